From an optimization exercise on the open Yosys and OpenROAD flow, aimed at small area; shortcuts taken in it are not production practice. At most, simulation tests tie the RTL to the original design; equivalence was not proved. Runs are listed by start time; runs that overlapped did not see each other's results, and the first one shown may already differ from the original design. Not every run is shown, and edits may drop behaviour that the tests do not exercise. Function not checked in runs 1 and 8 to 10: the RTL went through the layout flow alone. The flow treats the clock pin as an ideal source, which a real chip does not have. Power and IR drop assume default switching activity.

`design.v`:
```
module HastiBus(input clk, input reset,
    input [31:0] io_master_haddr,
    input  io_master_hwrite,
    input [2:0] io_master_hsize,
    input [2:0] io_master_hburst,
    input [3:0] io_master_hprot,
    input [1:0] io_master_htrans,
    input  io_master_hmastlock,
    input [31:0] io_master_hwdata,
    output[31:0] io_master_hrdata,
    output io_master_hready,
    output io_master_hresp,
    output[31:0] io_slaves_2_haddr,
    output io_slaves_2_hwrite,
    output[2:0] io_slaves_2_hsize,
    output[2:0] io_slaves_2_hburst,
    output[3:0] io_slaves_2_hprot,
    output[1:0] io_slaves_2_htrans,
    output io_slaves_2_hmastlock,
    output[31:0] io_slaves_2_hwdata,
    input [31:0] io_slaves_2_hrdata,
    output io_slaves_2_hsel,
    output io_slaves_2_hreadyin,
    input  io_slaves_2_hreadyout,
    input  io_slaves_2_hresp,
    output[31:0] io_slaves_1_haddr,
    output io_slaves_1_hwrite,
    output[2:0] io_slaves_1_hsize,
    output[2:0] io_slaves_1_hburst,
    output[3:0] io_slaves_1_hprot,
    output[1:0] io_slaves_1_htrans,
    output io_slaves_1_hmastlock,
    output[31:0] io_slaves_1_hwdata,
    input [31:0] io_slaves_1_hrdata,
    output io_slaves_1_hsel,
    output io_slaves_1_hreadyin,
    input  io_slaves_1_hreadyout,
    input  io_slaves_1_hresp,
    output[31:0] io_slaves_0_haddr,
    output io_slaves_0_hwrite,
    output[2:0] io_slaves_0_hsize,
    output[2:0] io_slaves_0_hburst,
    output[3:0] io_slaves_0_hprot,
    output[1:0] io_slaves_0_htrans,
    output io_slaves_0_hmastlock,
    output[31:0] io_slaves_0_hwdata,
    input [31:0] io_slaves_0_hrdata,
    output io_slaves_0_hsel,
    output io_slaves_0_hreadyin,
    input  io_slaves_0_hreadyout,
    input  io_slaves_0_hresp
);
  wire T0;
  reg  skb_valid;
  wire T67;
  wire T1;
  wire T2;
  wire T3;
  wire T4;
  wire T5;
  wire T6;
  wire[2:0] T7;
  wire[2:0] T8;
  wire[2:0] T9;
  wire T10;
  wire T11;
  wire[1:0] master_htrans;
  reg [1:0] skb_htrans;
  wire[1:0] T12;
  wire T13;
  wire T14;
  wire[3:0] T15;
  wire[31:0] master_haddr;
  reg [31:0] skb_haddr;
  wire[31:0] T16;
  wire T17;
  wire T18;
  wire T19;
  wire[3:0] T20;
  wire T21;
  wire T22;
  wire T23;
  wire[3:0] T24;
  wire T25;
  wire T26;
  wire T27;
  wire T28;
  wire T29;
  wire T30;
  wire T31;
  wire T32;
  reg  R33;
  wire T68;
  wire T34;
  wire T35;
  reg  R36;
  wire T69;
  wire T37;
  reg  R38;
  wire T70;
  wire T39;
  wire master_hready;
  wire T40;
  wire T41;
  wire T42;
  wire T43;
  wire T44;
  wire T45;
  wire T46;
  wire T47;
  wire[31:0] master_hwdata;
  wire master_hmastlock;
  reg  skb_hmastlock;
  wire T48;
  wire[3:0] master_hprot;
  reg [3:0] skb_hprot;
  wire[3:0] T49;
  wire[2:0] master_hburst;
  reg [2:0] skb_hburst;
  wire[2:0] T50;
  wire[2:0] master_hsize;
  reg [2:0] skb_hsize;
  wire[2:0] T51;
  wire master_hwrite;
  reg  skb_hwrite;
  wire T52;
  wire T53;
  wire T54;
  wire T55;
  wire T56;
  wire T57;
  wire T58;
  wire T59;
  wire T60;
  wire T61;
  wire[31:0] T62;
  wire[31:0] T63;
  wire[31:0] T64;
  wire[31:0] T65;
  wire[31:0] T66;
  assign io_slaves_0_hreadyin = T0;
  assign T0 = skb_valid | io_master_hready;
  assign T67 = reset ? 1'h0 : T1;
  assign T1 = master_hready ? T2 : skb_valid;
  assign T2 = T32 & T3;
  assign T3 = T25 | T4;
  assign T4 = T6 & T5;
  assign T5 = io_slaves_2_hreadyout ^ 1'h1;
  assign T6 = T7[2];
  assign T7 = T21 ? 3'h1 : T8;
  assign T8 = T17 ? 3'h2 : T9;
  assign T9 = T10 ? 3'h4 : 3'h0;
  assign T10 = T14 & T11;
  assign T11 = master_htrans != 2'h0;
  assign master_htrans = skb_valid ? skb_htrans : io_master_htrans;
  assign T12 = T13 ? io_master_htrans : skb_htrans;
  assign T13 = master_hready & T2;
  assign T14 = T15 == 4'h0;
  assign T15 = master_haddr[31:28];
  assign master_haddr = skb_valid ? skb_haddr : io_master_haddr;
  assign T16 = T13 ? io_master_haddr : skb_haddr;
  assign T17 = T19 & T18;
  assign T18 = master_htrans != 2'h0;
  assign T19 = T20 == 4'h2;
  assign T20 = master_haddr[31:28];
  assign T21 = T23 & T22;
  assign T22 = master_htrans != 2'h0;
  assign T23 = T24 == 4'h3;
  assign T24 = master_haddr[31:28];
  assign T25 = T29 | T26;
  assign T26 = T28 & T27;
  assign T27 = io_slaves_1_hreadyout ^ 1'h1;
  assign T28 = T7[1];
  assign T29 = T31 & T30;
  assign T30 = io_slaves_0_hreadyout ^ 1'h1;
  assign T31 = T7[0];
  assign T32 = T35 | R33;
  assign T68 = reset ? 1'h0 : T34;
  assign T34 = master_hready ? T6 : R33;
  assign T35 = R38 | R36;
  assign T69 = reset ? 1'h0 : T37;
  assign T37 = master_hready ? T28 : R36;
  assign T70 = reset ? 1'h0 : T39;
  assign T39 = master_hready ? T31 : R38;
  assign master_hready = T45 | T40;
  assign T40 = T42 | T41;
  assign T41 = R33 ? io_slaves_2_hreadyout : 1'h0;
  assign T42 = T44 | T43;
  assign T43 = R36 ? io_slaves_1_hreadyout : 1'h0;
  assign T44 = R38 ? io_slaves_0_hreadyout : 1'h0;
  assign T45 = T46 == 1'h0;
  assign T46 = T47 | R33;
  assign T47 = R38 | R36;
  assign io_slaves_0_hsel = T31;
  assign io_slaves_0_hwdata = master_hwdata;
  assign master_hwdata = io_master_hwdata;
  assign io_slaves_0_hmastlock = master_hmastlock;
  assign master_hmastlock = skb_valid ? skb_hmastlock : io_master_hmastlock;
  assign T48 = T13 ? io_master_hmastlock : skb_hmastlock;
  assign io_slaves_0_htrans = master_htrans;
  assign io_slaves_0_hprot = master_hprot;
  assign master_hprot = skb_valid ? skb_hprot : io_master_hprot;
  assign T49 = T13 ? io_master_hprot : skb_hprot;
  assign io_slaves_0_hburst = master_hburst;
  assign master_hburst = skb_valid ? skb_hburst : io_master_hburst;
  assign T50 = T13 ? io_master_hburst : skb_hburst;
  assign io_slaves_0_hsize = master_hsize;
  assign master_hsize = skb_valid ? skb_hsize : io_master_hsize;
  assign T51 = T13 ? io_master_hsize : skb_hsize;
  assign io_slaves_0_hwrite = master_hwrite;
  assign master_hwrite = skb_valid ? skb_hwrite : io_master_hwrite;
  assign T52 = T13 ? io_master_hwrite : skb_hwrite;
  assign io_slaves_0_haddr = master_haddr;
  assign io_slaves_1_hreadyin = T53;
  assign T53 = skb_valid | io_master_hready;
  assign io_slaves_1_hsel = T28;
  assign io_slaves_1_hwdata = master_hwdata;
  assign io_slaves_1_hmastlock = master_hmastlock;
  assign io_slaves_1_htrans = master_htrans;
  assign io_slaves_1_hprot = master_hprot;
  assign io_slaves_1_hburst = master_hburst;
  assign io_slaves_1_hsize = master_hsize;
  assign io_slaves_1_hwrite = master_hwrite;
  assign io_slaves_1_haddr = master_haddr;
  assign io_slaves_2_hreadyin = T54;
  assign T54 = skb_valid | io_master_hready;
  assign io_slaves_2_hsel = T6;
  assign io_slaves_2_hwdata = master_hwdata;
  assign io_slaves_2_hmastlock = master_hmastlock;
  assign io_slaves_2_htrans = master_htrans;
  assign io_slaves_2_hprot = master_hprot;
  assign io_slaves_2_hburst = master_hburst;
  assign io_slaves_2_hsize = master_hsize;
  assign io_slaves_2_hwrite = master_hwrite;
  assign io_slaves_2_haddr = master_haddr;
  assign io_master_hresp = T55;
  assign T55 = T57 | T56;
  assign T56 = R33 ? io_slaves_2_hresp : 1'h0;
  assign T57 = T59 | T58;
  assign T58 = R36 ? io_slaves_1_hresp : 1'h0;
  assign T59 = R38 ? io_slaves_0_hresp : 1'h0;
  assign io_master_hready = T60;
  assign T60 = T61 & master_hready;
  assign T61 = skb_valid ^ 1'h1;
  assign io_master_hrdata = T62;
  assign T62 = T64 | T63;
  assign T63 = R33 ? io_slaves_2_hrdata : 32'h0;
  assign T64 = T66 | T65;
  assign T65 = R36 ? io_slaves_1_hrdata : 32'h0;
  assign T66 = R38 ? io_slaves_0_hrdata : 32'h0;
  always @(posedge clk) begin
    if(reset) begin
      skb_valid <= 1'h0;
    end else if(master_hready) begin
      skb_valid <= T2;
    end
    if(T13) begin
      skb_htrans <= io_master_htrans;
    end
    if(T13) begin
      skb_haddr <= io_master_haddr;
    end
    if(reset) begin
      R33 <= 1'h0;
    end else if(master_hready) begin
      R33 <= T6;
    end
    if(reset) begin
      R36 <= 1'h0;
    end else if(master_hready) begin
      R36 <= T28;
    end
    if(reset) begin
      R38 <= 1'h0;
    end else if(master_hready) begin
      R38 <= T31;
    end
    if(T13) begin
      skb_hmastlock <= io_master_hmastlock;
    end
    if(T13) begin
      skb_hprot <= io_master_hprot;
    end
    if(T13) begin
      skb_hburst <= io_master_hburst;
    end
    if(T13) begin
      skb_hsize <= io_master_hsize;
    end
    if(T13) begin
      skb_hwrite <= io_master_hwrite;
    end
  end
endmodule
module HastiSlaveMux(input clk, input reset,
    input [31:0] io_ins_2_haddr,
    input  io_ins_2_hwrite,
    input [2:0] io_ins_2_hsize,
    input [2:0] io_ins_2_hburst,
    input [3:0] io_ins_2_hprot,
    input [1:0] io_ins_2_htrans,
    input  io_ins_2_hmastlock,
    input [31:0] io_ins_2_hwdata,
    output[31:0] io_ins_2_hrdata,
    input  io_ins_2_hsel,
    input  io_ins_2_hreadyin,
    output io_ins_2_hreadyout,
    output io_ins_2_hresp,
    input [31:0] io_ins_1_haddr,
    input  io_ins_1_hwrite,
    input [2:0] io_ins_1_hsize,
    input [2:0] io_ins_1_hburst,
    input [3:0] io_ins_1_hprot,
    input [1:0] io_ins_1_htrans,
    input  io_ins_1_hmastlock,
    input [31:0] io_ins_1_hwdata,
    output[31:0] io_ins_1_hrdata,
    input  io_ins_1_hsel,
    input  io_ins_1_hreadyin,
    output io_ins_1_hreadyout,
    output io_ins_1_hresp,
    input [31:0] io_ins_0_haddr,
    input  io_ins_0_hwrite,
    input [2:0] io_ins_0_hsize,
    input [2:0] io_ins_0_hburst,
    input [3:0] io_ins_0_hprot,
    input [1:0] io_ins_0_htrans,
    input  io_ins_0_hmastlock,
    input [31:0] io_ins_0_hwdata,
    output[31:0] io_ins_0_hrdata,
    input  io_ins_0_hsel,
    input  io_ins_0_hreadyin,
    output io_ins_0_hreadyout,
    output io_ins_0_hresp,
    output[31:0] io_out_haddr,
    output io_out_hwrite,
    output[2:0] io_out_hsize,
    output[2:0] io_out_hburst,
    output[3:0] io_out_hprot,
    output[1:0] io_out_htrans,
    output io_out_hmastlock,
    output[31:0] io_out_hwdata,
    input [31:0] io_out_hrdata,
    output io_out_hsel,
    output io_out_hreadyin,
    input  io_out_hreadyout,
    input  io_out_hresp
);
  wire T0;
  wire T1;
  wire[2:0] T2;
  wire[2:0] T3;
  wire[2:0] T4;
  wire requests_2;
  reg  R5;
  wire T168;
  wire T6;
  wire T7;
  wire T8;
  wire T9;
  wire T10;
  wire T11;
  wire T12;
  wire T13;
  wire T14;
  wire requests_1;
  reg  R15;
  wire T169;
  wire T16;
  wire T17;
  wire T18;
  wire T19;
  wire T20;
  wire T21;
  wire T22;
  wire T23;
  wire T24;
  wire T25;
  wire requests_0;
  reg  R26;
  wire T170;
  wire T27;
  wire T28;
  wire T29;
  wire T30;
  wire T31;
  wire T32;
  wire T33;
  wire T34;
  wire T35;
  wire T36;
  wire T37;
  wire[31:0] T38;
  wire[31:0] T39;
  reg  R40;
  wire T171;
  wire T41;
  wire[31:0] T42;
  wire[31:0] T43;
  reg  R44;
  wire T172;
  wire T45;
  wire[31:0] T46;
  reg  R47;
  wire T173;
  wire T48;
  wire T49;
  wire T50;
  wire T51;
  reg  R52;
  wire T53;
  wire T54;
  wire T55;
  wire T56;
  wire T57;
  reg  R58;
  wire T59;
  wire T60;
  wire T61;
  wire T62;
  reg  R63;
  wire T64;
  wire T65;
  wire[1:0] T66;
  wire[1:0] T67;
  wire[1:0] T68;
  reg [1:0] R69;
  wire[1:0] T70;
  wire[1:0] T71;
  wire[1:0] T72;
  wire[1:0] T73;
  reg [1:0] R74;
  wire[1:0] T75;
  wire[1:0] T76;
  wire[1:0] T77;
  reg [1:0] R78;
  wire[1:0] T79;
  wire[3:0] T80;
  wire[3:0] T81;
  wire[3:0] T82;
  reg [3:0] R83;
  wire[3:0] T84;
  wire[3:0] T85;
  wire[3:0] T86;
  wire[3:0] T87;
  reg [3:0] R88;
  wire[3:0] T89;
  wire[3:0] T90;
  wire[3:0] T91;
  reg [3:0] R92;
  wire[3:0] T93;
  wire[2:0] T94;
  wire[2:0] T95;
  wire[2:0] T96;
  reg [2:0] R97;
  wire[2:0] T98;
  wire[2:0] T99;
  wire[2:0] T100;
  wire[2:0] T101;
  reg [2:0] R102;
  wire[2:0] T103;
  wire[2:0] T104;
  wire[2:0] T105;
  reg [2:0] R106;
  wire[2:0] T107;
  wire[2:0] T108;
  wire[2:0] T109;
  wire[2:0] T110;
  reg [2:0] R111;
  wire[2:0] T112;
  wire[2:0] T113;
  wire[2:0] T114;
  wire[2:0] T115;
  reg [2:0] R116;
  wire[2:0] T117;
  wire[2:0] T118;
  wire[2:0] T119;
  reg [2:0] R120;
  wire[2:0] T121;
  wire T122;
  wire T123;
  wire T124;
  reg  R125;
  wire T126;
  wire T127;
  wire T128;
  wire T129;
  reg  R130;
  wire T131;
  wire T132;
  wire T133;
  reg  R134;
  wire T135;
  wire[31:0] T136;
  wire[31:0] T137;
  wire[31:0] T138;
  reg [31:0] R139;
  wire[31:0] T140;
  wire[31:0] T141;
  wire[31:0] T142;
  wire[31:0] T143;
  reg [31:0] R144;
  wire[31:0] T145;
  wire[31:0] T146;
  wire[31:0] T147;
  reg [31:0] R148;
  wire[31:0] T149;
  wire T150;
  wire T151;
  wire T152;
  wire T153;
  wire[31:0] T154;
  wire[31:0] T155;
  wire[31:0] T174;
  wire T156;
  wire T157;
  wire T158;
  wire T159;
  wire[31:0] T160;
  wire[31:0] T161;
  wire[31:0] T175;
  wire T162;
  wire T163;
  wire T164;
  wire T165;
  wire[31:0] T166;
  wire[31:0] T167;
  wire[31:0] T176;
  assign io_out_hreadyin = io_out_hreadyout;
  assign io_out_hsel = T0;
  assign T0 = T37 | T1;
  assign T1 = T2[2];
  assign T2 = requests_0 ? 3'h1 : T3;
  assign T3 = requests_1 ? 3'h2 : T4;
  assign T4 = requests_2 ? 3'h4 : 3'h0;
  assign requests_2 = T14 | R5;
  assign T168 = reset ? 1'h0 : T6;
  assign T6 = T10 ? T9 : T7;
  assign T7 = T8 ? 1'h0 : R5;
  assign T8 = io_out_hreadyout & T1;
  assign T9 = io_ins_2_hsel & io_ins_2_hreadyin;
  assign T10 = io_out_hreadyout & T11;
  assign T11 = T13 & T12;
  assign T12 = R5 ^ 1'h1;
  assign T13 = T1 ^ 1'h1;
  assign T14 = io_ins_2_hsel & io_ins_2_hreadyin;
  assign requests_1 = T25 | R15;
  assign T169 = reset ? 1'h0 : T16;
  assign T16 = T21 ? T20 : T17;
  assign T17 = T18 ? 1'h0 : R15;
  assign T18 = io_out_hreadyout & T19;
  assign T19 = T2[1];
  assign T20 = io_ins_1_hsel & io_ins_1_hreadyin;
  assign T21 = io_out_hreadyout & T22;
  assign T22 = T24 & T23;
  assign T23 = R15 ^ 1'h1;
  assign T24 = T19 ^ 1'h1;
  assign T25 = io_ins_1_hsel & io_ins_1_hreadyin;
  assign requests_0 = T36 | R26;
  assign T170 = reset ? 1'h0 : T27;
  assign T27 = T32 ? T31 : T28;
  assign T28 = T29 ? 1'h0 : R26;
  assign T29 = io_out_hreadyout & T30;
  assign T30 = T2[0];
  assign T31 = io_ins_0_hsel & io_ins_0_hreadyin;
  assign T32 = io_out_hreadyout & T33;
  assign T33 = T35 & T34;
  assign T34 = R26 ^ 1'h1;
  assign T35 = T30 ^ 1'h1;
  assign T36 = io_ins_0_hsel & io_ins_0_hreadyin;
  assign T37 = T30 | T19;
  assign io_out_hwdata = T38;
  assign T38 = T42 | T39;
  assign T39 = R40 ? io_ins_2_hwdata : 32'h0;
  assign T171 = reset ? 1'h1 : T41;
  assign T41 = io_out_hreadyout ? T1 : R40;
  assign T42 = T46 | T43;
  assign T43 = R44 ? io_ins_1_hwdata : 32'h0;
  assign T172 = reset ? 1'h1 : T45;
  assign T45 = io_out_hreadyout ? T19 : R44;
  assign T46 = R47 ? io_ins_0_hwdata : 32'h0;
  assign T173 = reset ? 1'h1 : T48;
  assign T48 = io_out_hreadyout ? T30 : R47;
  assign io_out_hmastlock = T49;
  assign T49 = T55 | T50;
  assign T50 = T1 ? T51 : 1'h0;
  assign T51 = R5 ? R52 : io_ins_2_hmastlock;
  assign T53 = T54 ? io_ins_2_hmastlock : R52;
  assign T54 = T10 & T9;
  assign T55 = T61 | T56;
  assign T56 = T19 ? T57 : 1'h0;
  assign T57 = R15 ? R58 : io_ins_1_hmastlock;
  assign T59 = T60 ? io_ins_1_hmastlock : R58;
  assign T60 = T21 & T20;
  assign T61 = T30 ? T62 : 1'h0;
  assign T62 = R26 ? R63 : io_ins_0_hmastlock;
  assign T64 = T65 ? io_ins_0_hmastlock : R63;
  assign T65 = T32 & T31;
  assign io_out_htrans = T66;
  assign T66 = T71 | T67;
  assign T67 = T1 ? T68 : 2'h0;
  assign T68 = R5 ? R69 : io_ins_2_htrans;
  assign T70 = T54 ? io_ins_2_htrans : R69;
  assign T71 = T76 | T72;
  assign T72 = T19 ? T73 : 2'h0;
  assign T73 = R15 ? R74 : io_ins_1_htrans;
  assign T75 = T60 ? io_ins_1_htrans : R74;
  assign T76 = T30 ? T77 : 2'h0;
  assign T77 = R26 ? R78 : io_ins_0_htrans;
  assign T79 = T65 ? io_ins_0_htrans : R78;
  assign io_out_hprot = T80;
  assign T80 = T85 | T81;
  assign T81 = T1 ? T82 : 4'h0;
  assign T82 = R5 ? R83 : io_ins_2_hprot;
  assign T84 = T54 ? io_ins_2_hprot : R83;
  assign T85 = T90 | T86;
  assign T86 = T19 ? T87 : 4'h0;
  assign T87 = R15 ? R88 : io_ins_1_hprot;
  assign T89 = T60 ? io_ins_1_hprot : R88;
  assign T90 = T30 ? T91 : 4'h0;
  assign T91 = R26 ? R92 : io_ins_0_hprot;
  assign T93 = T65 ? io_ins_0_hprot : R92;
  assign io_out_hburst = T94;
  assign T94 = T99 | T95;
  assign T95 = T1 ? T96 : 3'h0;
  assign T96 = R5 ? R97 : io_ins_2_hburst;
  assign T98 = T54 ? io_ins_2_hburst : R97;
  assign T99 = T104 | T100;
  assign T100 = T19 ? T101 : 3'h0;
  assign T101 = R15 ? R102 : io_ins_1_hburst;
  assign T103 = T60 ? io_ins_1_hburst : R102;
  assign T104 = T30 ? T105 : 3'h0;
  assign T105 = R26 ? R106 : io_ins_0_hburst;
  assign T107 = T65 ? io_ins_0_hburst : R106;
  assign io_out_hsize = T108;
  assign T108 = T113 | T109;
  assign T109 = T1 ? T110 : 3'h0;
  assign T110 = R5 ? R111 : io_ins_2_hsize;
  assign T112 = T54 ? io_ins_2_hsize : R111;
  assign T113 = T118 | T114;
  assign T114 = T19 ? T115 : 3'h0;
  assign T115 = R15 ? R116 : io_ins_1_hsize;
  assign T117 = T60 ? io_ins_1_hsize : R116;
  assign T118 = T30 ? T119 : 3'h0;
  assign T119 = R26 ? R120 : io_ins_0_hsize;
  assign T121 = T65 ? io_ins_0_hsize : R120;
  assign io_out_hwrite = T122;
  assign T122 = T127 | T123;
  assign T123 = T1 ? T124 : 1'h0;
  assign T124 = R5 ? R125 : io_ins_2_hwrite;
  assign T126 = T54 ? io_ins_2_hwrite : R125;
  assign T127 = T132 | T128;
  assign T128 = T19 ? T129 : 1'h0;
  assign T129 = R15 ? R130 : io_ins_1_hwrite;
  assign T131 = T60 ? io_ins_1_hwrite : R130;
  assign T132 = T30 ? T133 : 1'h0;
  assign T133 = R26 ? R134 : io_ins_0_hwrite;
  assign T135 = T65 ? io_ins_0_hwrite : R134;
  assign io_out_haddr = T136;
  assign T136 = T141 | T137;
  assign T137 = T1 ? T138 : 32'h0;
  assign T138 = R5 ? R139 : io_ins_2_haddr;
  assign T140 = T54 ? io_ins_2_haddr : R139;
  assign T141 = T146 | T142;
  assign T142 = T19 ? T143 : 32'h0;
  assign T143 = R15 ? R144 : io_ins_1_haddr;
  assign T145 = T60 ? io_ins_1_haddr : R144;
  assign T146 = T30 ? T147 : 32'h0;
  assign T147 = R26 ? R148 : io_ins_0_haddr;
  assign T149 = T65 ? io_ins_0_haddr : R148;
  assign io_ins_0_hresp = T150;
  assign T150 = R47 & io_out_hresp;
  assign io_ins_0_hreadyout = T151;
  assign T151 = io_out_hreadyout & T152;
  assign T152 = T153 | R47;
  assign T153 = R26 ^ 1'h1;
  assign io_ins_0_hrdata = T154;
  assign T154 = T155 & io_out_hrdata;
  assign T155 = 32'h0 - T174;
  assign T174 = {31'h0, R47};
  assign io_ins_1_hresp = T156;
  assign T156 = R44 & io_out_hresp;
  assign io_ins_1_hreadyout = T157;
  assign T157 = io_out_hreadyout & T158;
  assign T158 = T159 | R44;
  assign T159 = R15 ^ 1'h1;
  assign io_ins_1_hrdata = T160;
  assign T160 = T161 & io_out_hrdata;
  assign T161 = 32'h0 - T175;
  assign T175 = {31'h0, R44};
  assign io_ins_2_hresp = T162;
  assign T162 = R40 & io_out_hresp;
  assign io_ins_2_hreadyout = T163;
  assign T163 = io_out_hreadyout & T164;
  assign T164 = T165 | R40;
  assign T165 = R5 ^ 1'h1;
  assign io_ins_2_hrdata = T166;
  assign T166 = T167 & io_out_hrdata;
  assign T167 = 32'h0 - T176;
  assign T176 = {31'h0, R40};
  always @(posedge clk) begin
    if(reset) begin
      R5 <= 1'h0;
    end else if(T10) begin
      R5 <= T9;
    end else if(T8) begin
      R5 <= 1'h0;
    end
    if(reset) begin
      R15 <= 1'h0;
    end else if(T21) begin
      R15 <= T20;
    end else if(T18) begin
      R15 <= 1'h0;
    end
    if(reset) begin
      R26 <= 1'h0;
    end else if(T32) begin
      R26 <= T31;
    end else if(T29) begin
      R26 <= 1'h0;
    end
    if(reset) begin
      R40 <= 1'h1;
    end else if(io_out_hreadyout) begin
      R40 <= T1;
    end
    if(reset) begin
      R44 <= 1'h1;
    end else if(io_out_hreadyout) begin
      R44 <= T19;
    end
    if(reset) begin
      R47 <= 1'h1;
    end else if(io_out_hreadyout) begin
      R47 <= T30;
    end
    if(T54) begin
      R52 <= io_ins_2_hmastlock;
    end
    if(T60) begin
      R58 <= io_ins_1_hmastlock;
    end
    if(T65) begin
      R63 <= io_ins_0_hmastlock;
    end
    if(T54) begin
      R69 <= io_ins_2_htrans;
    end
    if(T60) begin
      R74 <= io_ins_1_htrans;
    end
    if(T65) begin
      R78 <= io_ins_0_htrans;
    end
    if(T54) begin
      R83 <= io_ins_2_hprot;
    end
    if(T60) begin
      R88 <= io_ins_1_hprot;
    end
    if(T65) begin
      R92 <= io_ins_0_hprot;
    end
    if(T54) begin
      R97 <= io_ins_2_hburst;
    end
    if(T60) begin
      R102 <= io_ins_1_hburst;
    end
    if(T65) begin
      R106 <= io_ins_0_hburst;
    end
    if(T54) begin
      R111 <= io_ins_2_hsize;
    end
    if(T60) begin
      R116 <= io_ins_1_hsize;
    end
    if(T65) begin
      R120 <= io_ins_0_hsize;
    end
    if(T54) begin
      R125 <= io_ins_2_hwrite;
    end
    if(T60) begin
      R130 <= io_ins_1_hwrite;
    end
    if(T65) begin
      R134 <= io_ins_0_hwrite;
    end
    if(T54) begin
      R139 <= io_ins_2_haddr;
    end
    if(T60) begin
      R144 <= io_ins_1_haddr;
    end
    if(T65) begin
      R148 <= io_ins_0_haddr;
    end
  end
endmodule
module HastiXbar(input clk, input reset,
    input [31:0] io_masters_2_haddr,
    input  io_masters_2_hwrite,
    input [2:0] io_masters_2_hsize,
    input [2:0] io_masters_2_hburst,
    input [3:0] io_masters_2_hprot,
    input [1:0] io_masters_2_htrans,
    input  io_masters_2_hmastlock,
    input [31:0] io_masters_2_hwdata,
    output[31:0] io_masters_2_hrdata,
    output io_masters_2_hready,
    output io_masters_2_hresp,
    input [31:0] io_masters_1_haddr,
    input  io_masters_1_hwrite,
    input [2:0] io_masters_1_hsize,
    input [2:0] io_masters_1_hburst,
    input [3:0] io_masters_1_hprot,
    input [1:0] io_masters_1_htrans,
    input  io_masters_1_hmastlock,
    input [31:0] io_masters_1_hwdata,
    output[31:0] io_masters_1_hrdata,
    output io_masters_1_hready,
    output io_masters_1_hresp,
    input [31:0] io_masters_0_haddr,
    input  io_masters_0_hwrite,
    input [2:0] io_masters_0_hsize,
    input [2:0] io_masters_0_hburst,
    input [3:0] io_masters_0_hprot,
    input [1:0] io_masters_0_htrans,
    input  io_masters_0_hmastlock,
    input [31:0] io_masters_0_hwdata,
    output[31:0] io_masters_0_hrdata,
    output io_masters_0_hready,
    output io_masters_0_hresp,
    output[31:0] io_slaves_2_haddr,
    output io_slaves_2_hwrite,
    output[2:0] io_slaves_2_hsize,
    output[2:0] io_slaves_2_hburst,
    output[3:0] io_slaves_2_hprot,
    output[1:0] io_slaves_2_htrans,
    output io_slaves_2_hmastlock,
    output[31:0] io_slaves_2_hwdata,
    input [31:0] io_slaves_2_hrdata,
    output io_slaves_2_hsel,
    output io_slaves_2_hreadyin,
    input  io_slaves_2_hreadyout,
    input  io_slaves_2_hresp,
    output[31:0] io_slaves_1_haddr,
    output io_slaves_1_hwrite,
    output[2:0] io_slaves_1_hsize,
    output[2:0] io_slaves_1_hburst,
    output[3:0] io_slaves_1_hprot,
    output[1:0] io_slaves_1_htrans,
    output io_slaves_1_hmastlock,
    output[31:0] io_slaves_1_hwdata,
    input [31:0] io_slaves_1_hrdata,
    output io_slaves_1_hsel,
    output io_slaves_1_hreadyin,
    input  io_slaves_1_hreadyout,
    input  io_slaves_1_hresp,
    output[31:0] io_slaves_0_haddr,
    output io_slaves_0_hwrite,
    output[2:0] io_slaves_0_hsize,
    output[2:0] io_slaves_0_hburst,
    output[3:0] io_slaves_0_hprot,
    output[1:0] io_slaves_0_htrans,
    output io_slaves_0_hmastlock,
    output[31:0] io_slaves_0_hwdata,
    input [31:0] io_slaves_0_hrdata,
    output io_slaves_0_hsel,
    output io_slaves_0_hreadyin,
    input  io_slaves_0_hreadyout,
    input  io_slaves_0_hresp
);
  wire[31:0] HastiBus_io_master_hrdata;
  wire HastiBus_io_master_hready;
  wire HastiBus_io_master_hresp;
  wire[31:0] HastiBus_io_slaves_2_haddr;
  wire HastiBus_io_slaves_2_hwrite;
  wire[2:0] HastiBus_io_slaves_2_hsize;
  wire[2:0] HastiBus_io_slaves_2_hburst;
  wire[3:0] HastiBus_io_slaves_2_hprot;
  wire[1:0] HastiBus_io_slaves_2_htrans;
  wire HastiBus_io_slaves_2_hmastlock;
  wire[31:0] HastiBus_io_slaves_2_hwdata;
  wire HastiBus_io_slaves_2_hsel;
  wire HastiBus_io_slaves_2_hreadyin;
  wire[31:0] HastiBus_io_slaves_1_haddr;
  wire HastiBus_io_slaves_1_hwrite;
  wire[2:0] HastiBus_io_slaves_1_hsize;
  wire[2:0] HastiBus_io_slaves_1_hburst;
  wire[3:0] HastiBus_io_slaves_1_hprot;
  wire[1:0] HastiBus_io_slaves_1_htrans;
  wire HastiBus_io_slaves_1_hmastlock;
  wire[31:0] HastiBus_io_slaves_1_hwdata;
  wire HastiBus_io_slaves_1_hsel;
  wire HastiBus_io_slaves_1_hreadyin;
  wire[31:0] HastiBus_io_slaves_0_haddr;
  wire HastiBus_io_slaves_0_hwrite;
  wire[2:0] HastiBus_io_slaves_0_hsize;
  wire[2:0] HastiBus_io_slaves_0_hburst;
  wire[3:0] HastiBus_io_slaves_0_hprot;
  wire[1:0] HastiBus_io_slaves_0_htrans;
  wire HastiBus_io_slaves_0_hmastlock;
  wire[31:0] HastiBus_io_slaves_0_hwdata;
  wire HastiBus_io_slaves_0_hsel;
  wire HastiBus_io_slaves_0_hreadyin;
  wire[31:0] HastiBus_1_io_master_hrdata;
  wire HastiBus_1_io_master_hready;
  wire HastiBus_1_io_master_hresp;
  wire[31:0] HastiBus_1_io_slaves_2_haddr;
  wire HastiBus_1_io_slaves_2_hwrite;
  wire[2:0] HastiBus_1_io_slaves_2_hsize;
  wire[2:0] HastiBus_1_io_slaves_2_hburst;
  wire[3:0] HastiBus_1_io_slaves_2_hprot;
  wire[1:0] HastiBus_1_io_slaves_2_htrans;
  wire HastiBus_1_io_slaves_2_hmastlock;
  wire[31:0] HastiBus_1_io_slaves_2_hwdata;
  wire HastiBus_1_io_slaves_2_hsel;
  wire HastiBus_1_io_slaves_2_hreadyin;
  wire[31:0] HastiBus_1_io_slaves_1_haddr;
  wire HastiBus_1_io_slaves_1_hwrite;
  wire[2:0] HastiBus_1_io_slaves_1_hsize;
  wire[2:0] HastiBus_1_io_slaves_1_hburst;
  wire[3:0] HastiBus_1_io_slaves_1_hprot;
  wire[1:0] HastiBus_1_io_slaves_1_htrans;
  wire HastiBus_1_io_slaves_1_hmastlock;
  wire[31:0] HastiBus_1_io_slaves_1_hwdata;
  wire HastiBus_1_io_slaves_1_hsel;
  wire HastiBus_1_io_slaves_1_hreadyin;
  wire[31:0] HastiBus_1_io_slaves_0_haddr;
  wire HastiBus_1_io_slaves_0_hwrite;
  wire[2:0] HastiBus_1_io_slaves_0_hsize;
  wire[2:0] HastiBus_1_io_slaves_0_hburst;
  wire[3:0] HastiBus_1_io_slaves_0_hprot;
  wire[1:0] HastiBus_1_io_slaves_0_htrans;
  wire HastiBus_1_io_slaves_0_hmastlock;
  wire[31:0] HastiBus_1_io_slaves_0_hwdata;
  wire HastiBus_1_io_slaves_0_hsel;
  wire HastiBus_1_io_slaves_0_hreadyin;
  wire[31:0] HastiBus_2_io_master_hrdata;
  wire HastiBus_2_io_master_hready;
  wire HastiBus_2_io_master_hresp;
  wire[31:0] HastiBus_2_io_slaves_2_haddr;
  wire HastiBus_2_io_slaves_2_hwrite;
  wire[2:0] HastiBus_2_io_slaves_2_hsize;
  wire[2:0] HastiBus_2_io_slaves_2_hburst;
  wire[3:0] HastiBus_2_io_slaves_2_hprot;
  wire[1:0] HastiBus_2_io_slaves_2_htrans;
  wire HastiBus_2_io_slaves_2_hmastlock;
  wire[31:0] HastiBus_2_io_slaves_2_hwdata;
  wire HastiBus_2_io_slaves_2_hsel;
  wire HastiBus_2_io_slaves_2_hreadyin;
  wire[31:0] HastiBus_2_io_slaves_1_haddr;
  wire HastiBus_2_io_slaves_1_hwrite;
  wire[2:0] HastiBus_2_io_slaves_1_hsize;
  wire[2:0] HastiBus_2_io_slaves_1_hburst;
  wire[3:0] HastiBus_2_io_slaves_1_hprot;
  wire[1:0] HastiBus_2_io_slaves_1_htrans;
  wire HastiBus_2_io_slaves_1_hmastlock;
  wire[31:0] HastiBus_2_io_slaves_1_hwdata;
  wire HastiBus_2_io_slaves_1_hsel;
  wire HastiBus_2_io_slaves_1_hreadyin;
  wire[31:0] HastiBus_2_io_slaves_0_haddr;
  wire HastiBus_2_io_slaves_0_hwrite;
  wire[2:0] HastiBus_2_io_slaves_0_hsize;
  wire[2:0] HastiBus_2_io_slaves_0_hburst;
  wire[3:0] HastiBus_2_io_slaves_0_hprot;
  wire[1:0] HastiBus_2_io_slaves_0_htrans;
  wire HastiBus_2_io_slaves_0_hmastlock;
  wire[31:0] HastiBus_2_io_slaves_0_hwdata;
  wire HastiBus_2_io_slaves_0_hsel;
  wire HastiBus_2_io_slaves_0_hreadyin;
  wire[31:0] HastiSlaveMux_io_ins_2_hrdata;
  wire HastiSlaveMux_io_ins_2_hreadyout;
  wire HastiSlaveMux_io_ins_2_hresp;
  wire[31:0] HastiSlaveMux_io_ins_1_hrdata;
  wire HastiSlaveMux_io_ins_1_hreadyout;
  wire HastiSlaveMux_io_ins_1_hresp;
  wire[31:0] HastiSlaveMux_io_ins_0_hrdata;
  wire HastiSlaveMux_io_ins_0_hreadyout;
  wire HastiSlaveMux_io_ins_0_hresp;
  wire[31:0] HastiSlaveMux_io_out_haddr;
  wire HastiSlaveMux_io_out_hwrite;
  wire[2:0] HastiSlaveMux_io_out_hsize;
  wire[2:0] HastiSlaveMux_io_out_hburst;
  wire[3:0] HastiSlaveMux_io_out_hprot;
  wire[1:0] HastiSlaveMux_io_out_htrans;
  wire HastiSlaveMux_io_out_hmastlock;
  wire[31:0] HastiSlaveMux_io_out_hwdata;
  wire HastiSlaveMux_io_out_hsel;
  wire HastiSlaveMux_io_out_hreadyin;
  wire[31:0] HastiSlaveMux_1_io_ins_2_hrdata;
  wire HastiSlaveMux_1_io_ins_2_hreadyout;
  wire HastiSlaveMux_1_io_ins_2_hresp;
  wire[31:0] HastiSlaveMux_1_io_ins_1_hrdata;
  wire HastiSlaveMux_1_io_ins_1_hreadyout;
  wire HastiSlaveMux_1_io_ins_1_hresp;
  wire[31:0] HastiSlaveMux_1_io_ins_0_hrdata;
  wire HastiSlaveMux_1_io_ins_0_hreadyout;
  wire HastiSlaveMux_1_io_ins_0_hresp;
  wire[31:0] HastiSlaveMux_1_io_out_haddr;
  wire HastiSlaveMux_1_io_out_hwrite;
  wire[2:0] HastiSlaveMux_1_io_out_hsize;
  wire[2:0] HastiSlaveMux_1_io_out_hburst;
  wire[3:0] HastiSlaveMux_1_io_out_hprot;
  wire[1:0] HastiSlaveMux_1_io_out_htrans;
  wire HastiSlaveMux_1_io_out_hmastlock;
  wire[31:0] HastiSlaveMux_1_io_out_hwdata;
  wire HastiSlaveMux_1_io_out_hsel;
  wire HastiSlaveMux_1_io_out_hreadyin;
  wire[31:0] HastiSlaveMux_2_io_ins_2_hrdata;
  wire HastiSlaveMux_2_io_ins_2_hreadyout;
  wire HastiSlaveMux_2_io_ins_2_hresp;
  wire[31:0] HastiSlaveMux_2_io_ins_1_hrdata;
  wire HastiSlaveMux_2_io_ins_1_hreadyout;
  wire HastiSlaveMux_2_io_ins_1_hresp;
  wire[31:0] HastiSlaveMux_2_io_ins_0_hrdata;
  wire HastiSlaveMux_2_io_ins_0_hreadyout;
  wire HastiSlaveMux_2_io_ins_0_hresp;
  wire[31:0] HastiSlaveMux_2_io_out_haddr;
  wire HastiSlaveMux_2_io_out_hwrite;
  wire[2:0] HastiSlaveMux_2_io_out_hsize;
  wire[2:0] HastiSlaveMux_2_io_out_hburst;
  wire[3:0] HastiSlaveMux_2_io_out_hprot;
  wire[1:0] HastiSlaveMux_2_io_out_htrans;
  wire HastiSlaveMux_2_io_out_hmastlock;
  wire[31:0] HastiSlaveMux_2_io_out_hwdata;
  wire HastiSlaveMux_2_io_out_hsel;
  wire HastiSlaveMux_2_io_out_hreadyin;
  assign io_slaves_0_hreadyin = HastiSlaveMux_io_out_hreadyin;
  assign io_slaves_0_hsel = HastiSlaveMux_io_out_hsel;
  assign io_slaves_0_hwdata = HastiSlaveMux_io_out_hwdata;
  assign io_slaves_0_hmastlock = HastiSlaveMux_io_out_hmastlock;
  assign io_slaves_0_htrans = HastiSlaveMux_io_out_htrans;
  assign io_slaves_0_hprot = HastiSlaveMux_io_out_hprot;
  assign io_slaves_0_hburst = HastiSlaveMux_io_out_hburst;
  assign io_slaves_0_hsize = HastiSlaveMux_io_out_hsize;
  assign io_slaves_0_hwrite = HastiSlaveMux_io_out_hwrite;
  assign io_slaves_0_haddr = HastiSlaveMux_io_out_haddr;
  assign io_slaves_1_hreadyin = HastiSlaveMux_1_io_out_hreadyin;
  assign io_slaves_1_hsel = HastiSlaveMux_1_io_out_hsel;
  assign io_slaves_1_hwdata = HastiSlaveMux_1_io_out_hwdata;
  assign io_slaves_1_hmastlock = HastiSlaveMux_1_io_out_hmastlock;
  assign io_slaves_1_htrans = HastiSlaveMux_1_io_out_htrans;
  assign io_slaves_1_hprot = HastiSlaveMux_1_io_out_hprot;
  assign io_slaves_1_hburst = HastiSlaveMux_1_io_out_hburst;
  assign io_slaves_1_hsize = HastiSlaveMux_1_io_out_hsize;
  assign io_slaves_1_hwrite = HastiSlaveMux_1_io_out_hwrite;
  assign io_slaves_1_haddr = HastiSlaveMux_1_io_out_haddr;
  assign io_slaves_2_hreadyin = HastiSlaveMux_2_io_out_hreadyin;
  assign io_slaves_2_hsel = HastiSlaveMux_2_io_out_hsel;
  assign io_slaves_2_hwdata = HastiSlaveMux_2_io_out_hwdata;
  assign io_slaves_2_hmastlock = HastiSlaveMux_2_io_out_hmastlock;
  assign io_slaves_2_htrans = HastiSlaveMux_2_io_out_htrans;
  assign io_slaves_2_hprot = HastiSlaveMux_2_io_out_hprot;
  assign io_slaves_2_hburst = HastiSlaveMux_2_io_out_hburst;
  assign io_slaves_2_hsize = HastiSlaveMux_2_io_out_hsize;
  assign io_slaves_2_hwrite = HastiSlaveMux_2_io_out_hwrite;
  assign io_slaves_2_haddr = HastiSlaveMux_2_io_out_haddr;
  assign io_masters_0_hresp = HastiBus_io_master_hresp;
  assign io_masters_0_hready = HastiBus_io_master_hready;
  assign io_masters_0_hrdata = HastiBus_io_master_hrdata;
  assign io_masters_1_hresp = HastiBus_1_io_master_hresp;
  assign io_masters_1_hready = HastiBus_1_io_master_hready;
  assign io_masters_1_hrdata = HastiBus_1_io_master_hrdata;
  assign io_masters_2_hresp = HastiBus_2_io_master_hresp;
  assign io_masters_2_hready = HastiBus_2_io_master_hready;
  assign io_masters_2_hrdata = HastiBus_2_io_master_hrdata;
  HastiBus HastiBus(.clk(clk), .reset(reset),
       .io_master_haddr( io_masters_0_haddr ),
       .io_master_hwrite( io_masters_0_hwrite ),
       .io_master_hsize( io_masters_0_hsize ),
       .io_master_hburst( io_masters_0_hburst ),
       .io_master_hprot( io_masters_0_hprot ),
       .io_master_htrans( io_masters_0_htrans ),
       .io_master_hmastlock( io_masters_0_hmastlock ),
       .io_master_hwdata( io_masters_0_hwdata ),
       .io_master_hrdata( HastiBus_io_master_hrdata ),
       .io_master_hready( HastiBus_io_master_hready ),
       .io_master_hresp( HastiBus_io_master_hresp ),
       .io_slaves_2_haddr( HastiBus_io_slaves_2_haddr ),
       .io_slaves_2_hwrite( HastiBus_io_slaves_2_hwrite ),
       .io_slaves_2_hsize( HastiBus_io_slaves_2_hsize ),
       .io_slaves_2_hburst( HastiBus_io_slaves_2_hburst ),
       .io_slaves_2_hprot( HastiBus_io_slaves_2_hprot ),
       .io_slaves_2_htrans( HastiBus_io_slaves_2_htrans ),
       .io_slaves_2_hmastlock( HastiBus_io_slaves_2_hmastlock ),
       .io_slaves_2_hwdata( HastiBus_io_slaves_2_hwdata ),
       .io_slaves_2_hrdata( HastiSlaveMux_2_io_ins_0_hrdata ),
       .io_slaves_2_hsel( HastiBus_io_slaves_2_hsel ),
       .io_slaves_2_hreadyin( HastiBus_io_slaves_2_hreadyin ),
       .io_slaves_2_hreadyout( HastiSlaveMux_2_io_ins_0_hreadyout ),
       .io_slaves_2_hresp( HastiSlaveMux_2_io_ins_0_hresp ),
       .io_slaves_1_haddr( HastiBus_io_slaves_1_haddr ),
       .io_slaves_1_hwrite( HastiBus_io_slaves_1_hwrite ),
       .io_slaves_1_hsize( HastiBus_io_slaves_1_hsize ),
       .io_slaves_1_hburst( HastiBus_io_slaves_1_hburst ),
       .io_slaves_1_hprot( HastiBus_io_slaves_1_hprot ),
       .io_slaves_1_htrans( HastiBus_io_slaves_1_htrans ),
       .io_slaves_1_hmastlock( HastiBus_io_slaves_1_hmastlock ),
       .io_slaves_1_hwdata( HastiBus_io_slaves_1_hwdata ),
       .io_slaves_1_hrdata( HastiSlaveMux_1_io_ins_0_hrdata ),
       .io_slaves_1_hsel( HastiBus_io_slaves_1_hsel ),
       .io_slaves_1_hreadyin( HastiBus_io_slaves_1_hreadyin ),
       .io_slaves_1_hreadyout( HastiSlaveMux_1_io_ins_0_hreadyout ),
       .io_slaves_1_hresp( HastiSlaveMux_1_io_ins_0_hresp ),
       .io_slaves_0_haddr( HastiBus_io_slaves_0_haddr ),
       .io_slaves_0_hwrite( HastiBus_io_slaves_0_hwrite ),
       .io_slaves_0_hsize( HastiBus_io_slaves_0_hsize ),
       .io_slaves_0_hburst( HastiBus_io_slaves_0_hburst ),
       .io_slaves_0_hprot( HastiBus_io_slaves_0_hprot ),
       .io_slaves_0_htrans( HastiBus_io_slaves_0_htrans ),
       .io_slaves_0_hmastlock( HastiBus_io_slaves_0_hmastlock ),
       .io_slaves_0_hwdata( HastiBus_io_slaves_0_hwdata ),
       .io_slaves_0_hrdata( HastiSlaveMux_io_ins_0_hrdata ),
       .io_slaves_0_hsel( HastiBus_io_slaves_0_hsel ),
       .io_slaves_0_hreadyin( HastiBus_io_slaves_0_hreadyin ),
       .io_slaves_0_hreadyout( HastiSlaveMux_io_ins_0_hreadyout ),
       .io_slaves_0_hresp( HastiSlaveMux_io_ins_0_hresp )
  );
  HastiBus HastiBus_1(.clk(clk), .reset(reset),
       .io_master_haddr( io_masters_1_haddr ),
       .io_master_hwrite( io_masters_1_hwrite ),
       .io_master_hsize( io_masters_1_hsize ),
       .io_master_hburst( io_masters_1_hburst ),
       .io_master_hprot( io_masters_1_hprot ),
       .io_master_htrans( io_masters_1_htrans ),
       .io_master_hmastlock( io_masters_1_hmastlock ),
       .io_master_hwdata( io_masters_1_hwdata ),
       .io_master_hrdata( HastiBus_1_io_master_hrdata ),
       .io_master_hready( HastiBus_1_io_master_hready ),
       .io_master_hresp( HastiBus_1_io_master_hresp ),
       .io_slaves_2_haddr( HastiBus_1_io_slaves_2_haddr ),
       .io_slaves_2_hwrite( HastiBus_1_io_slaves_2_hwrite ),
       .io_slaves_2_hsize( HastiBus_1_io_slaves_2_hsize ),
       .io_slaves_2_hburst( HastiBus_1_io_slaves_2_hburst ),
       .io_slaves_2_hprot( HastiBus_1_io_slaves_2_hprot ),
       .io_slaves_2_htrans( HastiBus_1_io_slaves_2_htrans ),
       .io_slaves_2_hmastlock( HastiBus_1_io_slaves_2_hmastlock ),
       .io_slaves_2_hwdata( HastiBus_1_io_slaves_2_hwdata ),
       .io_slaves_2_hrdata( HastiSlaveMux_2_io_ins_1_hrdata ),
       .io_slaves_2_hsel( HastiBus_1_io_slaves_2_hsel ),
       .io_slaves_2_hreadyin( HastiBus_1_io_slaves_2_hreadyin ),
       .io_slaves_2_hreadyout( HastiSlaveMux_2_io_ins_1_hreadyout ),
       .io_slaves_2_hresp( HastiSlaveMux_2_io_ins_1_hresp ),
       .io_slaves_1_haddr( HastiBus_1_io_slaves_1_haddr ),
       .io_slaves_1_hwrite( HastiBus_1_io_slaves_1_hwrite ),
       .io_slaves_1_hsize( HastiBus_1_io_slaves_1_hsize ),
       .io_slaves_1_hburst( HastiBus_1_io_slaves_1_hburst ),
       .io_slaves_1_hprot( HastiBus_1_io_slaves_1_hprot ),
       .io_slaves_1_htrans( HastiBus_1_io_slaves_1_htrans ),
       .io_slaves_1_hmastlock( HastiBus_1_io_slaves_1_hmastlock ),
       .io_slaves_1_hwdata( HastiBus_1_io_slaves_1_hwdata ),
       .io_slaves_1_hrdata( HastiSlaveMux_1_io_ins_1_hrdata ),
       .io_slaves_1_hsel( HastiBus_1_io_slaves_1_hsel ),
       .io_slaves_1_hreadyin( HastiBus_1_io_slaves_1_hreadyin ),
       .io_slaves_1_hreadyout( HastiSlaveMux_1_io_ins_1_hreadyout ),
       .io_slaves_1_hresp( HastiSlaveMux_1_io_ins_1_hresp ),
       .io_slaves_0_haddr( HastiBus_1_io_slaves_0_haddr ),
       .io_slaves_0_hwrite( HastiBus_1_io_slaves_0_hwrite ),
       .io_slaves_0_hsize( HastiBus_1_io_slaves_0_hsize ),
       .io_slaves_0_hburst( HastiBus_1_io_slaves_0_hburst ),
       .io_slaves_0_hprot( HastiBus_1_io_slaves_0_hprot ),
       .io_slaves_0_htrans( HastiBus_1_io_slaves_0_htrans ),
       .io_slaves_0_hmastlock( HastiBus_1_io_slaves_0_hmastlock ),
       .io_slaves_0_hwdata( HastiBus_1_io_slaves_0_hwdata ),
       .io_slaves_0_hrdata( HastiSlaveMux_io_ins_1_hrdata ),
       .io_slaves_0_hsel( HastiBus_1_io_slaves_0_hsel ),
       .io_slaves_0_hreadyin( HastiBus_1_io_slaves_0_hreadyin ),
       .io_slaves_0_hreadyout( HastiSlaveMux_io_ins_1_hreadyout ),
       .io_slaves_0_hresp( HastiSlaveMux_io_ins_1_hresp )
  );
  HastiBus HastiBus_2(.clk(clk), .reset(reset),
       .io_master_haddr( io_masters_2_haddr ),
       .io_master_hwrite( io_masters_2_hwrite ),
       .io_master_hsize( io_masters_2_hsize ),
       .io_master_hburst( io_masters_2_hburst ),
       .io_master_hprot( io_masters_2_hprot ),
       .io_master_htrans( io_masters_2_htrans ),
       .io_master_hmastlock( io_masters_2_hmastlock ),
       .io_master_hwdata( io_masters_2_hwdata ),
       .io_master_hrdata( HastiBus_2_io_master_hrdata ),
       .io_master_hready( HastiBus_2_io_master_hready ),
       .io_master_hresp( HastiBus_2_io_master_hresp ),
       .io_slaves_2_haddr( HastiBus_2_io_slaves_2_haddr ),
       .io_slaves_2_hwrite( HastiBus_2_io_slaves_2_hwrite ),
       .io_slaves_2_hsize( HastiBus_2_io_slaves_2_hsize ),
       .io_slaves_2_hburst( HastiBus_2_io_slaves_2_hburst ),
       .io_slaves_2_hprot( HastiBus_2_io_slaves_2_hprot ),
       .io_slaves_2_htrans( HastiBus_2_io_slaves_2_htrans ),
       .io_slaves_2_hmastlock( HastiBus_2_io_slaves_2_hmastlock ),
       .io_slaves_2_hwdata( HastiBus_2_io_slaves_2_hwdata ),
       .io_slaves_2_hrdata( HastiSlaveMux_2_io_ins_2_hrdata ),
       .io_slaves_2_hsel( HastiBus_2_io_slaves_2_hsel ),
       .io_slaves_2_hreadyin( HastiBus_2_io_slaves_2_hreadyin ),
       .io_slaves_2_hreadyout( HastiSlaveMux_2_io_ins_2_hreadyout ),
       .io_slaves_2_hresp( HastiSlaveMux_2_io_ins_2_hresp ),
       .io_slaves_1_haddr( HastiBus_2_io_slaves_1_haddr ),
       .io_slaves_1_hwrite( HastiBus_2_io_slaves_1_hwrite ),
       .io_slaves_1_hsize( HastiBus_2_io_slaves_1_hsize ),
       .io_slaves_1_hburst( HastiBus_2_io_slaves_1_hburst ),
       .io_slaves_1_hprot( HastiBus_2_io_slaves_1_hprot ),
       .io_slaves_1_htrans( HastiBus_2_io_slaves_1_htrans ),
       .io_slaves_1_hmastlock( HastiBus_2_io_slaves_1_hmastlock ),
       .io_slaves_1_hwdata( HastiBus_2_io_slaves_1_hwdata ),
       .io_slaves_1_hrdata( HastiSlaveMux_1_io_ins_2_hrdata ),
       .io_slaves_1_hsel( HastiBus_2_io_slaves_1_hsel ),
       .io_slaves_1_hreadyin( HastiBus_2_io_slaves_1_hreadyin ),
       .io_slaves_1_hreadyout( HastiSlaveMux_1_io_ins_2_hreadyout ),
       .io_slaves_1_hresp( HastiSlaveMux_1_io_ins_2_hresp ),
       .io_slaves_0_haddr( HastiBus_2_io_slaves_0_haddr ),
       .io_slaves_0_hwrite( HastiBus_2_io_slaves_0_hwrite ),
       .io_slaves_0_hsize( HastiBus_2_io_slaves_0_hsize ),
       .io_slaves_0_hburst( HastiBus_2_io_slaves_0_hburst ),
       .io_slaves_0_hprot( HastiBus_2_io_slaves_0_hprot ),
       .io_slaves_0_htrans( HastiBus_2_io_slaves_0_htrans ),
       .io_slaves_0_hmastlock( HastiBus_2_io_slaves_0_hmastlock ),
       .io_slaves_0_hwdata( HastiBus_2_io_slaves_0_hwdata ),
       .io_slaves_0_hrdata( HastiSlaveMux_io_ins_2_hrdata ),
       .io_slaves_0_hsel( HastiBus_2_io_slaves_0_hsel ),
       .io_slaves_0_hreadyin( HastiBus_2_io_slaves_0_hreadyin ),
       .io_slaves_0_hreadyout( HastiSlaveMux_io_ins_2_hreadyout ),
       .io_slaves_0_hresp( HastiSlaveMux_io_ins_2_hresp )
  );
  HastiSlaveMux HastiSlaveMux(.clk(clk), .reset(reset),
       .io_ins_2_haddr( HastiBus_2_io_slaves_0_haddr ),
       .io_ins_2_hwrite( HastiBus_2_io_slaves_0_hwrite ),
       .io_ins_2_hsize( HastiBus_2_io_slaves_0_hsize ),
       .io_ins_2_hburst( HastiBus_2_io_slaves_0_hburst ),
       .io_ins_2_hprot( HastiBus_2_io_slaves_0_hprot ),
       .io_ins_2_htrans( HastiBus_2_io_slaves_0_htrans ),
       .io_ins_2_hmastlock( HastiBus_2_io_slaves_0_hmastlock ),
       .io_ins_2_hwdata( HastiBus_2_io_slaves_0_hwdata ),
       .io_ins_2_hrdata( HastiSlaveMux_io_ins_2_hrdata ),
       .io_ins_2_hsel( HastiBus_2_io_slaves_0_hsel ),
       .io_ins_2_hreadyin( HastiBus_2_io_slaves_0_hreadyin ),
       .io_ins_2_hreadyout( HastiSlaveMux_io_ins_2_hreadyout ),
       .io_ins_2_hresp( HastiSlaveMux_io_ins_2_hresp ),
       .io_ins_1_haddr( HastiBus_1_io_slaves_0_haddr ),
       .io_ins_1_hwrite( HastiBus_1_io_slaves_0_hwrite ),
       .io_ins_1_hsize( HastiBus_1_io_slaves_0_hsize ),
       .io_ins_1_hburst( HastiBus_1_io_slaves_0_hburst ),
       .io_ins_1_hprot( HastiBus_1_io_slaves_0_hprot ),
       .io_ins_1_htrans( HastiBus_1_io_slaves_0_htrans ),
       .io_ins_1_hmastlock( HastiBus_1_io_slaves_0_hmastlock ),
       .io_ins_1_hwdata( HastiBus_1_io_slaves_0_hwdata ),
       .io_ins_1_hrdata( HastiSlaveMux_io_ins_1_hrdata ),
       .io_ins_1_hsel( HastiBus_1_io_slaves_0_hsel ),
       .io_ins_1_hreadyin( HastiBus_1_io_slaves_0_hreadyin ),
       .io_ins_1_hreadyout( HastiSlaveMux_io_ins_1_hreadyout ),
       .io_ins_1_hresp( HastiSlaveMux_io_ins_1_hresp ),
       .io_ins_0_haddr( HastiBus_io_slaves_0_haddr ),
       .io_ins_0_hwrite( HastiBus_io_slaves_0_hwrite ),
       .io_ins_0_hsize( HastiBus_io_slaves_0_hsize ),
       .io_ins_0_hburst( HastiBus_io_slaves_0_hburst ),
       .io_ins_0_hprot( HastiBus_io_slaves_0_hprot ),
       .io_ins_0_htrans( HastiBus_io_slaves_0_htrans ),
       .io_ins_0_hmastlock( HastiBus_io_slaves_0_hmastlock ),
       .io_ins_0_hwdata( HastiBus_io_slaves_0_hwdata ),
       .io_ins_0_hrdata( HastiSlaveMux_io_ins_0_hrdata ),
       .io_ins_0_hsel( HastiBus_io_slaves_0_hsel ),
       .io_ins_0_hreadyin( HastiBus_io_slaves_0_hreadyin ),
       .io_ins_0_hreadyout( HastiSlaveMux_io_ins_0_hreadyout ),
       .io_ins_0_hresp( HastiSlaveMux_io_ins_0_hresp ),
       .io_out_haddr( HastiSlaveMux_io_out_haddr ),
       .io_out_hwrite( HastiSlaveMux_io_out_hwrite ),
       .io_out_hsize( HastiSlaveMux_io_out_hsize ),
       .io_out_hburst( HastiSlaveMux_io_out_hburst ),
       .io_out_hprot( HastiSlaveMux_io_out_hprot ),
       .io_out_htrans( HastiSlaveMux_io_out_htrans ),
       .io_out_hmastlock( HastiSlaveMux_io_out_hmastlock ),
       .io_out_hwdata( HastiSlaveMux_io_out_hwdata ),
       .io_out_hrdata( io_slaves_0_hrdata ),
       .io_out_hsel( HastiSlaveMux_io_out_hsel ),
       .io_out_hreadyin( HastiSlaveMux_io_out_hreadyin ),
       .io_out_hreadyout( io_slaves_0_hreadyout ),
       .io_out_hresp( io_slaves_0_hresp )
  );
  HastiSlaveMux HastiSlaveMux_1(.clk(clk), .reset(reset),
       .io_ins_2_haddr( HastiBus_2_io_slaves_1_haddr ),
       .io_ins_2_hwrite( HastiBus_2_io_slaves_1_hwrite ),
       .io_ins_2_hsize( HastiBus_2_io_slaves_1_hsize ),
       .io_ins_2_hburst( HastiBus_2_io_slaves_1_hburst ),
       .io_ins_2_hprot( HastiBus_2_io_slaves_1_hprot ),
       .io_ins_2_htrans( HastiBus_2_io_slaves_1_htrans ),
       .io_ins_2_hmastlock( HastiBus_2_io_slaves_1_hmastlock ),
       .io_ins_2_hwdata( HastiBus_2_io_slaves_1_hwdata ),
       .io_ins_2_hrdata( HastiSlaveMux_1_io_ins_2_hrdata ),
       .io_ins_2_hsel( HastiBus_2_io_slaves_1_hsel ),
       .io_ins_2_hreadyin( HastiBus_2_io_slaves_1_hreadyin ),
       .io_ins_2_hreadyout( HastiSlaveMux_1_io_ins_2_hreadyout ),
       .io_ins_2_hresp( HastiSlaveMux_1_io_ins_2_hresp ),
       .io_ins_1_haddr( HastiBus_1_io_slaves_1_haddr ),
       .io_ins_1_hwrite( HastiBus_1_io_slaves_1_hwrite ),
       .io_ins_1_hsize( HastiBus_1_io_slaves_1_hsize ),
       .io_ins_1_hburst( HastiBus_1_io_slaves_1_hburst ),
       .io_ins_1_hprot( HastiBus_1_io_slaves_1_hprot ),
       .io_ins_1_htrans( HastiBus_1_io_slaves_1_htrans ),
       .io_ins_1_hmastlock( HastiBus_1_io_slaves_1_hmastlock ),
       .io_ins_1_hwdata( HastiBus_1_io_slaves_1_hwdata ),
       .io_ins_1_hrdata( HastiSlaveMux_1_io_ins_1_hrdata ),
       .io_ins_1_hsel( HastiBus_1_io_slaves_1_hsel ),
       .io_ins_1_hreadyin( HastiBus_1_io_slaves_1_hreadyin ),
       .io_ins_1_hreadyout( HastiSlaveMux_1_io_ins_1_hreadyout ),
       .io_ins_1_hresp( HastiSlaveMux_1_io_ins_1_hresp ),
       .io_ins_0_haddr( HastiBus_io_slaves_1_haddr ),
       .io_ins_0_hwrite( HastiBus_io_slaves_1_hwrite ),
       .io_ins_0_hsize( HastiBus_io_slaves_1_hsize ),
       .io_ins_0_hburst( HastiBus_io_slaves_1_hburst ),
       .io_ins_0_hprot( HastiBus_io_slaves_1_hprot ),
       .io_ins_0_htrans( HastiBus_io_slaves_1_htrans ),
       .io_ins_0_hmastlock( HastiBus_io_slaves_1_hmastlock ),
       .io_ins_0_hwdata( HastiBus_io_slaves_1_hwdata ),
       .io_ins_0_hrdata( HastiSlaveMux_1_io_ins_0_hrdata ),
       .io_ins_0_hsel( HastiBus_io_slaves_1_hsel ),
       .io_ins_0_hreadyin( HastiBus_io_slaves_1_hreadyin ),
       .io_ins_0_hreadyout( HastiSlaveMux_1_io_ins_0_hreadyout ),
       .io_ins_0_hresp( HastiSlaveMux_1_io_ins_0_hresp ),
       .io_out_haddr( HastiSlaveMux_1_io_out_haddr ),
       .io_out_hwrite( HastiSlaveMux_1_io_out_hwrite ),
       .io_out_hsize( HastiSlaveMux_1_io_out_hsize ),
       .io_out_hburst( HastiSlaveMux_1_io_out_hburst ),
       .io_out_hprot( HastiSlaveMux_1_io_out_hprot ),
       .io_out_htrans( HastiSlaveMux_1_io_out_htrans ),
       .io_out_hmastlock( HastiSlaveMux_1_io_out_hmastlock ),
       .io_out_hwdata( HastiSlaveMux_1_io_out_hwdata ),
       .io_out_hrdata( io_slaves_1_hrdata ),
       .io_out_hsel( HastiSlaveMux_1_io_out_hsel ),
       .io_out_hreadyin( HastiSlaveMux_1_io_out_hreadyin ),
       .io_out_hreadyout( io_slaves_1_hreadyout ),
       .io_out_hresp( io_slaves_1_hresp )
  );
  HastiSlaveMux HastiSlaveMux_2(.clk(clk), .reset(reset),
       .io_ins_2_haddr( HastiBus_2_io_slaves_2_haddr ),
       .io_ins_2_hwrite( HastiBus_2_io_slaves_2_hwrite ),
       .io_ins_2_hsize( HastiBus_2_io_slaves_2_hsize ),
       .io_ins_2_hburst( HastiBus_2_io_slaves_2_hburst ),
       .io_ins_2_hprot( HastiBus_2_io_slaves_2_hprot ),
       .io_ins_2_htrans( HastiBus_2_io_slaves_2_htrans ),
       .io_ins_2_hmastlock( HastiBus_2_io_slaves_2_hmastlock ),
       .io_ins_2_hwdata( HastiBus_2_io_slaves_2_hwdata ),
       .io_ins_2_hrdata( HastiSlaveMux_2_io_ins_2_hrdata ),
       .io_ins_2_hsel( HastiBus_2_io_slaves_2_hsel ),
       .io_ins_2_hreadyin( HastiBus_2_io_slaves_2_hreadyin ),
       .io_ins_2_hreadyout( HastiSlaveMux_2_io_ins_2_hreadyout ),
       .io_ins_2_hresp( HastiSlaveMux_2_io_ins_2_hresp ),
       .io_ins_1_haddr( HastiBus_1_io_slaves_2_haddr ),
       .io_ins_1_hwrite( HastiBus_1_io_slaves_2_hwrite ),
       .io_ins_1_hsize( HastiBus_1_io_slaves_2_hsize ),
       .io_ins_1_hburst( HastiBus_1_io_slaves_2_hburst ),
       .io_ins_1_hprot( HastiBus_1_io_slaves_2_hprot ),
       .io_ins_1_htrans( HastiBus_1_io_slaves_2_htrans ),
       .io_ins_1_hmastlock( HastiBus_1_io_slaves_2_hmastlock ),
       .io_ins_1_hwdata( HastiBus_1_io_slaves_2_hwdata ),
       .io_ins_1_hrdata( HastiSlaveMux_2_io_ins_1_hrdata ),
       .io_ins_1_hsel( HastiBus_1_io_slaves_2_hsel ),
       .io_ins_1_hreadyin( HastiBus_1_io_slaves_2_hreadyin ),
       .io_ins_1_hreadyout( HastiSlaveMux_2_io_ins_1_hreadyout ),
       .io_ins_1_hresp( HastiSlaveMux_2_io_ins_1_hresp ),
       .io_ins_0_haddr( HastiBus_io_slaves_2_haddr ),
       .io_ins_0_hwrite( HastiBus_io_slaves_2_hwrite ),
       .io_ins_0_hsize( HastiBus_io_slaves_2_hsize ),
       .io_ins_0_hburst( HastiBus_io_slaves_2_hburst ),
       .io_ins_0_hprot( HastiBus_io_slaves_2_hprot ),
       .io_ins_0_htrans( HastiBus_io_slaves_2_htrans ),
       .io_ins_0_hmastlock( HastiBus_io_slaves_2_hmastlock ),
       .io_ins_0_hwdata( HastiBus_io_slaves_2_hwdata ),
       .io_ins_0_hrdata( HastiSlaveMux_2_io_ins_0_hrdata ),
       .io_ins_0_hsel( HastiBus_io_slaves_2_hsel ),
       .io_ins_0_hreadyin( HastiBus_io_slaves_2_hreadyin ),
       .io_ins_0_hreadyout( HastiSlaveMux_2_io_ins_0_hreadyout ),
       .io_ins_0_hresp( HastiSlaveMux_2_io_ins_0_hresp ),
       .io_out_haddr( HastiSlaveMux_2_io_out_haddr ),
       .io_out_hwrite( HastiSlaveMux_2_io_out_hwrite ),
       .io_out_hsize( HastiSlaveMux_2_io_out_hsize ),
       .io_out_hburst( HastiSlaveMux_2_io_out_hburst ),
       .io_out_hprot( HastiSlaveMux_2_io_out_hprot ),
       .io_out_htrans( HastiSlaveMux_2_io_out_htrans ),
       .io_out_hmastlock( HastiSlaveMux_2_io_out_hmastlock ),
       .io_out_hwdata( HastiSlaveMux_2_io_out_hwdata ),
       .io_out_hrdata( io_slaves_2_hrdata ),
       .io_out_hsel( HastiSlaveMux_2_io_out_hsel ),
       .io_out_hreadyin( HastiSlaveMux_2_io_out_hreadyin ),
       .io_out_hreadyout( io_slaves_2_hreadyout ),
       .io_out_hresp( io_slaves_2_hresp )
  );
endmodule
module HastiToPociBridge(input clk, input reset,
    input [31:0] io_in_haddr,
    input  io_in_hwrite,
    input [2:0] io_in_hsize,
    input [2:0] io_in_hburst,
    input [3:0] io_in_hprot,
    input [1:0] io_in_htrans,
    input  io_in_hmastlock,
    input [31:0] io_in_hwdata,
    output[31:0] io_in_hrdata,
    input  io_in_hsel,
    input  io_in_hreadyin,
    output io_in_hreadyout,
    output io_in_hresp,
    output[31:0] io_out_paddr,
    output io_out_pwrite,
    output io_out_psel,
    output io_out_penable,
    output[31:0] io_out_pwdata,
    input [31:0] io_out_prdata,
    input  io_out_pready,
    input  io_out_pslverr
);
  wire T0;
  reg [1:0] state;
  wire[1:0] T26;
  wire[1:0] T1;
  wire[1:0] T2;
  wire[1:0] T3;
  wire[1:0] T4;
  wire[1:0] T5;
  wire T6;
  wire transfer;
  wire T7;
  wire T8;
  wire T9;
  wire T10;
  wire T11;
  wire T12;
  wire T13;
  wire T14;
  wire T15;
  wire T16;
  wire T17;
  wire T18;
  wire T19;
  reg  hwrite_reg;
  wire T20;
  reg [31:0] haddr_reg;
  wire[31:0] T21;
  wire T22;
  wire T23;
  wire T24;
  wire T25;
  assign io_out_pwdata = io_in_hwdata;
  assign io_out_penable = T0;
  assign T0 = state == 2'h2;
  assign T26 = reset ? 2'h0 : T1;
  assign T1 = T17 ? 2'h2 : T2;
  assign T2 = T15 ? 2'h1 : T3;
  assign T3 = T11 ? 2'h0 : T4;
  assign T4 = T10 ? 2'h2 : T5;
  assign T5 = T6 ? 2'h1 : state;
  assign T6 = T9 & transfer;
  assign transfer = T8 & T7;
  assign T7 = io_in_htrans[1];
  assign T8 = io_in_hsel & io_in_hreadyin;
  assign T9 = 2'h0 == state;
  assign T10 = 2'h1 == state;
  assign T11 = T14 & T12;
  assign T12 = io_out_pready & T13;
  assign T13 = ~ transfer;
  assign T14 = 2'h2 == state;
  assign T15 = T14 & T16;
  assign T16 = io_out_pready & transfer;
  assign T17 = T14 & T18;
  assign T18 = ~ io_out_pready;
  assign io_out_psel = T19;
  assign T19 = state != 2'h0;
  assign io_out_pwrite = hwrite_reg;
  assign T20 = transfer ? io_in_hwrite : hwrite_reg;
  assign io_out_paddr = haddr_reg;
  assign T21 = transfer ? io_in_haddr : haddr_reg;
  assign io_in_hresp = io_out_pslverr;
  assign io_in_hreadyout = T22;
  assign T22 = T24 | T23;
  assign T23 = state == 2'h0;
  assign T24 = T25 & io_out_pready;
  assign T25 = state == 2'h2;
  assign io_in_hrdata = io_out_prdata;
  always @(posedge clk) begin
    if(reset) begin
      state <= 2'h0;
    end else if(T17) begin
      state <= 2'h2;
    end else if(T15) begin
      state <= 2'h1;
    end else if(T11) begin
      state <= 2'h0;
    end else if(T10) begin
      state <= 2'h2;
    end else if(T6) begin
      state <= 2'h1;
    end
    if(transfer) begin
      hwrite_reg <= io_in_hwrite;
    end
    if(transfer) begin
      haddr_reg <= io_in_haddr;
    end
  end
endmodule
module PociBus(
    input [31:0] io_master_paddr,
    input  io_master_pwrite,
    input  io_master_psel,
    input  io_master_penable,
    input [31:0] io_master_pwdata,
    output[31:0] io_master_prdata,
    output io_master_pready,
    output io_master_pslverr,
    output[31:0] io_slaves_2_paddr,
    output io_slaves_2_pwrite,
    output io_slaves_2_psel,
    output io_slaves_2_penable,
    output[31:0] io_slaves_2_pwdata,
    input [31:0] io_slaves_2_prdata,
    input  io_slaves_2_pready,
    input  io_slaves_2_pslverr,
    output[31:0] io_slaves_1_paddr,
    output io_slaves_1_pwrite,
    output io_slaves_1_psel,
    output io_slaves_1_penable,
    output[31:0] io_slaves_1_pwdata,
    input [31:0] io_slaves_1_prdata,
    input  io_slaves_1_pready,
    input  io_slaves_1_pslverr,
    output[31:0] io_slaves_0_paddr,
    output io_slaves_0_pwrite,
    output io_slaves_0_psel,
    output io_slaves_0_penable,
    output[31:0] io_slaves_0_pwdata,
    input [31:0] io_slaves_0_prdata,
    input  io_slaves_0_pready,
    input  io_slaves_0_pslverr
);
  wire T0;
  wire T1;
  wire[2:0] T2;
  wire[2:0] T3;
  wire[2:0] T4;
  wire T5;
  wire T6;
  wire[3:0] T7;
  wire T8;
  wire T9;
  wire[3:0] T10;
  wire T11;
  wire T12;
  wire[3:0] T13;
  wire T14;
  wire T15;
  wire T16;
  wire T17;
  wire T18;
  wire T19;
  wire T20;
  wire T21;
  wire T22;
  wire T23;
  wire T24;
  wire T25;
  wire T26;
  wire T27;
  wire[31:0] T28;
  wire[31:0] T29;
  wire[31:0] T30;
  wire[31:0] T31;
  wire[31:0] T32;
  assign io_slaves_0_pwdata = io_master_pwdata;
  assign io_slaves_0_penable = T0;
  assign T0 = io_master_penable & T1;
  assign T1 = T2[0];
  assign T2 = T11 ? 3'h1 : T3;
  assign T3 = T8 ? 3'h2 : T4;
  assign T4 = T5 ? 3'h4 : 3'h0;
  assign T5 = T6 & io_master_psel;
  assign T6 = T7 == 4'h0;
  assign T7 = io_master_paddr[27:24];
  assign T8 = T9 & io_master_psel;
  assign T9 = T10 == 4'h1;
  assign T10 = io_master_paddr[27:24];
  assign T11 = T12 & io_master_psel;
  assign T12 = T13 == 4'h2;
  assign T13 = io_master_paddr[27:24];
  assign io_slaves_0_psel = T1;
  assign io_slaves_0_pwrite = io_master_pwrite;
  assign io_slaves_0_paddr = io_master_paddr;
  assign io_slaves_1_pwdata = io_master_pwdata;
  assign io_slaves_1_penable = T14;
  assign T14 = io_master_penable & T15;
  assign T15 = T2[1];
  assign io_slaves_1_psel = T15;
  assign io_slaves_1_pwrite = io_master_pwrite;
  assign io_slaves_1_paddr = io_master_paddr;
  assign io_slaves_2_pwdata = io_master_pwdata;
  assign io_slaves_2_penable = T16;
  assign T16 = io_master_penable & T17;
  assign T17 = T2[2];
  assign io_slaves_2_psel = T17;
  assign io_slaves_2_pwrite = io_master_pwrite;
  assign io_slaves_2_paddr = io_master_paddr;
  assign io_master_pslverr = T18;
  assign T18 = T20 | T19;
  assign T19 = T17 ? io_slaves_2_pslverr : 1'h0;
  assign T20 = T22 | T21;
  assign T21 = T15 ? io_slaves_1_pslverr : 1'h0;
  assign T22 = T1 ? io_slaves_0_pslverr : 1'h0;
  assign io_master_pready = T23;
  assign T23 = T25 | T24;
  assign T24 = T17 ? io_slaves_2_pready : 1'h0;
  assign T25 = T27 | T26;
  assign T26 = T15 ? io_slaves_1_pready : 1'h0;
  assign T27 = T1 ? io_slaves_0_pready : 1'h0;
  assign io_master_prdata = T28;
  assign T28 = T30 | T29;
  assign T29 = T17 ? io_slaves_2_prdata : 32'h0;
  assign T30 = T32 | T31;
  assign T31 = T15 ? io_slaves_1_prdata : 32'h0;
  assign T32 = T1 ? io_slaves_0_prdata : 32'h0;
endmodule
module BusHarness(input clk, input reset,
    input [31:0] io_jtag_haddr,
    input  io_jtag_hwrite,
    input [2:0] io_jtag_hsize,
    input [2:0] io_jtag_hburst,
    input [3:0] io_jtag_hprot,
    input [1:0] io_jtag_htrans,
    input  io_jtag_hmastlock,
    input [31:0] io_jtag_hwdata,
    output[31:0] io_jtag_hrdata,
    output io_jtag_hready,
    output io_jtag_hresp,
    input [31:0] io_dmem_haddr,
    input  io_dmem_hwrite,
    input [2:0] io_dmem_hsize,
    input [2:0] io_dmem_hburst,
    input [3:0] io_dmem_hprot,
    input [1:0] io_dmem_htrans,
    input  io_dmem_hmastlock,
    input [31:0] io_dmem_hwdata,
    output[31:0] io_dmem_hrdata,
    output io_dmem_hready,
    output io_dmem_hresp,
    input [31:0] io_imem_haddr,
    input  io_imem_hwrite,
    input [2:0] io_imem_hsize,
    input [2:0] io_imem_hburst,
    input [3:0] io_imem_hprot,
    input [1:0] io_imem_htrans,
    input  io_imem_hmastlock,
    input [31:0] io_imem_hwdata,
    output[31:0] io_imem_hrdata,
    output io_imem_hready,
    output io_imem_hresp,
    output[31:0] io_uart_paddr,
    output io_uart_pwrite,
    output io_uart_psel,
    output io_uart_penable,
    output[31:0] io_uart_pwdata,
    input [31:0] io_uart_prdata,
    input  io_uart_pready,
    input  io_uart_pslverr,
    output[31:0] io_spi_paddr,
    output io_spi_pwrite,
    output io_spi_psel,
    output io_spi_penable,
    output[31:0] io_spi_pwdata,
    input [31:0] io_spi_prdata,
    input  io_spi_pready,
    input  io_spi_pslverr,
    output[31:0] io_i2c_paddr,
    output io_i2c_pwrite,
    output io_i2c_psel,
    output io_i2c_penable,
    output[31:0] io_i2c_pwdata,
    input [31:0] io_i2c_prdata,
    input  io_i2c_pready,
    input  io_i2c_pslverr,
    output[31:0] io_datamem_haddr,
    output io_datamem_hwrite,
    output[2:0] io_datamem_hsize,
    output[2:0] io_datamem_hburst,
    output[3:0] io_datamem_hprot,
    output[1:0] io_datamem_htrans,
    output io_datamem_hmastlock,
    output[31:0] io_datamem_hwdata,
    input [31:0] io_datamem_hrdata,
    output io_datamem_hsel,
    output io_datamem_hreadyin,
    input  io_datamem_hreadyout,
    input  io_datamem_hresp,
    output[31:0] io_codemem_haddr,
    output io_codemem_hwrite,
    output[2:0] io_codemem_hsize,
    output[2:0] io_codemem_hburst,
    output[3:0] io_codemem_hprot,
    output[1:0] io_codemem_htrans,
    output io_codemem_hmastlock,
    output[31:0] io_codemem_hwdata,
    input [31:0] io_codemem_hrdata,
    output io_codemem_hsel,
    output io_codemem_hreadyin,
    input  io_codemem_hreadyout,
    input  io_codemem_hresp
);
  wire[31:0] bridge0_inst_io_in_hrdata;
  wire bridge0_inst_io_in_hreadyout;
  wire bridge0_inst_io_in_hresp;
  wire[31:0] bridge0_inst_io_out_paddr;
  wire bridge0_inst_io_out_pwrite;
  wire bridge0_inst_io_out_psel;
  wire bridge0_inst_io_out_penable;
  wire[31:0] bridge0_inst_io_out_pwdata;
  wire[31:0] bridge0_apb_xbar_io_master_prdata;
  wire bridge0_apb_xbar_io_master_pready;
  wire bridge0_apb_xbar_io_master_pslverr;
  wire[31:0] bridge0_apb_xbar_io_slaves_2_paddr;
  wire bridge0_apb_xbar_io_slaves_2_pwrite;
  wire bridge0_apb_xbar_io_slaves_2_psel;
  wire bridge0_apb_xbar_io_slaves_2_penable;
  wire[31:0] bridge0_apb_xbar_io_slaves_2_pwdata;
  wire[31:0] bridge0_apb_xbar_io_slaves_1_paddr;
  wire bridge0_apb_xbar_io_slaves_1_pwrite;
  wire bridge0_apb_xbar_io_slaves_1_psel;
  wire bridge0_apb_xbar_io_slaves_1_penable;
  wire[31:0] bridge0_apb_xbar_io_slaves_1_pwdata;
  wire[31:0] bridge0_apb_xbar_io_slaves_0_paddr;
  wire bridge0_apb_xbar_io_slaves_0_pwrite;
  wire bridge0_apb_xbar_io_slaves_0_psel;
  wire bridge0_apb_xbar_io_slaves_0_penable;
  wire[31:0] bridge0_apb_xbar_io_slaves_0_pwdata;
  wire[31:0] ahb_xbar_io_masters_2_hrdata;
  wire ahb_xbar_io_masters_2_hready;
  wire ahb_xbar_io_masters_2_hresp;
  wire[31:0] ahb_xbar_io_masters_1_hrdata;
  wire ahb_xbar_io_masters_1_hready;
  wire ahb_xbar_io_masters_1_hresp;
  wire[31:0] ahb_xbar_io_masters_0_hrdata;
  wire ahb_xbar_io_masters_0_hready;
  wire ahb_xbar_io_masters_0_hresp;
  wire[31:0] ahb_xbar_io_slaves_2_haddr;
  wire ahb_xbar_io_slaves_2_hwrite;
  wire[2:0] ahb_xbar_io_slaves_2_hsize;
  wire[2:0] ahb_xbar_io_slaves_2_hburst;
  wire[3:0] ahb_xbar_io_slaves_2_hprot;
  wire[1:0] ahb_xbar_io_slaves_2_htrans;
  wire ahb_xbar_io_slaves_2_hmastlock;
  wire[31:0] ahb_xbar_io_slaves_2_hwdata;
  wire ahb_xbar_io_slaves_2_hsel;
  wire ahb_xbar_io_slaves_2_hreadyin;
  wire[31:0] ahb_xbar_io_slaves_1_haddr;
  wire ahb_xbar_io_slaves_1_hwrite;
  wire[2:0] ahb_xbar_io_slaves_1_hsize;
  wire[2:0] ahb_xbar_io_slaves_1_hburst;
  wire[3:0] ahb_xbar_io_slaves_1_hprot;
  wire[1:0] ahb_xbar_io_slaves_1_htrans;
  wire ahb_xbar_io_slaves_1_hmastlock;
  wire[31:0] ahb_xbar_io_slaves_1_hwdata;
  wire ahb_xbar_io_slaves_1_hsel;
  wire ahb_xbar_io_slaves_1_hreadyin;
  wire[31:0] ahb_xbar_io_slaves_0_haddr;
  wire ahb_xbar_io_slaves_0_hwrite;
  wire[2:0] ahb_xbar_io_slaves_0_hsize;
  wire[2:0] ahb_xbar_io_slaves_0_hburst;
  wire[3:0] ahb_xbar_io_slaves_0_hprot;
  wire[1:0] ahb_xbar_io_slaves_0_htrans;
  wire ahb_xbar_io_slaves_0_hmastlock;
  wire[31:0] ahb_xbar_io_slaves_0_hwdata;
  wire ahb_xbar_io_slaves_0_hsel;
  wire ahb_xbar_io_slaves_0_hreadyin;
  assign io_codemem_hreadyin = ahb_xbar_io_slaves_2_hreadyin;
  assign io_codemem_hsel = ahb_xbar_io_slaves_2_hsel;
  assign io_codemem_hwdata = ahb_xbar_io_slaves_2_hwdata;
  assign io_codemem_hmastlock = ahb_xbar_io_slaves_2_hmastlock;
  assign io_codemem_htrans = ahb_xbar_io_slaves_2_htrans;
  assign io_codemem_hprot = ahb_xbar_io_slaves_2_hprot;
  assign io_codemem_hburst = ahb_xbar_io_slaves_2_hburst;
  assign io_codemem_hsize = ahb_xbar_io_slaves_2_hsize;
  assign io_codemem_hwrite = ahb_xbar_io_slaves_2_hwrite;
  assign io_codemem_haddr = ahb_xbar_io_slaves_2_haddr;
  assign io_datamem_hreadyin = ahb_xbar_io_slaves_1_hreadyin;
  assign io_datamem_hsel = ahb_xbar_io_slaves_1_hsel;
  assign io_datamem_hwdata = ahb_xbar_io_slaves_1_hwdata;
  assign io_datamem_hmastlock = ahb_xbar_io_slaves_1_hmastlock;
  assign io_datamem_htrans = ahb_xbar_io_slaves_1_htrans;
  assign io_datamem_hprot = ahb_xbar_io_slaves_1_hprot;
  assign io_datamem_hburst = ahb_xbar_io_slaves_1_hburst;
  assign io_datamem_hsize = ahb_xbar_io_slaves_1_hsize;
  assign io_datamem_hwrite = ahb_xbar_io_slaves_1_hwrite;
  assign io_datamem_haddr = ahb_xbar_io_slaves_1_haddr;
  assign io_i2c_pwdata = bridge0_apb_xbar_io_slaves_2_pwdata;
  assign io_i2c_penable = bridge0_apb_xbar_io_slaves_2_penable;
  assign io_i2c_psel = bridge0_apb_xbar_io_slaves_2_psel;
  assign io_i2c_pwrite = bridge0_apb_xbar_io_slaves_2_pwrite;
  assign io_i2c_paddr = bridge0_apb_xbar_io_slaves_2_paddr;
  assign io_spi_pwdata = bridge0_apb_xbar_io_slaves_1_pwdata;
  assign io_spi_penable = bridge0_apb_xbar_io_slaves_1_penable;
  assign io_spi_psel = bridge0_apb_xbar_io_slaves_1_psel;
  assign io_spi_pwrite = bridge0_apb_xbar_io_slaves_1_pwrite;
  assign io_spi_paddr = bridge0_apb_xbar_io_slaves_1_paddr;
  assign io_uart_pwdata = bridge0_apb_xbar_io_slaves_0_pwdata;
  assign io_uart_penable = bridge0_apb_xbar_io_slaves_0_penable;
  assign io_uart_psel = bridge0_apb_xbar_io_slaves_0_psel;
  assign io_uart_pwrite = bridge0_apb_xbar_io_slaves_0_pwrite;
  assign io_uart_paddr = bridge0_apb_xbar_io_slaves_0_paddr;
  assign io_imem_hresp = ahb_xbar_io_masters_2_hresp;
  assign io_imem_hready = ahb_xbar_io_masters_2_hready;
  assign io_imem_hrdata = ahb_xbar_io_masters_2_hrdata;
  assign io_dmem_hresp = ahb_xbar_io_masters_1_hresp;
  assign io_dmem_hready = ahb_xbar_io_masters_1_hready;
  assign io_dmem_hrdata = ahb_xbar_io_masters_1_hrdata;
  assign io_jtag_hresp = ahb_xbar_io_masters_0_hresp;
  assign io_jtag_hready = ahb_xbar_io_masters_0_hready;
  assign io_jtag_hrdata = ahb_xbar_io_masters_0_hrdata;
  HastiXbar ahb_xbar(.clk(clk), .reset(reset),
       .io_masters_2_haddr( io_imem_haddr ),
       .io_masters_2_hwrite( io_imem_hwrite ),
       .io_masters_2_hsize( io_imem_hsize ),
       .io_masters_2_hburst( io_imem_hburst ),
       .io_masters_2_hprot( io_imem_hprot ),
       .io_masters_2_htrans( io_imem_htrans ),
       .io_masters_2_hmastlock( io_imem_hmastlock ),
       .io_masters_2_hwdata( io_imem_hwdata ),
       .io_masters_2_hrdata( ahb_xbar_io_masters_2_hrdata ),
       .io_masters_2_hready( ahb_xbar_io_masters_2_hready ),
       .io_masters_2_hresp( ahb_xbar_io_masters_2_hresp ),
       .io_masters_1_haddr( io_dmem_haddr ),
       .io_masters_1_hwrite( io_dmem_hwrite ),
       .io_masters_1_hsize( io_dmem_hsize ),
       .io_masters_1_hburst( io_dmem_hburst ),
       .io_masters_1_hprot( io_dmem_hprot ),
       .io_masters_1_htrans( io_dmem_htrans ),
       .io_masters_1_hmastlock( io_dmem_hmastlock ),
       .io_masters_1_hwdata( io_dmem_hwdata ),
       .io_masters_1_hrdata( ahb_xbar_io_masters_1_hrdata ),
       .io_masters_1_hready( ahb_xbar_io_masters_1_hready ),
       .io_masters_1_hresp( ahb_xbar_io_masters_1_hresp ),
       .io_masters_0_haddr( io_jtag_haddr ),
       .io_masters_0_hwrite( io_jtag_hwrite ),
       .io_masters_0_hsize( io_jtag_hsize ),
       .io_masters_0_hburst( io_jtag_hburst ),
       .io_masters_0_hprot( io_jtag_hprot ),
       .io_masters_0_htrans( io_jtag_htrans ),
       .io_masters_0_hmastlock( io_jtag_hmastlock ),
       .io_masters_0_hwdata( io_jtag_hwdata ),
       .io_masters_0_hrdata( ahb_xbar_io_masters_0_hrdata ),
       .io_masters_0_hready( ahb_xbar_io_masters_0_hready ),
       .io_masters_0_hresp( ahb_xbar_io_masters_0_hresp ),
       .io_slaves_2_haddr( ahb_xbar_io_slaves_2_haddr ),
       .io_slaves_2_hwrite( ahb_xbar_io_slaves_2_hwrite ),
       .io_slaves_2_hsize( ahb_xbar_io_slaves_2_hsize ),
       .io_slaves_2_hburst( ahb_xbar_io_slaves_2_hburst ),
       .io_slaves_2_hprot( ahb_xbar_io_slaves_2_hprot ),
       .io_slaves_2_htrans( ahb_xbar_io_slaves_2_htrans ),
       .io_slaves_2_hmastlock( ahb_xbar_io_slaves_2_hmastlock ),
       .io_slaves_2_hwdata( ahb_xbar_io_slaves_2_hwdata ),
       .io_slaves_2_hrdata( io_codemem_hrdata ),
       .io_slaves_2_hsel( ahb_xbar_io_slaves_2_hsel ),
       .io_slaves_2_hreadyin( ahb_xbar_io_slaves_2_hreadyin ),
       .io_slaves_2_hreadyout( io_codemem_hreadyout ),
       .io_slaves_2_hresp( io_codemem_hresp ),
       .io_slaves_1_haddr( ahb_xbar_io_slaves_1_haddr ),
       .io_slaves_1_hwrite( ahb_xbar_io_slaves_1_hwrite ),
       .io_slaves_1_hsize( ahb_xbar_io_slaves_1_hsize ),
       .io_slaves_1_hburst( ahb_xbar_io_slaves_1_hburst ),
       .io_slaves_1_hprot( ahb_xbar_io_slaves_1_hprot ),
       .io_slaves_1_htrans( ahb_xbar_io_slaves_1_htrans ),
       .io_slaves_1_hmastlock( ahb_xbar_io_slaves_1_hmastlock ),
       .io_slaves_1_hwdata( ahb_xbar_io_slaves_1_hwdata ),
       .io_slaves_1_hrdata( io_datamem_hrdata ),
       .io_slaves_1_hsel( ahb_xbar_io_slaves_1_hsel ),
       .io_slaves_1_hreadyin( ahb_xbar_io_slaves_1_hreadyin ),
       .io_slaves_1_hreadyout( io_datamem_hreadyout ),
       .io_slaves_1_hresp( io_datamem_hresp ),
       .io_slaves_0_haddr( ahb_xbar_io_slaves_0_haddr ),
       .io_slaves_0_hwrite( ahb_xbar_io_slaves_0_hwrite ),
       .io_slaves_0_hsize( ahb_xbar_io_slaves_0_hsize ),
       .io_slaves_0_hburst( ahb_xbar_io_slaves_0_hburst ),
       .io_slaves_0_hprot( ahb_xbar_io_slaves_0_hprot ),
       .io_slaves_0_htrans( ahb_xbar_io_slaves_0_htrans ),
       .io_slaves_0_hmastlock( ahb_xbar_io_slaves_0_hmastlock ),
       .io_slaves_0_hwdata( ahb_xbar_io_slaves_0_hwdata ),
       .io_slaves_0_hrdata( bridge0_inst_io_in_hrdata ),
       .io_slaves_0_hsel( ahb_xbar_io_slaves_0_hsel ),
       .io_slaves_0_hreadyin( ahb_xbar_io_slaves_0_hreadyin ),
       .io_slaves_0_hreadyout( bridge0_inst_io_in_hreadyout ),
       .io_slaves_0_hresp( bridge0_inst_io_in_hresp )
  );
  HastiToPociBridge bridge0_inst(.clk(clk), .reset(reset),
       .io_in_haddr( ahb_xbar_io_slaves_0_haddr ),
       .io_in_hwrite( ahb_xbar_io_slaves_0_hwrite ),
       .io_in_hsize( ahb_xbar_io_slaves_0_hsize ),
       .io_in_hburst( ahb_xbar_io_slaves_0_hburst ),
       .io_in_hprot( ahb_xbar_io_slaves_0_hprot ),
       .io_in_htrans( ahb_xbar_io_slaves_0_htrans ),
       .io_in_hmastlock( ahb_xbar_io_slaves_0_hmastlock ),
       .io_in_hwdata( ahb_xbar_io_slaves_0_hwdata ),
       .io_in_hrdata( bridge0_inst_io_in_hrdata ),
       .io_in_hsel( ahb_xbar_io_slaves_0_hsel ),
       .io_in_hreadyin( ahb_xbar_io_slaves_0_hreadyin ),
       .io_in_hreadyout( bridge0_inst_io_in_hreadyout ),
       .io_in_hresp( bridge0_inst_io_in_hresp ),
       .io_out_paddr( bridge0_inst_io_out_paddr ),
       .io_out_pwrite( bridge0_inst_io_out_pwrite ),
       .io_out_psel( bridge0_inst_io_out_psel ),
       .io_out_penable( bridge0_inst_io_out_penable ),
       .io_out_pwdata( bridge0_inst_io_out_pwdata ),
       .io_out_prdata( bridge0_apb_xbar_io_master_prdata ),
       .io_out_pready( bridge0_apb_xbar_io_master_pready ),
       .io_out_pslverr( bridge0_apb_xbar_io_master_pslverr )
  );
  PociBus bridge0_apb_xbar(
       .io_master_paddr( bridge0_inst_io_out_paddr ),
       .io_master_pwrite( bridge0_inst_io_out_pwrite ),
       .io_master_psel( bridge0_inst_io_out_psel ),
       .io_master_penable( bridge0_inst_io_out_penable ),
       .io_master_pwdata( bridge0_inst_io_out_pwdata ),
       .io_master_prdata( bridge0_apb_xbar_io_master_prdata ),
       .io_master_pready( bridge0_apb_xbar_io_master_pready ),
       .io_master_pslverr( bridge0_apb_xbar_io_master_pslverr ),
       .io_slaves_2_paddr( bridge0_apb_xbar_io_slaves_2_paddr ),
       .io_slaves_2_pwrite( bridge0_apb_xbar_io_slaves_2_pwrite ),
       .io_slaves_2_psel( bridge0_apb_xbar_io_slaves_2_psel ),
       .io_slaves_2_penable( bridge0_apb_xbar_io_slaves_2_penable ),
       .io_slaves_2_pwdata( bridge0_apb_xbar_io_slaves_2_pwdata ),
       .io_slaves_2_prdata( io_i2c_prdata ),
       .io_slaves_2_pready( io_i2c_pready ),
       .io_slaves_2_pslverr( io_i2c_pslverr ),
       .io_slaves_1_paddr( bridge0_apb_xbar_io_slaves_1_paddr ),
       .io_slaves_1_pwrite( bridge0_apb_xbar_io_slaves_1_pwrite ),
       .io_slaves_1_psel( bridge0_apb_xbar_io_slaves_1_psel ),
       .io_slaves_1_penable( bridge0_apb_xbar_io_slaves_1_penable ),
       .io_slaves_1_pwdata( bridge0_apb_xbar_io_slaves_1_pwdata ),
       .io_slaves_1_prdata( io_spi_prdata ),
       .io_slaves_1_pready( io_spi_pready ),
       .io_slaves_1_pslverr( io_spi_pslverr ),
       .io_slaves_0_paddr( bridge0_apb_xbar_io_slaves_0_paddr ),
       .io_slaves_0_pwrite( bridge0_apb_xbar_io_slaves_0_pwrite ),
       .io_slaves_0_psel( bridge0_apb_xbar_io_slaves_0_psel ),
       .io_slaves_0_penable( bridge0_apb_xbar_io_slaves_0_penable ),
       .io_slaves_0_pwdata( bridge0_apb_xbar_io_slaves_0_pwdata ),
       .io_slaves_0_prdata( io_uart_prdata ),
       .io_slaves_0_pready( io_uart_pready ),
       .io_slaves_0_pslverr( io_uart_pslverr )
  );
endmodule
```
`run.sh`:
```
#!/bin/bash
# synth_recipe.tcl (not shown) runs the flow's synth.tcl, then flattens the netlist and writes it again
# the make line also repeats each setting of config.mk as NAME=value (left out here)
make -C /OpenROAD-flow-scripts/flow DESIGN_CONFIG=/design/flow/config.mk WORK_HOME=/design/flow/orfs CLKGATE_MAP_FILE= SYNTH_SCRIPT=/design/flow/synth_recipe.tcl finish
```
`config.mk`:
```
export PLATFORM = sky130hd
export DESIGN_NAME = BusHarness
export DESIGN_NICKNAME = BusHarness
export VERILOG_FILES = /design/flow/design.v
export SDC_FILE = /design/flow/constraint.sdc
export NUM_CORES = 4
export LEC_CHECK = 0
export CAP_MARGIN = 20
export CORE_AREA = 4 4 276 276
export DIE_AREA = 0 0 280 280
export PLACE_DENSITY = 0.6
export SLEW_MARGIN = 20
```
`constraint.sdc`:
```
create_clock -name core_clock -period 8.0 [get_ports {clk}]
set_input_delay 1.6000 -clock core_clock [delete_from_list [all_inputs] [get_ports {clk}]]
set_output_delay 1.6000 -clock core_clock [all_outputs]
set_load 0.01 [all_outputs]
```
==> flow_summary_export.csv, run 1 <==
group,metric,value,unit
synthesis,yosysUniqueCellTypes,61,
finish,fillers,6340,
routing,vias,27400,
synthesis,synth_most_common_cell,"edfxtp_1",
synthesis,synth_area_leader_cell,"edfxtp_1",
clocking,htreeDepth,2,
synthesis,syn_area_per_cell,11.1,sq um
global_route,grt_first_pass_wirelength,210000,um
clocking,clk_latency,0.64,ns
synthesis,netlist_instances,2672,
power_and_ir_drop,p_leak,14.8,nW
global_route,grt_use_total,0.378,
clocking,cts_sinks,581,
synthesis,ys_seq_area_frac,0.576,
timing,slew_headroom,0.229,
clocking,cts_buffer_depth,3,
clocking,post_cts_buffers,0,
global_route,grt_pass1_vias,26300,
synthesis,synthXorXnorAreaFrac,0,
synthesis,yosys_warnings,3,
synthesis,synth_compound_area_frac,0.194,
power_and_ir_drop,p_per_area,187,nW/um^2
global_route,grt_start_max_net_pins,94,
synthesis,muxShareOfSynthArea,0.0613,
timing,rsz0062_at_grt,"false",
routing,dr.pass1.iters,12,
synthesis,synth_top_area_frac,0.554,
placement,place.gp.congestion,1.00,
timing,setup_violations,0,
min_path,min_path_type,"reg -> reg",
placement,dp_hpwl,113000,um
clocking,cts_resized,0,
timing,min_period,7.04,ns
worst_setup_path,start_kind,"flip-flop",
finish,syn_to_final_growth,37.0,%
worst_setup_path,r2r_cells,9,
finish,final_core_util,0.557,
die,floorplan.rows,99,
timing,worst_pin_slew,1.15,ns
finish,layout-drive-gt1-share,0.0660,
synthesis,yosys.area_share.simple,0.0661,
synthesis,synth_commonest_cells,"edfxtp_1 (549), nor2_1 (310), inv_1 (306), a21oi_1 (266), a222oi_1 (224)",
synthesis,synth_edf_count,549,
timing,tns,0,ns
routing,avgViaCountPerCell,6.12,
synthesis,yosys_most_used_dff,"edfxtp_1",
worst_setup_path,critPathKind,"reg -> out",
finish,finalNetCount,3833,
min_path,hold_path_depth,2,
routing,wl_per_cell,34.7,um
die,die_area,78400,sq um
synthesis,synthAdderAreaFrac,0.00126,
power_and_ir_drop,swShare,0.274,
timing,fin_skew,0.0410,ns
synthesis,synth_top_family_by_area,"compound AO/OA/AOI/OAI gates",
clocking,cts_tree,"done",
timing,fmax,142,MHz
routing,routed_wl,155000,um
timing,slew_violations,0,
die,fp.dieW,280,um
power_and_ir_drop,switching_power,0.00209,W
global_route,overflow,0,
power_and_ir_drop,pwr-share-clk,0.352,
placement,port_buffers,868,
worst_setup_path,worst_ep_required_time,6.40,ns
clocking,root_buffer,"clkbuf_16",
worst_setup_path,crit_fanout,36,
power_and_ir_drop,seq_power_share,0.458,
synthesis,ys_async_sr_fraction,0,
power_and_ir_drop,power.total,0.00761,W
routing,antenna_left,0,
die,ios,869,
routing,drc_errors,0,
power_and_ir_drop,p_int,0.00552,W
synthesis,ys_ff_latch,581,
run_status,status,"complete, no violations",
timing,hold_violations,0,
synthesis,syn_area,29700,sq um
synthesis,synth_area_leaders,"edfxtp_1 (55%), a222oi_1 (7.5%), a21oi_1 (4.5%)",
die,start_util,0.406,
worst_setup_path,arrival,5.44,ns
routing,drt_first_iter_violations,4100,
clocking,clkTransAtPathRegs,0.07,ns
flow_run,drv_cap,0,
global_route,antenna_found_initial,62,
power_and_ir_drop,pwr-share-comb,0.190,
die,die_h,280,um
worst_setup_path,endpoint_kind,"output port",
clocking,cts_hold_buf,0,
power_and_ir_drop,peakVddDrop,169,uV
clocking,cts_made_buffers,58,
die,fp.coreArea,73200,sq um
timing,finalCritPeriodShare,0.880,
==> final timing paths <==
path | start | end | slack (ns)
setup / recovery | bridge0_inst.state[0]$_SDFFE_PP0P_ | io_codemem_htrans[0] | 0.96
hold / removal | ahb_xbar.HastiBus_1.R33$_SDFFE_PP0P_ | ahb_xbar.HastiBus_1.R33$_SDFFE_PP0P_ | 0.51
setup reg to reg | bridge0_inst.state[0]$_SDFFE_PP0P_ | bridge0_inst.haddr_reg[31]$_DFFE_PP_ | 3.48
hold reg to reg | ahb_xbar.HastiBus_1.R33$_SDFFE_PP0P_ | ahb_xbar.HastiBus_1.R33$_SDFFE_PP0P_ | 0.51
==> cell type report <==
type / count / area (sq um) / area share
sequential: 581 / 17200 / 0.421
multi-input combinational: 1558 / 10200 / 0.250
timing repair buffer: 919 / 9120 / 0.224
clock buffer: 66 / 1480 / 0.0364
tap: 959 / 1200 / 0.0294
inverter: 306 / 1150 / 0.0282
clock inverter: 38 / 347 / 0.00850
antenna: 44 / 110 / 0.00270
==> critical path, cell delays in order, from the launching register on <==
cell,delay [ns]
dfxtp_1,0.32
inv_1,0.10
ha_1,0.43
or3_2,0.78
nor2_4,0.09
o2111ai_1,0.42
nand2_1,0.17
a31oi_1,0.56
and2_1,0.39
o21ai_4,0.21
buf_12,0.23
o221ai_1,0.43
clkdlybuf4s50_1,0.64
==> cell usage in the layout, fill, tap and decap left out, types with 9 or more instances in the layout <==
| cell type | instances |
|---|---|
| nor3_1 | 14 |
| dfxtp_4 | 9 |
| clkbuf_16 | 58 |
| conb_1 | 126 |
| nand3_1 | 14 |
| nand2_1 | 63 |
| clkinv_2 | 13 |
| a222oi_1 | 224 |
| a21oi_1 | 266 |
| o21ai_1 | 10 |
| a221oi_1 | 9 |
| clkinv_1 | 14 |
| nor3_2 | 9 |
| edfxtp_1 | 549 |
| a22oi_1 | 87 |
| diode_2 | 44 |
| clkdlybuf4s50_1 | 868 |
| inv_1 | 304 |
| dfxtp_2 | 10 |
| buf_4 | 46 |
| o221ai_1 | 90 |
| and2_1 | 16 |
| o21ai_0 | 67 |
| dfxtp_1 | 13 |
| mux2i_1 | 127 |
| nor2_1 | 308 |
| mux2_2 | 45 |
==> routing by layer <==
| layer | share of wire | global-route usage | up-vias | wire length (um) |
|---|---|---|---|---|
| li1 | - | - | 11500 | - |
| met1 | 0.36 | 0.464 | 13700 | 56000 |
| met2 | 0.46 | 0.602 | 1851 | 72100 |
| met3 | 0.12 | 0.128 | 312 | 18600 |
| met4 | 0.054 | 0.184 | 30 | 8340 |
| met5 | 0.0013 | 0 | - | 199 |
==> metrics by stage <==
| stage | cell area (sq um) | hold slack, ns | setup WS (ns) | std cells |
|---|---|---|---|---|
| detailed placement | 38800 | 0.494 | 1.10 | 4323 |
| floorplan | 30200 | 0.449 | 1.54 | 2797 |
| global placement | 38800 | 0.477 | 1.02 | 4321 |
| CTS | 40600 | 0.505 | 1.05 | 4427 |
| finish | 40800 | 0.509 | 0.957 | 4471 |
| global route | 40700 | 0.553 | 0.731 | 4457 |
==> power groups by stage <==
stage          Sequential, W  Combinational [W]  Clock [W]
3_5_place_dp         0.00354            0.00141          0
6_report             0.00348            0.00145    0.00268
3_3_place_gp         0.00354            0.00140          0
5_1_grt              0.00348            0.00151    0.00282
4_1_cts              0.00348            0.00142    0.00270
2_1_floorplan        0.00348           0.000641          0
==> logic make-up (layout without fill, tap and decap cells) <==
logic type      Yosys count  after routing
fa+ha+maj                 3              3
simple gates            467            467
mux                     174            174
other cells               1            170
buf+inv                 658           1329
flops                   581            581
compound gates          788            788
==> inputs of run 2 (changes only) <==
==> design.v (replaced) <==
module BusHarness(input clk, input reset,
    input [31:0] io_jtag_haddr,
    input  io_jtag_hwrite,
    input [2:0] io_jtag_hsize,
    input [2:0] io_jtag_hburst,
    input [3:0] io_jtag_hprot,
    input [1:0] io_jtag_htrans,
    input  io_jtag_hmastlock,
    input [31:0] io_jtag_hwdata,
    output[31:0] io_jtag_hrdata,
    output io_jtag_hready,
    output io_jtag_hresp,
    input [31:0] io_dmem_haddr,
    input  io_dmem_hwrite,
    input [2:0] io_dmem_hsize,
    input [2:0] io_dmem_hburst,
    input [3:0] io_dmem_hprot,
    input [1:0] io_dmem_htrans,
    input  io_dmem_hmastlock,
    input [31:0] io_dmem_hwdata,
    output[31:0] io_dmem_hrdata,
    output io_dmem_hready,
    output io_dmem_hresp,
    input [31:0] io_imem_haddr,
    input  io_imem_hwrite,
    input [2:0] io_imem_hsize,
    input [2:0] io_imem_hburst,
    input [3:0] io_imem_hprot,
    input [1:0] io_imem_htrans,
    input  io_imem_hmastlock,
    input [31:0] io_imem_hwdata,
    output[31:0] io_imem_hrdata,
    output io_imem_hready,
    output io_imem_hresp,
    output[31:0] io_uart_paddr,
    output io_uart_pwrite,
    output io_uart_psel,
    output io_uart_penable,
    output[31:0] io_uart_pwdata,
    input [31:0] io_uart_prdata,
    input  io_uart_pready,
    input  io_uart_pslverr,
    output[31:0] io_spi_paddr,
    output io_spi_pwrite,
    output io_spi_psel,
    output io_spi_penable,
    output[31:0] io_spi_pwdata,
    input [31:0] io_spi_prdata,
    input  io_spi_pready,
    input  io_spi_pslverr,
    output[31:0] io_i2c_paddr,
    output io_i2c_pwrite,
    output io_i2c_psel,
    output io_i2c_penable,
    output[31:0] io_i2c_pwdata,
    input [31:0] io_i2c_prdata,
    input  io_i2c_pready,
    input  io_i2c_pslverr,
    output[31:0] io_datamem_haddr,
    output io_datamem_hwrite,
    output[2:0] io_datamem_hsize,
    output[2:0] io_datamem_hburst,
    output[3:0] io_datamem_hprot,
    output[1:0] io_datamem_htrans,
    output io_datamem_hmastlock,
    output[31:0] io_datamem_hwdata,
    input [31:0] io_datamem_hrdata,
    output io_datamem_hsel,
    output io_datamem_hreadyin,
    input  io_datamem_hreadyout,
    input  io_datamem_hresp,
    output[31:0] io_codemem_haddr,
    output io_codemem_hwrite,
    output[2:0] io_codemem_hsize,
    output[2:0] io_codemem_hburst,
    output[3:0] io_codemem_hprot,
    output[1:0] io_codemem_htrans,
    output io_codemem_hmastlock,
    output[31:0] io_codemem_hwdata,
    input [31:0] io_codemem_hrdata,
    output io_codemem_hsel,
    output io_codemem_hreadyin,
    input  io_codemem_hreadyout,
    input  io_codemem_hresp
);
  localparam W = 46;
  wire [31:0] m_hrdata_w [0:2];
  wire [2:0]  m_hresp_w;
  wire [W-1:0] io_m [0:2];
  assign io_m[0] = {io_jtag_hmastlock, io_jtag_hprot, io_jtag_hburst, io_jtag_hsize, io_jtag_hwrite, io_jtag_htrans, io_jtag_haddr};
  assign io_m[1] = {io_dmem_hmastlock, io_dmem_hprot, io_dmem_hburst, io_dmem_hsize, io_dmem_hwrite, io_dmem_htrans, io_dmem_haddr};
  assign io_m[2] = {io_imem_hmastlock, io_imem_hprot, io_imem_hburst, io_imem_hsize, io_imem_hwrite, io_imem_htrans, io_imem_haddr};
  wire [31:0] hw_m [0:2];
  assign hw_m[0] = io_jtag_hwdata;
  assign hw_m[1] = io_dmem_hwdata;
  assign hw_m[2] = io_imem_hwdata;
  wire [2:0]  s_rdy;
  wire [2:0]  s_resp;
  wire [31:0] s_rdata [0:2];
  reg  [2:0]   skb_valid;
  reg  [2:0]   dph [0:2];       
  reg  [W-1:0] buf_q [0:2];     
  reg  [2:0] hold [0:2];
  reg  [2:0] own  [0:2];
  wire [2:0] hold_any;
  assign hold_any[0] = hold[0][0] | hold[1][0] | hold[2][0];
  assign hold_any[1] = hold[0][1] | hold[1][1] | hold[2][1];
  assign hold_any[2] = hold[0][2] | hold[1][2] | hold[2][2];
  wire [W-1:0] req_m [0:2];     
  wire [2:0]   sel   [0:2];     
  wire [2:0]   rdy_ms [0:2];    
  wire [2:0]   mrdy;            
  wire [2:0]   skid;
  wire [2:0]   hrdyin;
  genvar m, s;
  generate
    for (m = 0; m < 3; m = m + 1) begin : g_m
      wire use_buf = skb_valid[m] | hold_any[m];
      assign req_m[m] = use_buf ? buf_q[m] : io_m[m];
      wire [3:0] rgn = skb_valid[m] ? buf_q[m][31:28] : io_m[m][31:28];
      wire [1:0] trn = skb_valid[m] ? buf_q[m][33:32] : io_m[m][33:32];
      wire act = trn != 2'b00;
      assign sel[m][0] = act & (rgn == 4'h3);
      assign sel[m][1] = act & (rgn == 4'h2);
      assign sel[m][2] = act & (rgn == 4'h0);
      for (s = 0; s < 3; s = s + 1) begin : g_s
        assign rdy_ms[m][s] = s_rdy[s] & (~hold[s][m] | own[s][m]);
      end
      assign mrdy[m] = ~(|dph[m]) | (|(dph[m] & rdy_ms[m]));
      assign skid[m] = (|dph[m]) & (|(sel[m] & ~rdy_ms[m]));
      assign hrdyin[m] = skb_valid[m] | mrdy[m];
      always @(posedge clk) begin
        buf_q[m] <= req_m[m];
        if (reset) begin
          skb_valid[m] <= 1'b0;
          dph[m] <= 3'b000;
        end else if (mrdy[m]) begin
          skb_valid[m] <= skid[m];
          dph[m] <= sel[m];
        end
      end
    end
  endgenerate
  wire [2:0] m_hready = ~skb_valid & mrdy;
  wire [2:0]   grant [0:2];     
  wire [W-1:0] s_req [0:2];
  wire [31:0]  s_hwdata [0:2];
  generate
    for (s = 0; s < 3; s = s + 1) begin : g_p
      wire [2:0] rq;
      assign rq[0] = (sel[0][s] & hrdyin[0]) | hold[s][0];
      assign rq[1] = (sel[1][s] & hrdyin[1]) | hold[s][1];
      assign rq[2] = (sel[2][s] & hrdyin[2]) | hold[s][2];
      assign grant[s][0] = rq[0];
      assign grant[s][1] = ~rq[0] & rq[1];
      assign grant[s][2] = ~rq[0] & ~rq[1] & rq[2];
      assign s_req[s] = rq[0] ? req_m[0] : rq[1] ? req_m[1] : req_m[2];
      assign s_hwdata[s] = own[s][0] ? hw_m[0] : own[s][1] ? hw_m[1] : hw_m[2];
      always @(posedge clk) begin
        if (reset) begin
          hold[s] <= 3'b000;
          own[s]  <= 3'b111;
        end else if (s_rdy[s]) begin
          hold[s] <= rq & ~grant[s];
          own[s]  <= grant[s];
        end
      end
    end
  endgenerate
  wire [2:0] s_hsel;
  assign s_hsel[0] = |grant[0];
  assign s_hsel[1] = |grant[1];
  assign s_hsel[2] = |grant[2];
  generate
    for (m = 0; m < 3; m = m + 1) begin : g_r
      wire [2:0] rs = dph[m] & {own[2][m], own[1][m], own[0][m]};
      assign m_hrdata_w[m] = ({32{rs[0]}} & s_rdata[0]) | ({32{rs[1]}} & s_rdata[1]) | ({32{rs[2]}} & s_rdata[2]);
      assign m_hresp_w[m] = |(rs & s_resp);
    end
  endgenerate
  reg  [1:0]  state;
  reg  [31:0] paddr_q;
  reg         pwrite_q;
  wire transfer = s_hsel[0] & s_rdy[0] & s_req[0][33];
  wire psel = state != 2'd0;
  wire penable = state == 2'd2;
  wire [2:0] ps;
  assign ps[0] = psel & (paddr_q[27:24] == 4'h2);
  assign ps[1] = psel & (paddr_q[27:24] == 4'h1);
  assign ps[2] = psel & (paddr_q[27:24] == 4'h0);
  wire pready = (ps[0] & io_uart_pready) | (ps[1] & io_spi_pready) | (ps[2] & io_i2c_pready);
  assign s_resp[0] = (ps[0] & io_uart_pslverr) | (ps[1] & io_spi_pslverr) | (ps[2] & io_i2c_pslverr);
  assign s_rdata[0] = ({32{ps[0]}} & io_uart_prdata) | ({32{ps[1]}} & io_spi_prdata) | ({32{ps[2]}} & io_i2c_prdata);
  assign s_rdy[0] = (state == 2'd0) | (penable & pready);
  always @(posedge clk) begin
    if (reset) state <= 2'd0;
    else if (state == 2'd2) state <= pready ? (transfer ? 2'd1 : 2'd0) : 2'd2;
    else if (state == 2'd1) state <= 2'd2;
    else if (transfer) state <= 2'd1;
    if (transfer) begin
      paddr_q  <= s_req[0][31:0];
      pwrite_q <= s_req[0][34];
    end
  end
  assign io_uart_paddr = paddr_q;
  assign io_spi_paddr  = paddr_q;
  assign io_i2c_paddr  = paddr_q;
  assign io_uart_pwrite = pwrite_q;
  assign io_spi_pwrite  = pwrite_q;
  assign io_i2c_pwrite  = pwrite_q;
  assign io_uart_psel = ps[0];
  assign io_spi_psel  = ps[1];
  assign io_i2c_psel  = ps[2];
  assign io_uart_penable = penable & ps[0];
  assign io_spi_penable  = penable & ps[1];
  assign io_i2c_penable  = penable & ps[2];
  assign io_uart_pwdata = s_hwdata[0];
  assign io_spi_pwdata  = s_hwdata[0];
  assign io_i2c_pwdata  = s_hwdata[0];
  assign s_rdy[1] = io_datamem_hreadyout;
  assign s_resp[1] = io_datamem_hresp;
  assign s_rdata[1] = io_datamem_hrdata;
  assign s_rdy[2] = io_codemem_hreadyout;
  assign s_resp[2] = io_codemem_hresp;
  assign s_rdata[2] = io_codemem_hrdata;
  assign {io_datamem_hmastlock, io_datamem_hprot, io_datamem_hburst, io_datamem_hsize, io_datamem_hwrite, io_datamem_htrans, io_datamem_haddr} = s_req[1];
  assign io_datamem_hwdata = s_hwdata[1];
  assign io_datamem_hsel = s_hsel[1];
  assign io_datamem_hreadyin = io_datamem_hreadyout;
  assign {io_codemem_hmastlock, io_codemem_hprot, io_codemem_hburst, io_codemem_hsize, io_codemem_hwrite, io_codemem_htrans, io_codemem_haddr} = s_req[2];
  assign io_codemem_hwdata = s_hwdata[2];
  assign io_codemem_hsel = s_hsel[2];
  assign io_codemem_hreadyin = io_codemem_hreadyout;
  assign io_jtag_hready = m_hready[0];
  assign io_dmem_hready = m_hready[1];
  assign io_imem_hready = m_hready[2];
  assign io_jtag_hresp = m_hresp_w[0];
  assign io_dmem_hresp = m_hresp_w[1];
  assign io_imem_hresp = m_hresp_w[2];
  assign io_jtag_hrdata = m_hrdata_w[0];
  assign io_dmem_hrdata = m_hrdata_w[1];
  assign io_imem_hrdata = m_hrdata_w[2];
endmodule
==> run 2 against run 1 <==
  * Still clean on timing, DRC and antenna
  * Clock power decreased by 66%
  * Flip-flop and latch count decreased by 381
  * Global-route usage is 16 points lower
  * Synthesized area is 46% lower
  * Worst hold slack worse by 0.021 ns
  * Core utilization decreased by 21 points
  * Sequential power down 68%
  * Critical endpoint is now io_codemem_haddr[4]
  * Largest cell class is now multi-input gates
==> flow_summary_export.csv, run 2 <==
group,metric,value,unit
power_and_ir_drop,pwr-share-clk,0.284,
timing,worst_hold_slack,0.488,ns
timing,slew_violations,0,
global_route,grt_pass1_vias,17300,
clocking,cts_sinks,200,
worst_setup_path,timing.rr.end,"paddr_q[10]$_DFFE_PP_",
timing,min_period,6.84,ns
power_and_ir_drop,p_int,0.00213,W
synthesis,synthXorXnorAreaFrac,0,
routing,avgViaCountPerCell,4.95,
worst_setup_path,cp_cell_sequence,"clkdlybuf4s50_1, and3_1, nor4_4, nor3_4, buf_12, or3_1, a41o_1, clkdlybuf4s50_1",
die,die_area,78400,sq um
run_status,status,"complete, no violations",
finish,syn_to_final_growth,57.5,%
global_route,grt_first_pass_wirelength,126000,um
routing,antenna_left,0,
worst_setup_path,endpoint_kind,"output port",
clocking,cts_hold_buf,0,
finish,seq_area,4350,sq um
worst_setup_path,worst_ep_required_time,6.40,ns
routing,wl_per_cell,24.6,um
synthesis,yosys_most_used_dff,"dfxtp_1",
clocking,clk_latency,0.46,ns
min_path,hold_path_depth,1,
finish,final_common_cell,"clkdlybuf4s50_1",
clocking,cts_made_buffers,17,
worst_setup_path,crit_path_max_incr_delay,0.95,ns
synthesis,synth_area_leader_cell,"dfxtp_1",
min_path,holdCritStartpoint,"buf_q[0][31]$_DFF_P_",
finish,multi_input_area,9500,sq um
flow_run,drv_cap,0,
synthesis,synth_compound_area_frac,0.195,
synthesis,synth_most_common_cell,"nand2_1",
die,start_util,0.221,
placement,port_buffers,868,
synthesis,syn_area,16200,sq um
routing,dr.pass1.iters,13,
power_and_ir_drop,pwr-share-comb,0.368,
synthesis,ys_async_sr_fraction,0,
timing,slew_headroom,0.242,
die,die_h,280,um
finish,largest_register_ffs,138,
power_and_ir_drop,seq_power_share,0.348,
timing,setup_violations,0,
synthesis,synth_top_family_by_area,"multiplexers",
global_route,overflow,0,
clocking,cts_buffer_depth,2,
synthesis,yosys.area_share.simple,0.175,
clocking,root_buffer,"clkbuf_16",
worst_setup_path,start_kind,"input port",
timing,finalCritPeriodShare,0.855,
routing,drt_first_iter_violations,1861,
worst_setup_path,arrival,5.24,ns
global_route,antenna_found_initial,23,
finish,layout-drive-gt1-share,0.0602,
timing,fin_skew,0.0157,ns
placement,dp_hpwl,70100,um
routing,drc_errors,0,
synthesis,synthAdderAreaFrac,0,
synthesis,synth_area_leaders,"dfxtp_1 (21%), mux2i_1 (17%), nand2_1 (6.7%)",
die,floorplan.rows,99,
synthesis,ys_ff_latch,200,
clocking,cts_resized,0,
global_route,grt_start_max_net_pins,96,
timing,rsz0062_at_grt,"false",
synthesis,yosysUniqueCellTypes,64,
synthesis,syn_area_per_cell,7.76,sq um
synthesis,synth_edf_count,33,
finish,top_regs,"buf_q: 138 flops, paddr_q: 32 flops",
die,ios,869,
clocking,post_cts_buffers,0,
routing,vias,18300,
power_and_ir_drop,switching_power,0.00104,W
synthesis,netlist_instances,2087,
die,fp.dieW,280,um
worst_setup_path,rr_startpoint,"skb_valid[0]$_SDFFE_PP0P_",
finish,finalNetCount,3119,
timing,tns,0,ns
min_path,hold_path_end,"buf_q[0][31]$_DFF_P_",
worst_setup_path,cpMostUsedCell,"clkdlybuf4s50_1",
power_and_ir_drop,p_per_area,124,nW/um^2
timing,fmax,146,MHz
synthesis,muxShareOfSynthArea,0.211,
finish,layout_common_cells,"clkdlybuf4s50_1 (868), nand2_1 (291), mux2i_1 (283)",
min_path,min_path_type,"reg -> reg",
worst_setup_path,critPathSlowestCell,"clkdlybuf4s50_1",
timing,worst_pin_slew,1.13,ns
synthesis,ys_seq_area_frac,0.268,
clocking,clkTransAtPathRegs,0.08,ns
synthesis,synth_commonest_cells,"nand2_1 (291), mux2i_1 (283), inv_1 (198), nor2_1 (191), dfxtp_1 (167)",
global_route,grt_use_total,0.216,
finish,regMostFlops,"buf_q",
power_and_ir_drop,swShare,0.328,
finish,fillers,7642,
power_and_ir_drop,p_leak,11.3,nW
die,fp.coreArea,73200,sq um
routing,routed_wl,91100,um
placement,place.gp.congestion,0.911,
worst_setup_path,r2r_cells,9,
power_and_ir_drop,peakVddDrop,113,uV
worst_setup_path,reg2reg_slack,4.31,ns
timing,hold_violations,0,
synthesis,yosys_warnings,5,
worst_setup_path,critPathKind,"in -> out",
clocking,cts_tree,"done",
worst_setup_path,crit_fanout,44,
synthesis,synth_top_area_frac,0.207,
clocking,htreeDepth,4,
==> run 2: worst max path at each step <==
stage | to | slack (ns) | startpoint
after CTS | io_codemem_haddr[4] | 1.15 | io_codemem_hreadyout
after floorplan | io_codemem_hburst[0] | 2.94 | io_codemem_hreadyout
after detailed placement | io_codemem_haddr[4] | 1.17 | io_codemem_hreadyout
after global placement | io_codemem_haddr[4] | 1.17 | io_codemem_hreadyout
after global routing | io_codemem_haddr[4] | 1.03 | io_codemem_hreadyout
final | io_codemem_haddr[4] | 1.16 | io_codemem_hreadyout
==> run 2: worst max-delay path, delay by kind of cell <==
kind / cells / cell delay, ns
AOI/OAI and AO/OA: 1 / 0.17
and+or+nand+nor: 4 / 1.57
buffers and inverters: 3 / 1.82
==> run 2: through the flow <==
stage / total power [W] / cells / setup slack (ns) / instance area, sq um / utilization
2_1_floorplan: 0.00162 / 2087 / 2.94 / 16200 / -
3_3_place_gp: 0.00228 / 3653 / 1.17 / 24900 / 0.340
3_5_place_dp: 0.00228 / 3653 / 1.17 / 24900 / 0.340
4_1_cts: 0.00320 / 3685 / 1.15 / 25500 / 0.348
5_1_grt: 0.00330 / 3696 / 1.03 / 25500 / 0.348
6_report: 0.00316 / 3701 / 1.16 / 25500 / 0.348
==> run 2: final cells by class <==
cell class | instances | area share
diodes | 16 | 0.00157
repair buffers | 913 | 0.355
multi-input cells | 1383 | 0.373
inverters | 198 | 0.0291
clock inverters | 14 | 0.00589
well taps | 959 | 0.0470
flip-flops and latches | 200 | 0.171
clock buffers | 18 | 0.0177
==> run 2: cell families after synthesis <==
family	Yosys count
simple gates	639
buf+inv	504
compound gates	409
mux	335
flops	200
==> run 2: per-layer routing <==
metal / share of wire / GRT usage / wire, um / vias to the layer above
met5: 0.00030 / 0 / 27 / -
met4: 0.037 / 0.0821 / 3410 / 4
met3: 0.085 / 0.0570 / 7760 / 118
met2: 0.47 / 0.363 / 43100 / 927
met1: 0.40 / 0.266 / 36800 / 8717
li1: - / - / - / 8538
==> run 2: power by group through the flow <==
stage / Combinational [W] / Sequential [W] / Clock [W]
finish: 0.00116 / 0.00110 / 0.000899
floorplan: 0.000503 / 0.00112 / 0
CTS: 0.00117 / 0.00110 / 0.000933
global route: 0.00123 / 0.00111 / 0.000962
global placement: 0.00116 / 0.00112 / 0
detailed placement: 0.00116 / 0.00112 / 0
==> inputs of run 3 (changes only) <==
==> flow/run.sh (new file) <==
#!/bin/bash
# Standard ORFS layout, except that the port buffers are the smallest buffer cell
# (buf_1) instead of the cell buffer_ports picks by default.
set -euo pipefail
export BUFFER_PORTS_ARGS="-buffer_cell sky130_fd_sc_hd__buf_1"
bash standard.sh finish > flow_make.log 2>&1
==> standard.sh (new file) <==
#!/bin/bash
# synth_recipe.tcl (not shown) runs the flow's synth.tcl, then flattens the netlist and writes it again
# the make line also repeats each setting of config.mk as NAME=value (left out here)
make -C /OpenROAD-flow-scripts/flow DESIGN_CONFIG=/design/flow/config.mk WORK_HOME=/design/flow/orfs CLKGATE_MAP_FILE= SYNTH_SCRIPT=/design/flow/synth_recipe.tcl "${@:-finish}"
removed: run.sh
==> run 3 against run 2 <==
  * Still clean
  * Clock-buffer cell count rose by 4
  * Critical path depth rose by 1
  * Die area did not move
  * Clock skew barely moved
  * Global-route usage fell by 0.90 points
  * Synthesized cell count did not move
  * Flip-flop and latch count did not move
  * Maximum frequency rose by 18%
  * Largest cell class unchanged
  * Largest power group is now registers
  * Highest routed layer unchanged
==> flow_summary_export.csv, run 3 <==
group,metric,value,unit
run_status,status,"complete, no violations",
routing,drc_errors,0,
die,fp.dieW,280,um
min_path,hold_path_end,"own[0][0]$_SDFFE_PP1P_",
clocking,cts_buffer_depth,2,
routing,antenna_left,0,
die,ios,869,
placement,place.gp.congestion,0.922,
die,start_util,0.221,
timing,worst_hold_slack,0.459,ns
clocking,root_buffer,"clkbuf_16",
min_path,holdCritStartpoint,"own[0][0]$_SDFFE_PP1P_",
timing,min_period,5.80,ns
worst_setup_path,critPathKind,"in -> out",
global_route,grt_first_pass_wirelength,121000,um
worst_setup_path,start_kind,"input port",
timing,setup_violations,0,
synthesis,synth_top_area_frac,0.207,
global_route,overflow,0,
power_and_ir_drop,p_int,0.00180,W
global_route,grt_busiest_layer,"met2",
clocking,cts_sinks,200,
global_route,use_met3,0.0533,
worst_setup_path,crit_fanout,70,
die,floorplan.rows,99,
timing,setup_ws,2.20,ns
finish,syn_to_final_growth,23.7,%
global_route,antenna_found_initial,14,
clocking,clk_latency,0.45,ns
placement,pre_cts_slack,2.13,ns
timing,tns,0,ns
global_route,grt_start_max_net_pins,96,
die,die_h,280,um
worst_setup_path,timing.rr.end,"paddr_q[4]$_DFFE_PP_",
synthesis,ys_ff_latch,200,
synthesis,syn_area,16200,sq um
routing,drt_first_iter_violations,1885,
synthesis,netlist_instances,2087,
power_and_ir_drop,peakVddDrop,120,uV
worst_setup_path,r2r_cells,7,
worst_setup_path,rr_startpoint,"hold[2][1]$_SDFFE_PP0P_",
clocking,htreeDepth,4,
finish,largest_register_ffs,138,
clocking,cts_made_buffers,17,
clocking,cts_resized,0,
synthesis,ys_seq_area_frac,0.268,
synthesis,yosys_warnings,5,
placement,dp_hpwl,67500,um
routing,vias,18600,
timing,finalCritPeriodShare,0.725,
finish,final_core_util,0.274,
timing,worst_pin_slew,1.09,ns
worst_setup_path,worst_ep_required_time,6.40,ns
finish,finalNetCount,3118,
power_and_ir_drop,p_per_area,140,nW/um^2
timing,slew_violations,0,
power_and_ir_drop,p_leak,8.99,nW
worst_setup_path,arrival,4.20,ns
power_and_ir_drop,swShare,0.358,
finish,layout-drive-gt1-share,0.0591,
worst_setup_path,endpoint_kind,"output port",
synthesis,syn_area_per_cell,7.76,sq um
clocking,cts_tree,"done",
routing,dr.pass1.iters,19,
synthesis,synth_most_common_cell,"nand2_1",
power_and_ir_drop,pwr-share-comb,0.299,
placement,port_buffers,868,
timing,fin_skew,0.0157,ns
clocking,clkTransAtPathRegs,0.07,ns
flow_run,drv_cap,0,
worst_setup_path,cp_cell_sequence,"buf_1, or4_1, nor2_1, o21ai_0, nor3_4, buf_12, or3_1, a41o_1, buf_1",
worst_setup_path,cpMostUsedCell,"buf_1",
global_route,met1_usage,0.253,
timing,rsz0062_at_grt,"false",
clocking,cts_hold_buf,0,
min_path,hold_path_depth,2,
finish,regMostFlops,"buf_q",
power_and_ir_drop,seq_power_share,0.391,
routing,avgViaCountPerCell,5.03,
synthesis,synth_edf_count,33,
worst_setup_path,critPathSlowestCell,"nor3_4",
min_path,min_path_type,"reg -> reg",
finish,top_regs,"buf_q: 138 flops, paddr_q: 32 flops",
synthesis,yosys_most_used_dff,"dfxtp_1",
power_and_ir_drop,switching_power,0.00101,W
worst_setup_path,worst-path-buf-inv,3,
routing,wl_per_cell,23.6,um
synthesis,ys_async_sr_fraction,0,
timing,hold_violations,0,
synthesis,synth_commonest_cells,"nand2_1 (291), mux2i_1 (283), inv_1 (198), nor2_1 (191), dfxtp_1 (167)",
synthesis,synth_area_leaders,"dfxtp_1 (21%), mux2i_1 (17%), nand2_1 (6.7%)",
worst_setup_path,crit_path_max_incr_delay,0.61,ns
clocking,post_cts_buffers,0,
power_and_ir_drop,pwr-share-clk,0.310,
worst_setup_path,reg2reg_slack,4.04,ns
synthesis,yosysUniqueCellTypes,64,
synthesis,synth_area_leader_cell,"dfxtp_1",
global_route,grt_use_total,0.207,
finish,layout_common_cells,"buf_1 (868), nand2_1 (291), mux2i_1 (283)",
global_route,grt_pass1_vias,17100,
worst_setup_path,cp_num_cells,9,
global_route,grt_use_met2,0.353,
routing,routed_wl,87300,um
timing,slew_headroom,0.263,
timing,fmax,172,MHz
finish,final_common_cell,"buf_1",
worst_setup_path,crit_family,"simple AND/OR/NAND/NOR gates",
die,fp.coreArea,73200,sq um
die,die_area,78400,sq um
run 3: cell counts after synthesis:
Identical to the previous run, type by type.
run 3: power groups by stage:
stage	registers (W)	clock network [W]	logic, W
6_report	0.00110	0.000873	0.000840
5_1_grt	0.00110	0.000935	0.000901
4_1_cts	0.00110	0.000901	0.000833
3_5_place_dp	0.00112	0	0.000829
3_3_place_gp	0.00112	0	0.000828
2_1_floorplan	0.00112	0	0.000503
run 3: tightest hold or removal path, cell delays in order (launching register included):
cell and delay (ns):
dfxtp_2 0.33, a21oi_1 0.05, o21ai_0 0.05
run 3: worst max-delay path by stage:
stage / start / to
finish: io_dmem_haddr[28] / io_codemem_haddr[19]
CTS: io_dmem_haddr[28] / io_codemem_haddr[19]
detailed placement: io_dmem_haddr[28] / io_codemem_haddr[19]
global placement: io_dmem_haddr[28] / io_codemem_haddr[19]
global route: io_dmem_haddr[28] / io_codemem_haddr[19]
floorplan: io_codemem_hreadyout / io_codemem_hburst[0]
run 3: logic make-up after synthesis:
| group | Yosys count | share of synthesized area |
|---|---|---|
| AND/OR/NAND/NOR | 639 | 0.175 |
| multiplexers | 335 | 0.211 |
| buffers and inverters | 504 | 0.151 |
| AO/OA/AOI/OAI | 409 | 0.195 |
| flip-flops | 200 | 0.268 |
run 3: through the flow:
stage | instances | power [W] | instance area [sq um]
after CTS | 3684 | 0.00283 | 20000
final | 3692 | 0.00281 | 20000
after floorplan | 2087 | 0.00162 | 16200
after global placement | 3652 | 0.00195 | 19400
after global routing | 3686 | 0.00294 | 20000
after detailed placement | 3652 | 0.00195 | 19400
run 3: area by class of cell:
| type | count | area [sq um] |
|---|---|---|
| fill | 8179 | 53200 |
| timing repair buffer | 912 | 3640 |
| sequential | 200 | 4350 |
| multi-input combinational | 1383 | 9500 |
| inverter | 198 | 743 |
| clock buffer | 22 | 484 |
| tap | 959 | 1200 |
| antenna | 8 | 20.0 |
| clock inverter | 10 | 82.6 |
run 3: metal layers:
| metal | up-vias | wire length, um |
|---|---|---|
| met2 | 1058 | 41400 |
| met3 | 154 | 7690 |
| li1 | 8508 | - |
| met5 | - | 37 |
| met4 | 6 | 3510 |
| met1 | 8827 | 34600 |
==> inputs of run 4 (changes only) <==
--- a/config.mk
+++ b/config.mk
@@ -7,2 +7,3 @@
 export LEC_CHECK = 0
+export ABC_AREA = 1
 export CAP_MARGIN = 20
==> run 4 against run 3 <==
  * Clock-buffer cell count is 2 lower
  * Global-route usage is 1.0 points lower
  * Non-clock buffer count is 14 lower
  * First-iteration DRC count is 18% lower
  * Clock power is 1% lower
  * Critical path depth is 4 higher
  * Sequential power is 17% higher
  * Worst hold slack better by 0.0025 ns
  * Power is 53% higher
==> flow_summary_export.csv, run 4 <==
group,metric,value,unit
routing,drc_errors,0,
placement,place.gp.congestion,0.949,
die,fp.coreArea,73200,sq um
global_route,grt_busiest_layer,"met2",
placement,dp_hpwl,65300,um
routing,antenna_left,0,
die,ios,869,
timing,fmax,170,MHz
routing,avgViaCountPerCell,4.66,
finish,fillers,8378,
min_path,hold_path_end,"buf_q[0][31]$_DFF_P_",
timing,slew_violations,0,
min_path,min_path_type,"reg -> reg",
finish,top_regs,"buf_q: 138 flops, paddr_q: 32 flops",
clocking,root_buffer,"clkbuf_16",
finish,finalNetCount,3479,
min_path,hold_path_depth,2,
die,floorplan.rows,99,
timing,slew_headroom,0.348,
synthesis,ys_seq_area_frac,0.280,
synthesis,yosysUniqueCellTypes,47,
global_route,grt_use_total,0.197,
timing,fin_skew,0.0274,ns
finish,layout_common_cells,"nand2_1 (1,001), buf_1 (868), inv_1 (253)",
global_route,antenna_found_initial,28,
flow_run,drv_cap,0,
global_route,grt_pass1_vias,17400,
routing,drt_first_iter_violations,1547,
synthesis,ys_ff_latch,200,
timing,setup_ws,2.12,ns
die,die_area,78400,sq um
worst_setup_path,start_kind,"flip-flop",
clocking,cts_resized,0,
die,fp.dieW,280,um
timing,worst_pin_slew,0.978,ns
finish,largest_register_ffs,138,
finish,instances_no_fill,4061,
finish,regMostFlops,"buf_q",
synthesis,synth_commonest_cells,"nand2_1 (1,001), inv_1 (257), o21ai_0 (207), dfxtp_1 (167), nand3_1 (155)",
clocking,cts_hold_buf,0,
power_and_ir_drop,peakVddDrop,128,uV
synthesis,ys_async_sr_fraction,0,
finish,syn_to_final_growth,23.4,%
worst_setup_path,r2r_cells,8,
worst_setup_path,critPathKind,"reg -> out",
routing,wl_per_cell,20.3,um
worst_setup_path,endpoint_kind,"output port",
routing,routed_wl,82400,um
timing,min_period,5.88,ns
clocking,clkTransAtPathRegs,0.09,ns
routing,vias,18900,
finish,multi_input_area,8450,sq um
worst_setup_path,arrival,4.28,ns
clocking,cts_made_buffers,17,
global_route,grt_start_max_net_pins,75,
clocking,htreeDepth,4,
finish,layout-drive-gt1-share,0.0629,
timing,setup_violations,0,
power_and_ir_drop,p_leak,7.81,nW
synthesis,synth_most_common_cell,"nand2_1",
worst_setup_path,crit_fanout,42,
worst_setup_path,timing.rr.end,"paddr_q[11]$_DFFE_PP_",
run_status,status,"complete, no violations",
placement,pre_cts_slack,2.11,ns
synthesis,synth_edf_count,33,
finish,seq_area,4340,sq um
global_route,use_met3,0.0711,
global_route,overflow,0,
worst_setup_path,reg2reg_slack,4.15,ns
clocking,cts_tree,"done",
synthesis,synth_area_leader_cell,"nand2_1",
timing,tns,0,ns
finish,final_common_cell,"nand2_1",
placement,placed_cells,4013,
worst_setup_path,worst_ep_required_time,6.40,ns
power_and_ir_drop,p_per_area,226,nW/um^2
synthesis,netlist_instances,2430,
global_route,met1_usage,0.236,
synthesis,yosys_most_used_dff,"dfxtp_1",
die,start_util,0.211,
routing,dr.pass1.iters,5,
synthesis,syn_area_per_cell,6.36,sq um
synthesis,synth_top_area_frac,0.243,
worst_setup_path,rr_startpoint,"skb_valid[2]$_SDFFE_PP0P_",
min_path,holdCritStartpoint,"buf_q[0][31]$_DFF_P_",
worst_setup_path,critPathLaunch,"skb_valid[0]$_SDFFE_PP0P_",
clocking,cts_sinks,200,
synthesis,yosys_warnings,5,
clocking,cts_buffer_depth,2,
clocking,clk_latency,0.46,ns
timing,rsz0062_at_grt,"false",
clocking,post_cts_buffers,0,
synthesis,synth_area_leaders,"nand2_1 (24%), dfxtp_1 (22%), o21ai_0 (6.7%)",
die,die_h,280,um
synthesis,syn_area,15500,sq um
timing,finalCritPeriodShare,0.735,
global_route,grt_use_met2,0.325,
global_route,grt_first_pass_wirelength,116000,um
timing,hold_violations,0,
placement,port_buffers,868,
[run 4: area by class of cell]
class	count	area share
Timing Repair Buffer	898	0.183
Multi-Input combinational cell	1688	0.443
Tap cell	959	0.0629
Clock inverter	12	0.00531
Antenna cell	16	0.00210
Inverter	268	0.0532
Sequential cell	200	0.227
Clock buffer	20	0.0239
[run 4: worst max path at each step]
stage / endpoint / slack [ns]
floorplan: io_datamem_haddr[25] / 3.37
global placement: io_datamem_htrans[1] / 2.20
detailed placement: io_codemem_haddr[2] / 2.11
CTS: io_codemem_haddr[0] / 1.97
global route: io_datamem_haddr[0] / 1.80
finish: io_codemem_haddr[2] / 2.12
[run 4: cell families (layout without fill, tap and decap cells)]
logic type | count (synthesis) | in the layout | synth area share
simple gates | 1233 | 1233 | 0.326
buf+inv | 542 | 1198 | 0.174
compound gates | 435 | 435 | 0.206
flops | 200 | 200 | 0.280
mux | 20 | 20 | 0.0146
other cells | 0 | 16 | 0
[run 4: critical path, stage by stage (launching register included)]
cell and delay, ns:
dfxtp_2 0.33, inv_2 0.36, buf_4 0.48, or2_0 0.16, o21ai_1 0.19, nand2_1 0.17, nand3_1 0.17, nor2_2 0.24
nand2_4 0.12, inv_4 0.44, nor2_8 0.19, inv_4 0.48, o221ai_1 0.20, buf_1 0.17
[run 4: per-layer routing]
| metal | wire length, um | vias to the layer above |
|---|---|---|
| li1 | - | 9029 |
| met1 | 32400 | 8675 |
| met2 | 38100 | 1049 |
| met3 | 8590 | 164 |
| met4 | 3220 | 10 |
| met5 | 65 | - |
[run 4: power breakdown]
group | internal, W | switching (W) | leakage, nW | total, W
clock | 0.000427 | 0.000435 | 0.277 | 0.000861
combinational | 0.000618 | 0.00153 | 5.83 | 0.00215
sequential | 0.00122 | 0.0000720 | 1.70 | 0.00129
[run 4: through the flow]
stage,total power [W],utilization,area (sq um),hold WS (ns)
global placement,0.00345,0.252,18500,0.437
floorplan,0.00274,-,15500,0.423
finish,0.00430,0.261,19100,0.462
CTS,0.00434,0.260,19000,0.462
detailed placement,0.00346,0.252,18500,0.439
global route,0.00458,0.260,19100,0.483
==> inputs of run 5 (changes only) <==
--- a/design.v
+++ b/design.v
@@ -113,2 +113,3 @@
   wire [2:0]   skid;
+  wire         apb_hold;
   wire [2:0]   hrdyin;
@@ -117,3 +118,3 @@
     for (m = 0; m < 3; m = m + 1) begin : g_m
-      wire use_buf = skb_valid[m] | hold_any[m];
+      wire use_buf = skb_valid[m] | hold_any[m] | (apb_hold & own[0][m]);
       assign req_m[m] = use_buf ? buf_q[m] : io_m[m];
@@ -156,4 +157,4 @@
       assign grant[s][2] = ~rq[0] & ~rq[1] & rq[2];
-      assign s_req[s] = rq[0] ? req_m[0] : rq[1] ? req_m[1] : req_m[2];
-      assign s_hwdata[s] = own[s][0] ? hw_m[0] : own[s][1] ? hw_m[1] : hw_m[2];
+      assign s_req[s] = ({W{grant[s][0]}} & req_m[0]) | ({W{grant[s][1]}} & req_m[1]) | ({W{grant[s][2]}} & req_m[2]);
+      assign s_hwdata[s] = ({32{own[s][0]}} & hw_m[0]) | ({32{own[s][1]}} & hw_m[1]) | ({32{own[s][2]}} & hw_m[2]);
       always @(posedge clk) begin
@@ -181,4 +182,2 @@
   reg  [1:0]  state;
-  reg  [31:0] paddr_q;
-  reg         pwrite_q;
   wire transfer = s_hsel[0] & s_rdy[0] & s_req[0][33];
@@ -186,2 +185,5 @@
   wire penable = state == 2'd2;
+  assign apb_hold = psel & ~s_rdy[0];
+  wire [31:0] paddr_q = ({32{own[0][0]}} & buf_q[0][31:0]) | ({32{own[0][1]}} & buf_q[1][31:0]) | ({32{own[0][2]}} & buf_q[2][31:0]);
+  wire pwrite_q = (own[0][0] & buf_q[0][34]) | (own[0][1] & buf_q[1][34]) | (own[0][2] & buf_q[2][34]);
   wire [2:0] ps;
@@ -199,6 +201,2 @@
     else if (transfer) state <= 2'd1;
-    if (transfer) begin
-      paddr_q  <= s_req[0][31:0];
-      pwrite_q <= s_req[0][34];
-    end
   end
==> flow/run.sh (replaced) <==
#!/bin/bash
# Standard ORFS layout with two changes:
#  - ABC maps the logic with an area-oriented script (flow/abc_area.script, used in
#    place of ORFS's abc_area.script; flip-flop mapping is untouched),
#  - port buffers use the smallest buffer cell (buf_1).
set -euo pipefail
W=$(pwd)
rm -rf "$W/orfs_scripts"
cp -r "$FLOW_HOME/scripts" "$W/orfs_scripts"
cp "$W/flow/abc_area.script" "$W/orfs_scripts/abc_area.script"
export SCRIPTS_DIR="$W/orfs_scripts"
export BUFFER_PORTS_ARGS="-buffer_cell sky130_fd_sc_hd__buf_1"
bash standard.sh finish > flow_make.log 2>&1
==> flow/abc_area.script (new file) <==
strash
dch
amap
strash
dch
amap
topo
--- a/config.mk
+++ b/config.mk
@@ -9,4 +9,7 @@
 export CAP_MARGIN = 20
-export CORE_AREA = 4 4 276 276
-export DIE_AREA = 0 0 280 280
+export CELL_PAD_IN_SITES_DETAIL_PLACEMENT = 1
+export CELL_PAD_IN_SITES_GLOBAL_PLACEMENT = 1
+export CORE_AREA = 4 4 206 206
+export CTS_BUF_LIST = sky130_fd_sc_hd__clkbuf_4
+export DIE_AREA = 0 0 210 210
 export PLACE_DENSITY = 0.6
==> run 5 against run 4 <==
  * The flow now stops in 3_2_place_iop
  * Synthesized area decreased by 25%
  * Synthesized cell count decreased by 41%
==> flow_summary_export.csv, run 5 <==
group,metric,value,unit
synthesis,synth_area_leaders,"dfxtp_1 (29%), a222oi_1 (14%), clkinv_1 (9.3%)",
synthesis,yosys.area_share.simple,0.0445,
run_status,firstError,"[ERROR PPL-0024] Number of IO pins (869) exceeds maximum number of available positions (754). Increase the die perimeter from 840.00um to 1181.84um.",
synthesis,synth_top_family_by_area,"compound AO/OA/AOI/OAI gates",
die,die_h,210,um
run_status,status,"did not finish",
die,start_util,0.288,
synthesis,muxShareOfSynthArea,0,
die,fp.dieW,210,um
synthesis,ys_seq_area_frac,0.290,
synthesis,syn_area_per_cell,8.01,sq um
synthesis,yosys_most_used_dff,"dfxtp_1",
die,floorplan.rows,73,
run_status,stop_stage,"3_2_place_iop",
synthesis,synthXorXnorAreaFrac,0,
synthesis,syn_area,11500,sq um
synthesis,synth_top_area_frac,0.290,
synthesis,ys_ff_latch,167,
synthesis,synth_compound_area_frac,0.487,
synthesis,synth_most_common_cell,"clkinv_1",
synthesis,synth_area_leader_cell,"dfxtp_1",
synthesis,synth_edf_count,0,
synthesis,yosys_warnings,5,
synthesis,ys_async_sr_fraction,0,
synthesis,synthAdderAreaFrac,0,
synthesis,synth_commonest_cells,"clkinv_1 (285), o21ai_0 (205), dfxtp_1 (167), a222oi_1 (163), buf_4 (132)",
synthesis,netlist_instances,1439,
synthesis,yosysUniqueCellTypes,27,
run 5: changes by cell type after synthesis, moves of 26 or more:
cell      delta
nand2_1    -983
clkinv_1   +282
inv_1      -257
a222oi_1   +163
nand3_1    -151
o22a_1     +100
clkbuf_1    -87
a22o_1      +86
a22oi_1     +75
o21a_1      -69
o221ai_2    -55
o22ai_1     +53
edfxtp_1    -33
o221ai_1    -26
run 5: kinds of logic after synthesis:
logic type,after synthesis
buffers and inverters,417
DFF,167
and+or+nand+nor,112
AOI/OAI and AO/OA,743
==> inputs of run 6 (changes only) <==
--- a/config.mk
+++ b/config.mk
@@ -9,7 +9,4 @@
 export CAP_MARGIN = 20
-export CELL_PAD_IN_SITES_DETAIL_PLACEMENT = 1
-export CELL_PAD_IN_SITES_GLOBAL_PLACEMENT = 1
-export CORE_AREA = 4 4 206 206
-export CTS_BUF_LIST = sky130_fd_sc_hd__clkbuf_4
-export DIE_AREA = 0 0 210 210
+export CORE_AREA = 4 4 276 276
+export DIE_AREA = 0 0 280 280
 export PLACE_DENSITY = 0.6
==> run 6 against run 5 <==
  * The run now finishes clean
  * Synthesized cell count is the same
  * Synthesized area is the same
==> flow_summary_export.csv, run 6 <==
group,metric,value,unit
routing,avgViaCountPerCell,5.20,
finish,top_regs,"buf_q: 138 flops, dph: 9 flops, own: 9 flops",
worst_setup_path,arrival,5.89,ns
routing,vias,16700,
worst_setup_path,cpMostUsedCell,"o21ai_0",
worst_setup_path,crit_fanout,31,
global_route,grt_start_max_net_pins,47,
global_route,grt_use_total,0.201,
timing,min_period,7.49,ns
synthesis,synth_area_leaders,"dfxtp_1 (29%), a222oi_1 (14%), clkinv_1 (9.3%)",
finish,multi_input_area,6180,sq um
run_status,status,"complete, no violations",
finish,fillers,8417,
timing,worst_pin_slew,1.03,ns
synthesis,synth_area_leader_cell,"dfxtp_1",
die,floorplan.rows,99,
timing,finalCritPeriodShare,0.936,
die,ios,869,
finish,layout_common_cells,"buf_1 (867), clkinv_1 (279), o21ai_0 (204)",
clocking,post_cts_buffers,0,
routing,wl_per_cell,26.7,um
timing,fmax,134,MHz
flow_run,drv_cap,0,
synthesis,synth_most_common_cell,"clkinv_1",
placement,placed_cells,3172,
synthesis,ys_async_sr_fraction,0,
clocking,cts_tree,"done",
placement,dpl-instance-area,15400,sq um
finish,regMostFlops,"buf_q",
worst_setup_path,crit_path_max_incr_delay,0.64,ns
global_route,antenna_found_initial,27,
finish,seq_area,3350,sq um
synthesis,yosys_most_used_dff,"dfxtp_1",
clocking,cts_resized,0,
finish,syn_to_final_growth,38.7,%
finish,layout-drive-gt1-share,0.0396,
die,fp.coreArea,73200,sq um
timing,hold_violations,0,
routing,drc_errors,0,
synthesis,syn_area,11500,sq um
worst_setup_path,cp_cell_sequence,"a222oi_1, clkinv_1, or3_1, nor3_1, a22oi_1, nand2_1, buf_4, o21ai_0, o221ai_1, nor2_1, o21ai_0, nand2_2, buf_4, o21ai_0, buf_1",
global_route,grt_first_pass_wirelength,115000,um
clocking,cts_made_buffers,17,
finish,largest_register_ffs,138,
worst_setup_path,endpoint_kind,"output port",
clocking,cts_sinks,167,
routing,drt_first_iter_violations,2643,
die,start_util,0.157,
routing,antenna_left,0,
timing,rsz0062_at_grt,"false",
global_route,overflow,0,
synthesis,synth_edf_count,0,
finish,fin_area,16000,sq um
timing,tns,0,ns
placement,place.gp.congestion,0.980,
synthesis,syn_area_per_cell,8.01,sq um
timing,slew_headroom,0.312,
synthesis,yosysUniqueCellTypes,27,
clocking,root_buffer,"clkbuf_16",
power_and_ir_drop,peakVddDrop,165,uV
clocking,clkTransAtPathRegs,0.09,ns
placement,port_buffers,868,
synthesis,ys_ff_latch,167,
power_and_ir_drop,p_leak,4.78,nW
finish,instances_no_fill,3215,
timing,setup_violations,0,
routing,routed_wl,85800,um
finish,finalNetCount,2638,
routing,dr.pass1.iters,14,
clocking,htreeDepth,4,
worst_setup_path,critPathKind,"reg -> out",
worst_setup_path,start_kind,"flip-flop",
min_path,min_path_type,"reg -> reg",
routing,met2_length,40500,um
routing,top_layer_used,"met5",
worst_setup_path,worst_ep_required_time,6.40,ns
timing,slew_violations,0,
clocking,cts_hold_buf,0,
die,die_h,280,um
timing,fin_skew,0.0165,ns
die,die_area,78400,sq um
finish,final_common_cell,"buf_1",
synthesis,netlist_instances,1439,
clocking,cts_buffer_depth,2,
clocking,clk_latency,0.45,ns
timing,worst_hold_slack,0.493,ns
power_and_ir_drop,p_per_area,254,nW/um^2
synthesis,synth_commonest_cells,"clkinv_1 (285), o21ai_0 (205), dfxtp_1 (167), a222oi_1 (163), buf_4 (132)",
routing,routed-wl-met3,9790,um
placement,dp_hpwl,65300,um
worst_setup_path,critPathSlowestCell,"nand2_2",
global_route,grt_pass1_vias,15300,
die,fp.dieW,280,um
routing,wl_met1,32100,um
synthesis,ys_seq_area_frac,0.290,
synthesis,yosys_warnings,5,
synthesis,synth_top_area_frac,0.290,
## run 6: worst paths after layout
path	start	endpoint	slack [ns]	cells past startpoint
setup / recovery	own[0][1]$_SDFFE_PP1P_	io_codemem_haddr[12]	0.51	15
hold / removal	buf_q[1][45]$_DFF_P_	buf_q[1][45]$_DFF_P_	0.49	2
setup reg to reg	own[0][1]$_SDFFE_PP1P_	state[0]$_SDFFE_PP0P_	2.77	16
hold reg to reg	buf_q[1][45]$_DFF_P_	buf_q[1][45]$_DFF_P_	0.49	2
## run 6: where the power goes
part	internal, W	switching [W]	total, W	leakage [nW]
sequential	0.00104	0.000125	0.00116	1.40
combinational	0.000552	0.00145	0.00201	3.09
clock	0.000450	0.000439	0.000889	0.290
total	0.00204	0.00202	0.00406	4.78
## run 6: kinds of logic after synthesis
kind of cell    Yosys count  share of synthesized area
compound gates          743                      0.487
buf+inv                 417                      0.179
flops                   167                      0.290
simple gates            112                     0.0445
## run 6: final cells by class
type / count / share of cell area
Tap cell: 959 / 0.0750
Antenna cell: 11 / 0.00172
Multi-Input combinational cell: 855 / 0.387
Clock inverter: 15 / 0.0111
Clock buffer: 17 / 0.0266
Inverter: 285 / 0.0671
Sequential cell: 167 / 0.210
Timing Repair Buffer: 906 / 0.222
## run 6: critical path: cells and delay by family (launching register included)
family	cells	cell delay, ns
flops	1	0.37
compound gates	6	2.13
simple gates	5	1.80
buf+inv	4	1.12
## run 6: metrics by stage
step / util / power [W] / worst slack [ns]
after floorplan: - / 0.00236 / 0.369
after global placement: 0.210 / 0.00315 / 1.23
after detailed placement: 0.210 / 0.00315 / 1.08
after CTS: 0.218 / 0.00405 / 0.555
after global routing: 0.218 / 0.00426 / 0.0921
final: 0.218 / 0.00406 / 0.513
## run 6: routing by layer
| layer | vias up | global-route usage |
|---|---|---|
| li1 | 7202 | - |
| met1 | 7945 | 0.243 |
| met2 | 1383 | 0.342 |
| met3 | 167 | 0.0609 |
| met4 | 6 | 0.0664 |
| met5 | - | 0.0140 |
==> inputs of run 7 (changes only) <==
--- a/config.mk
+++ b/config.mk
@@ -10,2 +10,3 @@
 export CORE_AREA = 4 4 276 276
+export CTS_BUF_LIST = sky130_fd_sc_hd__clkbuf_8
 export DIE_AREA = 0 0 280 280
==> run 7 against run 6 <==
  * Core utilization fell by 0.26 points
  * Final area down 1.2%
  * First-iteration DRC count is 3.3% higher
  * Via count grew 0.21%
  * Clock-buffer cell count stayed put
  * Power down 5.3%
  * Largest cell class unchanged
==> flow_summary_export.csv, run 7 <==
group,metric,value,unit
run_status,status,"complete, no violations",
routing,avgViaCountPerCell,5.21,
power_and_ir_drop,p_per_area,243,nW/um^2
finish,syn_to_final_growth,37.1,%
global_route,grt_start_max_net_pins,47,
die,fp.dieW,280,um
die,die_h,280,um
worst_setup_path,start_kind,"flip-flop",
clocking,cts_made_buffers,17,
synthesis,syn_area_per_cell,8.01,sq um
timing,rsz0062_at_grt,"false",
worst_setup_path,timing.rr.end,"state[0]$_SDFFE_PP0P_",
synthesis,netlist_instances,1439,
worst_setup_path,reg2reg_slack,2.83,ns
routing,vias,16700,
worst_setup_path,worst_ep_required_time,6.40,ns
synthesis,synth_commonest_cells,"clkinv_1 (285), o21ai_0 (205), dfxtp_1 (167), a222oi_1 (163), buf_4 (132)",
timing,tns,0,ns
placement,pre_cts_slack,1.08,ns
synthesis,ys_seq_area_frac,0.290,
die,fp.coreArea,73200,sq um
power_and_ir_drop,p_int,0.00185,W
worst_setup_path,crit_fanout,31,
placement,place.gp.congestion,0.980,
power_and_ir_drop,swShare,0.518,
power_and_ir_drop,peakVddDrop,159,uV
finish,fillers,8434,
die,start_util,0.157,
synthesis,synth_area_leaders,"dfxtp_1 (29%), a222oi_1 (14%), clkinv_1 (9.3%)",
finish,final_core_util,0.216,
timing,slew_headroom,0.362,
worst_setup_path,cpMostUsedCell,"o21ai_0",
clocking,cts_tree,"done",
clocking,cts_buffer_depth,2,
finish,layout-drive-gt1-share,0.0396,
timing,fin_skew,0.0221,ns
synthesis,ys_ff_latch,167,
worst_setup_path,critPathLaunch,"own[0][1]$_SDFFE_PP1P_",
worst_setup_path,cp_cell_sequence,"a222oi_1, clkinv_1, or3_1, nor3_1, a22oi_1, nand2_1, buf_4, o21ai_0, o221ai_1, nor2_1, o21ai_0, nand2_2, buf_4, o21ai_0, buf_1",
clocking,htreeDepth,4,
global_route,grt_use_total,0.201,
finish,layout_common_cells,"buf_1 (867), clkinv_1 (279), o21ai_0 (204)",
worst_setup_path,arrival,5.95,ns
synthesis,yosys_warnings,5,
worst_setup_path,endpoint_kind,"output port",
global_route,grt_first_pass_wirelength,115000,um
clocking,cts_sinks,167,
synthesis,yosys_most_used_dff,"dfxtp_1",
clocking,root_buffer,"clkbuf_8",
flow_run,drv_cap,0,
clocking,clkTransAtPathRegs,0.12,ns
power_and_ir_drop,seq_power_share,0.302,
finish,regMostFlops,"buf_q",
finish,final_common_cell,"buf_1",
synthesis,synth_top_area_frac,0.290,
routing,routed_wl,85800,um
synthesis,ys_async_sr_fraction,0,
worst_setup_path,crit_path_max_incr_delay,0.62,ns
min_path,min_path_type,"reg -> reg",
routing,drt_first_iter_violations,2729,
timing,worst_pin_slew,0.957,ns
die,floorplan.rows,99,
die,ios,869,
clocking,clk_latency,0.51,ns
worst_setup_path,cp-endpoint,"io_codemem_haddr[12]",
die,die_area,78400,sq um
timing,setup_violations,0,
power_and_ir_drop,pwr-share-comb,0.521,
global_route,grt_pass1_vias,15300,
synthesis,synth_most_common_cell,"clkinv_1",
timing,finalCritPeriodShare,0.944,
placement,placed_cells,3172,
routing,drc_errors,0,
worst_setup_path,critPathSlowestCell,"nand2_2",
timing,min_period,7.55,ns
finish,largest_register_ffs,138,
synthesis,syn_area,11500,sq um
global_route,overflow,0,
synthesis,synth_area_leader_cell,"dfxtp_1",
synthesis,yosysUniqueCellTypes,27,
worst_setup_path,r2r_cells,16,
routing,dr.pass1.iters,14,
finish,top_regs,"buf_q: 138 flops, dph: 9 flops, own: 9 flops",
timing,fmax,132,MHz
worst_setup_path,rr_startpoint,"own[0][1]$_SDFFE_PP1P_",
finish,instances_no_fill,3215,
min_path,holdCritStartpoint,"buf_q[1][45]$_DFF_P_",
power_and_ir_drop,p_leak,4.70,nW
placement,port_buffers,868,
clocking,cts_resized,0,
placement,dp_hpwl,65300,um
timing,hold_violations,0,
synthesis,synth_edf_count,0,
global_route,antenna_found_initial,27,
power_and_ir_drop,pwr-share-clk,0.177,
timing,setup_ws,0.452,ns
routing,wl_per_cell,26.7,um
routing,antenna_left,0,
power_and_ir_drop,switching_power,0.00199,W
timing,slew_violations,0,
clocking,cts_hold_buf,0,
clocking,post_cts_buffers,0,
finish,finalNetCount,2638,
worst_setup_path,critPathKind,"reg -> out",
-- run 7: final cells by class --
type,count,area [sq um],area share
inverters,285,1070,0.0679
clock buffers,17,234,0.0148
flip-flops and latches,167,3350,0.212
well taps,959,1200,0.0760
repair buffers,906,3550,0.225
diodes,11,27.5,0.00174
multi-input cells,855,6180,0.391
clock inverters,15,178,0.0112
-- run 7: power by group through the flow --
stage | clock network [W] | logic, W | registers (W)
2_1_floorplan | 0 | 0.00120 | 0.00116
4_1_cts | 0.000704 | 0.00198 | 0.00116
3_5_place_dp | 0 | 0.00198 | 0.00117
5_1_grt | 0.000726 | 0.00214 | 0.00118
3_3_place_gp | 0 | 0.00198 | 0.00117
6_report | 0.000681 | 0.00200 | 0.00116
-- run 7: worst max-delay path: cells and delay by family (launching register included) --
| family | cells | cell delay [ns] |
|---|---|---|
| AO/OA/AOI/OAI | 6 | 2.15 |
| AND/OR/NAND/NOR | 5 | 1.79 |
| buffers and inverters | 4 | 1.11 |
| flip-flops | 1 | 0.38 |
-- run 7: how the worst min path moves through the flow --
stage / endpoint / slack [ns] / cells after the start
4_1_cts: buf_q[1][45]$_DFF_P_ / 0.50 / 2
2_1_floorplan: buf_q[1][45]$_DFF_P_ / 0.45 / 2
3_5_place_dp: buf_q[1][45]$_DFF_P_ / 0.47 / 2
5_1_grt: dph[1][1]$_SDFFE_PP0P_ / 0.53 / 2
3_3_place_gp: buf_q[1][45]$_DFF_P_ / 0.47 / 2
6_report: buf_q[1][45]$_DFF_P_ / 0.50 / 2
-- run 7: metrics by stage --
step | instance area, sq um | total power [W] | hold WS [ns]
3_3_place_gp | 15400 | 0.00315 | 0.468
2_1_floorplan | 11600 | 0.00236 | 0.454
5_1_grt | 15800 | 0.00404 | 0.529
4_1_cts | 15800 | 0.00384 | 0.502
6_report | 15800 | 0.00384 | 0.502
3_5_place_dp | 15400 | 0.00315 | 0.471
-- run 7: layer usage --
metal,wire (um),track usage
met5,138,0.0140
met2,40500,0.343
met3,9760,0.0584
met1,32100,0.242
met4,3320,0.0680
-- run 7: cell families after synthesis --
| group | count (synthesis) | synth area share |
|---|---|---|
| AND/OR/NAND/NOR | 112 | 0.0445 |
| flip-flops | 167 | 0.290 |
| buffers and inverters | 417 | 0.179 |
| AO/OA/AOI/OAI | 743 | 0.487 |
==> inputs of run 8 (changes only) <==
--- a/design.v
+++ b/design.v
@@ -102,2 +102,3 @@
   reg  [W-1:0] buf_q [0:2];     
+  reg  [2:0]   tgt_q [0:2];     
   reg  [2:0] hold [0:2];
@@ -120,8 +121,8 @@
       assign req_m[m] = use_buf ? buf_q[m] : io_m[m];
-      wire [3:0] rgn = skb_valid[m] ? buf_q[m][31:28] : io_m[m][31:28];
-      wire [1:0] trn = skb_valid[m] ? buf_q[m][33:32] : io_m[m][33:32];
-      wire act = trn != 2'b00;
-      assign sel[m][0] = act & (rgn == 4'h3);
-      assign sel[m][1] = act & (rgn == 4'h2);
-      assign sel[m][2] = act & (rgn == 4'h0);
+      wire act = io_m[m][33:32] != 2'b00;
+      wire [2:0] dec_io;
+      assign dec_io[0] = act & (io_m[m][31:28] == 4'h3);
+      assign dec_io[1] = act & (io_m[m][31:28] == 4'h2);
+      assign dec_io[2] = act & (io_m[m][31:28] == 4'h0);
+      assign sel[m] = skb_valid[m] ? tgt_q[m] : dec_io;
       for (s = 0; s < 3; s = s + 1) begin : g_s
@@ -134,2 +135,3 @@
         buf_q[m] <= req_m[m];
+        if (~use_buf) tgt_q[m] <= dec_io;
         if (reset) begin
@@ -202,5 +204,5 @@
   end
-  assign io_uart_paddr = paddr_q;
-  assign io_spi_paddr  = paddr_q;
-  assign io_i2c_paddr  = paddr_q;
+  assign io_uart_paddr = {~ps[0], ~ps[0], ps[0], ps[0], ~ps[0], ~ps[0], ps[0], ~ps[0], paddr_q[23:0]};
+  assign io_spi_paddr  = {~ps[1], ~ps[1], ps[1], ps[1], ~ps[1], ~ps[1], ~ps[1], ps[1], paddr_q[23:0]};
+  assign io_i2c_paddr  = {~ps[2], ~ps[2], ps[2], ps[2], ~ps[2], ~ps[2], ~ps[2], ~ps[2], paddr_q[23:0]};
   assign io_uart_pwrite = pwrite_q;
@@ -223,3 +225,4 @@
   assign s_rdata[2] = io_codemem_hrdata;
-  assign {io_datamem_hmastlock, io_datamem_hprot, io_datamem_hburst, io_datamem_hsize, io_datamem_hwrite, io_datamem_htrans, io_datamem_haddr} = s_req[1];
+  assign {io_datamem_hmastlock, io_datamem_hprot, io_datamem_hburst, io_datamem_hsize, io_datamem_hwrite, io_datamem_htrans, io_datamem_haddr[27:0]} = {s_req[1][45:32], s_req[1][27:0]};
+  assign io_datamem_haddr[31:28] = {~s_hsel[1], ~s_hsel[1], s_hsel[1], ~s_hsel[1]};
   assign io_datamem_hwdata = s_hwdata[1];
@@ -227,3 +230,4 @@
   assign io_datamem_hreadyin = io_datamem_hreadyout;
-  assign {io_codemem_hmastlock, io_codemem_hprot, io_codemem_hburst, io_codemem_hsize, io_codemem_hwrite, io_codemem_htrans, io_codemem_haddr} = s_req[2];
+  assign {io_codemem_hmastlock, io_codemem_hprot, io_codemem_hburst, io_codemem_hsize, io_codemem_hwrite, io_codemem_htrans, io_codemem_haddr[27:0]} = {s_req[2][45:32], s_req[2][27:0]};
+  assign io_codemem_haddr[31:28] = {4{~s_hsel[2]}};
   assign io_codemem_hwdata = s_hwdata[2];
--- a/config.mk
+++ b/config.mk
@@ -9,4 +9,6 @@
 export CAP_MARGIN = 20
+export CELL_PAD_IN_SITES_DETAIL_PLACEMENT = 1
+export CELL_PAD_IN_SITES_GLOBAL_PLACEMENT = 1
 export CORE_AREA = 4 4 276 276
-export CTS_BUF_LIST = sky130_fd_sc_hd__clkbuf_8
+export CTS_BUF_LIST = sky130_fd_sc_hd__clkbuf_8 sky130_fd_sc_hd__clkbuf_16
 export DIE_AREA = 0 0 280 280
==> run 8 against run 7 <==
  * Synthesized cell count decreased by 2.9%
  * Wire length is 3.7% lower
  * Critical path type unchanged
  * Critical path depth grew 5
==> flow_summary_export.csv, run 8 <==
group,metric,value,unit
timing,finalCritPeriodShare,0.917,
worst_setup_path,critPathKind,"reg -> out",
finish,final_common_cell,"buf_1",
synthesis,yosys_most_used_dff,"dfxtp_1",
die,floorplan.rows,99,
worst_setup_path,r2r_cells,20,
synthesis,synth_most_common_cell,"clkinv_1",
global_route,antenna_found_initial,25,
worst_setup_path,arrival,5.73,ns
clocking,cts_sinks,164,
worst_setup_path,crit_fanout,37,
timing,slew_violations,0,
placement,pre_cts_slack,0.755,ns
clocking,htreeDepth,4,
power_and_ir_drop,power.total,0.00789,W
die,start_util,0.154,
routing,routed_wl,82700,um
timing,hold_violations,0,
clocking,clkTransAtPathRegs,0.08,ns
timing,setup_ws,0.667,ns
worst_setup_path,start_kind,"flip-flop",
synthesis,syn_area_per_cell,8.08,sq um
die,fp.dieW,280,um
routing,drc_errors,0,
die,die_area,78400,sq um
synthesis,synth_area_leader_cell,"dfxtp_1",
synthesis,yosys_warnings,6,
worst_setup_path,worst_ep_required_time,6.40,ns
flow_run,drv_cap,0,
power_and_ir_drop,p_per_area,503,nW/um^2
routing,wl_per_cell,26.2,um
timing,tns,0,ns
synthesis,netlist_instances,1397,
placement,port_buffers,868,
clocking,root_buffer,"clkbuf_16",
global_route,overflow,0,
synthesis,syn_area,11300,sq um
timing,rsz0062_at_grt,"false",
routing,antenna_left,0,
synthesis,ys_async_sr_fraction,0,
routing,avgViaCountPerCell,4.97,
worst_setup_path,reg2reg_slack,3.07,ns
finish,seq_area,3380,sq um
clocking,cts_made_buffers,17,
global_route,grt_use_total,0.196,
routing,drt_first_iter_violations,1483,
synthesis,ys_seq_area_frac,0.299,
clocking,cts_buffer_depth,2,
clocking,cts_tree,"done",
global_route,grt_pass1_vias,15600,
synthesis,synth_edf_count,9,
routing,dr.pass1.iters,9,
placement,place.gp.congestion,0.875,
synthesis,synth_area_leaders,"dfxtp_1 (27%), a222oi_1 (14%), buf_4 (9.5%)",
die,ios,869,
finish,largest_register_ffs,126,
clocking,cts_hold_buf,0,
clocking,clk_latency,0.45,ns
global_route,grt_first_pass_wirelength,114000,um
timing,min_period,7.33,ns
finish,final_core_util,0.214,
finish,multi_input_area,5940,sq um
routing,vias,15700,
synthesis,synth_commonest_cells,"clkinv_1 (269), o21ai_0 (201), a222oi_1 (156), dfxtp_1 (155), buf_4 (143)",
worst_setup_path,endpoint_kind,"output port",
timing,worst_hold_slack,0.490,ns
timing,worst_pin_slew,1.00,ns
power_and_ir_drop,peakVddDrop,209,uV
timing,slew_headroom,0.327,
finish,syn_to_final_growth,38.9,%
finish,fillers,9217,
die,die_h,280,um
min_path,min_path_type,"reg -> reg",
synthesis,synth_top_area_frac,0.275,
finish,layout_common_cells,"buf_1 (868), clkinv_1 (267), o21ai_0 (198)",
synthesis,yosysUniqueCellTypes,26,
timing,fmax,136,MHz
finish,regMostFlops,"buf_q",
timing,fin_skew,0.0175,ns
synthesis,ys_ff_latch,164,
timing,setup_violations,0,
finish,finalNetCount,2581,
placement,dp_hpwl,63700,um
finish,layout-drive-gt1-share,0.0393,
global_route,grt_start_max_net_pins,46,
power_and_ir_drop,p_leak,4.70,nW
die,fp.coreArea,73200,sq um
min_path,hold_path_depth,2,
run_status,status,"complete, no violations",
run 8: cell types whose count changed in the layout (fill, tap and decap cells not counted), moves of 7 or more:
cell	change
a22oi_1	-12
clkinv_1	-12
a222oi_1	-7
clkbuf_8	-17
clkbuf_16	+17
nor2_1	+11
dfxtp_1	-12
edfxtp_1	+9
run 8: layer usage:
metal  global-route usage  vias up  wire [um]
li1                     -     6967          -
met1                0.230     7706      32100
met2                0.336      872      40100
met3               0.0583      140       7380
met4               0.0745        8       2990
met5                    0        -         57
run 8: logic make-up (layout without fill, tap and decap cells):
logic type | Yosys count | count (layout) | share of synthesized area
flip-flops | 164 | 164 | 0.299
AND/OR/NAND/NOR | 104 | 104 | 0.0383
other | 0 | 9 | 0
AO/OA/AOI/OAI | 717 | 717 | 0.478
buffers and inverters | 412 | 1203 | 0.185
run 8: path summary, 6_finish.rpt:
kind                          startpoint                     end
hold reg to reg   own[2][2]$_SDFFE_PP1P_  own[2][2]$_SDFFE_PP1P_
setup reg to reg  own[0][2]$_SDFFE_PP1P_   state[0]$_SDFFE_PP0P_
setup / recovery  own[0][2]$_SDFFE_PP1P_    io_datamem_haddr[29]
hold / removal    own[2][2]$_SDFFE_PP1P_  own[2][2]$_SDFFE_PP1P_
run 8: worst max-delay path: stages (launching register included):
cell	delay, ns
dfxtp_4	0.62
clkinv_1	0.26
o221ai_1	0.39
nand2b_1	0.28
nor2_4	0.05
clkinv_1	0.12
nor2_1	0.07
a221oi_1	0.31
nand2_1	0.38
o21ai_0	0.28
o21ai_0	0.17
a21oi_1	0.32
clkinv_1	0.22
nor2_1	0.29
nor2_1	0.12
nor2_1	0.18
nor2_4	0.11
buf_4	0.29
nor2_2	0.47
clkinv_1	0.17
buf_1	0.16
run 8: where the power goes:
group / leakage, nW / internal (W) / total [W] / switching [W]
combinational: 3.00 / 0.00154 / 0.00550 / 0.00396
sequential: 1.40 / 0.00126 / 0.00153 / 0.000269
clock: 0.299 / 0.000450 / 0.000866 / 0.000416
run 8: repair_timing:
action	4_1_cts	5_1_grt
gates resized for setup	0	1
setup endpoints to repair	0	2
setup buffers	0	0
endpoints found under the hold margin	0	0
run 8: final cells by class:
class / instances / share of cell area
clock inverters: 15 / 0.0117
flip-flops and latches: 164 / 0.216
diodes: 9 / 0.00144
clock buffers: 17 / 0.0271
repair buffers: 902 / 0.224
inverters: 269 / 0.0644
multi-input cells: 821 / 0.379
well taps: 959 / 0.0765
run 8: per-stage QoR:
step	cell area, sq um	cells
floorplan	11300	1397
global placement	15000	3115
detailed placement	15000	3115
CTS	15700	3147
global route	15700	3154
finish	15700	3156
==> inputs of run 9 (changes only) <==
==> flow/run.sh (replaced) <==
#!/bin/bash
# Standard ORFS layout with three changes:
#  - ABC maps the logic with an area-oriented script (flow/abc_area.script, used in
#    place of ORFS's abc_area.script; flip-flop mapping is untouched),
#  - port buffers use the smallest buffer cell (buf_1),
#  - after CTS, each clock buffer that drives flip-flops is sized to the smallest
#    clkbuf that keeps its flip-flops' clock slew low (flow/post_cts.tcl).
set -euo pipefail
W=$(pwd)
rm -rf "$W/orfs_scripts"
cp -r "$FLOW_HOME/scripts" "$W/orfs_scripts"
cp "$W/flow/abc_area.script" "$W/orfs_scripts/abc_area.script"
export SCRIPTS_DIR="$W/orfs_scripts"
export BUFFER_PORTS_ARGS="-buffer_cell sky130_fd_sc_hd__buf_1"
export POST_CTS_TCL="$W/flow/post_cts.tcl"
bash standard.sh finish > flow_make.log 2>&1
==> flow/post_cts.tcl (new file) <==
# Size each clock-tree buffer to the smallest clkbuf whose clock pins keep a low slew.
set clk_slew_target 0.105
set clk_cands {sky130_fd_sc_hd__clkbuf_4 sky130_fd_sc_hd__clkbuf_8 sky130_fd_sc_hd__clkbuf_16}
proc clk_sink_slew {inst} {
  set worst 0.0
  set out [get_pins -of_objects $inst -filter "direction == output"]
  foreach p [get_pins -of_objects [get_nets -of_objects $out] -filter "direction == input"] {
    set s [get_property $p slew_max]
    if {$s > $worst} { set worst $s }
  }
  return $worst
}
estimate_parasitics -placement
set leaves {}
foreach inst [get_cells clkbuf_*] {
  set out [get_pins -of_objects $inst -filter "direction == output"]
  set ff 0
  foreach p [get_pins -of_objects [get_nets -of_objects $out] -filter "direction == input"] {
    if {[get_property $p is_clock]} { incr ff }
  }
  # only buffers that drive flip-flops directly
  set is_leaf 1
  foreach p [get_pins -of_objects [get_nets -of_objects $out] -filter "direction == input"] {
    if {[string match "*clkbuf*" [get_property [get_cells -of_objects $p] ref_name]]} { set is_leaf 0 }
  }
  if {$is_leaf} { lappend leaves $inst }
}
foreach inst $leaves {
  set orig [get_property $inst ref_name]
  foreach c $clk_cands {
    replace_cell $inst $c
    estimate_parasitics -placement
    set s [clk_sink_slew $inst]
    if {$s <= $clk_slew_target || $c eq [lindex $clk_cands end]} {
      puts "clock buffer [get_full_name $inst]: $orig -> $c (sink slew [format %.3f $s])"
      break
    }
  }
}

# legalize after the size changes
detailed_placement
check_placement -verbose
--- a/config.mk
+++ b/config.mk
@@ -9,6 +9,3 @@
 export CAP_MARGIN = 20
-export CELL_PAD_IN_SITES_DETAIL_PLACEMENT = 1
-export CELL_PAD_IN_SITES_GLOBAL_PLACEMENT = 1
 export CORE_AREA = 4 4 276 276
-export CTS_BUF_LIST = sky130_fd_sc_hd__clkbuf_8 sky130_fd_sc_hd__clkbuf_16
 export DIE_AREA = 0 0 280 280
==> run 9 against run 8 <==
  * Wire length grew 2.7%
  * Clock skew grew 0.0044 ns
  * Clock-buffer cell count is the same
  * Die area is the same
  * Largest power group unchanged
  * Synthesized cell count is the same
  * Critical path type unchanged
  * Critical endpoint is now io_codemem_hsel
  * Synthesized area is the same
  * Largest cell class unchanged
  * Sequential power grew 3%
  * Cell count grew 0.16%
  * Register-to-register slack gained 0.11 ns
  * Sequential share of layout area grew 0.19 points
  * Worst hold slack lost 0.0072 ns
==> flow_summary_export.csv, run 9 <==
group,metric,value,unit
finish,layout_common_cells,"buf_1 (868), clkinv_1 (267), o21ai_0 (198)",
finish,fin_area,15600,sq um
worst_setup_path,arrival,5.74,ns
power_and_ir_drop,power.total,0.00789,W
die,start_util,0.154,
timing,rsz0062_at_grt,"false",
timing,tns,0,ns
clocking,cts_tree,"done",
run_status,status,"complete, no violations",
finish,regMostFlops,"buf_q",
synthesis,synth_top_area_frac,0.275,
min_path,hold_path_depth,2,
finish,fillers,8397,
power_and_ir_drop,p_per_area,507,nW/um^2
flow_run,drv_cap,0,
synthesis,ys_ff_latch,164,
timing,setup_violations,0,
global_route,overflow,0,
worst_setup_path,endpoint_kind,"output port",
synthesis,ys_async_sr_fraction,0,
synthesis,netlist_instances,1397,
timing,finalCritPeriodShare,0.917,
placement,dpl-instance-area,15100,sq um
timing,hold_violations,0,
finish,largest_register_ffs,126,
timing,fin_skew,0.0219,ns
finish,layout-drive-gt1-share,0.0406,
routing,routed_wl,84900,um
placement,port_buffers,868,
synthesis,synth_edf_count,9,
global_route,grt_use_total,0.200,
synthesis,syn_area_per_cell,8.08,sq um
routing,wl_per_cell,26.9,um
die,die_area,78400,sq um
worst_setup_path,crit_fanout,39,
routing,avgViaCountPerCell,5.11,
timing,fmax,136,MHz
synthesis,synth_area_leader_cell,"dfxtp_1",
timing,slew_violations,0,
placement,placed_cells,3118,
timing,setup_ws,0.663,ns
clocking,clkTransAtPathRegs,0.10,ns
synthesis,synth_area_leaders,"dfxtp_1 (27%), a222oi_1 (14%), buf_4 (9.5%)",
synthesis,yosys_warnings,6,
clocking,cts_sinks,164,
placement,dp_hpwl,66700,um
placement,pre_cts_slack,1.00,ns
die,fp.dieW,280,um
clocking,clk_latency,0.42,ns
synthesis,synth_commonest_cells,"clkinv_1 (269), o21ai_0 (201), a222oi_1 (156), dfxtp_1 (155), buf_4 (143)",
global_route,grt_pass1_vias,14800,
die,floorplan.rows,99,
worst_setup_path,worst_ep_required_time,6.40,ns
routing,dr.pass1.iters,14,
power_and_ir_drop,p_leak,4.64,nW
global_route,antenna_found_initial,29,
finish,syn_to_final_growth,37.8,%
worst_setup_path,start_kind,"flip-flop",
placement,place.gp.congestion,0.991,
timing,min_period,7.34,ns
die,fp.coreArea,73200,sq um
synthesis,synth_most_common_cell,"clkinv_1",
worst_setup_path,reg2reg_slack,3.18,ns
routing,drt_first_iter_violations,2427,
global_route,grt_start_max_net_pins,45,
synthesis,yosysUniqueCellTypes,26,
die,ios,869,
routing,vias,16200,
global_route,grt_first_pass_wirelength,114000,um
finish,finalNetCount,2584,
worst_setup_path,r2r_cells,13,
power_and_ir_drop,peakVddDrop,281,uV
synthesis,ys_seq_area_frac,0.299,
synthesis,yosys_most_used_dff,"dfxtp_1",
die,die_h,280,um
worst_setup_path,critPathKind,"reg -> out",
min_path,min_path_type,"reg -> reg",
synthesis,syn_area,11300,sq um
timing,slew_headroom,0.318,
routing,drc_errors,0,
finish,final_common_cell,"buf_1",
routing,antenna_left,0,
timing,worst_pin_slew,1.02,ns
finish,instances_no_fill,3161,
[run 9: changes by cell type in the layout (fill, tap and decap cells not counted), sizes merged]
| cell | change |
|---|---|
| buf | +3 |
| bufinv | -1 |
| clkinv | -1 |
| clkinvlp | +1 |
| diode | +2 |
| inv | +1 |
[run 9: path summary, 6_finish.rpt]
path	from	end
worst max-delay path	own[0][2]$_SDFFE_PP1P_	io_codemem_hsel
worst max register to register	own[0][2]$_SDFFE_PP1P_	own[2][1]$_SDFFE_PP1P_
worst min register to register	own[2][2]$_SDFFE_PP1P_	own[2][2]$_SDFFE_PP1P_
worst min-delay path	own[2][2]$_SDFFE_PP1P_	own[2][2]$_SDFFE_PP1P_
[run 9: area by class of cell]
class	count	area, sq um	area share
inverters	269	1010	0.0649
clock inverters	15	158	0.0101
multi-input cells	821	5940	0.382
flip-flops and latches	164	3390	0.218
well taps	959	1200	0.0771
diodes	11	27.5	0.00177
clock buffers	17	302	0.0194
repair buffers	905	3540	0.227
[run 9: stage by stage]
step,hold WS (ns),utilization
6_report,0.483,0.212
5_1_grt,0.507,0.212
3_5_place_dp,0.467,0.206
3_3_place_gp,0.462,0.206
2_1_floorplan,0.454,-
[run 9: logic make-up (layout without fill, tap and decap cells)]
| logic type | count (synthesis) | in the layout | synth area share |
|---|---|---|---|
| AO/OA/AOI/OAI | 717 | 717 | 0.478 |
| flip-flops | 164 | 164 | 0.299 |
| buffers and inverters | 412 | 1206 | 0.185 |
| other | 0 | 11 | 0 |
| AND/OR/NAND/NOR | 104 | 104 | 0.0383 |
[run 9: worst max-delay path: stages (launching register included)]
cell and delay [ns]:
dfxtp_4 0.47, a222oi_1 0.75, nand2b_1 0.28, nor2_4 0.15
clkinv_1 0.18, nor2_1 0.19, a221oi_1 0.09, nand2_1 0.42
o21ai_0 0.25, o221ai_1 0.46, nor2_1 0.17, o21ai_0 0.36
clkinv_1 0.14, nand2_1 0.33, nor2_4 0.11, buf_4 0.29
nor2_2 0.37, clkinv_1 0.11, buf_1 0.14
[run 9: routing by layer]
layer / track usage / vias to the layer above / part of all wire
li1: - / 6980 / -
met2: 0.329 / 1247 / 0.47
met1: 0.235 / 7758 / 0.37
met4: 0.0706 / 12 / 0.034
met5: 0 / - / 0.00093
met3: 0.0817 / 164 / 0.13
[run 9: where the power goes]
part	switching (W)	internal, W	total, W
sequential	0.000319	0.00126	0.00158
combinational	0.00406	0.00155	0.00561
clock	0.000393	0.000302	0.000695
total	0.00477	0.00311	0.00789
==> inputs of run 10 (changes only) <==
==> flow/run.sh (replaced) <==
#!/bin/bash
# Standard ORFS layout with two changes:
#  - ABC maps the logic with an area-oriented script (flow/abc_area.script, used in
#    place of ORFS's abc_area.script; flip-flop mapping is untouched),
#  - port buffers use the smallest buffer cell (buf_1).
set -euo pipefail
W=$(pwd)
rm -rf "$W/orfs_scripts"
cp -r "$FLOW_HOME/scripts" "$W/orfs_scripts"
cp "$W/flow/abc_area.script" "$W/orfs_scripts/abc_area.script"
export SCRIPTS_DIR="$W/orfs_scripts"
export BUFFER_PORTS_ARGS="-buffer_cell sky130_fd_sc_hd__buf_1"
bash standard.sh finish > flow_make.log 2>&1
--- a/config.mk
+++ b/config.mk
@@ -11,3 +11,3 @@
 export DIE_AREA = 0 0 280 280
-export PLACE_DENSITY = 0.6
+export PLACE_DENSITY = 0.35
 export SLEW_MARGIN = 20
removed: flow/post_cts.tcl
==> run 10 against run 9 <==
  * Via count decreased by 0.68%
  * Synthesized cell count unchanged
  * Sequential share of layout area decreased by 0.27 points
  * Flip-flop and latch count unchanged
  * Combinational power increased by 1%
  * Cell count about the same
  * Critical path depth increased by 2
  * Largest cell class unchanged
  * Sequential power decreased by 4%
  * Highest routed layer unchanged
  * Power increased by 2.4%
  * Wire length increased by 5.0%
  * Non-clock buffer count decreased by 1
==> flow_summary_export.csv, run 10 <==
group,metric,value,unit
clocking,clkTransAtPathRegs,0.07,ns
power_and_ir_drop,p_int,0.00328,W
synthesis,ys_async_sr_fraction,0,
global_route,overflow,0,
synthesis,netlist_instances,1397,
timing,slew_violations,0,
worst_setup_path,critPathKind,"reg -> out",
power_and_ir_drop,swShare,0.593,
power_and_ir_drop,pwr-share-clk,0.108,
routing,vias,16100,
routing,wl_per_cell,28.2,um
clocking,root_buffer,"clkbuf_16",
finish,layout-drive-gt1-share,0.0384,
clocking,cts_buffer_depth,2,
finish,finalNetCount,2583,
worst_setup_path,reg2reg_slack,3.31,ns
synthesis,syn_area,11300,sq um
clocking,cts_resized,0,
worst_setup_path,timing.rr.end,"own[2][2]$_SDFFE_PP1P_",
timing,rsz0062_at_grt,"false",
power_and_ir_drop,seq_power_share,0.187,
clocking,clk_latency,0.46,ns
placement,dp_hpwl,68200,um
routing,dr.pass1.iters,12,
die,ios,869,
global_route,grt_first_pass_wirelength,120000,um
finish,syn_to_final_growth,39.2,%
clocking,post_cts_buffers,0,
clocking,cts_made_buffers,17,
routing,drt_first_iter_violations,2092,
timing,fmax,140,MHz
timing,fin_skew,0.0237,ns
finish,largest_register_ffs,126,
synthesis,ys_ff_latch,164,
die,fp.dieW,280,um
worst_setup_path,crit_fanout,24,
placement,pre_cts_slack,1.30,ns
die,start_util,0.154,
routing,routed_wl,89200,um
clocking,cts_tree,"done",
timing,hold_violations,0,
die,floorplan.rows,99,
worst_setup_path,arrival,5.57,ns
synthesis,synth_top_area_frac,0.275,
power_and_ir_drop,peakVddDrop,346,uV
clocking,cts_hold_buf,0,
routing,drc_errors,0,
power_and_ir_drop,switching_power,0.00479,W
die,die_h,280,um
synthesis,syn_area_per_cell,8.08,sq um
power_and_ir_drop,pwr-share-comb,0.705,
synthesis,synth_area_leaders,"dfxtp_1 (27%), a222oi_1 (14%), buf_4 (9.5%)",
min_path,holdCritStartpoint,"own[2][2]$_SDFFE_PP1P_",
die,fp.coreArea,73200,sq um
finish,layout_common_cells,"buf_1 (868), clkinv_1 (267), o21ai_0 (198)",
die,die_area,78400,sq um
finish,regMostFlops,"buf_q",
synthesis,synth_commonest_cells,"clkinv_1 (269), o21ai_0 (201), a222oi_1 (156), dfxtp_1 (155), buf_4 (143)",
synthesis,yosys_warnings,6,
synthesis,yosys_most_used_dff,"dfxtp_1",
timing,worst_pin_slew,1.08,ns
global_route,grt_start_max_net_pins,60,
synthesis,ys_seq_area_frac,0.299,
min_path,hold_path_depth,2,
min_path,min_path_type,"reg -> reg",
worst_setup_path,start_kind,"flip-flop",
synthesis,synth_most_common_cell,"clkinv_1",
global_route,grt_pass1_vias,15500,
power_and_ir_drop,p_per_area,514,nW/um^2
synthesis,synth_area_leader_cell,"dfxtp_1",
worst_setup_path,rr_startpoint,"own[0][0]$_SDFFE_PP1P_",
power_and_ir_drop,p_leak,4.71,nW
timing,setup_violations,0,
clocking,cts_sinks,164,
timing,min_period,7.17,ns
finish,final_common_cell,"buf_1",
placement,port_buffers,868,
global_route,grt_use_total,0.211,
global_route,antenna_found_initial,35,
worst_setup_path,r2r_cells,18,
placement,place.gp.congestion,1.00,
placement,placed_cells,3116,
timing,finalCritPeriodShare,0.896,
flow_run,drv_cap,0,
worst_setup_path,worst_ep_required_time,6.40,ns
clocking,htreeDepth,4,
synthesis,synth_edf_count,9,
min_path,hold_path_end,"own[2][2]$_SDFFE_PP1P_",
routing,antenna_left,0,
synthesis,yosysUniqueCellTypes,26,
worst_setup_path,endpoint_kind,"output port",
timing,slew_headroom,0.281,
timing,tns,0,ns
run_status,status,"complete, no violations",
finish,instances_no_fill,3162,
power_and_ir_drop,power.total,0.00807,W
timing,setup_ws,0.832,ns
routing,avgViaCountPerCell,5.08,
-- run 10: per-stage QoR --
| step | hold slack [ns] | area (sq um) | util |
|---|---|---|---|
| 2_1_floorplan | 0.454 | 11300 | - |
| 3_3_place_gp | 0.472 | 15100 | 0.206 |
| 3_5_place_dp | 0.476 | 15100 | 0.206 |
| 4_1_cts | 0.487 | 15700 | 0.214 |
| 5_1_grt | 0.498 | 15700 | 0.215 |
| 6_report | 0.486 | 15700 | 0.215 |
-- run 10: power groups by stage --
| stage | combinational (W) | clock [W] | sequential (W) |
|---|---|---|---|
| after global placement | 0.00576 | 0 | 0.00152 |
| after CTS | 0.00572 | 0.000899 | 0.00151 |
| after detailed placement | 0.00570 | 0 | 0.00152 |
| after floorplan | 0.00340 | 0 | 0.00152 |
| after global routing | 0.00610 | 0.000926 | 0.00156 |
| final | 0.00569 | 0.000869 | 0.00151 |
-- run 10: worst max-delay path, cell delays in order (launching register included) --
cell      delay [ns]
dfxtp_4         0.44
a222oi_1        0.63
clkinv_1        0.32
nor2_4          0.18
clkinv_1        0.20
nor2_1          0.19
a221oi_1        0.09
nand2_1         0.22
buf_4           0.23
o21ai_0         0.17
o21ai_0         0.29
a21oi_1         0.13
clkinv_1        0.12
nor2_1          0.09
nor2_1          0.18
nor2_1          0.09
nor2_4          0.75
buf_4           0.33
a22oi_1         0.11
o21ai_0         0.13
buf_1           0.20
-- run 10: worst max path at each step --
stage	from	to	slack [ns]	cells after the start
after floorplan	own[0][2]$_SDFFE_PP1P_	io_datamem_haddr[29]	0.13	17
after global placement	io_codemem_hreadyout	io_codemem_haddr[16]	1.34	14
after detailed placement	own[0][0]$_SDFFE_PP1P_	io_codemem_haddr[15]	1.30	20
after CTS	own[0][0]$_SDFFE_PP1P_	io_codemem_haddr[15]	0.75	20
after global routing	own[0][0]$_SDFFE_PP1P_	io_codemem_hprot[1]	0.40	20
final	own[0][0]$_SDFFE_PP1P_	io_codemem_haddr[15]	0.83	20
-- run 10: layer usage --
metal  vias to the layer above  part of all wire  GRT usage
li1                       6987                 -          -
met1                      7865              0.39      0.255
met2                      1057              0.48      0.352
met3                       132              0.10     0.0667
met4                        10             0.028     0.0776
met5                         -           0.00079          0
-- run 10: area by class of cell --
type / instances / area [sq um]
antenna: 13 / 32.5
clock buffer: 18 / 429
clock inverter: 14 / 169
fill: 8514 / 57500
inverter: 269 / 1010
multi-input combinational: 821 / 5930
sequential: 164 / 3380
tap: 959 / 1200
timing repair buffer: 904 / 3560
-- run 10: cell families (layout without fill, tap and decap cells) --
family,count (synthesis),count (layout),share of synthesized area
other cells,0,13,0
simple gates,104,104,0.0383
compound gates,717,717,0.478
buf+inv,412,1205,0.185
flops,164,164,0.299
==> inputs of run 11 (changes only) <==
--- a/design.v
+++ b/design.v
@@ -102,3 +102,2 @@
   reg  [W-1:0] buf_q [0:2];     
-  reg  [2:0]   tgt_q [0:2];     
   reg  [2:0] hold [0:2];
@@ -126,3 +125,3 @@
       assign dec_io[2] = act & (io_m[m][31:28] == 4'h0);
-      assign sel[m] = skb_valid[m] ? tgt_q[m] : dec_io;
+      assign sel[m] = skb_valid[m] ? dph[m] : dec_io;
       for (s = 0; s < 3; s = s + 1) begin : g_s
@@ -135,3 +134,2 @@
         buf_q[m] <= req_m[m];
-        if (~use_buf) tgt_q[m] <= dec_io;
         if (reset) begin
==> flow/run.sh (replaced) <==
#!/bin/bash
# Standard ORFS layout with three changes:
#  - ABC maps the logic with an area-oriented script (flow/abc_area.script, used in
#    place of ORFS's abc_area.script; flip-flop mapping is untouched),
#  - port buffers use the smallest buffer cell (buf_1),
#  - after CTS, each clock buffer that drives flip-flops is sized to the smallest
#    clkbuf that keeps its flip-flops' clock slew low (flow/post_cts.tcl).
set -euo pipefail
W=$(pwd)
rm -rf "$W/orfs_scripts"
cp -r "$FLOW_HOME/scripts" "$W/orfs_scripts"
cp "$W/flow/abc_area.script" "$W/orfs_scripts/abc_area.script"
export SCRIPTS_DIR="$W/orfs_scripts"
export BUFFER_PORTS_ARGS="-buffer_cell sky130_fd_sc_hd__buf_1"
export POST_CTS_TCL="$W/flow/post_cts.tcl"
bash standard.sh finish > flow_make.log 2>&1
==> flow/post_cts.tcl (new file) <==
# Size each clock-tree buffer to the smallest clkbuf whose clock pins keep a low slew.
set clk_slew_target 0.105
set clk_cands {sky130_fd_sc_hd__clkbuf_4 sky130_fd_sc_hd__clkbuf_8 sky130_fd_sc_hd__clkbuf_16}
proc clk_sink_slew {inst} {
  set worst 0.0
  set out [get_pins -of_objects $inst -filter "direction == output"]
  foreach p [get_pins -of_objects [get_nets -of_objects $out] -filter "direction == input"] {
    set s [get_property $p slew_max]
    if {$s > $worst} { set worst $s }
  }
  return $worst
}
estimate_parasitics -placement
set leaves {}
foreach inst [get_cells clkbuf_*] {
  set out [get_pins -of_objects $inst -filter "direction == output"]
  set ff 0
  foreach p [get_pins -of_objects [get_nets -of_objects $out] -filter "direction == input"] {
    if {[get_property $p is_clock]} { incr ff }
  }
  # only buffers that drive flip-flops directly
  set is_leaf 1
  foreach p [get_pins -of_objects [get_nets -of_objects $out] -filter "direction == input"] {
    if {[string match "*clkbuf*" [get_property [get_cells -of_objects $p] ref_name]]} { set is_leaf 0 }
  }
  if {$is_leaf} { lappend leaves $inst }
}
foreach inst $leaves {
  set orig [get_property $inst ref_name]
  foreach c $clk_cands {
    replace_cell $inst $c
    estimate_parasitics -placement
    set s [clk_sink_slew $inst]
    if {$s <= $clk_slew_target || $c eq [lindex $clk_cands end]} {
      puts "clock buffer [get_full_name $inst]: $orig -> $c (sink slew [format %.3f $s])"
      break
    }
  }
}

# legalize after the size changes
detailed_placement
check_placement -verbose
--- a/config.mk
+++ b/config.mk
@@ -8,6 +8,6 @@
 export ABC_AREA = 1
-export CAP_MARGIN = 20
+export CAP_MARGIN = 5
 export CORE_AREA = 4 4 276 276
 export DIE_AREA = 0 0 280 280
-export PLACE_DENSITY = 0.35
-export SLEW_MARGIN = 20
+export PLACE_DENSITY = 0.6
+export SLEW_MARGIN = 5
==> run 11 against run 10 <==
  * Sequential power fell by 21%
  * Still clean on timing, DRC and antenna
  * Die area unchanged
  * Clock skew decreased by 0.011 ns
  * Via count down 0.85%
  * Maximum frequency fell by 3.6%
  * Combinational power decreased by 55%
  * Wire length shrank 18%
  * Core utilization down 0.76 points
  * Synthesized area down 2.5%
  * Power is 46% lower
  * Cell count shrank 0.70%
  * Sequential share of layout area is 0.98 points lower
==> flow_summary_export.csv, run 11 <==
group,metric,value,unit
synthesis,yosysUniqueCellTypes,28,
placement,place.gp.congestion,0.925,
clocking,cts_tree,"done",
routing,avgViaCountPerCell,5.07,
synthesis,synthXorXnorAreaFrac,0,
finish,syn_to_final_growth,37.7,%
synthesis,muxShareOfSynthArea,0,
finish,instances_no_fill,3140,
synthesis,yosys_most_used_dff,"dfxtp_1",
worst_setup_path,critPathKind,"reg -> out",
placement,placed_cells,3102,
timing,slew_violations,0,
die,fp.dieW,280,um
placement,port_buffers,868,
timing,fmax,135,MHz
flow_run,drv_cap,0,
timing,worst_pin_slew,1.17,ns
synthesis,synth_area_leaders,"dfxtp_1 (28%), a222oi_1 (14%), buf_4 (9.7%)",
finish,top_regs,"buf_q: 126 flops, dph: 9 flops, own: 9 flops",
synthesis,synthAdderAreaFrac,0,
timing,tns,0,ns
routing,drt_first_iter_violations,2267,
finish,layout_common_cells,"buf_1 (868), clkinv_1 (269), o21ai_0 (207)",
die,die_area,78400,sq um
die,die_h,280,um
synthesis,netlist_instances,1383,
routing,routed_wl,73400,um
clocking,cts_sinks,155,
run_status,status,"complete, no violations",
routing,dr.pass1.iters,14,
routing,vias,15900,
clocking,clkTransAtPathRegs,0.09,ns
synthesis,ys_async_sr_fraction,0,
routing,drc_errors,0,
power_and_ir_drop,p_per_area,288,nW/um^2
global_route,antenna_found_initial,12,
power_and_ir_drop,peakVddDrop,163,uV
synthesis,yosys_warnings,5,
die,fp.coreArea,73200,sq um
global_route,overflow,0,
timing,fin_skew,0.0131,ns
timing,slew_headroom,0.218,
global_route,grt_use_total,0.170,
timing,hold_violations,0,
timing,setup_violations,0,
finish,finalNetCount,2568,
clocking,clk_latency,0.41,ns
global_route,grt_pass1_vias,14300,
die,start_util,0.150,
finish,largest_register_ffs,126,
finish,fillers,8380,
synthesis,synth_edf_count,0,
finish,final_common_cell,"buf_1",
synthesis,syn_area,11000,sq um
routing,wl_per_cell,23.4,um
min_path,min_path_type,"reg -> reg",
worst_setup_path,start_kind,"flip-flop",
synthesis,ys_ff_latch,155,
finish,layout-drive-gt1-share,0.0363,
die,floorplan.rows,99,
timing,min_period,7.43,ns
synthesis,synth_commonest_cells,"clkinv_1 (270), o21ai_0 (207), a222oi_1 (157), dfxtp_1 (155), buf_4 (143)",
synthesis,synth_top_family_by_area,"compound AO/OA/AOI/OAI gates",
synthesis,yosys.area_share.simple,0.0372,
synthesis,synth_area_leader_cell,"dfxtp_1",
timing,rsz0062_at_grt,"false",
global_route,grt_start_max_net_pins,49,
finish,regMostFlops,"buf_q",
worst_setup_path,arrival,5.83,ns
worst_setup_path,crit_fanout,43,
placement,dpl-instance-area,14800,sq um
synthesis,synth_most_common_cell,"clkinv_1",
synthesis,synth_top_area_frac,0.282,
synthesis,ys_seq_area_frac,0.282,
global_route,grt_first_pass_wirelength,101000,um
worst_setup_path,worst-path-buf-inv,8,
routing,antenna_left,0,
die,ios,869,
timing,worst_hold_slack,0.495,ns
worst_setup_path,cp_cell_sequence,"a222oi_1, clkinv_1, or3_1, nor2_4, a222oi_1, o22ai_1, buf_4, clkinv_1, a21oi_1, o22ai_1, clkinv_1, nor2_1, o21ai_0, clkinv_1, nand3_1, inv_2, nor2_1, clkinv_1, buf_1",
worst_setup_path,crit_family,"buffers and inverters",
worst_setup_path,critPathSlowestCell,"nor2_1",
timing,finalCritPeriodShare,0.929,
placement,dp_hpwl,56100,um
worst_setup_path,cpMostUsedCell,"clkinv_1",
finish,fin_area,15200,sq um
synthesis,syn_area_per_cell,7.96,sq um
worst_setup_path,crit_path_max_incr_delay,0.66,ns
worst_setup_path,endpoint_kind,"output port",
worst_setup_path,worst_ep_required_time,6.40,ns
synthesis,synth_compound_area_frac,0.492,
power_and_ir_drop,p_leak,4.47,nW
[run 11: cell count changes in the layout (fill, tap and decap cells not counted), sizes merged, moves of 3 or more]
cell and delta:
edfxtp -9, a21oi +6, inv -4, nand3 +4
o21ai +6, nor2 -14, o22ai -6, clkinv +5
or2 -3, diode -7
[run 11: worst register-to-register path, cell delays in order (launching register included)]
cell,delay (ns)
dfxtp_4,0.49
a222oi_1,0.64
clkinv_1,0.27
or3_1,0.48
nor2_4,0.10
a222oi_1,0.10
o22ai_1,0.12
buf_4,0.17
clkinv_1,0.19
nor2_1,0.22
a21oi_1,0.09
o21ai_0,0.11
a21oi_1,0.12
clkinv_1,0.12
nor2_1,0.08
o21ai_0,0.30
and3_2,0.97
a221o_1,0.29
[run 11: routing by layer]
| metal | vias up | routed length, um | track usage |
|---|---|---|---|
| li1 | 6944 | - | - |
| met1 | 7616 | 28900 | 0.217 |
| met2 | 1228 | 34000 | 0.275 |
| met3 | 119 | 8170 | 0.0484 |
| met4 | 8 | 2320 | 0.0615 |
| met5 | - | 51 | 0 |
[run 11: final cells by class]
cell class	count	area [sq um]	area share
multi-input combinational	815	5890	0.389
timing repair buffer	903	3530	0.233
sequential	155	3110	0.205
tap	959	1200	0.0792
inverter	270	1010	0.0669
clock buffer	19	275	0.0182
clock inverter	13	118	0.00776
antenna	6	15.0	0.000990
[run 11: logic make-up (layout without fill, tap and decap cells)]
family,after synthesis,in the layout
other,0,6
DFF,155,155
AOI/OAI and AO/OA,721,721
buffers and inverters,413,1205
and+or+nand+nor,94,94
[run 11: final timing paths]
check	start	end	slack [ns]	cells after the start
worst max-delay path	own[0][2]$_SDFFE_PP1P_	io_codemem_hsel	0.57	19
worst min register to register	buf_q[1][36]$_DFF_P_	buf_q[1][36]$_DFF_P_	0.49	2
worst max register to register	own[0][2]$_SDFFE_PP1P_	own[1][2]$_SDFFE_PP1P_	3.09	17
worst min-delay path	buf_q[1][36]$_DFF_P_	buf_q[1][36]$_DFF_P_	0.49	2
[run 11: metrics by stage]
step                      setup slack, ns  power [W]  utilization
after floorplan                   0.00980    0.00277            -
after detailed placement            0.852    0.00374        0.202
after global routing              0.00158    0.00462        0.207
after global placement              0.769    0.00373        0.202
final                               0.568    0.00437        0.207
[run 11: where the power goes]
| part | total [W] | switching, W | internal, W | leakage [nW] |
|---|---|---|---|---|
| clock | 0.000618 | 0.000335 | 0.000283 | 0.201 |
| combinational | 0.00255 | 0.00180 | 0.000747 | 2.97 |
| sequential | 0.00120 | 0.000171 | 0.00103 | 1.30 |
| total | 0.00437 | 0.00231 | 0.00206 | 4.47 |
==> inputs of run 12 (changes only) <==
--- a/config.mk
+++ b/config.mk
@@ -8,3 +8,3 @@
 export ABC_AREA = 1
-export CAP_MARGIN = 5
+export CAP_MARGIN = 20
 export CORE_AREA = 4 4 276 276
@@ -12,2 +12,2 @@
 export PLACE_DENSITY = 0.6
-export SLEW_MARGIN = 5
+export SLEW_MARGIN = 20
==> run 12 against run 11 <==
  * Worst hold slack gained 0.00070 ns
  * Sequential power is essentially flat
  * Via count shrank 0.49%
  * First-iteration DRC count shrank 1.5%
  * Die area is the same
  * Wire length grew 0.17%
  * Maximum frequency grew 0.95%
  * Core utilization is essentially flat
  * Clock-buffer cell count is the same
  * Synthesized area is the same
  * Global-route usage shrank 0.068 points
  * Largest cell class unchanged
==> flow_summary_export.csv, run 12 <==
group,metric,value,unit
run_status,status,"complete, no violations",
worst_setup_path,crit_fanout,43,
global_route,grt_first_pass_wirelength,101000,um
timing,setup_violations,0,
die,fp.dieW,280,um
timing,fin_skew,0.0235,ns
power_and_ir_drop,peakVddDrop,160,uV
synthesis,synth_edf_count,0,
synthesis,ys_async_sr_fraction,0,
global_route,grt_start_max_net_pins,49,
synthesis,synth_top_family_by_area,"compound AO/OA/AOI/OAI gates",
worst_setup_path,crit_path_max_incr_delay,0.66,ns
clocking,cts_tree,"done",
routing,avgViaCountPerCell,5.04,
power_and_ir_drop,p_per_area,287,nW/um^2
clocking,cts_sinks,155,
synthesis,ys_ff_latch,155,
synthesis,synthAdderAreaFrac,0,
clocking,clk_latency,0.41,ns
routing,dr.pass1.iters,14,
power_and_ir_drop,pwr-share-clk,0.135,
die,ios,869,
finish,syn_to_final_growth,37.5,%
synthesis,muxShareOfSynthArea,0,
min_path,min_path_type,"reg -> reg",
global_route,antenna_found_initial,12,
finish,regMostFlops,"buf_q",
finish,final_common_cell,"buf_1",
worst_setup_path,critPathKind,"reg -> out",
worst_setup_path,worst-path-buf-inv,7,
worst_setup_path,cp_cell_sequence,"a222oi_1, clkinv_1, or3_1, nor2_4, a222oi_1, o22ai_1, buf_4, clkinv_1, o21ai_0, nor2_1, nor2_4, clkinv_1, nand3_1, inv_2, nor2_1, clkinv_1, buf_1",
global_route,overflow,0,
worst_setup_path,crit_family,"simple AND/OR/NAND/NOR gates",
power_and_ir_drop,swShare,0.533,
synthesis,yosys_warnings,5,
synthesis,synth_most_common_cell,"clkinv_1",
worst_setup_path,endpoint_kind,"output port",
synthesis,synth_top_area_frac,0.282,
die,die_area,78400,sq um
power_and_ir_drop,switching_power,0.00232,W
global_route,grt_use_total,0.170,
worst_setup_path,worst_ep_required_time,6.40,ns
synthesis,synthXorXnorAreaFrac,0,
finish,finalNetCount,2568,
power_and_ir_drop,pwr-share-comb,0.589,
routing,drc_errors,0,
routing,routed_wl,73500,um
worst_setup_path,cpMostUsedCell,"clkinv_1",
finish,top_regs,"buf_q: 126 flops, dph: 9 flops, own: 9 flops",
placement,place.gp.congestion,0.925,
synthesis,netlist_instances,1383,
synthesis,synth_area_leader_cell,"dfxtp_1",
synthesis,syn_area,11000,sq um
timing,hold_violations,0,
synthesis,synth_compound_area_frac,0.492,
timing,finalCritPeriodShare,0.920,
placement,pre_cts_slack,0.874,ns
finish,layout_common_cells,"buf_1 (868), clkinv_1 (269), o21ai_0 (207)",
routing,antenna_left,0,
timing,slew_headroom,0.235,
power_and_ir_drop,seq_power_share,0.277,
die,die_h,280,um
placement,port_buffers,868,
synthesis,synth_area_leaders,"dfxtp_1 (28%), a222oi_1 (14%), buf_4 (9.7%)",
placement,dp_hpwl,56100,um
synthesis,yosysUniqueCellTypes,28,
routing,vias,15800,
routing,wl_per_cell,23.4,um
timing,slew_violations,0,
global_route,grt_pass1_vias,14400,
worst_setup_path,start_kind,"flip-flop",
synthesis,yosys.area_share.simple,0.0372,
synthesis,synth_commonest_cells,"clkinv_1 (270), o21ai_0 (207), a222oi_1 (157), dfxtp_1 (155), buf_4 (143)",
die,start_util,0.150,
timing,worst_pin_slew,1.15,ns
synthesis,syn_area_per_cell,7.96,sq um
timing,setup_ws,0.637,ns
routing,drt_first_iter_violations,2232,
finish,layout-drive-gt1-share,0.0359,
timing,rsz0062_at_grt,"false",
finish,final_core_util,0.207,
finish,largest_register_ffs,126,
worst_setup_path,critPathSlowestCell,"nor2_1",
power_and_ir_drop,p_int,0.00203,W
timing,fmax,136,MHz
flow_run,drv_cap,0,
clocking,clkTransAtPathRegs,0.08,ns
die,floorplan.rows,99,
die,fp.coreArea,73200,sq um
synthesis,yosys_most_used_dff,"dfxtp_1",
timing,min_period,7.36,ns
worst_setup_path,arrival,5.76,ns
power_and_ir_drop,p_leak,4.46,nW
timing,tns,0,ns
synthesis,ys_seq_area_frac,0.282,
-- run 12: cell counts after synthesis --
No cell type changed its count.
-- run 12: cells by family after synthesis --
logic type,count (synthesis)
AO/OA/AOI/OAI,721
buffers and inverters,413
flip-flops,155
AND/OR/NAND/NOR,94
-- run 12: routing by layer --
metal | vias to the layer above | track usage | wire (um)
met5 | - | 0 | 51
met4 | 8 | 0.0626 | 2440
met3 | 115 | 0.0510 | 8380
li1 | 6938 | - | -
met2 | 1189 | 0.274 | 33900
met1 | 7587 | 0.214 | 28700
-- run 12: cell type report --
cell class,count,area (sq um)
diodes,8,20.0
fillers,8353,58100
clock buffers,19,275
well taps,959,1200
clock inverters,12,92.6
inverters,270,1010
repair buffers,903,3530
multi-input cells,815,5900
flip-flops and latches,155,3110
-- run 12: power by group through the flow --
| stage | registers, W | logic, W | clock network, W |
|---|---|---|---|
| final | 0.00120 | 0.00256 | 0.000585 |
| after global routing | 0.00123 | 0.00274 | 0.000623 |
| after detailed placement | 0.00121 | 0.00253 | 0 |
| after global placement | 0.00121 | 0.00252 | 0 |
| after floorplan | 0.00118 | 0.00159 | 0 |
-- run 12: final timing paths --
check,endpoint,depth (start not counted),from,slack (ns)
hold / removal,buf_q[1][32]$_DFF_P_,2,buf_q[1][32]$_DFF_P_,0.50
setup / recovery,io_codemem_hsel,17,own[0][2]$_SDFFE_PP1P_,0.64
hold reg to reg,buf_q[1][32]$_DFF_P_,2,buf_q[1][32]$_DFF_P_,0.50
setup reg to reg,own[2][1]$_SDFFE_PP1P_,14,own[0][2]$_SDFFE_PP1P_,3.12
-- run 12: worst reg2reg max path, cell delays in order, from the launching register on --
cell	delay, ns
dfxtp_4	0.49
a222oi_1	0.65
clkinv_1	0.27
or3_1	0.48
nor2_4	0.11
a222oi_1	0.10
o22ai_1	0.12
buf_4	0.17
clkinv_1	0.20
o21ai_0	0.59
nor2_1	0.26
nor2_4	0.16
clkinv_1	0.14
nand2_2	0.77
o221ai_1	0.21
-- run 12: through the flow --
step / area (sq um) / std cells / hold slack [ns] / power (W)
floorplan: 11100 / 1383 / 0.454 / 0.00277
finish: 15100 / 3141 / 0.496 / 0.00434
detailed placement: 14800 / 3102 / 0.473 / 0.00373
global route: 15100 / 3135 / 0.515 / 0.00458
global placement: 14800 / 3102 / 0.467 / 0.00373
==> inputs of run 13 (changes only) <==
--- a/flow/run.sh
+++ b/flow/run.sh
@@ -15,2 +15,4 @@
 export POST_CTS_TCL="$W/flow/post_cts.tcl"
+# at floorplan, remove the synthesis buffers instead of a timing repair on wire-load models
+export REMOVE_ABC_BUFFERS=1
 bash standard.sh finish > flow_make.log 2>&1
==> run 13 against run 12 <==
  * Critical path type unchanged
  * Critical endpoint is now io_datamem_hprot[3]
  * Core utilization barely moved
  * Still clean
  * Critical path depth increased by 1
  * Largest cell class unchanged
  * Combinational power about the same
  * Clock-buffer cell count decreased by 1
  * Power grew 1.9%
  * Clock power up about 10%
  * Flip-flop and latch count is the same
==> flow_summary_export.csv, run 13 <==
group,metric,value,unit
run_status,status,"complete, no violations",
global_route,overflow,0,
global_route,grt_start_max_net_pins,63,
synthesis,syn_area,11000,sq um
timing,min_period,7.51,ns
worst_setup_path,reg2reg_slack,2.76,ns
worst_setup_path,critPathKind,"reg -> out",
clocking,cts_sinks,155,
power_and_ir_drop,p_int,0.00204,W
worst_setup_path,crit_path_max_incr_delay,0.75,ns
worst_setup_path,worst_ep_required_time,6.40,ns
synthesis,synth_area_leaders,"dfxtp_1 (28%), a222oi_1 (14%), buf_4 (9.7%)",
routing,drt_first_iter_violations,2639,
placement,port_buffers,868,
power_and_ir_drop,pwr-share-clk,0.146,
clocking,clk_latency,0.41,ns
finish,finalNetCount,2566,
power_and_ir_drop,p_leak,4.47,nW
finish,fillers,8373,
routing,avgViaCountPerCell,5.05,
synthesis,synth_edf_count,0,
routing,vias,15800,
finish,top_regs,"buf_q: 126 flops, dph: 9 flops, own: 9 flops",
power_and_ir_drop,swShare,0.539,
synthesis,synth_top_area_frac,0.282,
synthesis,synth_most_common_cell,"clkinv_1",
clocking,cts_tree,"done",
die,ios,869,
die,start_util,0.150,
routing,drc_errors,0,
worst_setup_path,start_kind,"flip-flop",
routing,wl_per_cell,24.0,um
synthesis,synth_commonest_cells,"clkinv_1 (270), o21ai_0 (207), a222oi_1 (157), dfxtp_1 (155), buf_4 (143)",
timing,slew_headroom,0.273,
global_route,grt_use_total,0.176,
routing,routed_wl,75400,um
worst_setup_path,crit_fanout,62,
routing,dr.pass1.iters,15,
die,die_h,280,um
worst_setup_path,arrival,5.91,ns
synthesis,syn_area_per_cell,7.96,sq um
power_and_ir_drop,seq_power_share,0.273,
routing,antenna_left,0,
power_and_ir_drop,peakVddDrop,148,uV
timing,slew_violations,0,
min_path,min_path_type,"reg -> reg",
finish,layout_common_cells,"buf_1 (868), clkinv_1 (266), o21ai_0 (206)",
finish,regMostFlops,"buf_q",
placement,place.gp.congestion,0.897,
power_and_ir_drop,pwr-share-comb,0.582,
die,floorplan.rows,99,
finish,largest_register_ffs,126,
synthesis,yosys_warnings,5,
timing,tns,0,ns
synthesis,ys_ff_latch,155,
worst_setup_path,crit_family,"compound AO/OA/AOI/OAI gates",
power_and_ir_drop,p_per_area,292,nW/um^2
clocking,clkTransAtPathRegs,0.10,ns
global_route,grt_first_pass_wirelength,103000,um
finish,final_common_cell,"buf_1",
power_and_ir_drop,switching_power,0.00239,W
synthesis,synth_area_leader_cell,"dfxtp_1",
synthesis,netlist_instances,1383,
timing,worst_pin_slew,1.09,ns
global_route,grt_pass1_vias,14700,
timing,setup_violations,0,
finish,final_core_util,0.207,
worst_setup_path,cp_cell_sequence,"a222oi_1, clkinv_1, or3_1, nor2_4, a222oi_1, o22ai_1, clkinv_1, nor2_1, a21oi_1, o21ai_0, a21oi_1, clkinv_1, nor2_1, o21ai_0, and3_4, a22oi_1, o21ai_1, buf_1",
die,fp.coreArea,73200,sq um
die,die_area,78400,sq um
synthesis,yosysUniqueCellTypes,28,
synthesis,yosys_most_used_dff,"dfxtp_1",
flow_run,drv_cap,0,
synthesis,ys_seq_area_frac,0.282,
die,fp.dieW,280,um
timing,fin_skew,0.0166,ns
worst_setup_path,worst-path-buf-inv,4,
timing,finalCritPeriodShare,0.939,
timing,rsz0062_at_grt,"false",
global_route,antenna_found_initial,22,
timing,hold_violations,0,
finish,syn_to_final_growth,37.7,%
timing,fmax,133,MHz
finish,layout-drive-gt1-share,0.0377,
worst_setup_path,endpoint_kind,"output port",
synthesis,ys_async_sr_fraction,0,
placement,dp_hpwl,56700,um
worst_setup_path,critPathSlowestCell,"and3_4",
worst_setup_path,cpMostUsedCell,"clkinv_1",
==> run 13: metrics by stage <==
stage	cells	area [sq um]	total power [W]	setup slack, ns	hold slack [ns]
final	3141	15200	0.00443	0.488	0.492
after detailed placement	3100	14700	0.00376	0.684	0.475
after floorplan	1240	9940	0.00253	-2.80	0.454
after global routing	3136	15200	0.00468	0.0484	0.519
after global placement	3100	14700	0.00376	0.644	0.468
==> run 13: power by group through the flow <==
stage / clock (W) / combinational (W) / sequential [W]
floorplan: 0 / 0.00135 / 0.00118
global placement: 0 / 0.00254 / 0.00122
detailed placement: 0 / 0.00255 / 0.00122
global route: 0.000693 / 0.00275 / 0.00124
finish: 0.000645 / 0.00258 / 0.00121
==> run 13: path summary, 6_finish.rpt <==
check | from | to | cells after the start
hold reg to reg | buf_q[1][40]$_DFF_P_ | buf_q[1][40]$_DFF_P_ | 2
hold / removal | buf_q[1][40]$_DFF_P_ | buf_q[1][40]$_DFF_P_ | 2
setup / recovery | own[0][1]$_SDFFE_PP1P_ | io_datamem_hprot[3] | 18
setup reg to reg | own[0][1]$_SDFFE_PP1P_ | own[1][2]$_SDFFE_PP1P_ | 15
==> run 13: cell families (layout without fill, tap and decap cells) <==
group | Yosys count | count (layout) | synth area share
and+or+nand+nor | 94 | 94 | 0.0372
AOI/OAI and AO/OA | 721 | 721 | 0.492
DFF | 155 | 155 | 0.282
other | 0 | 9 | 0
buffers and inverters | 413 | 1203 | 0.190
==> run 13: final cells by class <==
| cell class | count | area [sq um] | share of cell area |
|---|---|---|---|
| antenna | 9 | 22.5 | 0.00148 |
| timing repair buffer | 901 | 3510 | 0.231 |
| tap | 959 | 1200 | 0.0791 |
| clock inverter | 14 | 146 | 0.00965 |
| inverter | 270 | 1020 | 0.0670 |
| multi-input combinational | 815 | 5890 | 0.388 |
| sequential | 155 | 3110 | 0.205 |
| clock buffer | 18 | 272 | 0.0179 |
==> run 13: layer usage <==
layer | vias up | wire, um | track usage
li1 | 6935 | - | -
met1 | 7499 | 29200 | 0.217
met2 | 1257 | 35100 | 0.292
met3 | 151 | 8210 | 0.0448
met4 | 6 | 2820 | 0.0729
met5 | - | 44 | 0
==> run 13: worst register-to-register path: cells and delay by family (launching register included) <==
| family | cells | cell delay [ns] |
|---|---|---|
| flops | 1 | 0.53 |
| compound gates | 7 | 2.54 |
| buf+inv | 4 | 0.96 |
| simple gates | 4 | 1.10 |
==> inputs of run 14 (changes only) <==
--- a/design.v
+++ b/design.v
@@ -103,3 +103,4 @@
   reg  [2:0] hold [0:2];
-  reg  [2:0] own  [0:2];
+  reg  [2:0] drop;               
+  wire [2:0] own [0:2];
   wire [2:0] hold_any;
@@ -127,3 +128,4 @@
       for (s = 0; s < 3; s = s + 1) begin : g_s
-        assign rdy_ms[m][s] = s_rdy[s] & (~hold[s][m] | own[s][m]);
+        assign own[s][m] = dph[m][s] & ~hold[s][m] & ~skb_valid[m] & ~drop[m];
+        assign rdy_ms[m][s] = s_rdy[s] & ~hold[s][m];
       end
@@ -137,2 +139,3 @@
           dph[m] <= 3'b000;
+          drop[m] <= 1'b0;
         end else if (mrdy[m]) begin
@@ -140,2 +143,3 @@
           dph[m] <= sel[m];
+          drop[m] <= ~(|dph[m]) & (|(sel[m] & ~s_rdy));
         end
@@ -162,6 +166,4 @@
           hold[s] <= 3'b000;
-          own[s]  <= 3'b111;
         end else if (s_rdy[s]) begin
           hold[s] <= rq & ~grant[s];
-          own[s]  <= grant[s];
         end
--- a/flow/run.sh
+++ b/flow/run.sh
@@ -15,4 +15,2 @@
 export POST_CTS_TCL="$W/flow/post_cts.tcl"
-# at floorplan, remove the synthesis buffers instead of a timing repair on wire-load models
-export REMOVE_ABC_BUFFERS=1
 bash standard.sh finish > flow_make.log 2>&1
==> run 14 against run 13 <==
  * Still clean on timing, DRC and antenna
  * Die area did not move
  * Power is 26% higher
  * Sequential share of layout area is 0.47 points lower
  * Sequential power shrank 3%
  * Via count up 3.2%
  * Worst setup slack improved by 0.041 ns
  * Highest routed layer unchanged
==> flow_summary_export.csv, run 14 <==
group,metric,value,unit
run_status,status,"complete, no violations",
finish,regMostFlops,"buf_q",
finish,top_regs,"buf_q: 126 flops, dph: 9 flops, hold: 6 flops",
global_route,use_met3,0.0813,
synthesis,syn_area,10500,sq um
synthesis,synth_commonest_cells,"clkinv_1 (207), o21ai_0 (195), a22oi_1 (186), a222oi_1 (157), dfxtp_1 (149)",
global_route,grt_use_met2,0.390,
timing,setup_violations,0,
global_route,met1_usage,0.279,
placement,dp_hpwl,80600,um
die,fp.dieW,280,um
die,floorplan.rows,99,
min_path,min_path_type,"reg -> reg",
power_and_ir_drop,peakVddDrop,164,uV
die,start_util,0.144,
global_route,overflow,0,
global_route,grt_use_total,0.237,
synthesis,syn_area_per_cell,8.03,sq um
timing,hold_violations,0,
finish,finalNetCount,2497,
die,die_area,78400,sq um
timing,worst_hold_slack,0.497,ns
worst_setup_path,reg2reg_slack,2.42,ns
worst_setup_path,crit_fanout,43,
worst_setup_path,crit_path_max_incr_delay,0.46,ns
synthesis,synth_most_common_cell,"clkinv_1",
global_route,grt_first_pass_wirelength,130000,um
finish,instances_no_fill,3081,
clocking,clkTransAtPathRegs,0.08,ns
synthesis,synth_area_leader_cell,"dfxtp_1",
clocking,cts_sinks,149,
synthesis,synth_area_leaders,"dfxtp_1 (28%), a222oi_1 (15%), a22oi_1 (13%)",
routing,avgViaCountPerCell,5.31,
routing,wl_per_cell,32.5,um
routing,dr.pass1.iters,14,
timing,slew_violations,0,
routing,antenna_left,0,
worst_setup_path,start_kind,"flip-flop",
worst_setup_path,cp_num_cells,25,
routing,routed_wl,100000,um
die,ios,869,
flow_run,drv_cap,0,
global_route,antenna_found_initial,35,
finish,fillers,8589,
placement,port_buffers,868,
placement,place.gp.congestion,0.985,
timing,fin_skew,0.0217,ns
finish,syn_to_final_growth,41.4,%
worst_setup_path,critPathKind,"reg -> out",
worst_setup_path,endpoint_kind,"output port",
worst_setup_path,arrival,5.87,ns
timing,worst_pin_slew,1.09,ns
global_route,grt_pass1_vias,14800,
worst_setup_path,rr_startpoint,"skb_valid[1]$_SDFFE_PP0P_",
worst_setup_path,critPathLaunch,"skb_valid[2]$_SDFFE_PP0P_",
synthesis,ys_seq_area_frac,0.284,
worst_setup_path,r2r_cells,20,
synthesis,yosys_most_used_dff,"dfxtp_1",
placement,placed_cells,3031,
power_and_ir_drop,power.total,0.00557,W
finish,layout-drive-gt1-share,0.0490,
timing,finalCritPeriodShare,0.934,
synthesis,ys_ff_latch,149,
timing,slew_headroom,0.274,
worst_setup_path,cp-endpoint,"io_codemem_haddr[27]",
power_and_ir_drop,p_per_area,374,nW/um^2
worst_setup_path,timing.rr.end,"state[0]$_SDFFE_PP0P_",
worst_setup_path,worst-path-buf-inv,10,
die,die_h,280,um
routing,vias,16400,
worst_setup_path,cpMostUsedCell,"clkinv_1",
clocking,clk_latency,0.41,ns
routing,drc_errors,0,
timing,tns,0,ns
timing,rsz0062_at_grt,"false",
synthesis,synth_top_area_frac,0.284,
finish,largest_register_ffs,126,
synthesis,ys_async_sr_fraction,0,
finish,layout_common_cells,"buf_1 (868), clkinv_1 (201), o21ai_0 (189)",
global_route,grt_busiest_layer,"met2",
finish,final_common_cell,"buf_1",
die,fp.coreArea,73200,sq um
synthesis,yosysUniqueCellTypes,29,
synthesis,yosys_warnings,4,
global_route,grt_start_max_net_pins,66,
timing,fmax,134,MHz
worst_setup_path,crit_family,"buffers and inverters",
synthesis,synth_edf_count,0,
worst_setup_path,worst_ep_required_time,6.40,ns
timing,min_period,7.47,ns
clocking,cts_tree,"done",
worst_setup_path,critPathSlowestCell,"dfxtp_1",
power_and_ir_drop,p_leak,4.39,nW
synthesis,netlist_instances,1309,
routing,drt_first_iter_violations,2706,
run 14: cell count changes in the layout (fill, tap and decap cells not counted), sizes merged, moves of 6 or more:
cell and delta:
o22a -98, nor2 +19, nor3 +7, clkinv -61, dfxtp -6, a22oi +100, a21oi -13, o21ai -12
diode +9, nand2 -11
run 14: layer usage:
| layer | share of wire | up-vias |
|---|---|---|
| met2 | 0.46 | 1468 |
| met3 | 0.12 | 242 |
| met1 | 0.37 | 7846 |
| li1 | - | 6787 |
| met5 | 0.00057 | - |
| met4 | 0.054 | 8 |
run 14: layout make-up:
| type | instances | area [sq um] | area share |
|---|---|---|---|
| diodes | 18 | 45.0 | 0.00303 |
| clock buffers | 18 | 283 | 0.0190 |
| clock inverters | 14 | 143 | 0.00959 |
| inverters | 207 | 781 | 0.0525 |
| multi-input cells | 810 | 5880 | 0.395 |
| flip-flops and latches | 149 | 2980 | 0.201 |
| well taps | 959 | 1200 | 0.0807 |
| repair buffers | 906 | 3560 | 0.239 |
run 14: power breakdown:
group          internal [W]  switching, W  leakage [nW]  total [W]
Combinational      0.000996       0.00274          2.92    0.00374
Sequential         0.000997      0.000169          1.25    0.00117
Clock              0.000303      0.000358         0.215   0.000661
Total               0.00230       0.00327          4.39    0.00557
run 14: cell families (layout without fill, tap and decap cells):
kind of cell	count (synthesis)	after routing	synth area share
AOI/OAI and AO/OA	702	702	0.495
other	0	18	0
DFF	149	149	0.284
buffers and inverters	350	1145	0.176
and+or+nand+nor	108	108	0.0449
run 14: worst min-delay path by stage:
stage	startpoint	endpoint	slack, ns	cells after the start
6_report	buf_q[1][38]$_DFF_P_	buf_q[1][38]$_DFF_P_	0.50	2
5_1_grt	buf_q[0][40]$_DFF_P_	buf_q[0][40]$_DFF_P_	0.52	1
3_5_place_dp	buf_q[1][42]$_DFF_P_	buf_q[1][42]$_DFF_P_	0.47	2
3_3_place_gp	buf_q[1][42]$_DFF_P_	buf_q[1][42]$_DFF_P_	0.47	2
2_1_floorplan	drop[0]$_SDFFE_PP0P_	drop[0]$_SDFFE_PP0P_	0.45	2
run 14: worst reg2reg max path, delay by kind of cell, from the launching register on:
kind	cells	cell delay (ns)
buffers and inverters	6	2.32
AO/OA/AOI/OAI	6	1.37
AND/OR/NAND/NOR	8	1.36
flip-flops	1	0.39
run 14: stage by stage:
stage / util / cell area, sq um / worst slack (ns)
6_report: 0.203 / 14900 / 0.529
5_1_grt: 0.203 / 14800 / 0.0382
3_5_place_dp: 0.197 / 14400 / 0.745
3_3_place_gp: 0.197 / 14400 / 0.847
2_1_floorplan: - / 10700 / 0.0317
==> inputs of run 15 (changes only) <==
--- a/flow/run.sh
+++ b/flow/run.sh
@@ -15,2 +15,4 @@
 export POST_CTS_TCL="$W/flow/post_cts.tcl"
+# at floorplan, remove the synthesis buffers instead of a timing repair on wire-load models
+export REMOVE_ABC_BUFFERS=1
 bash standard.sh finish > flow_make.log 2>&1
--- a/config.mk
+++ b/config.mk
@@ -11,2 +11,3 @@
 export DIE_AREA = 0 0 280 280
+export GPL_TIMING_DRIVEN = 0
 export PLACE_DENSITY = 0.6
==> run 15 against run 14 <==
  * Still clean on timing, DRC and antenna
  * Register-to-register slack got worse by 0.10 ns
  * Global-route usage decreased by 0.52 points
  * Synthesized area unchanged
  * Clock-buffer cell count is the same
  * Combinational power rose by 7.5%
  * Via count barely moved
  * Wire length down 2.5%
  * Sequential share of layout area is 1.2 points lower
  * Final area grew 6.4%
  * Worst setup slack lost 0.12 ns
  * Maximum frequency down 1.5%
  * Flip-flop and latch count is the same
  * Largest cell class unchanged
==> flow_summary_export.csv, run 15 <==
group,metric,value,unit
synthesis,synth_top_area_frac,0.284,
worst_setup_path,critPathKind,"reg -> out",
synthesis,yosys.area_share.simple,0.0449,
global_route,grt_pass1_vias,15100,
clocking,cts_sinks,149,
finish,regMostFlops,"buf_q",
finish,seq_area,2990,sq um
synthesis,ys_async_sr_fraction,0,
placement,place.gp.congestion,0.950,
power_and_ir_drop,pwr-share-clk,0.112,
routing,avgViaCountPerCell,5.21,
synthesis,yosys_warnings,4,
die,start_util,0.144,
worst_setup_path,crit_fanout,35,
synthesis,ys_seq_area_frac,0.284,
synthesis,yosys_most_used_dff,"dfxtp_1",
finish,syn_to_final_growth,50.5,%
synthesis,synth_most_common_cell,"clkinv_1",
power_and_ir_drop,swShare,0.571,
die,ios,869,
clocking,cts_tree,"done",
timing,tns,0,ns
global_route,met1_usage,0.263,
die,die_h,280,um
routing,wl_per_cell,31.1,um
timing,fin_skew,0.0218,ns
global_route,overflow,0,
die,fp.dieW,280,um
worst_setup_path,critPathSlowestCell,"dfxtp_2",
worst_setup_path,worst_ep_required_time,6.40,ns
routing,drt_first_iter_violations,2580,
synthesis,netlist_instances,1309,
finish,final_common_cell,"buf_1",
finish,top_regs,"buf_q: 126 flops, dph: 9 flops, hold: 6 flops",
timing,hold_violations,0,
synthesis,synth_edf_count,0,
worst_setup_path,start_kind,"flip-flop",
synthesis,syn_area,10500,sq um
timing,worst_pin_slew,1.17,ns
routing,vias,16400,
worst_setup_path,endpoint_kind,"output port",
power_and_ir_drop,power.total,0.00581,W
worst_setup_path,crit_path_max_incr_delay,0.39,ns
finish,finalNetCount,2553,
clocking,clkTransAtPathRegs,0.10,ns
die,die_area,78400,sq um
power_and_ir_drop,p_int,0.00249,W
timing,setup_violations,0,
timing,slew_headroom,0.220,
worst_setup_path,r2r_cells,25,
finish,layout-drive-gt1-share,0.0829,
run_status,status,"complete, no violations",
routing,drc_errors,0,
routing,dr.pass1.iters,12,
die,floorplan.rows,99,
power_and_ir_drop,peakVddDrop,157,uV
power_and_ir_drop,p_per_area,367,nW/um^2
min_path,min_path_type,"reg -> reg",
synthesis,syn_area_per_cell,8.03,sq um
synthesis,synth_compound_area_frac,0.495,
power_and_ir_drop,seq_power_share,0.195,
worst_setup_path,crit_family,"buffers and inverters",
placement,port_buffers,868,
worst_setup_path,cp_num_cells,29,
global_route,grt_busiest_layer,"met2",
routing,antenna_left,0,
timing,slew_violations,0,
finish,multi_input_area,5960,sq um
synthesis,synthXorXnorAreaFrac,0,
timing,fmax,132,MHz
power_and_ir_drop,switching_power,0.00332,W
flow_run,drv_cap,0,
power_and_ir_drop,pwr-share-comb,0.692,
synthesis,yosysUniqueCellTypes,29,
routing,routed_wl,97700,um
worst_setup_path,cpMostUsedCell,"buf_4",
min_path,hold_path_depth,2,
global_route,antenna_found_initial,40,
global_route,grt_first_pass_wirelength,128000,um
synthesis,synth_area_leader_cell,"dfxtp_1",
finish,layout_common_cells,"buf_1 (864), clkinv_1 (197), o21ai_0 (186)",
synthesis,ys_ff_latch,149,
timing,min_period,7.59,ns
finish,fillers,8366,
power_and_ir_drop,p_leak,4.84,nW
timing,finalCritPeriodShare,0.948,
global_route,grt_use_met2,0.381,
placement,dp_hpwl,78700,um
clocking,clk_latency,0.41,ns
worst_setup_path,arrival,5.99,ns
synthesis,synthAdderAreaFrac,0,
worst_setup_path,worst-path-buf-inv,12,
synthesis,synth_commonest_cells,"clkinv_1 (207), o21ai_0 (195), a22oi_1 (186), a222oi_1 (157), dfxtp_1 (149)",
global_route,grt_use_total,0.231,
synthesis,synth_area_leaders,"dfxtp_1 (28%), a222oi_1 (15%), a22oi_1 (13%)",
finish,largest_register_ffs,126,
synthesis,muxShareOfSynthArea,0,
die,fp.coreArea,73200,sq um
global_route,grt_start_max_net_pins,36,
global_route,use_met3,0.0863,
synthesis,synth_top_family_by_area,"compound AO/OA/AOI/OAI gates",
==> run 15: final cells by class <==
type                       instances  share of cell area
timing repair buffer             961               0.276
sequential                       149               0.189
tap                              959              0.0758
clock buffer                      18              0.0192
clock inverter                    14             0.00728
antenna                           24             0.00380
inverter                         207              0.0524
multi-input combinational        811               0.377
==> run 15: logic make-up (layout without fill, tap and decap cells) <==
family | after synthesis | in the layout
flip-flops | 149 | 149
AND/OR/NAND/NOR | 108 | 109
buffers and inverters | 350 | 1200
AO/OA/AOI/OAI | 702 | 702
other | 0 | 24
==> run 15: stage by stage <==
| step | util | cells | worst slack [ns] | hold slack (ns) | instance area, sq um |
|---|---|---|---|---|---|
| 3_5_place_dp | 0.204 | 3064 | -1.87 | 0.472 | 15000 |
| 6_report | 0.216 | 3143 | 0.413 | 0.496 | 15800 |
| 3_3_place_gp | 0.190 | 2993 | -21.94 | 0.463 | 13900 |
| 2_1_floorplan | - | 1166 | -6.21 | 0.447 | 9440 |
| 5_1_grt | 0.216 | 3131 | -0.0353 | 0.517 | 15800 |
==> run 15: power by group through the flow <==
stage	clock, W	combinational [W]	sequential (W)
after floorplan	0	0.00184	0.00110
after global placement	0	0.00364	0.00114
after detailed placement	0	0.00383	0.00114
after global routing	0.000700	0.00423	0.00116
final	0.000653	0.00402	0.00113
==> run 15: worst paths after layout <==
| check | from | end | slack (ns) |
|---|---|---|---|
| setup / recovery | skb_valid[1]$_SDFFE_PP0P_ | io_datamem_hwrite | 0.41 |
| hold / removal | buf_q[1][32]$_DFF_P_ | buf_q[1][32]$_DFF_P_ | 0.50 |
| setup reg to reg | skb_valid[1]$_SDFFE_PP0P_ | state[0]$_SDFFE_PP0P_ | 2.32 |
| hold reg to reg | buf_q[1][32]$_DFF_P_ | buf_q[1][32]$_DFF_P_ | 0.50 |
==> run 15: metal layers <==
metal  wire [um]  vias to the layer above
met5         188                        -
met4        5660                       10
met3       11900                      220
met2       45300                     1375
met1       34700                     7839
li1            -                     6917
==> run 15: worst register-to-register path, delay by kind of cell, from the launching register on <==
kind	cells	cell delay [ns]
compound gates	6	1.43
flops	1	0.39
buf+inv	11	2.50
simple gates	8	1.23
==> inputs of run 16 (changes only) <==
--- a/flow/run.sh
+++ b/flow/run.sh
@@ -15,4 +15,2 @@
 export POST_CTS_TCL="$W/flow/post_cts.tcl"
-# at floorplan, remove the synthesis buffers instead of a timing repair on wire-load models
-export REMOVE_ABC_BUFFERS=1
 bash standard.sh finish > flow_make.log 2>&1
--- a/flow/post_cts.tcl
+++ b/flow/post_cts.tcl
@@ -1,3 +1,3 @@
 # Size each clock-tree buffer to the smallest clkbuf whose clock pins keep a low slew.
-set clk_slew_target 0.105
+set clk_slew_target 0.115
 set clk_cands {sky130_fd_sc_hd__clkbuf_4 sky130_fd_sc_hd__clkbuf_8 sky130_fd_sc_hd__clkbuf_16}
--- a/config.mk
+++ b/config.mk
@@ -11,3 +11,2 @@
 export DIE_AREA = 0 0 280 280
-export GPL_TIMING_DRIVEN = 0
 export PLACE_DENSITY = 0.6
==> run 16 against run 15 <==
  * Maximum frequency rose by 0.28%
  * Largest cell class unchanged
  * Wire length is 2.4% higher
  * Power down 4.5%
  * Critical path depth shrank 4
  * Still clean
  * Core utilization is 1.3 points lower
  * Final area shrank 6.1%
  * Synthesized area stayed put
  * Clock skew up 0.0058 ns
  * Non-clock buffer count down 55
  * First-iteration DRC count grew 6.7%
==> flow_summary_export.csv, run 16 <==
group,metric,value,unit
run_status,status,"complete, no violations",
placement,dp_hpwl,80600,um
synthesis,syn_area_per_cell,8.03,sq um
worst_setup_path,worst_ep_required_time,6.40,ns
worst_setup_path,arrival,5.97,ns
placement,port_buffers,868,
timing,slew_headroom,0.277,
finish,layout_common_cells,"buf_1 (868), clkinv_1 (201), o21ai_0 (189)",
routing,vias,16300,
synthesis,ys_async_sr_fraction,0,
synthesis,yosys_warnings,4,
placement,pre_cts_slack,0.745,ns
die,fp.dieW,280,um
global_route,grt_start_max_net_pins,66,
timing,finalCritPeriodShare,0.946,
timing,setup_ws,0.434,ns
worst_setup_path,crit_fanout,43,
finish,instances_no_fill,3084,
finish,fin_area,14900,sq um
routing,antenna_left,0,
worst_setup_path,reg2reg_slack,2.38,ns
power_and_ir_drop,p_per_area,373,nW/um^2
finish,layout-drive-gt1-share,0.0490,
worst_setup_path,r2r_cells,20,
timing,min_period,7.57,ns
die,die_area,78400,sq um
synthesis,ys_ff_latch,149,
synthesis,synth_top_area_frac,0.284,
timing,hold_violations,0,
power_and_ir_drop,p_leak,4.38,nW
synthesis,synth_most_common_cell,"clkinv_1",
placement,dpl-instance-area,14400,sq um
die,ios,869,
die,start_util,0.144,
worst_setup_path,endpoint_kind,"output port",
clocking,clk_latency,0.41,ns
finish,regMostFlops,"buf_q",
power_and_ir_drop,power.total,0.00554,W
placement,placed_cells,3031,
worst_setup_path,timing.rr.end,"state[0]$_SDFFE_PP0P_",
flow_run,drv_cap,0,
finish,finalNetCount,2497,
power_and_ir_drop,swShare,0.590,
synthesis,synth_area_leader_cell,"dfxtp_1",
global_route,antenna_found_initial,35,
routing,avgViaCountPerCell,5.28,
power_and_ir_drop,pwr-share-clk,0.115,
timing,setup_violations,0,
worst_setup_path,critPathLaunch,"skb_valid[2]$_SDFFE_PP0P_",
power_and_ir_drop,p_int,0.00227,W
finish,fillers,8594,
timing,tns,0,ns
timing,fin_skew,0.0276,ns
routing,routed_wl,100000,um
synthesis,netlist_instances,1309,
timing,worst_pin_slew,1.08,ns
synthesis,synth_edf_count,0,
clocking,cts_tree,"done",
min_path,min_path_type,"reg -> reg",
die,fp.coreArea,73200,sq um
power_and_ir_drop,peakVddDrop,164,uV
die,floorplan.rows,99,
routing,drc_errors,0,
routing,wl_per_cell,32.4,um
global_route,grt_first_pass_wirelength,130000,um
synthesis,yosysUniqueCellTypes,29,
routing,drt_first_iter_violations,2754,
timing,fmax,132,MHz
placement,place.gp.congestion,0.985,
timing,slew_violations,0,
global_route,overflow,0,
synthesis,ys_seq_area_frac,0.284,
die,die_h,280,um
timing,rsz0062_at_grt,"false",
worst_setup_path,critPathKind,"reg -> out",
clocking,cts_sinks,149,
clocking,clkTransAtPathRegs,0.11,ns
global_route,grt_use_total,0.236,
finish,top_regs,"buf_q: 126 flops, dph: 9 flops, hold: 6 flops",
finish,final_common_cell,"buf_1",
power_and_ir_drop,pwr-share-comb,0.675,
synthesis,synth_area_leaders,"dfxtp_1 (28%), a222oi_1 (15%), a22oi_1 (13%)",
global_route,grt_pass1_vias,14800,
synthesis,yosys_most_used_dff,"dfxtp_1",
routing,dr.pass1.iters,13,
synthesis,syn_area,10500,sq um
power_and_ir_drop,switching_power,0.00327,W
finish,largest_register_ffs,126,
synthesis,synth_commonest_cells,"clkinv_1 (207), o21ai_0 (195), a22oi_1 (186), a222oi_1 (157), dfxtp_1 (149)",
finish,syn_to_final_growth,41.3,%
worst_setup_path,rr_startpoint,"skb_valid[1]$_SDFFE_PP0P_",
worst_setup_path,start_kind,"flip-flop",
power_and_ir_drop,seq_power_share,0.210,
worst_setup_path,cp-endpoint,"io_codemem_haddr[27]",
[run 16: cell counts after synthesis]
Identical to the previous run, type by type.
[run 16: logic make-up (layout without fill, tap and decap cells)]
family,Yosys count,count (layout),synth area share
other cells,0,21,0
simple gates,108,108,0.0449
compound gates,702,702,0.495
flops,149,149,0.284
buf+inv,350,1145,0.176
[run 16: layout make-up]
cell class | count | area, sq um | share of cell area
sequential | 149 | 2980 | 0.201
clock inverter | 14 | 143 | 0.00960
inverter | 207 | 781 | 0.0526
clock buffer | 18 | 260 | 0.0175
timing repair buffer | 906 | 3560 | 0.239
multi-input combinational | 810 | 5880 | 0.396
antenna | 21 | 52.6 | 0.00354
tap | 959 | 1200 | 0.0808
[run 16: how the worst min path moves through the flow]
stage,startpoint,end,slack [ns],depth (start not counted)
final,buf_q[1][38]$_DFF_P_,buf_q[1][38]$_DFF_P_,0.50,2
after global routing,buf_q[0][40]$_DFF_P_,buf_q[0][40]$_DFF_P_,0.52,1
after detailed placement,buf_q[1][42]$_DFF_P_,buf_q[1][42]$_DFF_P_,0.47,2
after global placement,buf_q[1][42]$_DFF_P_,buf_q[1][42]$_DFF_P_,0.47,2
after floorplan,drop[0]$_SDFFE_PP0P_,drop[0]$_SDFFE_PP0P_,0.45,2
[run 16: stage by stage]
| stage | hold WS [ns] | util |
|---|---|---|
| floorplan | 0.447 | - |
| global placement | 0.467 | 0.197 |
| detailed placement | 0.475 | 0.197 |
| global route | 0.522 | 0.203 |
| finish | 0.495 | 0.203 |
[run 16: metal layers]
layer  share of wire  global-route usage
met1            0.37               0.279
met2            0.47               0.390
met3            0.11              0.0801
met4           0.050               0.104
met5         0.00043                   0
[run 16: power by group through the flow]
stage	clock (W)	sequential, W	combinational (W)
5_1_grt	0.000673	0.00119	0.00394
2_1_floorplan	0	0.00110	0.00216
3_5_place_dp	0	0.00118	0.00364
6_report	0.000637	0.00116	0.00374
3_3_place_gp	0	0.00118	0.00364
[run 16: worst max-delay path: stages, from the launching register on]
cell and delay, ns:
dfxtp_1 0.47, clkinv_1 0.15, nand2_1 0.21, nor3_4 0.05, buf_4 0.22, a222oi_1 0.47
buf_4 0.23, clkinv_1 0.15, nor2_4 0.15, clkinv_1 0.26, nor2_1 0.21, a21oi_1 0.10
nand2_2 0.30, clkinv_1 0.30, nor2_1 0.22, a21oi_2 0.13, clkinv_1 0.11, nor2_1 0.09
o21ai_1 0.28, clkinv_1 0.13, nand2_1 0.16, nor2_4 0.05, buf_4 0.28, a22oi_1 0.34
o21ai_0 0.23, buf_1 0.20
==> inputs of run 17 (changes only) <==
==> flow/abc_area.script (replaced) <==
strash
dch
amap -F 4 -A 10
strash
dch
amap -F 4 -A 10
topo
==> run 17 against run 16 <==
  * Still clean on timing, DRC and antenna
  * Wire length fell by 2.8%
  * Clock power rose by 12%
  * Register-to-register slack improved by 0.84 ns
  * Critical path type unchanged
  * Highest routed layer unchanged
==> flow_summary_export.csv, run 17 <==
group,metric,value,unit
worst_setup_path,critPathKind,"reg -> out",
worst_setup_path,start_kind,"flip-flop",
die,die_area,78400,sq um
synthesis,synth_compound_area_frac,0.488,
synthesis,synth_area_leaders,"dfxtp_1 (28%), a222oi_1 (23%), a22o_1 (10%)",
worst_setup_path,endpoint_kind,"output port",
routing,drc_errors,0,
synthesis,synthXorXnorAreaFrac,0,
run_status,status,"complete, no violations",
finish,largest_register_ffs,126,
die,fp.coreArea,73200,sq um
placement,placed_cells,2984,
placement,place.gp.congestion,0.955,
routing,routed_wl,97300,um
global_route,grt_use_met2,0.372,
clocking,cts_tree,"done",
synthesis,muxShareOfSynthArea,0,
timing,min_period,7.63,ns
finish,syn_to_final_growth,42.3,%
synthesis,synth_area_leader_cell,"dfxtp_1",
finish,instances_no_fill,3036,
timing,setup_ws,0.375,ns
global_route,grt_first_pass_wirelength,127000,um
timing,setup_violations,0,
min_path,holdCritStartpoint,"buf_q[0][32]$_DFF_P_",
placement,port_buffers,868,
synthesis,ys_async_sr_fraction,0,
synthesis,yosys_most_used_dff,"dfxtp_1",
routing,dr.pass1.iters,12,
die,ios,869,
synthesis,syn_area,10600,sq um
clocking,clk_latency,0.42,ns
synthesis,yosysUniqueCellTypes,27,
synthesis,synth_top_family_by_area,"compound AO/OA/AOI/OAI gates",
clocking,cts_sinks,149,
die,start_util,0.144,
flow_run,drv_cap,0,
timing,worst_pin_slew,1.17,ns
routing,drt_first_iter_violations,3084,
timing,slew_headroom,0.223,
global_route,grt_pass1_vias,14800,
synthesis,ys_ff_latch,149,
synthesis,synth_most_common_cell,"clkinv_1",
die,floorplan.rows,99,
synthesis,yosys_warnings,4,
synthesis,netlist_instances,1261,
routing,antenna_left,0,
finish,final_common_cell,"buf_1",
routing,wl_per_cell,32.0,um
global_route,antenna_found_initial,45,
worst_setup_path,rr_startpoint,"skb_valid[2]$_SDFFE_PP0P_",
synthesis,synth_commonest_cells,"clkinv_1 (248), a222oi_1 (241), dfxtp_1 (149), buf_4 (143), a22o_1 (123)",
timing,fmax,131,MHz
placement,dpl-instance-area,14500,sq um
power_and_ir_drop,peakVddDrop,190,uV
timing,finalCritPeriodShare,0.953,
global_route,met1_usage,0.273,
finish,layout_common_cells,"buf_1 (860), clkinv_1 (241), a222oi_1 (241)",
timing,hold_violations,0,
placement,pre_cts_slack,0.604,ns
finish,fillers,8410,
global_route,grt_busiest_layer,"met2",
synthesis,synth_top_area_frac,0.283,
finish,top_regs,"buf_q: 126 flops, dph: 9 flops, hold: 6 flops",
finish,layout-drive-gt1-share,0.0539,
power_and_ir_drop,p_leak,4.61,nW
timing,worst_hold_slack,0.509,ns
global_route,grt_use_total,0.230,
min_path,min_path_type,"reg -> reg",
synthesis,syn_area_per_cell,8.37,sq um
timing,slew_violations,0,
worst_setup_path,critPathLaunch,"skb_valid[2]$_SDFFE_PP0P_",
global_route,use_met3,0.0895,
die,fp.dieW,280,um
global_route,grt_start_max_net_pins,59,
worst_setup_path,arrival,6.03,ns
global_route,overflow,0,
worst_setup_path,reg2reg_slack,3.22,ns
placement,dp_hpwl,78400,um
routing,avgViaCountPerCell,5.40,
worst_setup_path,crit_fanout,45,
finish,finalNetCount,2454,
finish,fin_area,15000,sq um
clocking,clkTransAtPathRegs,0.11,ns
synthesis,synthAdderAreaFrac,0,
timing,fin_skew,0.0328,ns
routing,vias,16400,
finish,multi_input_area,5730,sq um
synthesis,synth_edf_count,0,
synthesis,ys_seq_area_frac,0.283,
finish,seq_area,2980,sq um
die,die_h,280,um
finish,regMostFlops,"buf_q",
power_and_ir_drop,p_per_area,371,nW/um^2
synthesis,yosys.area_share.simple,0.0397,
worst_setup_path,worst_ep_required_time,6.40,ns
run 17: cell types whose count changed in the layout (fill, tap and decap cells not counted), sizes merged, moves of 4 or more:
cell,delta
a2111oi,-4
a21oi,+5
a222oi,+84
a22o,+40
a22oi,-85
buf,+5
clkinv,+48
diode,-5
inv,-4
nor2,-19
nor4,-4
o21ai,-79
o22ai,-36
run 17: worst paths after layout:
check | end | cells after the start
hold / removal | buf_q[0][32]$_DFF_P_ | 1
hold reg to reg | buf_q[0][32]$_DFF_P_ | 1
setup / recovery | io_codemem_haddr[18] | 24
setup reg to reg | state[0]$_SDFFE_PP0P_ | 21
run 17: layer usage:
layer,vias to the layer above,share of wire
met5,-,0.00082
met4,12,0.050
met3,235,0.12
met2,1491,0.46
met1,7924,0.37
li1,6720,-
run 17: layout make-up:
class | count | share of cell area
clock buffer | 17 | 0.0193
tap | 959 | 0.0799
inverter | 248 | 0.0626
multi-input combinational | 721 | 0.382
antenna | 16 | 0.00267
sequential | 149 | 0.199
timing repair buffer | 911 | 0.243
clock inverter | 15 | 0.0119
run 17: critical path: stages, from the launching register on:
cell and delay (ns):
dfxtp_1 0.38, or2_0 0.33, nor3_4 0.27, clkinv_2 0.12
a21oi_1 0.20, nor2_1 0.06, o221ai_1 0.18, nand2b_1 0.29
nor2_4 0.05, clkinv_1 0.04, buf_4 0.18, nor2_1 0.08
a21oi_1 0.14, nand2_1 0.07, buf_4 0.20, a21oi_1 0.53
clkinv_1 0.17, nor2_1 0.36, nor2b_4 0.06, buf_4 0.30
nor2_4 0.92, buf_4 0.28, a222oi_1 0.07, clkinv_1 0.09
buf_1 0.15
run 17: per-stage QoR:
| stage | util | setup TNS, ns | total power (W) |
|---|---|---|---|
| 2_1_floorplan | - | 0 | 0.00327 |
| 3_5_place_dp | 0.198 | 0 | 0.00476 |
| 5_1_grt | 0.205 | -0.0122 | 0.00582 |
| 3_3_place_gp | 0.197 | 0 | 0.00477 |
| 6_report | 0.205 | 0 | 0.00558 |
run 17: power by group:
group | internal, W | switching [W] | leakage (nW)
registers | 0.00101 | 0.000170 | 1.25
logic | 0.00101 | 0.00267 | 3.12
clock network | 0.000298 | 0.000418 | 0.233
total | 0.00231 | 0.00326 | 4.61
run 17: cells by family (layout without fill, tap and decap cells):
logic type,Yosys count,count (layout)
other cells,0,16
flops,149,149
compound gates,628,628
simple gates,93,93
buf+inv,391,1191
==> inputs of run 18 (changes only) <==
==> flow/abc_area.script (replaced) <==
strash
dch
amap
strash
dch
amap
topo
--- a/config.mk
+++ b/config.mk
@@ -11,3 +11,3 @@
 export DIE_AREA = 0 0 280 280
-export PLACE_DENSITY = 0.6
+export PLACE_DENSITY = 0.8
 export SLEW_MARGIN = 20
==> run 18 against run 17 <==
  * Still clean
  * Critical path depth fell by 6
  * Clock-buffer cell count is 2 higher
  * Final area down 1.1%
  * Cell count up 1.8%
  * Critical path type unchanged
  * Largest power group unchanged
  * Die area unchanged
  * Power down 0.78%
  * Sequential power about the same
==> flow_summary_export.csv, run 18 <==
group,metric,value,unit
synthesis,ys_ff_latch,149,
routing,drt_first_iter_violations,2652,
timing,worst_pin_slew,1.18,ns
finish,largest_register_ffs,126,
min_path,min_path_type,"reg -> reg",
timing,rsz0062_at_grt,"false",
power_and_ir_drop,p_leak,4.35,nW
clocking,clkTransAtPathRegs,0.08,ns
routing,vias,16300,
placement,dp_hpwl,78800,um
routing,avgViaCountPerCell,5.29,
timing,slew_headroom,0.210,
worst_setup_path,endpoint_kind,"output port",
finish,final_common_cell,"buf_1",
global_route,grt_use_total,0.233,
clocking,clk_latency,0.42,ns
power_and_ir_drop,seq_power_share,0.208,
synthesis,syn_area_per_cell,8.03,sq um
routing,antenna_left,0,
timing,min_period,7.58,ns
routing,routed_wl,98700,um
die,fp.coreArea,73200,sq um
synthesis,synth_area_leaders,"dfxtp_1 (28%), a222oi_1 (15%), a22oi_1 (13%)",
die,fp.dieW,280,um
timing,tns,0,ns
placement,port_buffers,868,
die,die_area,78400,sq um
timing,slew_violations,0,
power_and_ir_drop,p_int,0.00229,W
worst_setup_path,critPathKind,"reg -> out",
timing,fin_skew,0.0357,ns
global_route,grt_first_pass_wirelength,127000,um
routing,wl_per_cell,31.9,um
finish,fillers,8336,
placement,place.gp.congestion,0.954,
power_and_ir_drop,switching_power,0.00324,W
finish,layout_common_cells,"buf_1 (868), clkinv_1 (201), o21ai_0 (191)",
die,die_h,280,um
power_and_ir_drop,swShare,0.586,
clocking,cts_sinks,149,
run_status,status,"complete, no violations",
die,ios,869,
synthesis,synth_top_area_frac,0.284,
synthesis,synth_most_common_cell,"clkinv_1",
synthesis,synth_edf_count,0,
global_route,grt_start_max_net_pins,66,
global_route,grt_pass1_vias,15000,
die,floorplan.rows,99,
clocking,cts_tree,"done",
synthesis,yosys_most_used_dff,"dfxtp_1",
worst_setup_path,reg2reg_slack,2.21,ns
finish,layout-drive-gt1-share,0.0467,
synthesis,netlist_instances,1309,
flow_run,drv_cap,0,
power_and_ir_drop,power.total,0.00553,W
routing,drc_errors,0,
timing,setup_violations,0,
power_and_ir_drop,pwr-share-clk,0.120,
worst_setup_path,arrival,5.98,ns
power_and_ir_drop,p_per_area,372,nW/um^2
worst_setup_path,crit_fanout,43,
synthesis,yosys_warnings,4,
finish,regMostFlops,"buf_q",
power_and_ir_drop,pwr-share-comb,0.672,
routing,dr.pass1.iters,12,
finish,finalNetCount,2491,
worst_setup_path,worst_ep_required_time,6.40,ns
synthesis,syn_area,10500,sq um
synthesis,synth_commonest_cells,"clkinv_1 (207), o21ai_0 (195), a22oi_1 (186), a222oi_1 (157), dfxtp_1 (149)",
timing,hold_violations,0,
die,start_util,0.144,
timing,fmax,132,MHz
power_and_ir_drop,peakVddDrop,196,uV
global_route,overflow,0,
worst_setup_path,start_kind,"flip-flop",
synthesis,ys_async_sr_fraction,0,
synthesis,synth_area_leader_cell,"dfxtp_1",
finish,top_regs,"buf_q: 126 flops, dph: 9 flops, hold: 6 flops",
finish,syn_to_final_growth,41.3,%
synthesis,yosysUniqueCellTypes,29,
global_route,antenna_found_initial,59,
synthesis,ys_seq_area_frac,0.284,
timing,finalCritPeriodShare,0.948,
-- run 18: cell types whose count changed after synthesis, moves of 4 or more --
| cell | delta |
|---|---|
| a22oi_1 | +85 |
| a222oi_1 | -84 |
| o21ai_0 | +79 |
| clkinv_1 | -41 |
| a22o_1 | -40 |
| o22ai_1 | +36 |
| nor2_1 | +19 |
| a21oi_1 | -5 |
| a2111oi_0 | +4 |
| nor4_1 | +4 |
-- run 18: cell families (layout without fill, tap and decap cells) --
kind of cell,after synthesis,after routing,synth area share
DFF,149,149,0.284
and+or+nand+nor,108,108,0.0449
buffers and inverters,350,1139,0.176
other,0,34,0
AOI/OAI and AO/OA,702,702,0.495
-- run 18: worst paths after layout --
kind	startpoint	end	cells past startpoint
max	skb_valid[1]$_SDFFE_PP0P_	io_codemem_htrans[1]	18
min	buf_q[1][39]$_DFF_P_	buf_q[1][39]$_DFF_P_	2
max reg2reg	skb_valid[1]$_SDFFE_PP0P_	state[0]$_SDFFE_PP0P_	21
min reg2reg	buf_q[1][39]$_DFF_P_	buf_q[1][39]$_DFF_P_	2
-- run 18: metal layers --
metal | routed length [um] | GRT usage | up-vias
met1 | 35000 | 0.258 | 7758
met5 | 83 | 0 | -
li1 | - | - | 6796
met3 | 11700 | 0.0892 | 266
met2 | 46300 | 0.389 | 1508
met4 | 5540 | 0.122 | 14
-- run 18: through the flow --
stage / std cells / instance area (sq um) / setup WS, ns / hold WS (ns) / utilization
floorplan: 1309 / 10700 / 0.0317 / 0.447 / -
global placement: 3022 / 14300 / 0.638 / 0.477 / 0.196
detailed placement: 3022 / 14300 / 0.539 / 0.483 / 0.196
global route: 3077 / 14800 / 0.0152 / 0.528 / 0.202
finish: 3091 / 14900 / 0.418 / 0.507 / 0.203
-- run 18: power by group through the flow --
stage                     registers, W  logic (W)  clock network (W)
after floorplan                0.00110    0.00216                  0
after detailed placement       0.00117    0.00365                  0
after global routing           0.00118    0.00391           0.000703
final                          0.00115    0.00372           0.000665
after global placement         0.00116    0.00364                  0
-- run 18: cell type report --
type | instances | area (sq um) | area share
multi-input cells | 810 | 5880 | 0.396
repair buffers | 900 | 3500 | 0.236
flip-flops and latches | 149 | 2980 | 0.201
well taps | 959 | 1200 | 0.0808
inverters | 207 | 781 | 0.0526
clock buffers | 19 | 295 | 0.0199
clock inverters | 13 | 135 | 0.00910
diodes | 34 | 85.1 | 0.00573
-- run 18: worst max-delay path, cell delays in order (launching register included) --
cell and delay, ns:
dfxtp_1 0.39, or2_0 0.33, nor3b_4 0.31, buf_4 0.51, a222oi_1 0.14, buf_4 0.20, nand2b_1 0.18, nor2_4 0.05
clkinv_1 0.19, nor2_1 0.10, a21oi_1 0.20, nand2_2 0.24, o21ai_4 0.19, buf_4 0.55, clkinv_2 0.83, o22a_1 0.56
a22oi_1 0.20, o21ai_0 0.15, buf_1 0.19

==> afterwards: timing with drivers on the ports <==
Ports are ideal in the flow. The routed layouts listed here were re-timed in OpenROAD. Step 1, drivers: a clkbuf_16 drives clk and a buf_2 each remaining input, both assumed. Step 2 times the ports against the registers' clock, not the clock port: input delays grow and output delays shrink by t, the midpoint of the rising clock arrivals with the driver on. Three values: no drivers, after step 1, after step 2; two values: the first two.
run | t (ns) | setup slack, ns | worst register clock-pin slew, ns
run 1 | 0.684 | 0.957 / 0.896 / 0.906 | 0.07 / 0.07
run 2 | 0.497 | 1.164 / 1.135 / 1.135 | 0.09 / 0.09
run 3 | 0.495 | 2.200 / 2.152 / 2.152 | 0.08 / 0.09
run 4 | 0.492 | 2.118 / 2.068 / 2.102 | 0.09 / 0.09
run 6 | 0.483 | 0.513 / 0.471 / 0.954 | 0.09 / 0.09
run 7 | 0.536 | 0.452 / 0.414 / 0.950 | 0.12 / 0.12
run 8 | 0.492 | 0.667 / 0.616 / 1.108 | 0.08 / 0.08
run 9 | 0.459 | 0.663 / 0.611 / 1.070 | 0.10 / 0.10
run 10 | 0.499 | 0.832 / 0.779 / 1.215 | 0.08 / 0.08
run 11 | 0.449 | 0.568 / 0.518 / 0.967 | 0.09 / 0.09
run 12 | 0.448 | 0.637 / 0.589 / 1.037 | 0.10 / 0.10
run 13 | 0.450 | 0.488 / 0.437 / 0.887 | 0.10 / 0.10
run 14 | 0.448 | 0.529 / 0.482 / 0.929 | 0.10 / 0.10
run 15 | 0.445 | 0.413 / 0.366 / 0.811 | 0.10 / 0.10
run 16 | 0.444 | 0.434 / 0.386 / 0.830 | 0.11 / 0.11
run 17 | 0.450 | 0.375 / 0.327 / 0.777 | 0.12 / 0.12
run 18 | 0.443 | 0.418 / 0.373 / 0.816 | 0.12 / 0.12
After both steps every run listed still meets setup and hold. The setup slack of run 1, which loses most, moves by -0.061 ns with the drivers and by -0.051 ns with both steps.
